Background: an optimization exercise with open tools, aiming at small area and a short achievable clock period. Do not read the settings as production practice.
The RTL was checked by simulation tests, not by an equivalence proof against the original design.
Order is by start time. A run may have started before the one above it ended, and the first run may already hold edits.
Some runs may be left out. An edit can pass the tests and still lose a function that they never use.

==> flow/design.v <==
module main_decoder(
    input [31:0] instr,
    output [6:0] opcode,
    output [4:0] rd,
    output [4:0] rs1,
    output [4:0] rs2,
    output [2:0] funct3,
    output [6:0] funct7,
    output [11:0] imm_I,
    output [11:0] imm_S,
    output [11:0] imm_B,
    output [19:0] imm_U,
    output [19:0] imm_J);
    assign opcode = instr[6:0];
    assign rd = instr[11:7];
    assign rs1 = instr[19:15];
    assign rs2 = instr[24:20];
    assign funct3 = instr[14:12];
    assign funct7 = instr[31:25];
    assign imm_I = instr[31:20];
    assign imm_S = {instr[31:25], instr[11:7]};
    assign imm_B = {instr[31], instr[7], instr[30:25], instr[11:8]};
    assign imm_U = instr[31:12];
    assign imm_J = {instr[31], instr[19:12], instr[20], instr[30:21]};
endmodule
module alu_decoder(
    input [6:0] opcode,
    input [2:0] funct3,
    input [6:0] funct7,
    output [3:0] alu_ctrl);
parameter I_INSTR = 7'b0010011;
parameter R_INSTR = 7'b0110011;
parameter B_INSTR = 7'b1100011;
parameter LUI_INSTR = 7'b0110111;
parameter AUIPC_INSTR = 7'b0010111;
parameter JAL_INSTR = 7'b1101111;
parameter JALR_INSTR = 7'b1100111;
parameter ADD_SUB = 3'b000;
parameter SLL     = 3'b001;
parameter SLT     = 3'b010;
parameter SLTU    = 3'b011;
parameter XOR     = 3'b100;
parameter SRL_SRA = 3'b101;
parameter OR      = 3'b110;
parameter AND     = 3'b111;
parameter ALU_ADD = 4'b0000;
parameter ALU_SUB = 4'b0001;
parameter ALU_SLL = 4'b0010;
parameter ALU_SLT = 4'b0011;
parameter ALU_SLTU = 4'b0100;
parameter ALU_XOR = 4'b0101;
parameter ALU_SRL = 4'b0110;
parameter ALU_SRA = 4'b0111;
parameter ALU_OR = 4'b1000;
parameter ALU_AND = 4'b1001;
parameter BEQ = 3'b000;
parameter BNE = 3'b001;
parameter BLT = 3'b100;
parameter BGE = 3'b101;
parameter BLTU = 3'b110;
parameter BGEU = 3'b111;
parameter ALU_BEQ = 4'b0001;
parameter ALU_BNE = 4'b0001;
parameter ALU_BLT = 4'b0011;
parameter ALU_BGE = 4'b0011;
parameter ALU_BLTU = 4'b0100;
parameter ALU_BGEU = 4'b0100;
parameter ALU_LUI = 4'b1010;
parameter ALU_AUIPC = 4'b0000;
parameter ALU_JAL = 4'b0000;
parameter ALU_JALR = 4'b0000;
    assign alu_ctrl = alu_decode(opcode, funct3, funct7);
    function [3:0] alu_decode(input [6:0] opcode,
                                  input [2:0] funct3,
                                  input [6:0] funct7);
        begin
            alu_decode = ALU_ADD;
            case(opcode)
                I_INSTR: begin
                    case(funct3)
                        ADD_SUB: alu_decode = ALU_ADD;
                        SLT : alu_decode = ALU_SLT;
                        SLTU: alu_decode = ALU_SLTU;
                        XOR : alu_decode = ALU_XOR;
                        OR  : alu_decode = ALU_OR;
                        AND : alu_decode = ALU_AND;
                        SLL : alu_decode = ALU_SLL;
                        SRL_SRA : begin
                            case(funct7)
                                7'b0000000: alu_decode = ALU_SRL;
                                7'b0100000: alu_decode = ALU_SRA;
                            endcase
                        end
                    endcase
                end
                R_INSTR: begin
                    case(funct3)
                        ADD_SUB: begin
                            case(funct7)
                                7'b0000000: alu_decode = ALU_ADD;
                                7'b0100000: alu_decode = ALU_SUB;
                            endcase
                        end
                        SLL: alu_decode = ALU_SLL;
                        SLT: alu_decode = ALU_SLT;
                        SLTU: alu_decode = ALU_SLTU;
                        XOR: alu_decode = ALU_XOR;
                        SRL_SRA: begin
                            case(funct7)
                                7'b0000000: alu_decode = ALU_SRL;
                                7'b0100000: alu_decode = ALU_SRA;
                            endcase
                        end
                        OR: alu_decode = ALU_OR;
                        AND: alu_decode = ALU_AND;
                    endcase
                end
                B_INSTR: begin
                    case(funct3)
                        BEQ: alu_decode = ALU_BEQ;
                        BNE: alu_decode = ALU_BNE;
                        BLT: alu_decode = ALU_BLT;
                        BGE: alu_decode = ALU_BGE;
                        BLTU: alu_decode = ALU_BLTU;
                        BGEU: alu_decode = ALU_BGEU;
                    endcase
                end
                LUI_INSTR: alu_decode = ALU_LUI; 
                AUIPC_INSTR: alu_decode = ALU_AUIPC;
                JAL_INSTR: alu_decode = ALU_JAL;
                JALR_INSTR: alu_decode = ALU_JALR;
            endcase
        end
    endfunction
endmodule
module main_controller(
    input [6:0] opcode,
    input [2:0] funct3,
    input [6:0] funct7,
    output reg_w_en,         
    output dmem_w_en,        
    output store_load_sel,   
    output [1:0] reg_w_sel,  
    output rs2_imm_sel,      
    output [1:0] imm_sel,    
    output rs1_pc_sel,       
    output jump_en,          
    output csr_w_en,         
    output ret,              
    output wfi);             
    assign {reg_w_en, dmem_w_en, store_load_sel, reg_w_sel, rs2_imm_sel, imm_sel, rs1_pc_sel, jump_en, csr_w_en, ret, wfi} = control(opcode, funct3, funct7);
    function [12:0] control(input [6:0] opcode, input [2:0] funct3, input [6:0] funct7);
        begin
            control = 13'b0;
            case(opcode)
                7'b0000011: control = 13'b101_00_0_01_00000;   
                7'b0100011: control = 13'b010_00_0_01_00000;   
                7'b0110011: control = 13'b100_01_0_01_00000;   
                7'b0010011: control = 13'b100_01_1_01_00000;   
                7'b1100011: control = 13'b000_00_0_01_00000;   
                7'b0110111: control = 13'b100_01_1_00_00000;   
                7'b0010111: control = 13'b100_01_1_00_10000;   
                7'b1101111: control = 13'b100_10_1_10_11000;   
                7'b1100111: control = 13'b100_10_1_01_01000;   
                7'b1110011: begin
                    case(funct3)
                        3'b000:  begin
                            case(funct7)
                            7'b0011000: control = 13'b000_00_0_00_00010;  
                            7'b0001000: control = 13'b000_00_0_00_00001;
                            endcase
                        end
                        default: control = 13'b100_11_0_11_00100;   
                    endcase
                end   
            endcase
        end
    endfunction
endmodule
module alu(
    input [3:0] alu_ctrl,
    input [31:0] data_x,
    input [31:0] data_y,
    output [31:0] alu_out);
parameter ALU_ADD = 4'b0000;
parameter ALU_SUB = 4'b0001;
parameter ALU_SLL = 4'b0010;
parameter ALU_SLT = 4'b0011;
parameter ALU_SLTU = 4'b0100;
parameter ALU_XOR = 4'b0101;
parameter ALU_SRL = 4'b0110;
parameter ALU_SRA = 4'b0111;
parameter ALU_OR = 4'b1000;
parameter ALU_AND = 4'b1001;
parameter ALU_LUI = 4'b1010;
    assign alu_out = alu_exec(data_x, data_y, alu_ctrl);
    function [31:0] alu_exec(input [31:0] data_x, 
                             input [31:0] data_y, 
                             input [3:0] alu_ctrl);
        begin
            alu_exec = 32'h00000000;
            case(alu_ctrl)
                ALU_ADD : alu_exec = data_x + data_y;
                ALU_SUB : alu_exec = data_x - data_y;
                ALU_SLL : alu_exec = data_x << data_y[4:0];
                ALU_SLT : alu_exec = $signed(data_x) < $signed(data_y);
                ALU_SLTU: alu_exec = data_x < data_y;
                ALU_XOR : alu_exec = data_x ^ data_y;
                ALU_SRL : alu_exec = data_x >> data_y[4:0];
                ALU_SRA : alu_exec = $signed(data_x) >>> data_y[4:0];
                ALU_OR  : alu_exec = data_x | data_y;
                ALU_AND : alu_exec = data_x & data_y;
                ALU_LUI : alu_exec = data_y;
            endcase
        end
    endfunction
endmodule
module branch_controller(
    input [6:0] opcode,
    input [2:0] funct3,
    input [31:0] alu_out,
    output branch_ctrl);
parameter BEQ = 3'b000;
parameter BNE = 3'b001;
parameter BLT = 3'b100;
parameter BGE = 3'b101;
parameter BLTU = 3'b110;
parameter BGEU = 3'b111;
    assign branch_ctrl = branch_control(opcode, funct3, alu_out);
    function branch_control(input [6:0] opcode, input [2:0] funct3, input [31:0] alu_out);
        begin
            branch_control = 1'b0;
            case(opcode)
                7'b1100011:begin
                    case(funct3)
                        BEQ: branch_control = ~|alu_out;
                        BNE: branch_control = |alu_out;
                        BLT: branch_control = alu_out[0];
                        BGE: branch_control = ~alu_out[0];
                        BLTU: branch_control = alu_out[0];
                        BGEU: branch_control = ~alu_out[0];
                    endcase
                end
                default: branch_control = 1'b0;
            endcase
        end
    endfunction
endmodule
module regfile(
    input [4:0] rd_addr,
    input [4:0] rs1_addr,
    input [4:0] rs2_addr,
    input [31:0] w_data,
    input w_en,
    output [31:0] rs1_data,
    output [31:0] rs2_data,
    input clock);
    reg [31:0] register[0:31];
    assign rs1_data = (rs1_addr == 5'd0) ? 32'h0000_0000 : register[rs1_addr];
    assign rs2_data = (rs2_addr == 5'd0) ? 32'h0000_0000 : register[rs2_addr];
    always @(posedge clock) begin
        if(w_en == 1 && rd_addr != 32'h0000_0000) begin
            register[rd_addr] <= w_data;
        end else begin
            register[rd_addr] <= register[rd_addr];
        end
    end
endmodule
module csr_controller(input [2:0] funct3,
                      input [31:0] csr_r_data,
                      input [31:0] zimm,
                      input [31:0] rs1_data,
                      output [31:0] csr_w_data);
    assign csr_w_data = csr_wd_gen(funct3, csr_r_data, zimm, rs1_data);
    function [31:0] csr_wd_gen(input [2:0] funct3,
                               input [31:0] csr_r_data,
                               input [31:0] zimm,
                               input [31:0] rs1_data);
        begin
            case(funct3)
                3'b001: csr_wd_gen = rs1_data;      
                3'b010: csr_wd_gen = csr_r_data | rs1_data;  
                3'b011: csr_wd_gen = csr_r_data & (~rs1_data);  
                3'b101: csr_wd_gen = zimm;  
                3'b110: csr_wd_gen = csr_r_data | zimm;  
                3'b111: csr_wd_gen = csr_r_data & (~zimm);   
                default: csr_wd_gen = 32'h00000000;
            endcase
        end
    endfunction
endmodule
module csr_regfile(
    input [11:0] csr_addr,
    input [31:0] csr_w_data,
    input [31:0] pc,
    input csr_w_en,
    output [31:0] csr_r_data,
    output reg [31:0] mtvec,
    output reg [31:0] mepc,
    output reg [31:0] mie,
    input int_req,
    input ret,
    input reset,
    input clock);
parameter MSTATUS   = 12'h300;
parameter MIE       = 12'h304;
parameter MTVEC     = 12'h305;
parameter MSCRATCH  = 12'h340;
parameter MEPC      = 12'h341;
parameter MCAUSE    = 12'h342;
parameter MTVAL     = 12'h343;
parameter MIP       = 12'h344;
    reg [31:0] mstatus;
    reg [31:0] mcause, mtval, mip, mscratch;
    assign csr_r_data = (csr_addr == MSTATUS)   ? mstatus
                      : (csr_addr == MIE)       ? mie
                      : (csr_addr == MTVEC)     ? mtvec
                      : (csr_addr == MSCRATCH)  ? mscratch
                      : (csr_addr == MEPC)      ? mepc
                      : (csr_addr == MCAUSE)    ? mcause
                      : (csr_addr == MTVAL)     ? mtval
                      : 32'h00000000;
    always @(posedge clock) begin
        if(csr_w_en) begin
            case(csr_addr)
                MSCRATCH: mscratch <= csr_w_data;
            endcase
        end
        if(reset) begin
            mstatus <= 32'h00000008;
        end else if(ret) begin
            mstatus <= 32'h00000008;
        end else if(mstatus[3] && mie[11] && int_req) begin
            mstatus <= 32'h00000000;
        end else begin
            mstatus <= mstatus;
        end
        if(reset) begin
            mie <= 32'h00000800;
        end else if(ret) begin
            mie <= 32'h00000800;
        end else if(mstatus[3] && mie[11] && int_req) begin   
            mie <= 32'h00000000;
        end else begin
            mie <= mie;
        end
        if(mstatus[3] && mie[11] && int_req) begin
            mcause <= 32'h8000000b;
        end
        if(reset) begin
            mtvec <= 32'h00000500;
        end else if(mstatus[3] && mie[11] && int_req) begin
            mtvec <= 32'h00000500;
        end else begin
            mtvec <= 32'h00000500;
        end
        if(mstatus[3] && mie[11] && int_req) begin
            mtval <= 32'h0000000f;
        end else begin
            mtval <= mtval;
        end
        if(mstatus[3] && mie[11] && int_req) begin
            mepc <= pc;
        end else begin
            mepc <= mepc;
        end
    end
endmodule
module cpu(
    output reg [31:0] pc,
    input [31:0] instr,
    output [31:0] dmem_rw_addr,
    output [31:0] rs2_data,
    output dmem_w_en,
    output [2:0] funct3,
    input [31:0] dmem_r_data,
    input int_req,
    input clock,
    output reg_w_en,
    input reset
);
    wire [31:0] _pc;
    wire [31:0] load_addr;
    wire [31:0] store_addr;
    wire store_load_sel;     
    wire [4:0] rd_addr;
    wire [4:0] rs1_addr;
    wire [4:0] rs2_addr;
    wire [31:0] rs1_data;
    wire [31:0] reg_w_data;
    wire [1:0] reg_w_sel;       
    wire [11:0] imm_I;
    wire [11:0] offset_s;
    wire [6:0] funct7;
    wire [6:0] opcode;
    wire [3:0] alu_ctrl;
    wire [31:0] alu_out;
    wire [31:0] alu_data_y;
    wire [31:0] alu_data_x;
    wire rs2_imm_sel;    
    wire [31:0] imm_I_data;
    wire [11:0] imm_B;
    wire branch_ctrl;  
    wire [19:0] imm_U;
    wire [31:0] imm_U_data;
    wire [1:0] imm_sel;    
    wire rs1_pc_sel;     
    wire [19:0] imm_J;
    wire [31:0] imm_J_data;
    wire [31:0] imm_data;
    wire jump_en;    
    wire [31:0] csr_w_data;
    wire csr_w_en;
    wire [31:0] csr_r_data;
    wire ret;
    wire wfi;
    main_decoder main_dec(.instr(instr),
                          .opcode(opcode),
                          .rd(rd_addr), 
                          .rs1(rs1_addr),
                          .rs2(rs2_addr),
                          .funct3(funct3),
                          .funct7(funct7),
                          .imm_I(imm_I),
                          .imm_S(offset_s),
                          .imm_B(imm_B),
                          .imm_U(imm_U),
                          .imm_J(imm_J));
    alu_decoder alu_dec(.opcode(opcode),
                        .funct3(funct3),
                        .funct7(funct7),
                        .alu_ctrl(alu_ctrl));
    main_controller main_controller(.opcode(opcode),
                                    .funct3(funct3),
                                    .funct7(funct7),
                                    .reg_w_en(reg_w_en),
                                    .dmem_w_en(dmem_w_en),
                                    .store_load_sel(store_load_sel),
                                    .reg_w_sel(reg_w_sel),
                                    .rs2_imm_sel(rs2_imm_sel),
                                    .imm_sel(imm_sel),
                                    .rs1_pc_sel(rs1_pc_sel),
                                    .jump_en(jump_en),
                                    .csr_w_en(csr_w_en),
                                    .ret(ret),
                                    .wfi(wfi));
    assign imm_I_data = (funct3 == 3'b001 || funct3 == 3'b101) ? {27'h0, imm_I[4:0]}
                                                           : imm_I[11] ? {20'hfffff, imm_I} 
                                                                       : {20'h00000, imm_I};    
    assign imm_U_data = {imm_U, 12'h000};
    assign imm_J_data = imm_J[19] ? {8'hff, 3'b111, imm_J, 1'b0} : {11'b0, imm_J, 1'b0};
    assign imm_data = (imm_sel == 2'b01) ? imm_I_data 
                    : (imm_sel == 2'b00) ? imm_U_data
                    : (imm_sel == 2'b10) ? imm_J_data 
                    : (imm_sel == 2'b11) ? {24'h000000, 3'b000, rs1_addr}
                    : 32'h00000000;
    assign alu_data_x = rs1_pc_sel ? pc : rs1_data;
    assign alu_data_y = rs2_imm_sel ? imm_data : rs2_data; 
    alu alu(.alu_ctrl(alu_ctrl),
            .data_x(alu_data_x),
            .data_y(alu_data_y),
            .alu_out(alu_out));
    assign reg_w_data = (reg_w_sel == 2'b00) ? dmem_r_data
                      : (reg_w_sel == 2'b01) ? alu_out
                      : (reg_w_sel == 2'b10) ? pc + 4 
                      : (reg_w_sel == 2'b11) ? csr_r_data
                      : 32'h00000000;
    regfile regfile(.rd_addr(rd_addr),
                    .rs1_addr(rs1_addr),
                    .rs2_addr(rs2_addr),
                    .w_data(reg_w_data),
                    .w_en(reg_w_en),
                    .rs1_data(rs1_data),
                    .rs2_data(rs2_data),
                    .clock(clock));
    csr_controller csr_controller(.funct3(funct3),
                                  .csr_r_data(csr_r_data),
                                  .zimm(imm_data),
                                  .rs1_data(rs1_data),
                                  .csr_w_data(csr_w_data));
    wire [31:0] csr_ro_data;
    wire [11:0] csr_ro_addr;
    wire [31:0] mtvec;
    wire [31:0] mepc;
    wire [31:0] mie;
    csr_regfile csr_regfile(.csr_addr(imm_I),
                            .csr_w_data(csr_w_data),
                            .csr_w_en(csr_w_en),
                            .pc(_pc),
                            .csr_r_data(csr_r_data),
                            .mtvec(mtvec),
                            .mepc(mepc),
                            .mie(mie),
                            .int_req(|int_req),
                            .ret(ret),
                            .reset(reset),
                            .clock(clock));
    assign load_addr = rs1_data + {imm_I[11] ? 20'hfffff : 20'h00000, imm_I};
    assign store_addr = rs1_data + {offset_s[11] ? 20'hfffff : 20'h00000, offset_s};
    assign dmem_rw_addr = store_load_sel ? load_addr : store_addr;
    branch_controller branch_controller(.opcode(opcode),
                                        .funct3(funct3),
                                        .alu_out(alu_out),
                                        .branch_ctrl(branch_ctrl));
    assign _pc = (branch_ctrl) ? pc + {imm_B[11] ? {16'hffff, 3'b111} : {16'h0000, 3'b000}, imm_B, 1'b0}
               : (jump_en) ? {alu_out[31:1], 1'b0}
               : pc + 4;
    always @(posedge clock) begin
        if(reset) begin
            pc <= 32'h00000000;
        end else if(int_req && mie[11]) begin
            pc <= mtvec;
        end else if(wfi) begin
            pc <= pc;
        end else if(ret) begin
            pc <= mepc;
        end else if(branch_ctrl) begin
            pc <= pc + {imm_B[11] ? {16'hffff, 3'b111} : {16'h0000, 3'b000}, imm_B, 1'b0};
		  end else if(jump_en) begin				
            pc <= {alu_out[31:1], 1'b0};
        end else begin
            pc <= pc + 4;
        end
    end
endmodule
==> flow/run.sh <==
#!/bin/bash
# synth_recipe.tcl (not shown) runs the flow's synth.tcl, then flattens the netlist and writes it again
# the make line also repeats each setting of config.mk as NAME=value (left out here)
make -C /OpenROAD-flow-scripts/flow DESIGN_CONFIG=/design/flow/config.mk WORK_HOME=/design/flow/orfs CLKGATE_MAP_FILE= SYNTH_SCRIPT=/design/flow/synth_recipe.tcl finish
==> flow/config.mk <==
export PLATFORM = sky130hd
export DESIGN_NAME = cpu
export DESIGN_NICKNAME = cpu
export VERILOG_FILES = /design/flow/design.v
export SDC_FILE = /design/flow/constraint.sdc
export NUM_CORES = 4
export LEC_CHECK = 0
export CAP_MARGIN = 20
export CORE_MARGIN = 2
export CORE_UTILIZATION = 40
export SLEW_MARGIN = 20
==> flow/constraint.sdc <==
create_clock -name core_clock -period 15.0 [get_ports {clock}]
set_input_delay 3.0000 -clock core_clock [delete_from_list [all_inputs] [get_ports {clock}]]
set_output_delay 3.0000 -clock core_clock [all_outputs]
set_load 0.01 [all_outputs]
==> results of run 1 <==
==> kinds of logic after synthesis <==
group / Yosys count
XOR/XNOR: 98
AO/OA/AOI/OAI: 1222
buffers and inverters: 541
flip-flops: 1121
other: 1
AND/OR/NAND/NOR: 1050
multiplexers: 924
adder cells (fa/ha/maj): 163
==> worst reg2reg max path: stages, from the launching register on <==
cell      delay [ns]
edfxtp_1        0.39
mux4_2          0.46
mux2i_1         0.19
o22a_1          0.20
nand4_1         0.64
nand2_2         0.29
buf_4           0.37
ha_1            0.45
nand3_1         0.13
o21ai_0         0.11
or4_1           0.48
and3_1          0.22
nor4_1          0.72
o21a_1          0.26
o21ai_0         0.28
a21oi_1         0.52
a21oi_1         0.13
o31ai_1         0.34
buf_4           0.23
nor4b_1         0.06
and4_1          0.24
a41oi_1         0.40
nand3_4         0.46
buf_4           0.44
mux2_4          0.33
o21a_1          0.16
==> per-stage QoR <==
step	area [sq um]	setup WS [ns]	std cells
after floorplan	68400	2.34	5151
after global placement	73000	1.34	7357
after detailed placement	73100	1.33	7360
after CTS	76900	1.32	7579
after global routing	77000	0.875	7584
final	77000	1.13	7588
==> synth_stat cells (37+ instances only) <==
master,count,share of area [%]
edfxtp_1,1088,48
mux4_2,497,16
mux2i_1,366,5.4
nor2_1,313,1.7
nand2_1,286,1.6
a21oi_1,251,1.8
clkbuf_1,209,1.1
ha_1,159,2.9
o21ai_0,154,1.1
inv_1,131,0.72
a22oi_1,88,0.97
nand3_1,87,0.64
buf_2,78,0.57
a211oi_1,77,0.85
nor3_1,73,0.54
o211ai_1,73,0.80
a22o_1,72,0.92
xnor2_1,58,0.74
o21a_1,52,0.57
and3_1,48,0.44
o22ai_1,45,0.41
mux2_2,44,0.73
buf_1,42,0.23
xor2_1,40,0.51
a21o_1,37,0.41
==> layout make-up <==
class / count / share of cell area [%]
sequential: 1121 / 43.3
multi-input combinational: 3489 / 42.9
timing repair buffer: 387 / 4.44
clock buffer: 141 / 3.95
tap: 2218 / 3.60
clock inverter: 78 / 1.08
inverter: 148 / 0.728
antenna: 6 / 0.0195
==> per-layer routing <==
metal  wire length (microns)  vias to the layer above  part of all wire (%)  GRT usage, %
met5                      81                        -                 0.028             0
met4                   23900                       14                   8.1          22.9
met3                   32500                      859                    11          7.99
met2                  131000                     3704                    45          50.5
met1                  107000                    26700                    36          41.9
li1                        -                    21063                     -             -
==> sequential cells by signal, indices dropped and copies added (netlist names) <==
name,cells
csr_regfile.mepc,32
csr_regfile.mie,1
csr_regfile.mscratch,32
pc,32
regfile.register,1024
==> final timing paths <==
path                 endpoint  slack [ns]  cells after the start
max          dmem_rw_addr[30]        1.13                     25
min                     pc[0]        0.55                      2
max reg2reg            pc[31]        6.38                     25
min reg2reg             pc[0]        0.55                      2
==> reports/results.txt, run 1 <==
xor/xnor cell area share of the yosys netlist = 1.26%
layout cell share with drive strength beyond 1 = 20.9%
Post-synth ARST share = 0%
Critical Path Start = instr[18]
largest net degree at the start of global routing = 82
post-CTS setup buffers = 0
Arrival @ worst endpoint = 10.87 ns
per-cell routed wire length = 38.8 microns
clock-pin slew on the worst setup and hold paths = 0.06 ns
Clock Path Buffers = 3
Slew headroom = 13.1%
register area share after synthesis = 48.8%
max cap viols = 0
RSZ-0062 raised after global routing = no
Die ar. = 0.174 sq mm
critical path type = input port to output pin
Clock Latency Late Sink = 0.79 ns
Clock Skew = 0.0926 ns
Synth Area in Simple Gates = 7.34%
Mapped Cells = 5,120
Compound-Gate Fraction of Synth Area = 13.0%
dominant synthesized flop cell = edfxtp_1
drt via density = 6.90
Post-CTS Hold Buffers = 0
Multi-input gate area = 0.0330 sq mm
Post-synth EDFFs = 1,088
core area = 0.169 sq mm
Top delay family on crit path = compound AO/OA/AOI/OAI gates
fin crit period = 13.87 ns
Hold WS = 0.550 ns
initial antenna violation count = 27
worst slew pin tran = 1.30 ns
CTS tree = done
CP Capture Type = output pin
Nets = 5,495
Root Buffer = clkbuf_16
die height = 417 microns
number of global-route vias before repair = 49,804
syn avg cell area = 13.3 sq um
final setup TNS = 0 ns
routability cong. = 1.04
mapped cell area = 0.0682 sq mm
filler instances = 14,979
Yosys cell types = 111
clock sink count = 1,121
final core occ = 45.4%
Routed WL = 294,000 microns
Hold/Removal Path Class = register to register
GRT Total Usage = 33.2%
worst reg2reg path startpoint = regfile.register[10][3]
# setup viols final = 0
IO Pins = 168
Achievable Freq = 0.0721 GHz
CP max stage cell = a21boi_0
Crit path buffers/inverters = 4
maximum level of the CTS H-tree = 3
endpoints failing hold = 0
total CTS buffers = 118
Detailed Place HPWL = 200,000 microns
mux contribution to synthesized area = 22.8%
Max Fanout on Critical Path = 28
register area = 0.0333 sq mm
Final ANT Viol Nets = 0
Iter 0 DRT Violations = 8,165
Largest stage delay, worst path = 0.76 ns
Remaining DRCs = 0
gr ovfl total = 0
P&R area growth vs syn = 12.8%
critical path required time = 12.00 ns
Starting Density = 40.3%
PortBufs = 167
critical path startpoint category = input port
most frequent cells in the layout = edfxtp_1, mux4_2, mux2i_1
leading cell type in the layout, fill and taps excluded = edfxtp_1
hold_sp = csr_regfile.mepc[0]
synthesis warning total = 8
Seq cells post-synth = 1,121
Die X = 417 microns
DR pass1 iterations = 6
post-CTS resize count = 0
vias after detailed routing = 52,340
largest family of logic cells by synthesized area = multiplexers
first-pass GRT wire length = 404,000 microns
status = no timing/DRC/antenna violations
Most Frequent Cell on Critical Path = o21ai_0
Rows = 151
final-report max-slew violation count = 0
Post-Synth Adder-Cell Area = 3.03%
Final Cycle Share = 92.5%
Power of run 1 is not shown: the default activity estimate is doubtful for this run.
==> run 2: changes to the inputs <==
==> flow/design.v (replaced) <==
module add32_ks(
    input [31:0] a,
    input [31:0] b,
    output [31:0] s,
    output [31:0] po,
    output [31:0] go,
    output cout);
    wire [31:0] p = a ^ b;
    wire [31:0] g = a & b;
    assign po = p;
    assign go = g;
    wire G0 = g[1] | (p[1] & g[0]);
    wire P0 = p[1] & p[0];
    wire G1 = g[2] | (p[2] & g[1]);
    wire P1 = p[2] & p[1];
    wire G2 = g[3] | (p[3] & g[2]);
    wire P2 = p[3] & p[2];
    wire G3 = g[4] | (p[4] & g[3]);
    wire P3 = p[4] & p[3];
    wire G4 = g[5] | (p[5] & g[4]);
    wire P4 = p[5] & p[4];
    wire G5 = g[6] | (p[6] & g[5]);
    wire P5 = p[6] & p[5];
    wire G6 = g[7] | (p[7] & g[6]);
    wire P6 = p[7] & p[6];
    wire G7 = g[8] | (p[8] & g[7]);
    wire P7 = p[8] & p[7];
    wire G8 = g[9] | (p[9] & g[8]);
    wire P8 = p[9] & p[8];
    wire G9 = g[10] | (p[10] & g[9]);
    wire P9 = p[10] & p[9];
    wire G10 = g[11] | (p[11] & g[10]);
    wire P10 = p[11] & p[10];
    wire G11 = g[12] | (p[12] & g[11]);
    wire P11 = p[12] & p[11];
    wire G12 = g[13] | (p[13] & g[12]);
    wire P12 = p[13] & p[12];
    wire G13 = g[14] | (p[14] & g[13]);
    wire P13 = p[14] & p[13];
    wire G14 = g[15] | (p[15] & g[14]);
    wire P14 = p[15] & p[14];
    wire G15 = g[16] | (p[16] & g[15]);
    wire P15 = p[16] & p[15];
    wire G16 = g[17] | (p[17] & g[16]);
    wire P16 = p[17] & p[16];
    wire G17 = g[18] | (p[18] & g[17]);
    wire P17 = p[18] & p[17];
    wire G18 = g[19] | (p[19] & g[18]);
    wire P18 = p[19] & p[18];
    wire G19 = g[20] | (p[20] & g[19]);
    wire P19 = p[20] & p[19];
    wire G20 = g[21] | (p[21] & g[20]);
    wire P20 = p[21] & p[20];
    wire G21 = g[22] | (p[22] & g[21]);
    wire P21 = p[22] & p[21];
    wire G22 = g[23] | (p[23] & g[22]);
    wire P22 = p[23] & p[22];
    wire G23 = g[24] | (p[24] & g[23]);
    wire P23 = p[24] & p[23];
    wire G24 = g[25] | (p[25] & g[24]);
    wire P24 = p[25] & p[24];
    wire G25 = g[26] | (p[26] & g[25]);
    wire P25 = p[26] & p[25];
    wire G26 = g[27] | (p[27] & g[26]);
    wire P26 = p[27] & p[26];
    wire G27 = g[28] | (p[28] & g[27]);
    wire P27 = p[28] & p[27];
    wire G28 = g[29] | (p[29] & g[28]);
    wire P28 = p[29] & p[28];
    wire G29 = g[30] | (p[30] & g[29]);
    wire P29 = p[30] & p[29];
    wire G30 = g[31] | (p[31] & g[30]);
    wire P30 = p[31] & p[30];
    wire G31 = G1 | (P1 & g[0]);
    wire P31 = P1 & p[0];
    wire G32 = G2 | (P2 & G0);
    wire P32 = P2 & P0;
    wire G33 = G3 | (P3 & G1);
    wire P33 = P3 & P1;
    wire G34 = G4 | (P4 & G2);
    wire P34 = P4 & P2;
    wire G35 = G5 | (P5 & G3);
    wire P35 = P5 & P3;
    wire G36 = G6 | (P6 & G4);
    wire P36 = P6 & P4;
    wire G37 = G7 | (P7 & G5);
    wire P37 = P7 & P5;
    wire G38 = G8 | (P8 & G6);
    wire P38 = P8 & P6;
    wire G39 = G9 | (P9 & G7);
    wire P39 = P9 & P7;
    wire G40 = G10 | (P10 & G8);
    wire P40 = P10 & P8;
    wire G41 = G11 | (P11 & G9);
    wire P41 = P11 & P9;
    wire G42 = G12 | (P12 & G10);
    wire P42 = P12 & P10;
    wire G43 = G13 | (P13 & G11);
    wire P43 = P13 & P11;
    wire G44 = G14 | (P14 & G12);
    wire P44 = P14 & P12;
    wire G45 = G15 | (P15 & G13);
    wire P45 = P15 & P13;
    wire G46 = G16 | (P16 & G14);
    wire P46 = P16 & P14;
    wire G47 = G17 | (P17 & G15);
    wire P47 = P17 & P15;
    wire G48 = G18 | (P18 & G16);
    wire P48 = P18 & P16;
    wire G49 = G19 | (P19 & G17);
    wire P49 = P19 & P17;
    wire G50 = G20 | (P20 & G18);
    wire P50 = P20 & P18;
    wire G51 = G21 | (P21 & G19);
    wire P51 = P21 & P19;
    wire G52 = G22 | (P22 & G20);
    wire P52 = P22 & P20;
    wire G53 = G23 | (P23 & G21);
    wire P53 = P23 & P21;
    wire G54 = G24 | (P24 & G22);
    wire P54 = P24 & P22;
    wire G55 = G25 | (P25 & G23);
    wire P55 = P25 & P23;
    wire G56 = G26 | (P26 & G24);
    wire P56 = P26 & P24;
    wire G57 = G27 | (P27 & G25);
    wire P57 = P27 & P25;
    wire G58 = G28 | (P28 & G26);
    wire P58 = P28 & P26;
    wire G59 = G29 | (P29 & G27);
    wire P59 = P29 & P27;
    wire G60 = G30 | (P30 & G28);
    wire P60 = P30 & P28;
    wire G61 = G33 | (P33 & g[0]);
    wire P61 = P33 & p[0];
    wire G62 = G34 | (P34 & G0);
    wire P62 = P34 & P0;
    wire G63 = G35 | (P35 & G31);
    wire P63 = P35 & P31;
    wire G64 = G36 | (P36 & G32);
    wire P64 = P36 & P32;
    wire G65 = G37 | (P37 & G33);
    wire P65 = P37 & P33;
    wire G66 = G38 | (P38 & G34);
    wire P66 = P38 & P34;
    wire G67 = G39 | (P39 & G35);
    wire P67 = P39 & P35;
    wire G68 = G40 | (P40 & G36);
    wire P68 = P40 & P36;
    wire G69 = G41 | (P41 & G37);
    wire P69 = P41 & P37;
    wire G70 = G42 | (P42 & G38);
    wire P70 = P42 & P38;
    wire G71 = G43 | (P43 & G39);
    wire P71 = P43 & P39;
    wire G72 = G44 | (P44 & G40);
    wire P72 = P44 & P40;
    wire G73 = G45 | (P45 & G41);
    wire P73 = P45 & P41;
    wire G74 = G46 | (P46 & G42);
    wire P74 = P46 & P42;
    wire G75 = G47 | (P47 & G43);
    wire P75 = P47 & P43;
    wire G76 = G48 | (P48 & G44);
    wire P76 = P48 & P44;
    wire G77 = G49 | (P49 & G45);
    wire P77 = P49 & P45;
    wire G78 = G50 | (P50 & G46);
    wire P78 = P50 & P46;
    wire G79 = G51 | (P51 & G47);
    wire P79 = P51 & P47;
    wire G80 = G52 | (P52 & G48);
    wire P80 = P52 & P48;
    wire G81 = G53 | (P53 & G49);
    wire P81 = P53 & P49;
    wire G82 = G54 | (P54 & G50);
    wire P82 = P54 & P50;
    wire G83 = G55 | (P55 & G51);
    wire P83 = P55 & P51;
    wire G84 = G56 | (P56 & G52);
    wire P84 = P56 & P52;
    wire G85 = G57 | (P57 & G53);
    wire P85 = P57 & P53;
    wire G86 = G58 | (P58 & G54);
    wire P86 = P58 & P54;
    wire G87 = G59 | (P59 & G55);
    wire P87 = P59 & P55;
    wire G88 = G60 | (P60 & G56);
    wire P88 = P60 & P56;
    wire G89 = G65 | (P65 & g[0]);
    wire P89 = P65 & p[0];
    wire G90 = G66 | (P66 & G0);
    wire P90 = P66 & P0;
    wire G91 = G67 | (P67 & G31);
    wire P91 = P67 & P31;
    wire G92 = G68 | (P68 & G32);
    wire P92 = P68 & P32;
    wire G93 = G69 | (P69 & G61);
    wire P93 = P69 & P61;
    wire G94 = G70 | (P70 & G62);
    wire P94 = P70 & P62;
    wire G95 = G71 | (P71 & G63);
    wire P95 = P71 & P63;
    wire G96 = G72 | (P72 & G64);
    wire P96 = P72 & P64;
    wire G97 = G73 | (P73 & G65);
    wire P97 = P73 & P65;
    wire G98 = G74 | (P74 & G66);
    wire P98 = P74 & P66;
    wire G99 = G75 | (P75 & G67);
    wire P99 = P75 & P67;
    wire G100 = G76 | (P76 & G68);
    wire P100 = P76 & P68;
    wire G101 = G77 | (P77 & G69);
    wire P101 = P77 & P69;
    wire G102 = G78 | (P78 & G70);
    wire P102 = P78 & P70;
    wire G103 = G79 | (P79 & G71);
    wire P103 = P79 & P71;
    wire G104 = G80 | (P80 & G72);
    wire P104 = P80 & P72;
    wire G105 = G81 | (P81 & G73);
    wire P105 = P81 & P73;
    wire G106 = G82 | (P82 & G74);
    wire P106 = P82 & P74;
    wire G107 = G83 | (P83 & G75);
    wire P107 = P83 & P75;
    wire G108 = G84 | (P84 & G76);
    wire P108 = P84 & P76;
    wire G109 = G85 | (P85 & G77);
    wire P109 = P85 & P77;
    wire G110 = G86 | (P86 & G78);
    wire P110 = P86 & P78;
    wire G111 = G87 | (P87 & G79);
    wire P111 = P87 & P79;
    wire G112 = G88 | (P88 & G80);
    wire P112 = P88 & P80;
    wire G113 = G97 | (P97 & g[0]);
    wire P113 = P97 & p[0];
    wire G114 = G98 | (P98 & G0);
    wire P114 = P98 & P0;
    wire G115 = G99 | (P99 & G31);
    wire P115 = P99 & P31;
    wire G116 = G100 | (P100 & G32);
    wire P116 = P100 & P32;
    wire G117 = G101 | (P101 & G61);
    wire P117 = P101 & P61;
    wire G118 = G102 | (P102 & G62);
    wire P118 = P102 & P62;
    wire G119 = G103 | (P103 & G63);
    wire P119 = P103 & P63;
    wire G120 = G104 | (P104 & G64);
    wire P120 = P104 & P64;
    wire G121 = G105 | (P105 & G89);
    wire P121 = P105 & P89;
    wire G122 = G106 | (P106 & G90);
    wire P122 = P106 & P90;
    wire G123 = G107 | (P107 & G91);
    wire P123 = P107 & P91;
    wire G124 = G108 | (P108 & G92);
    wire P124 = P108 & P92;
    wire G125 = G109 | (P109 & G93);
    wire P125 = P109 & P93;
    wire G126 = G110 | (P110 & G94);
    wire P126 = P110 & P94;
    wire G127 = G111 | (P111 & G95);
    wire P127 = P111 & P95;
    wire G128 = G112 | (P112 & G96);
    wire P128 = P112 & P96;
    assign s[0] = p[0];
    assign s[1] = p[1] ^ g[0];
    assign s[2] = p[2] ^ G0;
    assign s[3] = p[3] ^ G31;
    assign s[4] = p[4] ^ G32;
    assign s[5] = p[5] ^ G61;
    assign s[6] = p[6] ^ G62;
    assign s[7] = p[7] ^ G63;
    assign s[8] = p[8] ^ G64;
    assign s[9] = p[9] ^ G89;
    assign s[10] = p[10] ^ G90;
    assign s[11] = p[11] ^ G91;
    assign s[12] = p[12] ^ G92;
    assign s[13] = p[13] ^ G93;
    assign s[14] = p[14] ^ G94;
    assign s[15] = p[15] ^ G95;
    assign s[16] = p[16] ^ G96;
    assign s[17] = p[17] ^ G113;
    assign s[18] = p[18] ^ G114;
    assign s[19] = p[19] ^ G115;
    assign s[20] = p[20] ^ G116;
    assign s[21] = p[21] ^ G117;
    assign s[22] = p[22] ^ G118;
    assign s[23] = p[23] ^ G119;
    assign s[24] = p[24] ^ G120;
    assign s[25] = p[25] ^ G121;
    assign s[26] = p[26] ^ G122;
    assign s[27] = p[27] ^ G123;
    assign s[28] = p[28] ^ G124;
    assign s[29] = p[29] ^ G125;
    assign s[30] = p[30] ^ G126;
    assign s[31] = p[31] ^ G127;
    assign cout = G128;
endmodule
module add32c_bk(
    input [31:0] a,
    input [31:0] b,
    input cin,
    output [31:0] s,
    output [31:0] po,
    output [31:0] go,
    output cout);
    wire [31:0] p = a ^ b;
    wire [31:0] g = a & b;
    assign po = p;
    assign go = g;
    wire G0 = g[0] | (p[0] & cin);
    wire G1 = g[2] | (p[2] & g[1]);
    wire P1 = p[2] & p[1];
    wire G2 = g[4] | (p[4] & g[3]);
    wire P2 = p[4] & p[3];
    wire G3 = g[6] | (p[6] & g[5]);
    wire P3 = p[6] & p[5];
    wire G4 = g[8] | (p[8] & g[7]);
    wire P4 = p[8] & p[7];
    wire G5 = g[10] | (p[10] & g[9]);
    wire P5 = p[10] & p[9];
    wire G6 = g[12] | (p[12] & g[11]);
    wire P6 = p[12] & p[11];
    wire G7 = g[14] | (p[14] & g[13]);
    wire P7 = p[14] & p[13];
    wire G8 = g[16] | (p[16] & g[15]);
    wire P8 = p[16] & p[15];
    wire G9 = g[18] | (p[18] & g[17]);
    wire P9 = p[18] & p[17];
    wire G10 = g[20] | (p[20] & g[19]);
    wire P10 = p[20] & p[19];
    wire G11 = g[22] | (p[22] & g[21]);
    wire P11 = p[22] & p[21];
    wire G12 = g[24] | (p[24] & g[23]);
    wire P12 = p[24] & p[23];
    wire G13 = g[26] | (p[26] & g[25]);
    wire P13 = p[26] & p[25];
    wire G14 = g[28] | (p[28] & g[27]);
    wire P14 = p[28] & p[27];
    wire G15 = g[30] | (p[30] & g[29]);
    wire P15 = p[30] & p[29];
    wire G16 = G1 | (P1 & G0);
    wire G17 = G3 | (P3 & G2);
    wire P17 = P3 & P2;
    wire G18 = G5 | (P5 & G4);
    wire P18 = P5 & P4;
    wire G19 = G7 | (P7 & G6);
    wire P19 = P7 & P6;
    wire G20 = G9 | (P9 & G8);
    wire P20 = P9 & P8;
    wire G21 = G11 | (P11 & G10);
    wire P21 = P11 & P10;
    wire G22 = G13 | (P13 & G12);
    wire P22 = P13 & P12;
    wire G23 = G15 | (P15 & G14);
    wire P23 = P15 & P14;
    wire G24 = G17 | (P17 & G16);
    wire G25 = G19 | (P19 & G18);
    wire P25 = P19 & P18;
    wire G26 = G21 | (P21 & G20);
    wire P26 = P21 & P20;
    wire G27 = G23 | (P23 & G22);
    wire P27 = P23 & P22;
    wire G28 = G25 | (P25 & G24);
    wire G29 = G27 | (P27 & G26);
    wire P29 = P27 & P26;
    wire G30 = G29 | (P29 & G28);
    wire G31 = G26 | (P26 & G28);
    wire G32 = G18 | (P18 & G24);
    wire G33 = G20 | (P20 & G28);
    wire G34 = G22 | (P22 & G31);
    wire G35 = G2 | (P2 & G16);
    wire G36 = G4 | (P4 & G24);
    wire G37 = G6 | (P6 & G32);
    wire G38 = G8 | (P8 & G28);
    wire G39 = G10 | (P10 & G33);
    wire G40 = G12 | (P12 & G31);
    wire G41 = G14 | (P14 & G34);
    wire G42 = g[1] | (p[1] & G0);
    wire G43 = g[3] | (p[3] & G16);
    wire G44 = g[5] | (p[5] & G35);
    wire G45 = g[7] | (p[7] & G24);
    wire G46 = g[9] | (p[9] & G36);
    wire G47 = g[11] | (p[11] & G32);
    wire G48 = g[13] | (p[13] & G37);
    wire G49 = g[15] | (p[15] & G28);
    wire G50 = g[17] | (p[17] & G38);
    wire G51 = g[19] | (p[19] & G33);
    wire G52 = g[21] | (p[21] & G39);
    wire G53 = g[23] | (p[23] & G31);
    wire G54 = g[25] | (p[25] & G40);
    wire G55 = g[27] | (p[27] & G34);
    wire G56 = g[29] | (p[29] & G41);
    wire G57 = g[31] | (p[31] & G30);
    assign s[0] = p[0] ^ cin;
    assign s[1] = p[1] ^ G0;
    assign s[2] = p[2] ^ G42;
    assign s[3] = p[3] ^ G16;
    assign s[4] = p[4] ^ G43;
    assign s[5] = p[5] ^ G35;
    assign s[6] = p[6] ^ G44;
    assign s[7] = p[7] ^ G24;
    assign s[8] = p[8] ^ G45;
    assign s[9] = p[9] ^ G36;
    assign s[10] = p[10] ^ G46;
    assign s[11] = p[11] ^ G32;
    assign s[12] = p[12] ^ G47;
    assign s[13] = p[13] ^ G37;
    assign s[14] = p[14] ^ G48;
    assign s[15] = p[15] ^ G28;
    assign s[16] = p[16] ^ G49;
    assign s[17] = p[17] ^ G38;
    assign s[18] = p[18] ^ G50;
    assign s[19] = p[19] ^ G33;
    assign s[20] = p[20] ^ G51;
    assign s[21] = p[21] ^ G39;
    assign s[22] = p[22] ^ G52;
    assign s[23] = p[23] ^ G31;
    assign s[24] = p[24] ^ G53;
    assign s[25] = p[25] ^ G40;
    assign s[26] = p[26] ^ G54;
    assign s[27] = p[27] ^ G34;
    assign s[28] = p[28] ^ G55;
    assign s[29] = p[29] ^ G41;
    assign s[30] = p[30] ^ G56;
    assign s[31] = p[31] ^ G30;
    assign cout = G57;
endmodule
module add31_bk(
    input [30:0] a,
    input [30:0] b,
    output [30:0] s,
    output [30:0] po,
    output [30:0] go,
    output cout);
    wire [30:0] p = a ^ b;
    wire [30:0] g = a & b;
    assign po = p;
    assign go = g;
    wire G0 = g[1] | (p[1] & g[0]);
    wire P0 = p[1] & p[0];
    wire G1 = g[3] | (p[3] & g[2]);
    wire P1 = p[3] & p[2];
    wire G2 = g[5] | (p[5] & g[4]);
    wire P2 = p[5] & p[4];
    wire G3 = g[7] | (p[7] & g[6]);
    wire P3 = p[7] & p[6];
    wire G4 = g[9] | (p[9] & g[8]);
    wire P4 = p[9] & p[8];
    wire G5 = g[11] | (p[11] & g[10]);
    wire P5 = p[11] & p[10];
    wire G6 = g[13] | (p[13] & g[12]);
    wire P6 = p[13] & p[12];
    wire G7 = g[15] | (p[15] & g[14]);
    wire P7 = p[15] & p[14];
    wire G8 = g[17] | (p[17] & g[16]);
    wire P8 = p[17] & p[16];
    wire G9 = g[19] | (p[19] & g[18]);
    wire P9 = p[19] & p[18];
    wire G10 = g[21] | (p[21] & g[20]);
    wire P10 = p[21] & p[20];
    wire G11 = g[23] | (p[23] & g[22]);
    wire P11 = p[23] & p[22];
    wire G12 = g[25] | (p[25] & g[24]);
    wire P12 = p[25] & p[24];
    wire G13 = g[27] | (p[27] & g[26]);
    wire P13 = p[27] & p[26];
    wire G14 = g[29] | (p[29] & g[28]);
    wire P14 = p[29] & p[28];
    wire G15 = G1 | (P1 & G0);
    wire P15 = P1 & P0;
    wire G16 = G3 | (P3 & G2);
    wire P16 = P3 & P2;
    wire G17 = G5 | (P5 & G4);
    wire P17 = P5 & P4;
    wire G18 = G7 | (P7 & G6);
    wire P18 = P7 & P6;
    wire G19 = G9 | (P9 & G8);
    wire P19 = P9 & P8;
    wire G20 = G11 | (P11 & G10);
    wire P20 = P11 & P10;
    wire G21 = G13 | (P13 & G12);
    wire P21 = P13 & P12;
    wire G22 = G16 | (P16 & G15);
    wire P22 = P16 & P15;
    wire G23 = G18 | (P18 & G17);
    wire P23 = P18 & P17;
    wire G24 = G20 | (P20 & G19);
    wire P24 = P20 & P19;
    wire G25 = G23 | (P23 & G22);
    wire P25 = P23 & P22;
    wire G26 = G24 | (P24 & G25);
    wire P26 = P24 & P25;
    wire G27 = G17 | (P17 & G22);
    wire P27 = P17 & P22;
    wire G28 = G19 | (P19 & G25);
    wire P28 = P19 & P25;
    wire G29 = G21 | (P21 & G26);
    wire P29 = P21 & P26;
    wire G30 = G2 | (P2 & G15);
    wire P30 = P2 & P15;
    wire G31 = G4 | (P4 & G22);
    wire P31 = P4 & P22;
    wire G32 = G6 | (P6 & G27);
    wire P32 = P6 & P27;
    wire G33 = G8 | (P8 & G25);
    wire P33 = P8 & P25;
    wire G34 = G10 | (P10 & G28);
    wire P34 = P10 & P28;
    wire G35 = G12 | (P12 & G26);
    wire P35 = P12 & P26;
    wire G36 = G14 | (P14 & G29);
    wire P36 = P14 & P29;
    wire G37 = g[2] | (p[2] & G0);
    wire P37 = p[2] & P0;
    wire G38 = g[4] | (p[4] & G15);
    wire P38 = p[4] & P15;
    wire G39 = g[6] | (p[6] & G30);
    wire P39 = p[6] & P30;
    wire G40 = g[8] | (p[8] & G22);
    wire P40 = p[8] & P22;
    wire G41 = g[10] | (p[10] & G31);
    wire P41 = p[10] & P31;
    wire G42 = g[12] | (p[12] & G27);
    wire P42 = p[12] & P27;
    wire G43 = g[14] | (p[14] & G32);
    wire P43 = p[14] & P32;
    wire G44 = g[16] | (p[16] & G25);
    wire P44 = p[16] & P25;
    wire G45 = g[18] | (p[18] & G33);
    wire P45 = p[18] & P33;
    wire G46 = g[20] | (p[20] & G28);
    wire P46 = p[20] & P28;
    wire G47 = g[22] | (p[22] & G34);
    wire P47 = p[22] & P34;
    wire G48 = g[24] | (p[24] & G26);
    wire P48 = p[24] & P26;
    wire G49 = g[26] | (p[26] & G35);
    wire P49 = p[26] & P35;
    wire G50 = g[28] | (p[28] & G29);
    wire P50 = p[28] & P29;
    wire G51 = g[30] | (p[30] & G36);
    wire P51 = p[30] & P36;
    assign s[0] = p[0];
    assign s[1] = p[1] ^ g[0];
    assign s[2] = p[2] ^ G0;
    assign s[3] = p[3] ^ G37;
    assign s[4] = p[4] ^ G15;
    assign s[5] = p[5] ^ G38;
    assign s[6] = p[6] ^ G30;
    assign s[7] = p[7] ^ G39;
    assign s[8] = p[8] ^ G22;
    assign s[9] = p[9] ^ G40;
    assign s[10] = p[10] ^ G31;
    assign s[11] = p[11] ^ G41;
    assign s[12] = p[12] ^ G27;
    assign s[13] = p[13] ^ G42;
    assign s[14] = p[14] ^ G32;
    assign s[15] = p[15] ^ G43;
    assign s[16] = p[16] ^ G25;
    assign s[17] = p[17] ^ G44;
    assign s[18] = p[18] ^ G33;
    assign s[19] = p[19] ^ G45;
    assign s[20] = p[20] ^ G28;
    assign s[21] = p[21] ^ G46;
    assign s[22] = p[22] ^ G34;
    assign s[23] = p[23] ^ G47;
    assign s[24] = p[24] ^ G26;
    assign s[25] = p[25] ^ G48;
    assign s[26] = p[26] ^ G35;
    assign s[27] = p[27] ^ G49;
    assign s[28] = p[28] ^ G29;
    assign s[29] = p[29] ^ G50;
    assign s[30] = p[30] ^ G36;
    assign cout = G51;
endmodule
module alu_addsub(
    input [31:0] x,
    input [31:0] y,
    input sub,
    output [31:0] sum,
    output [31:0] p,
    output [31:0] g,
    output eq,
    output lt,
    output ltu);
    wire cout;
    add32c_bk a(.a(x), .b(y ^ {32{sub}}), .cin(sub), .s(sum), .po(p), .go(g), .cout(cout));
    assign eq  = ~|sum;
    assign ltu = ~cout;
    assign lt  = (x[31] ^ y[31]) ? x[31] : sum[31];
endmodule
module muxi(
    input s,
    input a1,
    input a0,
    output y_n);
    assign y_n = ~(s ? a1 : a0);
endmodule
module alu_shift(
    input [31:0] x,
    input [4:0] sh,
    input left,
    input arith,
    output [31:0] sr,      
    output [31:0] sl);     
    wire fill = arith & x[31];
    wire [31:0] t0, t1, t2, t3, t4, t5;
    genvar i;
    generate
        for (i = 0; i < 32; i = i + 1) begin : g_st
            muxi m0(.s(left),  .a1(x[31-i]), .a0(x[i]), .y_n(t0[i]));
            muxi m1(.s(sh[0]), .a1(i + 1  < 32 ? t0[(i + 1) % 32]  : ~fill), .a0(t0[i]), .y_n(t1[i]));
            muxi m2(.s(sh[1]), .a1(i + 2  < 32 ? t1[(i + 2) % 32]  : fill),  .a0(t1[i]), .y_n(t2[i]));
            muxi m3(.s(sh[2]), .a1(i + 4  < 32 ? t2[(i + 4) % 32]  : ~fill), .a0(t2[i]), .y_n(t3[i]));
            muxi m4(.s(sh[3]), .a1(i + 8  < 32 ? t3[(i + 8) % 32]  : fill),  .a0(t3[i]), .y_n(t4[i]));
            muxi m5(.s(sh[4]), .a1(i + 16 < 32 ? t4[(i + 16) % 32] : ~fill), .a0(t4[i]), .y_n(t5[i]));
            assign sl[i] = t5[31-i];
        end
    endgenerate
    assign sr = t5;
endmodule
module addr_add(
    input [31:0] a,
    input [31:0] b,
    output [31:0] s);
    wire [31:0] p, g;
    wire cout;
    add32_ks u(.a(a), .b(b), .s(s), .po(p), .go(g), .cout(cout));
endmodule
module rf_hold(
    input we,
    input we_n,
    input d,
    input q,
    output y);
    assign y = (d & we) | (q & we_n);
endmodule
module rf_word(
    input clock,
    input we,
    input we_n,
    input [31:0] d,
    output reg [31:0] q);
    wire [31:0] nxt;
    genvar b;
    generate
        for (b = 0; b < 32; b = b + 1) begin : g_bit
            rf_hold h(.we(we), .we_n(we_n), .d(d[b]), .q(q[b]), .y(nxt[b]));
        end
    endgenerate
    always @(posedge clock)
        q <= nxt;
endmodule
module rf_aoi3(
    input sa,
    input sb,
    input sc,
    input a,
    input b,
    input c,
    output y_n);
    assign y_n = ~((a & sa) | (b & sb) | (c & sc));
endmodule
module rf_nand(
    input sa,
    input a,
    output y_n);
    assign y_n = ~(a & sa);
endmodule
module rf_port(
    input [4:0] addr,
    input [32*31-1:0] flat,
    output [31:0] data);
    wire [31:1] sel;
    genvar k, b;
    generate
        for (k = 1; k < 32; k = k + 1) begin : g_sel
            assign sel[k] = (addr == k);
        end
    endgenerate
    wire [32*11-1:0] t_n;
    generate
        for (b = 0; b < 32; b = b + 1) begin : g_bit
            for (k = 0; k < 10; k = k + 1) begin : g_a3
                rf_aoi3 u(.sa(sel[3*k+1]), .sb(sel[3*k+2]), .sc(sel[3*k+3]),
                          .a(flat[(3*k)*32 + b]), .b(flat[(3*k+1)*32 + b]), .c(flat[(3*k+2)*32 + b]),
                          .y_n(t_n[k*32 + b]));
            end
            rf_nand u(.sa(sel[31]), .a(flat[30*32 + b]), .y_n(t_n[10*32 + b]));
        end
    endgenerate
    function [31:0] nand_all(input [32*11-1:0] v);
        integer j;
        begin
            nand_all = 32'hffffffff;
            for (j = 0; j < 11; j = j + 1)
                nand_all = nand_all & v[j*32 +: 32];
            nand_all = ~nand_all;
        end
    endfunction
    assign data = nand_all(t_n);
endmodule
module regfile(
    input clock,
    input [4:0] rd_addr,
    input [4:0] rs1_addr,
    input [4:0] rs2_addr,
    input [31:0] w_data,
    input w_en,
    output [31:0] rs1_data,
    output [31:0] rs2_data);
    wire [32*31-1:0] flat;
    genvar i;
    generate
        for (i = 1; i < 32; i = i + 1) begin : g_reg
            wire we = w_en && (rd_addr == i);
            rf_word w(.clock(clock), .we(we), .we_n(~we), .d(w_data), .q(flat[(i-1)*32 +: 32]));
        end
    endgenerate
    rf_port p1(.addr(rs1_addr), .flat(flat), .data(rs1_data));
    rf_port p2(.addr(rs2_addr), .flat(flat), .data(rs2_data));
endmodule
module csr_unit(
    input clock,
    input [11:0] addr,
    input is_csr,
    input [2:0] f3,
    input [4:0] zimm,
    input [31:0] rs1_data,
    input [31:1] mepc,
    input ie,
    output reg [31:0] csr_r);
    reg [31:0] mscratch;
    always @(*) begin
        case (addr)
            12'h300: csr_r = {28'h0, ie, 3'b000};
            12'h304: csr_r = {20'h0, ie, 11'h000};
            12'h305: csr_r = 32'h00000500;
            12'h340: csr_r = mscratch;
            12'h341: csr_r = {mepc, 1'b0};
            12'h342: csr_r = 32'h8000000b;    
            12'h343: csr_r = 32'h0000000f;    
            default: csr_r = 32'h0;
        endcase
    end
    wire [31:0] src = f3[2] ? {27'h0, zimm} : rs1_data;
    reg  [31:0] nxt;
    always @(*) begin
        case (f3[1:0])
            2'b01: nxt = src;
            2'b10: nxt = mscratch | src;
            2'b11: nxt = mscratch & ~src;
            default: nxt = 32'h0;
        endcase
    end
    always @(posedge clock)
        if (is_csr && addr == 12'h340)
            mscratch <= nxt;
endmodule
module pc_unit(
    input clock,
    input reset,
    input int_req,
    input is_wfi,
    input is_mret,
    input take_rel,          
    input is_jalr,
    input [31:0] p_imm,
    input [31:1] jalr_t,
    output [31:0] pc,
    output [31:1] pc4,
    output [31:0] p_sum,
    output [31:1] mepc_o,
    output ie_o);
    reg [31:1] pc_q;
    reg [31:1] mepc;
    reg        ie;           
    assign pc = {pc_q, 1'b0};
    assign mepc_o = mepc;
    assign ie_o = ie;
    assign pc4 = pc_q + 31'd2;
    wire [31:1] ps, pp, pg;
    wire pco;
    add31_bk pa(.a(pc_q), .b(p_imm[31:1]), .s(ps), .po(pp), .go(pg), .cout(pco));
    assign p_sum = {ps, 1'b0};
    wire        int_take = int_req & ie;
    wire [31:1] seq_pc = take_rel ? p_sum[31:1]
                       : is_jalr ? jalr_t
                       : pc4;
    always @(posedge clock) begin
        if (reset)
            pc_q <= 31'h0;
        else if (int_take)
            pc_q <= 31'h280;
        else if (is_wfi)
            pc_q <= pc_q;
        else if (is_mret)
            pc_q <= mepc;
        else
            pc_q <= seq_pc;
        if (int_take)
            mepc <= seq_pc;
        if (reset | is_mret)
            ie <= 1'b1;
        else if (int_take)
            ie <= 1'b0;
    end
endmodule
module cpu(
    output [31:0] pc,
    input [31:0] instr,
    output [31:0] dmem_rw_addr,
    output [31:0] rs2_data,
    output dmem_w_en,
    output [2:0] funct3,
    input [31:0] dmem_r_data,
    input int_req,
    input clock,
    output reg_w_en,
    input reset
);
    wire [6:0] op = instr[6:0];
    wire [4:0] rd = instr[11:7];
    wire [2:0] f3 = instr[14:12];
    wire [4:0] rs1 = instr[19:15];
    wire [4:0] rs2 = instr[24:20];
    wire [6:0] f7 = instr[31:25];
    assign funct3 = f3;
    wire is_load   = (op == 7'b0000011);
    wire is_store  = (op == 7'b0100011);
    wire is_op     = (op == 7'b0110011);
    wire is_opimm  = (op == 7'b0010011);
    wire is_branch = (op == 7'b1100011);
    wire is_lui    = (op == 7'b0110111);
    wire is_auipc  = (op == 7'b0010111);
    wire is_jal    = (op == 7'b1101111);
    wire is_jalr   = (op == 7'b1100111);
    wire is_sys    = (op == 7'b1110011);
    wire is_csr    = is_sys & (f3 != 3'b000);
    wire is_mret   = is_sys & (f3 == 3'b000) & (f7 == 7'b0011000);
    wire is_wfi    = is_sys & (f3 == 3'b000) & (f7 == 7'b0001000);
    wire is_alu    = is_op | is_opimm;
    assign reg_w_en  = is_load | is_alu | is_lui | is_auipc | is_jal | is_jalr | is_csr;
    assign dmem_w_en = is_store;
    wire f7_zero = (f7 == 7'b0000000);
    wire f7_alt  = (f7 == 7'b0100000);
    wire sh_f3   = (f3 == 3'b001) | (f3 == 3'b101);
    wire [31:0] rs1_data;
    wire [31:0] w_data;
    regfile rf(.clock(clock), .rd_addr(rd), .rs1_addr(rs1), .rs2_addr(rs2),
               .w_data(w_data), .w_en(reg_w_en), .rs1_data(rs1_data), .rs2_data(rs2_data));
    wire [31:0] imm_i  = {{20{instr[31]}}, instr[31:20]};
    wire [31:0] imm_s  = {{20{instr[31]}}, instr[31:25], instr[11:7]};
    wire [31:0] imm_sh = {27'h0, instr[24:20]};
    wire [31:0] imm_b  = {{20{instr[31]}}, instr[7], instr[30:25], instr[11:8], 1'b0};
    wire [31:0] imm_u  = {instr[31:12], 12'h0};
    wire [31:0] imm_j  = {{12{instr[31]}}, instr[19:12], instr[20], instr[30:21], 1'b0};
    wire [31:0] a_imm = is_store ? imm_s
                      : (is_jalr & sh_f3) ? imm_sh
                      : imm_i;
    wire [31:0] a_sum;
    addr_add aa(.a(rs1_data), .b(a_imm), .s(a_sum));
    assign dmem_rw_addr = a_sum;
    wire [31:0] alu_y = (is_op | is_branch) ? rs2_data
                      : sh_f3 ? imm_sh
                      : imm_i;
    wire alu_sub = is_branch | (f3 == 3'b010) | (f3 == 3'b011) | (is_op & (f3 == 3'b000) & f7_alt);
    wire [31:0] sum, sr, sl, ap, ag;
    wire eq, lt, ltu;
    alu_addsub as(.x(rs1_data), .y(alu_y), .sub(alu_sub), .sum(sum), .p(ap), .g(ag), .eq(eq), .lt(lt), .ltu(ltu));
    alu_shift shf(.x(rs1_data), .sh(is_op ? rs2_data[4:0] : instr[24:20]),
                  .left(~f3[2]), .arith(f7_alt & f3[2]), .sr(sr), .sl(sl));
    reg br_taken;
    always @(*) begin
        case (f3)
            3'b000: br_taken = eq;
            3'b001: br_taken = ~eq;
            3'b100: br_taken = lt;
            3'b101: br_taken = ~lt;
            3'b110: br_taken = ltu;
            3'b111: br_taken = ~ltu;
            default: br_taken = 1'b0;
        endcase
        br_taken = br_taken & is_branch;
    end
    wire [31:0] p_imm = is_jal ? imm_j : is_auipc ? imm_u : imm_b;
    wire [31:1] pc4, mepc;
    wire [31:0] p_sum;
    wire ie;
    pc_unit pcu(.clock(clock), .reset(reset), .int_req(int_req), .is_wfi(is_wfi), .is_mret(is_mret),
                .take_rel(br_taken | is_jal), .is_jalr(is_jalr), .p_imm(p_imm), .jalr_t(a_sum[31:1]),
                .pc(pc), .pc4(pc4), .p_sum(p_sum), .mepc_o(mepc), .ie_o(ie));
    wire [31:0] csr_r;
    csr_unit csr(.clock(clock), .addr(instr[31:20]), .is_csr(is_csr), .f3(f3), .zimm(rs1),
                 .rs1_data(rs1_data), .mepc(mepc), .ie(ie), .csr_r(csr_r));
    wire a_add  = (f3 == 3'b000) | ((f3 == 3'b101) & ~f7_zero & ~f7_alt);
    wire s_sum  = is_alu & a_add;
    wire s_sl   = is_alu & (f3 == 3'b001);
    wire s_slt  = is_alu & (f3 == 3'b010);
    wire s_sltu = is_alu & (f3 == 3'b011);
    wire s_xor  = is_alu & (f3 == 3'b100);
    wire s_sr   = is_alu & (f3 == 3'b101) & ~a_add;
    wire s_or   = is_alu & (f3 == 3'b110);
    wire s_and  = is_alu & (f3 == 3'b111);
    wire s_link = is_jal | is_jalr;
    assign w_data = ({32{is_load}}  & dmem_r_data)
                  | ({32{s_sum}}    & sum)
                  | ({32{s_sl}}     & sl)
                  | ({32{s_sr}}     & sr)
                  | ({32{s_xor}}    & ap)
                  | ({32{s_or}}     & (ap | ag))
                  | ({32{s_and}}    & ag)
                  | {31'h0, (s_slt & lt) | (s_sltu & ltu)}
                  | ({32{is_lui}}   & imm_u)
                  | ({32{is_auipc}} & p_sum)
                  | ({32{s_link}}   & {pc4, 1'b0})
                  | ({32{is_csr}}   & csr_r);
endmodule
--- a/flow/config.mk
+++ b/flow/config.mk
@@ -7,5 +7,9 @@
 export LEC_CHECK = 0
 export CAP_MARGIN = 20
 export CORE_MARGIN = 2
-export CORE_UTILIZATION = 40
+export CORE_UTILIZATION = 50
+export CTS_BUF_LIST = sky130_fd_sc_hd__clkbuf_8
+export SETUP_SLACK_MARGIN = 5
 export SLEW_MARGIN = 20
+export SYNTH_HIERARCHICAL = 1
+export SYNTH_MINIMUM_KEEP_SIZE = 0
==> run 2 against run 1 <==
Final cell count down 4.1%. First-iteration DRC count grew 98%. Sequential cell count shrank 34. Clock skew shrank 0.046 ns. Critical endpoint unchanged. Largest cell class is now multi-input combinational cells. Highest routed layer unchanged.
==> reports/results.txt, run 2 <==
Final Cycle Share = 73.7%
Remaining DRCs = 0
CTS tree = done
fin crit period = 11.05 ns
status = no timing/DRC/antenna violations
leading cell type in the layout, fill and taps excluded = dfxtp_1
critical path startpoint category = input port
Hold WS = 0.501 ns
Iter 0 DRT Violations = 16,127
syn avg cell area = 10.6 sq um
maximum level of the CTS H-tree = 4
# setup viols final = 0
Clock Skew = 0.0469 ns
R2R Setup Slk = 7.44 ns
Rows = 120
gr ovfl total = 0
routability cong. = 1.10
clock-pin slew on the worst setup and hold paths = 0.06 ns
layout cell share with drive strength beyond 1 = 19.5%
Post-CTS Hold Buffers = 0
Regs by FF count = rf.g.w.q: 992 flops, csr.mscratch: 32 flops
DR pass1 iterations = 17
number of global-route vias before repair = 53,141
clock sink count = 1,087
Final ANT Viol Nets = 0
mapped cell area = 0.0539 sq mm
Achievable Freq = 0.0905 GHz
PortBufs = 166
met3 routed WL = 55,000 microns
final-report max-slew violation count = 0
Slew headroom = 12.7%
met2 wire length = 117,000 microns
M1 WL = 106,000 microns
die height = 332 microns
Largest register FFs = 992
Top Metal Used = met5
core area = 0.107 sq mm
critical path type = input port to output pin
max cap viols = 0
P&R area growth vs syn = 24.1%
Detailed Place HPWL = 189,000 microns
Hold/Removal Path Class = register to register
drt via density = 8.19
total CTS buffers = 182
synthesis warning total = 11
Mapped Cells = 5,077
Die ar. = 0.111 sq mm
Die X = 332 microns
filler instances = 8,850
Max Fanout on Critical Path = 8
GRT Total Usage = 52.2%
Clock Latency Late Sink = 0.91 ns
Routed WL = 306,000 microns
most frequent cells in the layout = dfxtp_1, a22o_1, a222oi_1
RSZ-0062 raised after global routing = yes
Root Buffer = clkbuf_8
final setup TNS = 0 ns
largest net degree at the start of global routing = 55
IO Pins = 168
per-cell routed wire length = 42.0 microns
pre-CTS WS = 1.85 ns
critical path required time = 12.00 ns
initial antenna violation count = 37
largest reg by FF count = rf.g.w.q
CP Capture Type = output pin
Arrival @ worst endpoint = 8.05 ns
worst setup margin = 3.95 ns
first-pass GRT wire length = 418,000 microns
Clock Path Buffers = 3
Starting Density = 50.4%
worst slew pin tran = 1.31 ns
vias after detailed routing = 59,603
endpoints failing hold = 0
Nets = 5,915
[run 2: cell types whose count changed in the layout (fill, tap and decap cells not counted), moves of 158 or more]
cell | previous run | this run
nor2_1 | 281 | 50
a22o_1 | 72 | 1016
dfxtp_1 | 33 | 1024
edfxtp_1 | 1088 | 63
clkbuf_8 | 1 | 229
mux4_2 | 497 | 0
a21oi_1 | 246 | 88
a222oi_1 | 3 | 662
[run 2: cell type report]
cell class	count	area (sq um)	area share, %
Antenna cell	10	25.0	0.0374
Timing Repair Buffer	605	5780	8.62
Clock buffer	229	3150	4.71
Inverter	67	255	0.381
Sequential cell	1087	22400	33.4
Multi-Input combinational cell	3776	32900	49.2
Tap cell	1403	1760	2.62
Clock inverter	99	674	1.01
[run 2: timing repair]
| action | 4_1_cts | 5_1_grt |
|---|---|---|
| endpoints found under the setup margin | 437 | 141 |
| gates cloned | 23 | 3 |
| pin swaps | 171 | 178 |
| buffers inserted | 181 | 72 |
| gates resized for setup | 366 | 163 |
[run 2: routing by layer]
layer	vias up	track usage (%)
li1	23333	-
met1	28663	65.0
met2	6133	70.2
met3	1428	25.4
met4	46	35.5
met5	-	0.564
[run 2: stage by stage]
stage                     utilization (%)  area, sq um  std cells
after floorplan                         -        54100       5078
after global placement               54.8        58600       6653
after detailed placement             54.8        58600       6653
after CTS                            61.1        65400       7185
after global routing                 62.5        67000       7269
final                                62.6        67000       7276
[run 2: critical path, cell delays in order]
cell and delay [ns]:
buf_12 0.13, buf_12 0.14, or3b_4 0.32, nor3_4 0.07, buf_12 0.17, buf_4 0.16, a222oi_1 0.53, nand4_1 0.57
or3_4 0.67, ha_4 0.32, a21oi_1 0.23, o21ai_1 0.17, a21oi_2 0.16, o21bai_2 0.10, o31ai_4 0.28, o22ai_2 0.15
or4b_1 0.49, nand3_2 0.10, clkdlybuf4s15_2 0.22
[run 2: path summary, 6_finish.rpt]
kind / from / end / depth (start not counted)
worst min-delay path: rf.g_reg[1].w.q[16] / rf.g_reg[1].w.q[16] / 1
worst max-delay path: instr[15] / dmem_rw_addr[30] / 19
worst min register to register: rf.g_reg[1].w.q[16] / rf.g_reg[1].w.q[16] / 1
worst max register to register: rf.g_reg[16].w.q[20] / pcu.pc_q[2] / 28
Power of run 2 is not shown: the default activity estimate is doubtful for this run.
==> run 3: changes to the inputs <==
--- a/flow/design.v
+++ b/flow/design.v
@@ -1,305 +1,442 @@
-module add32_ks(
-    input [31:0] a,
+module c_nand2(input a, input b, output y); assign y = ~(a & b); endmodule
+module c_nor2(input a, input b, output y); assign y = ~(a | b); endmodule
+module c_inv(input a, output y); assign y = ~a; endmodule
+module c_nand3(input a, input b, input c, output y); assign y = ~(a & b & c); endmodule
+module c_nand4(input a, input b, input c, input d, output y); assign y = ~(a & b & c & d); endmodule
+module c_nor3(input a, input b, input c, output y); assign y = ~(a | b | c); endmodule
+module c_xor2(input a, input b, output y); assign y = a ^ b; endmodule
+module c_xnor2(input a, input b, output y); assign y = ~(a ^ b); endmodule
+module c_a21oi(input a1, input a2, input b1, output y); assign y = ~((a1 & a2) | b1); endmodule
+module c_o21ai(input a1, input a2, input b1, output y); assign y = ~((a1 | a2) & b1); endmodule
+module add32_fast(
+    input [31:0] an,
     input [31:0] b,
-    output [31:0] s,
-    output [31:0] po,
-    output [31:0] go,
-    output cout);
-    wire [31:0] p = a ^ b;
-    wire [31:0] g = a & b;
-    assign po = p;
-    assign go = g;
-    wire G0 = g[1] | (p[1] & g[0]);
-    wire P0 = p[1] & p[0];
-    wire G1 = g[2] | (p[2] & g[1]);
-    wire P1 = p[2] & p[1];
-    wire G2 = g[3] | (p[3] & g[2]);
-    wire P2 = p[3] & p[2];
-    wire G3 = g[4] | (p[4] & g[3]);
-    wire P3 = p[4] & p[3];
-    wire G4 = g[5] | (p[5] & g[4]);
-    wire P4 = p[5] & p[4];
-    wire G5 = g[6] | (p[6] & g[5]);
-    wire P5 = p[6] & p[5];
-    wire G6 = g[7] | (p[7] & g[6]);
-    wire P6 = p[7] & p[6];
-    wire G7 = g[8] | (p[8] & g[7]);
-    wire P7 = p[8] & p[7];
-    wire G8 = g[9] | (p[9] & g[8]);
-    wire P8 = p[9] & p[8];
-    wire G9 = g[10] | (p[10] & g[9]);
-    wire P9 = p[10] & p[9];
-    wire G10 = g[11] | (p[11] & g[10]);
-    wire P10 = p[11] & p[10];
-    wire G11 = g[12] | (p[12] & g[11]);
-    wire P11 = p[12] & p[11];
-    wire G12 = g[13] | (p[13] & g[12]);
-    wire P12 = p[13] & p[12];
-    wire G13 = g[14] | (p[14] & g[13]);
-    wire P13 = p[14] & p[13];
-    wire G14 = g[15] | (p[15] & g[14]);
-    wire P14 = p[15] & p[14];
-    wire G15 = g[16] | (p[16] & g[15]);
-    wire P15 = p[16] & p[15];
-    wire G16 = g[17] | (p[17] & g[16]);
-    wire P16 = p[17] & p[16];
-    wire G17 = g[18] | (p[18] & g[17]);
-    wire P17 = p[18] & p[17];
-    wire G18 = g[19] | (p[19] & g[18]);
-    wire P18 = p[19] & p[18];
-    wire G19 = g[20] | (p[20] & g[19]);
-    wire P19 = p[20] & p[19];
-    wire G20 = g[21] | (p[21] & g[20]);
-    wire P20 = p[21] & p[20];
-    wire G21 = g[22] | (p[22] & g[21]);
-    wire P21 = p[22] & p[21];
-    wire G22 = g[23] | (p[23] & g[22]);
-    wire P22 = p[23] & p[22];
-    wire G23 = g[24] | (p[24] & g[23]);
-    wire P23 = p[24] & p[23];
-    wire G24 = g[25] | (p[25] & g[24]);
-    wire P24 = p[25] & p[24];
-    wire G25 = g[26] | (p[26] & g[25]);
-    wire P25 = p[26] & p[25];
-    wire G26 = g[27] | (p[27] & g[26]);
-    wire P26 = p[27] & p[26];
-    wire G27 = g[28] | (p[28] & g[27]);
-    wire P27 = p[28] & p[27];
-    wire G28 = g[29] | (p[29] & g[28]);
-    wire P28 = p[29] & p[28];
-    wire G29 = g[30] | (p[30] & g[29]);
-    wire P29 = p[30] & p[29];
-    wire G30 = g[31] | (p[31] & g[30]);
-    wire P30 = p[31] & p[30];
-    wire G31 = G1 | (P1 & g[0]);
-    wire P31 = P1 & p[0];
-    wire G32 = G2 | (P2 & G0);
-    wire P32 = P2 & P0;
-    wire G33 = G3 | (P3 & G1);
-    wire P33 = P3 & P1;
-    wire G34 = G4 | (P4 & G2);
-    wire P34 = P4 & P2;
-    wire G35 = G5 | (P5 & G3);
-    wire P35 = P5 & P3;
-    wire G36 = G6 | (P6 & G4);
-    wire P36 = P6 & P4;
-    wire G37 = G7 | (P7 & G5);
-    wire P37 = P7 & P5;
-    wire G38 = G8 | (P8 & G6);
-    wire P38 = P8 & P6;
-    wire G39 = G9 | (P9 & G7);
-    wire P39 = P9 & P7;
-    wire G40 = G10 | (P10 & G8);
-    wire P40 = P10 & P8;
-    wire G41 = G11 | (P11 & G9);
-    wire P41 = P11 & P9;
-    wire G42 = G12 | (P12 & G10);
-    wire P42 = P12 & P10;
-    wire G43 = G13 | (P13 & G11);
-    wire P43 = P13 & P11;
-    wire G44 = G14 | (P14 & G12);
-    wire P44 = P14 & P12;
-    wire G45 = G15 | (P15 & G13);
-    wire P45 = P15 & P13;
-    wire G46 = G16 | (P16 & G14);
-    wire P46 = P16 & P14;
-    wire G47 = G17 | (P17 & G15);
-    wire P47 = P17 & P15;
-    wire G48 = G18 | (P18 & G16);
-    wire P48 = P18 & P16;
-    wire G49 = G19 | (P19 & G17);
-    wire P49 = P19 & P17;
-    wire G50 = G20 | (P20 & G18);
-    wire P50 = P20 & P18;
-    wire G51 = G21 | (P21 & G19);
-    wire P51 = P21 & P19;
-    wire G52 = G22 | (P22 & G20);
-    wire P52 = P22 & P20;
-    wire G53 = G23 | (P23 & G21);
-    wire P53 = P23 & P21;
-    wire G54 = G24 | (P24 & G22);
-    wire P54 = P24 & P22;
-    wire G55 = G25 | (P25 & G23);
-    wire P55 = P25 & P23;
-    wire G56 = G26 | (P26 & G24);
-    wire P56 = P26 & P24;
-    wire G57 = G27 | (P27 & G25);
-    wire P57 = P27 & P25;
-    wire G58 = G28 | (P28 & G26);
-    wire P58 = P28 & P26;
-    wire G59 = G29 | (P29 & G27);
-    wire P59 = P29 & P27;
-    wire G60 = G30 | (P30 & G28);
-    wire P60 = P30 & P28;
-    wire G61 = G33 | (P33 & g[0]);
-    wire P61 = P33 & p[0];
-    wire G62 = G34 | (P34 & G0);
-    wire P62 = P34 & P0;
-    wire G63 = G35 | (P35 & G31);
-    wire P63 = P35 & P31;
-    wire G64 = G36 | (P36 & G32);
-    wire P64 = P36 & P32;
-    wire G65 = G37 | (P37 & G33);
-    wire P65 = P37 & P33;
-    wire G66 = G38 | (P38 & G34);
-    wire P66 = P38 & P34;
-    wire G67 = G39 | (P39 & G35);
-    wire P67 = P39 & P35;
-    wire G68 = G40 | (P40 & G36);
-    wire P68 = P40 & P36;
-    wire G69 = G41 | (P41 & G37);
-    wire P69 = P41 & P37;
-    wire G70 = G42 | (P42 & G38);
-    wire P70 = P42 & P38;
-    wire G71 = G43 | (P43 & G39);
-    wire P71 = P43 & P39;
-    wire G72 = G44 | (P44 & G40);
-    wire P72 = P44 & P40;
-    wire G73 = G45 | (P45 & G41);
-    wire P73 = P45 & P41;
-    wire G74 = G46 | (P46 & G42);
-    wire P74 = P46 & P42;
-    wire G75 = G47 | (P47 & G43);
-    wire P75 = P47 & P43;
-    wire G76 = G48 | (P48 & G44);
-    wire P76 = P48 & P44;
-    wire G77 = G49 | (P49 & G45);
-    wire P77 = P49 & P45;
-    wire G78 = G50 | (P50 & G46);
-    wire P78 = P50 & P46;
-    wire G79 = G51 | (P51 & G47);
-    wire P79 = P51 & P47;
-    wire G80 = G52 | (P52 & G48);
-    wire P80 = P52 & P48;
-    wire G81 = G53 | (P53 & G49);
-    wire P81 = P53 & P49;
-    wire G82 = G54 | (P54 & G50);
-    wire P82 = P54 & P50;
-    wire G83 = G55 | (P55 & G51);
-    wire P83 = P55 & P51;
-    wire G84 = G56 | (P56 & G52);
-    wire P84 = P56 & P52;
-    wire G85 = G57 | (P57 & G53);
-    wire P85 = P57 & P53;
-    wire G86 = G58 | (P58 & G54);
-    wire P86 = P58 & P54;
-    wire G87 = G59 | (P59 & G55);
-    wire P87 = P59 & P55;
-    wire G88 = G60 | (P60 & G56);
-    wire P88 = P60 & P56;
-    wire G89 = G65 | (P65 & g[0]);
-    wire P89 = P65 & p[0];
-    wire G90 = G66 | (P66 & G0);
-    wire P90 = P66 & P0;
-    wire G91 = G67 | (P67 & G31);
-    wire P91 = P67 & P31;
-    wire G92 = G68 | (P68 & G32);
-    wire P92 = P68 & P32;
-    wire G93 = G69 | (P69 & G61);
-    wire P93 = P69 & P61;
-    wire G94 = G70 | (P70 & G62);
-    wire P94 = P70 & P62;
-    wire G95 = G71 | (P71 & G63);
-    wire P95 = P71 & P63;
-    wire G96 = G72 | (P72 & G64);
-    wire P96 = P72 & P64;
-    wire G97 = G73 | (P73 & G65);
-    wire P97 = P73 & P65;
-    wire G98 = G74 | (P74 & G66);
-    wire P98 = P74 & P66;
-    wire G99 = G75 | (P75 & G67);
-    wire P99 = P75 & P67;
-    wire G100 = G76 | (P76 & G68);
-    wire P100 = P76 & P68;
-    wire G101 = G77 | (P77 & G69);
-    wire P101 = P77 & P69;
-    wire G102 = G78 | (P78 & G70);
-    wire P102 = P78 & P70;
-    wire G103 = G79 | (P79 & G71);
-    wire P103 = P79 & P71;
-    wire G104 = G80 | (P80 & G72);
-    wire P104 = P80 & P72;
-    wire G105 = G81 | (P81 & G73);
-    wire P105 = P81 & P73;
-    wire G106 = G82 | (P82 & G74);
-    wire P106 = P82 & P74;
-    wire G107 = G83 | (P83 & G75);
-    wire P107 = P83 & P75;
-    wire G108 = G84 | (P84 & G76);
-    wire P108 = P84 & P76;
-    wire G109 = G85 | (P85 & G77);
-    wire P109 = P85 & P77;
-    wire G110 = G86 | (P86 & G78);
-    wire P110 = P86 & P78;
-    wire G111 = G87 | (P87 & G79);
-    wire P111 = P87 & P79;
-    wire G112 = G88 | (P88 & G80);
-    wire P112 = P88 & P80;
-    wire G113 = G97 | (P97 & g[0]);
-    wire P113 = P97 & p[0];
-    wire G114 = G98 | (P98 & G0);
-    wire P114 = P98 & P0;
-    wire G115 = G99 | (P99 & G31);
-    wire P115 = P99 & P31;
-    wire G116 = G100 | (P100 & G32);
-    wire P116 = P100 & P32;
-    wire G117 = G101 | (P101 & G61);
-    wire P117 = P101 & P61;
-    wire G118 = G102 | (P102 & G62);
-    wire P118 = P102 & P62;
-    wire G119 = G103 | (P103 & G63);
-    wire P119 = P103 & P63;
-    wire G120 = G104 | (P104 & G64);
-    wire P120 = P104 & P64;
-    wire G121 = G105 | (P105 & G89);
-    wire P121 = P105 & P89;
-    wire G122 = G106 | (P106 & G90);
-    wire P122 = P106 & P90;
-    wire G123 = G107 | (P107 & G91);
-    wire P123 = P107 & P91;
-    wire G124 = G108 | (P108 & G92);
-    wire P124 = P108 & P92;
-    wire G125 = G109 | (P109 & G93);
-    wire P125 = P109 & P93;
-    wire G126 = G110 | (P110 & G94);
-    wire P126 = P110 & P94;
-    wire G127 = G111 | (P111 & G95);
-    wire P127 = P111 & P95;
-    wire G128 = G112 | (P112 & G96);
-    wire P128 = P112 & P96;
-    assign s[0] = p[0];
-    assign s[1] = p[1] ^ g[0];
-    assign s[2] = p[2] ^ G0;
-    assign s[3] = p[3] ^ G31;
-    assign s[4] = p[4] ^ G32;
-    assign s[5] = p[5] ^ G61;
-    assign s[6] = p[6] ^ G62;
-    assign s[7] = p[7] ^ G63;
-    assign s[8] = p[8] ^ G64;
-    assign s[9] = p[9] ^ G89;
-    assign s[10] = p[10] ^ G90;
-    assign s[11] = p[11] ^ G91;
-    assign s[12] = p[12] ^ G92;
-    assign s[13] = p[13] ^ G93;
-    assign s[14] = p[14] ^ G94;
-    assign s[15] = p[15] ^ G95;
-    assign s[16] = p[16] ^ G96;
-    assign s[17] = p[17] ^ G113;
-    assign s[18] = p[18] ^ G114;
-    assign s[19] = p[19] ^ G115;
-    assign s[20] = p[20] ^ G116;
-    assign s[21] = p[21] ^ G117;
-    assign s[22] = p[22] ^ G118;
-    assign s[23] = p[23] ^ G119;
-    assign s[24] = p[24] ^ G120;
-    assign s[25] = p[25] ^ G121;
-    assign s[26] = p[26] ^ G122;
-    assign s[27] = p[27] ^ G123;
-    assign s[28] = p[28] ^ G124;
-    assign s[29] = p[29] ^ G125;
-    assign s[30] = p[30] ^ G126;
-    assign s[31] = p[31] ^ G127;
-    assign cout = G128;
+    output [31:0] s);
+    wire w1, w3, w5, w7, w9, w11, w13, w15, w17, w19, w21, w23;
+    wire w25, w27, w29, w31, w33, w35, w37, w39, w41, w43, w45, w47;
+    wire w49, w51, w53, w55, w57, w59, w61, w63, w65, w67, w69, w71;
+    wire w73, w75, w77, w79, w81, w83, w85, w87, w89, w91, w93, w95;
+    wire w97, w99, w101, w103, w105, w107, w109, w111, w113, w115, w117, w119;
+    wire w121, w123, w125, w127, w129, w131, w133, w135, w137, w139, w141, w143;
+    wire w145, w147, w149, w151, w153, w155, w157, w159, w161, w163, w165, w167;
+    wire w169, w171, w173, w175, w177, w179, w181, w183, w185, w187, w189, w191;
+    wire w193, w195, w197, w199, w201, w203, w205, w207, w209, w211, w213, w215;
+    wire w217, w219, w221, w223, w225, w227, w229, w231, w233, w235, w237, w239;
+    wire w241, w243, w245, w247, w249, w251, w253, w255, w257, w259, w261, w263;
+    wire w265, w267, w269, w271, w273, w275, w277, w279, w281, w283, w285, w287;
+    wire w289, w291, w293, w295, w297, w299, w301, w303, w305, w307, w309, w311;
+    wire w313, w315, w317, w319, w321, w323, w325, w327, w329, w331, w333, w335;
+    wire w337, w339, w341, w343, w345, w347, w349, w351, w353, w355, w357, w359;
+    wire w361, w363, w365, w367, w369, w371, w373, w375, w377, w379, w381, w383;
+    wire w385, w387, w389, w391, w393, w395, w397, w399, w401, w403, w405, w407;
+    wire w409, w411, w413, w415, w417, w419, w421, w423, w425, w427, w429, w431;
+    wire w433, w435, w437, w439, w441, w443, w445, w447, w449, w451, w453, w455;
+    wire w457, w459, w461, w463, w465, w467, w469, w471, w473, w475, w477, w479;
+    wire w481, w483, w485, w487, w489, w491, w493, w495, w497, w499, w501, w503;
+    wire w505, w507, w509, w511, w513, w515, w517, w519, w521, w523, w525, w527;
+    wire w529, w531, w533, w535, w537, w539, w541, w543, w545, w547, w549, w551;
+    wire w553, w555, w557, w559, w561, w563, w565, w567, w569, w571, w573, w575;
+    wire w577, w579, w581, w583, w585, w587, w589, w591, w593, w595, w597, w599;
+    wire w601, w603, w605, w607, w609, w611, w613, w615, w617, w619, w621, w623;
+    wire w625, w627, w629, w631, w633, w635, w637, w639, w641, w643, w645, w647;
+    wire w649, w651, w653, w655, w657, w659, w661, w663, w665, w667, w669, w671;
+    wire w673, w675, w677, w679, w681, w683, w685, w687, w689, w691, w693, w695;
+    wire w697, w699, w701, w703, w705, w707, w709, w711, w713, w715, w717, w719;
+    wire w721, w723;
+    assign s[0] = w3;
+    c_inv u2(.a(b[0]), .y(w1));
+    c_xnor2 u4(.a(an[0]), .b(b[0]), .y(w3));
+    c_nor2 u6(.a(an[0]), .b(w1), .y(w5));
+    c_inv u8(.a(b[1]), .y(w7));
+    c_xnor2 u10(.a(an[1]), .b(b[1]), .y(w9));
+    c_nor2 u12(.a(an[1]), .b(w7), .y(w11));
+    c_nand2 u14(.a(an[1]), .b(w7), .y(w13));
+    c_inv u16(.a(b[2]), .y(w15));
+    c_xnor2 u18(.a(an[2]), .b(b[2]), .y(w17));
+    c_nor2 u20(.a(an[2]), .b(w15), .y(w19));
+    c_nand2 u22(.a(an[2]), .b(w15), .y(w21));
+    c_inv u24(.a(b[3]), .y(w23));
+    c_xnor2 u26(.a(an[3]), .b(b[3]), .y(w25));
+    c_nor2 u28(.a(an[3]), .b(w23), .y(w27));
+    c_nand2 u30(.a(an[3]), .b(w23), .y(w29));
+    c_inv u32(.a(b[4]), .y(w31));
+    c_xnor2 u34(.a(an[4]), .b(b[4]), .y(w33));
+    c_nor2 u36(.a(an[4]), .b(w31), .y(w35));
+    c_nand2 u38(.a(an[4]), .b(w31), .y(w37));
+    c_inv u40(.a(b[5]), .y(w39));
+    c_xnor2 u42(.a(an[5]), .b(b[5]), .y(w41));
+    c_nor2 u44(.a(an[5]), .b(w39), .y(w43));
+    c_nand2 u46(.a(an[5]), .b(w39), .y(w45));
+    c_inv u48(.a(b[6]), .y(w47));
+    c_xnor2 u50(.a(an[6]), .b(b[6]), .y(w49));
+    c_nor2 u52(.a(an[6]), .b(w47), .y(w51));
+    c_nand2 u54(.a(an[6]), .b(w47), .y(w53));
+    c_inv u56(.a(b[7]), .y(w55));
+    c_xnor2 u58(.a(an[7]), .b(b[7]), .y(w57));
+    c_nor2 u60(.a(an[7]), .b(w55), .y(w59));
+    c_nand2 u62(.a(an[7]), .b(w55), .y(w61));
+    c_inv u64(.a(b[8]), .y(w63));
+    c_xnor2 u66(.a(an[8]), .b(b[8]), .y(w65));
+    c_nor2 u68(.a(an[8]), .b(w63), .y(w67));
+    c_nand2 u70(.a(an[8]), .b(w63), .y(w69));
+    c_inv u72(.a(b[9]), .y(w71));
+    c_xnor2 u74(.a(an[9]), .b(b[9]), .y(w73));
+    c_nor2 u76(.a(an[9]), .b(w71), .y(w75));
+    c_nand2 u78(.a(an[9]), .b(w71), .y(w77));
+    c_inv u80(.a(b[10]), .y(w79));
+    c_xnor2 u82(.a(an[10]), .b(b[10]), .y(w81));
+    c_nor2 u84(.a(an[10]), .b(w79), .y(w83));
+    c_nand2 u86(.a(an[10]), .b(w79), .y(w85));
+    c_inv u88(.a(b[11]), .y(w87));
+    c_xnor2 u90(.a(an[11]), .b(b[11]), .y(w89));
+    c_nor2 u92(.a(an[11]), .b(w87), .y(w91));
+    c_nand2 u94(.a(an[11]), .b(w87), .y(w93));
+    c_inv u96(.a(b[12]), .y(w95));
+    c_xnor2 u98(.a(an[12]), .b(b[12]), .y(w97));
+    c_nor2 u100(.a(an[12]), .b(w95), .y(w99));
+    c_nand2 u102(.a(an[12]), .b(w95), .y(w101));
+    c_inv u104(.a(b[13]), .y(w103));
+    c_xnor2 u106(.a(an[13]), .b(b[13]), .y(w105));
+    c_nor2 u108(.a(an[13]), .b(w103), .y(w107));
+    c_nand2 u110(.a(an[13]), .b(w103), .y(w109));
+    c_inv u112(.a(b[14]), .y(w111));
+    c_xnor2 u114(.a(an[14]), .b(b[14]), .y(w113));
+    c_nor2 u116(.a(an[14]), .b(w111), .y(w115));
+    c_nand2 u118(.a(an[14]), .b(w111), .y(w117));
+    c_inv u120(.a(b[15]), .y(w119));
+    c_xnor2 u122(.a(an[15]), .b(b[15]), .y(w121));
+    c_nor2 u124(.a(an[15]), .b(w119), .y(w123));
+    c_nand2 u126(.a(an[15]), .b(w119), .y(w125));
+    c_inv u128(.a(b[16]), .y(w127));
+    c_xnor2 u130(.a(an[16]), .b(b[16]), .y(w129));
+    c_nor2 u132(.a(an[16]), .b(w127), .y(w131));
+    c_nand2 u134(.a(an[16]), .b(w127), .y(w133));
+    c_inv u136(.a(b[17]), .y(w135));
+    c_xnor2 u138(.a(an[17]), .b(b[17]), .y(w137));
+    c_nor2 u140(.a(an[17]), .b(w135), .y(w139));
+    c_nand2 u142(.a(an[17]), .b(w135), .y(w141));
+    c_inv u144(.a(b[18]), .y(w143));
+    c_xnor2 u146(.a(an[18]), .b(b[18]), .y(w145));
+    c_nor2 u148(.a(an[18]), .b(w143), .y(w147));
+    c_nand2 u150(.a(an[18]), .b(w143), .y(w149));
+    c_inv u152(.a(b[19]), .y(w151));
+    c_xnor2 u154(.a(an[19]), .b(b[19]), .y(w153));
+    c_nor2 u156(.a(an[19]), .b(w151), .y(w155));
+    c_nand2 u158(.a(an[19]), .b(w151), .y(w157));
+    c_inv u160(.a(b[20]), .y(w159));
+    c_xnor2 u162(.a(an[20]), .b(b[20]), .y(w161));
+    c_nor2 u164(.a(an[20]), .b(w159), .y(w163));
+    c_nand2 u166(.a(an[20]), .b(w159), .y(w165));
+    c_inv u168(.a(b[21]), .y(w167));
+    c_xnor2 u170(.a(an[21]), .b(b[21]), .y(w169));
+    c_nor2 u172(.a(an[21]), .b(w167), .y(w171));
+    c_nand2 u174(.a(an[21]), .b(w167), .y(w173));
+    c_inv u176(.a(b[22]), .y(w175));
+    c_xnor2 u178(.a(an[22]), .b(b[22]), .y(w177));
+    c_nor2 u180(.a(an[22]), .b(w175), .y(w179));
+    c_nand2 u182(.a(an[22]), .b(w175), .y(w181));
+    c_inv u184(.a(b[23]), .y(w183));
+    c_xnor2 u186(.a(an[23]), .b(b[23]), .y(w185));
+    c_nor2 u188(.a(an[23]), .b(w183), .y(w187));
+    c_nand2 u190(.a(an[23]), .b(w183), .y(w189));
+    c_inv u192(.a(b[24]), .y(w191));
+    c_xnor2 u194(.a(an[24]), .b(b[24]), .y(w193));
+    c_nor2 u196(.a(an[24]), .b(w191), .y(w195));
+    c_nand2 u198(.a(an[24]), .b(w191), .y(w197));
+    c_inv u200(.a(b[25]), .y(w199));
+    c_xnor2 u202(.a(an[25]), .b(b[25]), .y(w201));
+    c_nor2 u204(.a(an[25]), .b(w199), .y(w203));
+    c_nand2 u206(.a(an[25]), .b(w199), .y(w205));
+    c_inv u208(.a(b[26]), .y(w207));
+    c_xnor2 u210(.a(an[26]), .b(b[26]), .y(w209));
+    c_nor2 u212(.a(an[26]), .b(w207), .y(w211));
+    c_nand2 u214(.a(an[26]), .b(w207), .y(w213));
+    c_inv u216(.a(b[27]), .y(w215));
+    c_xnor2 u218(.a(an[27]), .b(b[27]), .y(w217));
+    c_nor2 u220(.a(an[27]), .b(w215), .y(w219));
+    c_nand2 u222(.a(an[27]), .b(w215), .y(w221));
+    c_inv u224(.a(b[28]), .y(w223));
+    c_xnor2 u226(.a(an[28]), .b(b[28]), .y(w225));
+    c_nor2 u228(.a(an[28]), .b(w223), .y(w227));
+    c_nand2 u230(.a(an[28]), .b(w223), .y(w229));
+    c_inv u232(.a(b[29]), .y(w231));
+    c_xnor2 u234(.a(an[29]), .b(b[29]), .y(w233));
+    c_nor2 u236(.a(an[29]), .b(w231), .y(w235));
+    c_nand2 u238(.a(an[29]), .b(w231), .y(w237));
+    c_inv u240(.a(b[30]), .y(w239));
+    c_xnor2 u242(.a(an[30]), .b(b[30]), .y(w241));
+    c_nor2 u244(.a(an[30]), .b(w239), .y(w243));
+    c_nand2 u246(.a(an[30]), .b(w239), .y(w245));
+    c_inv u248(.a(b[31]), .y(w247));
+    c_xnor2 u250(.a(an[31]), .b(b[31]), .y(w249));
+    c_nor2 u252(.a(an[31]), .b(w247), .y(w251));
+    c_nand2 u254(.a(an[31]), .b(w247), .y(w253));
+    c_a21oi u256(.a1(w13), .a2(w5), .b1(w11), .y(w255));
+    c_a21oi u258(.a1(w21), .a2(w11), .b1(w19), .y(w257));
+    c_nand2 u260(.a(w21), .b(w13), .y(w259));
+    c_a21oi u262(.a1(w29), .a2(w19), .b1(w27), .y(w261));
+    c_nand2 u264(.a(w29), .b(w21), .y(w263));
+    c_a21oi u266(.a1(w37), .a2(w27), .b1(w35), .y(w265));
+    c_nand2 u268(.a(w37), .b(w29), .y(w267));
+    c_a21oi u270(.a1(w45), .a2(w35), .b1(w43), .y(w269));
+    c_nand2 u272(.a(w45), .b(w37), .y(w271));
+    c_a21oi u274(.a1(w53), .a2(w43), .b1(w51), .y(w273));
+    c_nand2 u276(.a(w53), .b(w45), .y(w275));
+    c_a21oi u278(.a1(w61), .a2(w51), .b1(w59), .y(w277));
+    c_nand2 u280(.a(w61), .b(w53), .y(w279));
+    c_a21oi u282(.a1(w69), .a2(w59), .b1(w67), .y(w281));
+    c_nand2 u284(.a(w69), .b(w61), .y(w283));
+    c_a21oi u286(.a1(w77), .a2(w67), .b1(w75), .y(w285));
+    c_nand2 u288(.a(w77), .b(w69), .y(w287));
+    c_a21oi u290(.a1(w85), .a2(w75), .b1(w83), .y(w289));
+    c_nand2 u292(.a(w85), .b(w77), .y(w291));
+    c_a21oi u294(.a1(w93), .a2(w83), .b1(w91), .y(w293));
+    c_nand2 u296(.a(w93), .b(w85), .y(w295));
+    c_a21oi u298(.a1(w101), .a2(w91), .b1(w99), .y(w297));
+    c_nand2 u300(.a(w101), .b(w93), .y(w299));
+    c_a21oi u302(.a1(w109), .a2(w99), .b1(w107), .y(w301));
+    c_nand2 u304(.a(w109), .b(w101), .y(w303));
+    c_a21oi u306(.a1(w117), .a2(w107), .b1(w115), .y(w305));
+    c_nand2 u308(.a(w117), .b(w109), .y(w307));
+    c_a21oi u310(.a1(w125), .a2(w115), .b1(w123), .y(w309));
+    c_nand2 u312(.a(w125), .b(w117), .y(w311));
+    c_a21oi u314(.a1(w133), .a2(w123), .b1(w131), .y(w313));
+    c_nand2 u316(.a(w133), .b(w125), .y(w315));
+    c_a21oi u318(.a1(w141), .a2(w131), .b1(w139), .y(w317));
+    c_nand2 u320(.a(w141), .b(w133), .y(w319));
+    c_a21oi u322(.a1(w149), .a2(w139), .b1(w147), .y(w321));
+    c_nand2 u324(.a(w149), .b(w141), .y(w323));
+    c_a21oi u326(.a1(w157), .a2(w147), .b1(w155), .y(w325));
+    c_nand2 u328(.a(w157), .b(w149), .y(w327));
+    c_a21oi u330(.a1(w165), .a2(w155), .b1(w163), .y(w329));
+    c_nand2 u332(.a(w165), .b(w157), .y(w331));
+    c_a21oi u334(.a1(w173), .a2(w163), .b1(w171), .y(w333));
+    c_nand2 u336(.a(w173), .b(w165), .y(w335));
+    c_a21oi u338(.a1(w181), .a2(w171), .b1(w179), .y(w337));
+    c_nand2 u340(.a(w181), .b(w173), .y(w339));
+    c_a21oi u342(.a1(w189), .a2(w179), .b1(w187), .y(w341));
+    c_nand2 u344(.a(w189), .b(w181), .y(w343));
+    c_a21oi u346(.a1(w197), .a2(w187), .b1(w195), .y(w345));
+    c_nand2 u348(.a(w197), .b(w189), .y(w347));
+    c_a21oi u350(.a1(w205), .a2(w195), .b1(w203), .y(w349));
+    c_nand2 u352(.a(w205), .b(w197), .y(w351));
+    c_a21oi u354(.a1(w213), .a2(w203), .b1(w211), .y(w353));
+    c_nand2 u356(.a(w213), .b(w205), .y(w355));
+    c_a21oi u358(.a1(w221), .a2(w211), .b1(w219), .y(w357));
+    c_nand2 u360(.a(w221), .b(w213), .y(w359));
+    c_a21oi u362(.a1(w229), .a2(w219), .b1(w227), .y(w361));
+    c_nand2 u364(.a(w229), .b(w221), .y(w363));
+    c_a21oi u366(.a1(w237), .a2(w227), .b1(w235), .y(w365));
+    c_nand2 u368(.a(w237), .b(w229), .y(w367));
+    c_a21oi u370(.a1(w245), .a2(w235), .b1(w243), .y(w369));
+    c_nand2 u372(.a(w245), .b(w237), .y(w371));
+    c_a21oi u374(.a1(w253), .a2(w243), .b1(w251), .y(w373));
+    c_nand2 u376(.a(w253), .b(w245), .y(w375));
+    c_inv u378(.a(w5), .y(w377));
+    c_o21ai u380(.a1(w259), .a2(w377), .b1(w257), .y(w379));
+    c_o21ai u382(.a1(w263), .a2(w255), .b1(w261), .y(w381));
+    c_o21ai u384(.a1(w267), .a2(w257), .b1(w265), .y(w383));
+    c_nor2 u386(.a(w267), .b(w259), .y(w385));
+    c_o21ai u388(.a1(w271), .a2(w261), .b1(w269), .y(w387));
+    c_nor2 u390(.a(w271), .b(w263), .y(w389));
+    c_o21ai u392(.a1(w275), .a2(w265), .b1(w273), .y(w391));
+    c_nor2 u394(.a(w275), .b(w267), .y(w393));
+    c_o21ai u396(.a1(w279), .a2(w269), .b1(w277), .y(w395));
+    c_nor2 u398(.a(w279), .b(w271), .y(w397));
+    c_o21ai u400(.a1(w283), .a2(w273), .b1(w281), .y(w399));
+    c_nor2 u402(.a(w283), .b(w275), .y(w401));
+    c_o21ai u404(.a1(w287), .a2(w277), .b1(w285), .y(w403));
+    c_nor2 u406(.a(w287), .b(w279), .y(w405));
+    c_o21ai u408(.a1(w291), .a2(w281), .b1(w289), .y(w407));
+    c_nor2 u410(.a(w291), .b(w283), .y(w409));
+    c_o21ai u412(.a1(w295), .a2(w285), .b1(w293), .y(w411));
+    c_nor2 u414(.a(w295), .b(w287), .y(w413));
+    c_o21ai u416(.a1(w299), .a2(w289), .b1(w297), .y(w415));
+    c_nor2 u418(.a(w299), .b(w291), .y(w417));
+    c_o21ai u420(.a1(w303), .a2(w293), .b1(w301), .y(w419));
+    c_nor2 u422(.a(w303), .b(w295), .y(w421));
+    c_o21ai u424(.a1(w307), .a2(w297), .b1(w305), .y(w423));
+    c_nor2 u426(.a(w307), .b(w299), .y(w425));
+    c_o21ai u428(.a1(w311), .a2(w301), .b1(w309), .y(w427));
+    c_nor2 u430(.a(w311), .b(w303), .y(w429));
+    c_o21ai u432(.a1(w315), .a2(w305), .b1(w313), .y(w431));
+    c_nor2 u434(.a(w315), .b(w307), .y(w433));
+    c_o21ai u436(.a1(w319), .a2(w309), .b1(w317), .y(w435));
+    c_nor2 u438(.a(w319), .b(w311), .y(w437));
+    c_o21ai u440(.a1(w323), .a2(w313), .b1(w321), .y(w439));
+    c_nor2 u442(.a(w323), .b(w315), .y(w441));
+    c_o21ai u444(.a1(w327), .a2(w317), .b1(w325), .y(w443));
+    c_nor2 u446(.a(w327), .b(w319), .y(w445));
+    c_o21ai u448(.a1(w331), .a2(w321), .b1(w329), .y(w447));
+    c_nor2 u450(.a(w331), .b(w323), .y(w449));
+    c_o21ai u452(.a1(w335), .a2(w325), .b1(w333), .y(w451));
+    c_nor2 u454(.a(w335), .b(w327), .y(w453));
+    c_o21ai u456(.a1(w339), .a2(w329), .b1(w337), .y(w455));
+    c_nor2 u458(.a(w339), .b(w331), .y(w457));
+    c_o21ai u460(.a1(w343), .a2(w333), .b1(w341), .y(w459));
+    c_nor2 u462(.a(w343), .b(w335), .y(w461));
+    c_o21ai u464(.a1(w347), .a2(w337), .b1(w345), .y(w463));
+    c_nor2 u466(.a(w347), .b(w339), .y(w465));
+    c_o21ai u468(.a1(w351), .a2(w341), .b1(w349), .y(w467));
+    c_nor2 u470(.a(w351), .b(w343), .y(w469));
+    c_o21ai u472(.a1(w355), .a2(w345), .b1(w353), .y(w471));
+    c_nor2 u474(.a(w355), .b(w347), .y(w473));
+    c_o21ai u476(.a1(w359), .a2(w349), .b1(w357), .y(w475));
+    c_nor2 u478(.a(w359), .b(w351), .y(w477));
+    c_o21ai u480(.a1(w363), .a2(w353), .b1(w361), .y(w479));
+    c_nor2 u482(.a(w363), .b(w355), .y(w481));
+    c_o21ai u484(.a1(w367), .a2(w357), .b1(w365), .y(w483));
+    c_nor2 u486(.a(w367), .b(w359), .y(w485));
+    c_o21ai u488(.a1(w371), .a2(w361), .b1(w369), .y(w487));
+    c_nor2 u490(.a(w371), .b(w363), .y(w489));
+    c_o21ai u492(.a1(w375), .a2(w365), .b1(w373), .y(w491));
+    c_nor2 u494(.a(w375), .b(w367), .y(w493));
+    c_a21oi u496(.a1(w385), .a2(w5), .b1(w383), .y(w495));
+    c_inv u498(.a(w255), .y(w497));
+    c_a21oi u500(.a1(w389), .a2(w497), .b1(w387), .y(w499));
+    c_a21oi u502(.a1(w393), .a2(w379), .b1(w391), .y(w501));
+    c_a21oi u504(.a1(w397), .a2(w381), .b1(w395), .y(w503));
+    c_a21oi u506(.a1(w401), .a2(w383), .b1(w399), .y(w505));
+    c_nand2 u508(.a(w401), .b(w385), .y(w507));
+    c_a21oi u510(.a1(w405), .a2(w387), .b1(w403), .y(w509));
+    c_nand2 u512(.a(w405), .b(w389), .y(w511));
+    c_a21oi u514(.a1(w409), .a2(w391), .b1(w407), .y(w513));
+    c_nand2 u516(.a(w409), .b(w393), .y(w515));
+    c_a21oi u518(.a1(w413), .a2(w395), .b1(w411), .y(w517));
+    c_nand2 u520(.a(w413), .b(w397), .y(w519));
+    c_a21oi u522(.a1(w417), .a2(w399), .b1(w415), .y(w521));
+    c_nand2 u524(.a(w417), .b(w401), .y(w523));
+    c_a21oi u526(.a1(w421), .a2(w403), .b1(w419), .y(w525));
+    c_nand2 u528(.a(w421), .b(w405), .y(w527));
+    c_a21oi u530(.a1(w425), .a2(w407), .b1(w423), .y(w529));
+    c_nand2 u532(.a(w425), .b(w409), .y(w531));
+    c_a21oi u534(.a1(w429), .a2(w411), .b1(w427), .y(w533));
+    c_nand2 u536(.a(w429), .b(w413), .y(w535));
+    c_a21oi u538(.a1(w433), .a2(w415), .b1(w431), .y(w537));
+    c_nand2 u540(.a(w433), .b(w417), .y(w539));
+    c_a21oi u542(.a1(w437), .a2(w419), .b1(w435), .y(w541));
+    c_nand2 u544(.a(w437), .b(w421), .y(w543));
+    c_a21oi u546(.a1(w441), .a2(w423), .b1(w439), .y(w545));
+    c_nand2 u548(.a(w441), .b(w425), .y(w547));
+    c_a21oi u550(.a1(w445), .a2(w427), .b1(w443), .y(w549));
+    c_nand2 u552(.a(w445), .b(w429), .y(w551));
+    c_a21oi u554(.a1(w449), .a2(w431), .b1(w447), .y(w553));
+    c_nand2 u556(.a(w449), .b(w433), .y(w555));
+    c_a21oi u558(.a1(w453), .a2(w435), .b1(w451), .y(w557));
+    c_nand2 u560(.a(w453), .b(w437), .y(w559));
+    c_a21oi u562(.a1(w457), .a2(w439), .b1(w455), .y(w561));
+    c_nand2 u564(.a(w457), .b(w441), .y(w563));
+    c_a21oi u566(.a1(w461), .a2(w443), .b1(w459), .y(w565));
+    c_nand2 u568(.a(w461), .b(w445), .y(w567));
+    c_a21oi u570(.a1(w465), .a2(w447), .b1(w463), .y(w569));
+    c_nand2 u572(.a(w465), .b(w449), .y(w571));
+    c_a21oi u574(.a1(w469), .a2(w451), .b1(w467), .y(w573));
+    c_nand2 u576(.a(w469), .b(w453), .y(w575));
+    c_a21oi u578(.a1(w473), .a2(w455), .b1(w471), .y(w577));
+    c_nand2 u580(.a(w473), .b(w457), .y(w579));
+    c_a21oi u582(.a1(w477), .a2(w459), .b1(w475), .y(w581));
+    c_nand2 u584(.a(w477), .b(w461), .y(w583));
+    c_a21oi u586(.a1(w481), .a2(w463), .b1(w479), .y(w585));
+    c_nand2 u588(.a(w481), .b(w465), .y(w587));
+    c_a21oi u590(.a1(w485), .a2(w467), .b1(w483), .y(w589));
+    c_nand2 u592(.a(w485), .b(w469), .y(w591));
+    c_a21oi u594(.a1(w489), .a2(w471), .b1(w487), .y(w593));
+    c_nand2 u596(.a(w489), .b(w473), .y(w595));
+    c_a21oi u598(.a1(w493), .a2(w475), .b1(w491), .y(w597));
+    c_nand2 u600(.a(w493), .b(w477), .y(w599));
+    c_o21ai u602(.a1(w507), .a2(w377), .b1(w505), .y(w601));
+    c_o21ai u604(.a1(w511), .a2(w255), .b1(w509), .y(w603));
+    c_inv u606(.a(w379), .y(w605));
+    c_o21ai u608(.a1(w515), .a2(w605), .b1(w513), .y(w607));
+    c_inv u610(.a(w381), .y(w609));
+    c_o21ai u612(.a1(w519), .a2(w609), .b1(w517), .y(w611));
+    c_o21ai u614(.a1(w523), .a2(w495), .b1(w521), .y(w613));
+    c_o21ai u616(.a1(w527), .a2(w499), .b1(w525), .y(w615));
+    c_o21ai u618(.a1(w531), .a2(w501), .b1(w529), .y(w617));
+    c_o21ai u620(.a1(w535), .a2(w503), .b1(w533), .y(w619));
+    c_o21ai u622(.a1(w539), .a2(w505), .b1(w537), .y(w621));
+    c_nor2 u624(.a(w539), .b(w507), .y(w623));
+    c_o21ai u626(.a1(w543), .a2(w509), .b1(w541), .y(w625));
+    c_nor2 u628(.a(w543), .b(w511), .y(w627));
+    c_o21ai u630(.a1(w547), .a2(w513), .b1(w545), .y(w629));
+    c_nor2 u632(.a(w547), .b(w515), .y(w631));
+    c_o21ai u634(.a1(w551), .a2(w517), .b1(w549), .y(w633));
+    c_nor2 u636(.a(w551), .b(w519), .y(w635));
+    c_o21ai u638(.a1(w555), .a2(w521), .b1(w553), .y(w637));
+    c_nor2 u640(.a(w555), .b(w523), .y(w639));
+    c_o21ai u642(.a1(w559), .a2(w525), .b1(w557), .y(w641));
+    c_nor2 u644(.a(w559), .b(w527), .y(w643));
+    c_o21ai u646(.a1(w563), .a2(w529), .b1(w561), .y(w645));
+    c_nor2 u648(.a(w563), .b(w531), .y(w647));
+    c_o21ai u650(.a1(w567), .a2(w533), .b1(w565), .y(w649));
+    c_nor2 u652(.a(w567), .b(w535), .y(w651));
+    c_o21ai u654(.a1(w571), .a2(w537), .b1(w569), .y(w653));
+    c_nor2 u656(.a(w571), .b(w539), .y(w655));
+    c_o21ai u658(.a1(w575), .a2(w541), .b1(w573), .y(w657));
+    c_nor2 u660(.a(w575), .b(w543), .y(w659));
+    c_o21ai u662(.a1(w579), .a2(w545), .b1(w577), .y(w661));
+    c_nor2 u664(.a(w579), .b(w547), .y(w663));
+    c_o21ai u666(.a1(w583), .a2(w549), .b1(w581), .y(w665));
+    c_nor2 u668(.a(w583), .b(w551), .y(w667));
+    c_o21ai u670(.a1(w587), .a2(w553), .b1(w585), .y(w669));
+    c_nor2 u672(.a(w587), .b(w555), .y(w671));
+    c_o21ai u674(.a1(w591), .a2(w557), .b1(w589), .y(w673));
+    c_nor2 u676(.a(w591), .b(w559), .y(w675));
+    c_o21ai u678(.a1(w595), .a2(w561), .b1(w593), .y(w677));
+    c_nor2 u680(.a(w595), .b(w563), .y(w679));
+    c_o21ai u682(.a1(w599), .a2(w565), .b1(w597), .y(w681));
+    c_nor2 u684(.a(w599), .b(w567), .y(w683));
+    c_a21oi u686(.a1(w623), .a2(w5), .b1(w621), .y(w685));
+    c_a21oi u688(.a1(w627), .a2(w497), .b1(w625), .y(w687));
+    c_a21oi u690(.a1(w631), .a2(w379), .b1(w629), .y(w689));
+    c_a21oi u692(.a1(w635), .a2(w381), .b1(w633), .y(w691));
+    c_inv u694(.a(w495), .y(w693));
+    c_a21oi u696(.a1(w639), .a2(w693), .b1(w637), .y(w695));
+    c_inv u698(.a(w499), .y(w697));
+    c_a21oi u700(.a1(w643), .a2(w697), .b1(w641), .y(w699));
+    c_inv u702(.a(w501), .y(w701));
+    c_a21oi u704(.a1(w647), .a2(w701), .b1(w645), .y(w703));
+    c_inv u706(.a(w503), .y(w705));
+    c_a21oi u708(.a1(w651), .a2(w705), .b1(w649), .y(w707));
+    c_a21oi u710(.a1(w655), .a2(w601), .b1(w653), .y(w709));
+    c_a21oi u712(.a1(w659), .a2(w603), .b1(w657), .y(w711));
+    c_a21oi u714(.a1(w663), .a2(w607), .b1(w661), .y(w713));
+    c_a21oi u716(.a1(w667), .a2(w611), .b1(w665), .y(w715));
+    c_a21oi u718(.a1(w671), .a2(w613), .b1(w669), .y(w717));
+    c_a21oi u720(.a1(w675), .a2(w615), .b1(w673), .y(w719));
+    c_a21oi u722(.a1(w679), .a2(w617), .b1(w677), .y(w721));
+    c_a21oi u724(.a1(w683), .a2(w619), .b1(w681), .y(w723));
+    c_xor2 u725(.a(w9), .b(w5), .y(s[1]));
+    c_xnor2 u726(.a(w17), .b(w255), .y(s[2]));
+    c_xor2 u727(.a(w25), .b(w379), .y(s[3]));
+    c_xor2 u728(.a(w33), .b(w381), .y(s[4]));
+    c_xnor2 u729(.a(w41), .b(w495), .y(s[5]));
+    c_xnor2 u730(.a(w49), .b(w499), .y(s[6]));
+    c_xnor2 u731(.a(w57), .b(w501), .y(s[7]));
+    c_xnor2 u732(.a(w65), .b(w503), .y(s[8]));
+    c_xor2 u733(.a(w73), .b(w601), .y(s[9]));
+    c_xor2 u734(.a(w81), .b(w603), .y(s[10]));
+    c_xor2 u735(.a(w89), .b(w607), .y(s[11]));
+    c_xor2 u736(.a(w97), .b(w611), .y(s[12]));
+    c_xor2 u737(.a(w105), .b(w613), .y(s[13]));
+    c_xor2 u738(.a(w113), .b(w615), .y(s[14]));
+    c_xor2 u739(.a(w121), .b(w617), .y(s[15]));
+    c_xor2 u740(.a(w129), .b(w619), .y(s[16]));
+    c_xnor2 u741(.a(w137), .b(w685), .y(s[17]));
+    c_xnor2 u742(.a(w145), .b(w687), .y(s[18]));
+    c_xnor2 u743(.a(w153), .b(w689), .y(s[19]));
+    c_xnor2 u744(.a(w161), .b(w691), .y(s[20]));
+    c_xnor2 u745(.a(w169), .b(w695), .y(s[21]));
+    c_xnor2 u746(.a(w177), .b(w699), .y(s[22]));
+    c_xnor2 u747(.a(w185), .b(w703), .y(s[23]));
+    c_xnor2 u748(.a(w193), .b(w707), .y(s[24]));
+    c_xnor2 u749(.a(w201), .b(w709), .y(s[25]));
+    c_xnor2 u750(.a(w209), .b(w711), .y(s[26]));
+    c_xnor2 u751(.a(w217), .b(w713), .y(s[27]));
+    c_xnor2 u752(.a(w225), .b(w715), .y(s[28]));
+    c_xnor2 u753(.a(w233), .b(w717), .y(s[29]));
+    c_xnor2 u754(.a(w241), .b(w719), .y(s[30]));
+    c_xnor2 u755(.a(w249), .b(w721), .y(s[31]));
 endmodule
 module add32c_bk(
     input [31:0] a,
@@ -626,12 +763,10 @@
     assign sr = t5;
 endmodule
 module addr_add(
-    input [31:0] a,
+    input [31:0] an,
     input [31:0] b,
     output [31:0] s);
-    wire [31:0] p, g;
-    wire cout;
-    add32_ks u(.a(a), .b(b), .s(s), .po(p), .go(g), .cout(cout));
+    add32_fast u(.an(an), .b(b), .s(s));
 endmodule
 module rf_hold(
     input we,
@@ -676,7 +811,7 @@
 module rf_port(
     input [4:0] addr,
     input [32*31-1:0] flat,
-    output [31:0] data);
+    output [31:0] data_n);
     wire [31:1] sel;
     genvar k, b;
     generate
@@ -695,16 +830,15 @@
             rf_nand u(.sa(sel[31]), .a(flat[30*32 + b]), .y_n(t_n[10*32 + b]));
         end
     endgenerate
-    function [31:0] nand_all(input [32*11-1:0] v);
-        integer j;
-        begin
-            nand_all = 32'hffffffff;
-            for (j = 0; j < 11; j = j + 1)
-                nand_all = nand_all & v[j*32 +: 32];
-            nand_all = ~nand_all;
+    wire [31:0] o0, o1, o2;
+    generate
+        for (b = 0; b < 32; b = b + 1) begin : g_or
+            c_nand4 n0(.a(t_n[0*32+b]), .b(t_n[1*32+b]), .c(t_n[2*32+b]), .d(t_n[3*32+b]), .y(o0[b]));
+            c_nand4 n1(.a(t_n[4*32+b]), .b(t_n[5*32+b]), .c(t_n[6*32+b]), .d(t_n[7*32+b]), .y(o1[b]));
+            c_nand3 n2(.a(t_n[8*32+b]), .b(t_n[9*32+b]), .c(t_n[10*32+b]), .y(o2[b]));
+            c_nor3  n3(.a(o0[b]), .b(o1[b]), .c(o2[b]), .y(data_n[b]));
         end
-    endfunction
-    assign data = nand_all(t_n);
+    endgenerate
 endmodule
 module regfile(
     input clock,
@@ -713,6 +847,7 @@
     input [4:0] rs2_addr,
     input [31:0] w_data,
     input w_en,
+    output [31:0] rs1_n,
     output [31:0] rs1_data,
     output [31:0] rs2_data);
     wire [32*31-1:0] flat;
@@ -723,8 +858,15 @@
             rf_word w(.clock(clock), .we(we), .we_n(~we), .d(w_data), .q(flat[(i-1)*32 +: 32]));
         end
     endgenerate
-    rf_port p1(.addr(rs1_addr), .flat(flat), .data(rs1_data));
-    rf_port p2(.addr(rs2_addr), .flat(flat), .data(rs2_data));
+    wire [31:0] rs2_n;
+    rf_port p1(.addr(rs1_addr), .flat(flat), .data_n(rs1_n));
+    rf_port p2(.addr(rs2_addr), .flat(flat), .data_n(rs2_n));
+    generate
+        for (i = 0; i < 32; i = i + 1) begin : g_inv
+            c_inv v1(.a(rs1_n[i]), .y(rs1_data[i]));
+            c_inv v2(.a(rs2_n[i]), .y(rs2_data[i]));
+        end
+    endgenerate
 endmodule
 module csr_unit(
     input clock,
@@ -851,10 +993,10 @@
     wire f7_zero = (f7 == 7'b0000000);
     wire f7_alt  = (f7 == 7'b0100000);
     wire sh_f3   = (f3 == 3'b001) | (f3 == 3'b101);
-    wire [31:0] rs1_data;
+    wire [31:0] rs1_data, rs1_n;
     wire [31:0] w_data;
     regfile rf(.clock(clock), .rd_addr(rd), .rs1_addr(rs1), .rs2_addr(rs2),
-               .w_data(w_data), .w_en(reg_w_en), .rs1_data(rs1_data), .rs2_data(rs2_data));
+               .w_data(w_data), .w_en(reg_w_en), .rs1_n(rs1_n), .rs1_data(rs1_data), .rs2_data(rs2_data));
     wire [31:0] imm_i  = {{20{instr[31]}}, instr[31:20]};
     wire [31:0] imm_s  = {{20{instr[31]}}, instr[31:25], instr[11:7]};
     wire [31:0] imm_sh = {27'h0, instr[24:20]};
@@ -865,7 +1007,7 @@
                       : (is_jalr & sh_f3) ? imm_sh
                       : imm_i;
     wire [31:0] a_sum;
-    addr_add aa(.a(rs1_data), .b(a_imm), .s(a_sum));
+    addr_add aa(.an(rs1_n), .b(a_imm), .s(a_sum));
     assign dmem_rw_addr = a_sum;
     wire [31:0] alu_y = (is_op | is_branch) ? rs2_data
                       : sh_f3 ? imm_sh
==> flow/flow/run.sh (new file) <==
#!/bin/bash
# The standard layout (the make command of standard.sh), with extra ORFS
# variables from flow/extra.txt (one VAR=VALUE per line) appended to the make
# command line. Each tool's output stays in the ORFS logs under orfs/logs/;
# make's own output goes to flow_make.log.
set -euo pipefail
line=$(grep -E '^make -C ' standard.sh)
line=${line% \"\$\{@:-finish\}\"}
eval "args=(${line#make })"
while IFS= read -r kv; do
  [[ -z "$kv" ]] && continue
  args+=("$kv")
done < flow/extra.txt
printf '%q ' make "${args[@]}" finish > make_cmd.txt
echo >> make_cmd.txt
make "${args[@]}" finish > flow_make.log 2>&1
# write the final DEF as standard.sh does after finish
sed -n '/^if \[\[ -f /,/^fi/p' standard.sh > write_def.sh
grep -q write_def write_def.sh
bash write_def.sh > write_def.log 2>&1
==> flow/flow/extra.txt (new file) <==
SETUP_SLACK_MARGIN=5
CTS_ARGS=-sink_clustering_enable -repair_clock_nets -dont_use_dummy_load
BUFFER_PORTS_ARGS=-buffer_cell sky130_fd_sc_hd__buf_2
==> flow/standard.sh (new file) <==
#!/bin/bash
# synth_recipe.tcl (not shown) runs the flow's synth.tcl, then flattens the netlist and writes it again
# the make line also repeats each setting of config.mk as NAME=value (left out here)
make -C /OpenROAD-flow-scripts/flow DESIGN_CONFIG=/design/flow/config.mk WORK_HOME=/design/flow/orfs CLKGATE_MAP_FILE= SYNTH_SCRIPT=/design/flow/synth_recipe.tcl "${@:-finish}"
--- a/flow/config.mk
+++ b/flow/config.mk
@@ -7,9 +7,7 @@
 export LEC_CHECK = 0
 export CAP_MARGIN = 20
 export CORE_MARGIN = 2
-export CORE_UTILIZATION = 50
-export CTS_BUF_LIST = sky130_fd_sc_hd__clkbuf_8
-export SETUP_SLACK_MARGIN = 5
+export CORE_UTILIZATION = 40
 export SLEW_MARGIN = 20
 export SYNTH_HIERARCHICAL = 1
 export SYNTH_MINIMUM_KEEP_SIZE = 0
removed: flow/run.sh
==> run 3 against run 2 <==
Routed wire length shrank 3.5%. Synthesized cell count increased by 4.6%. Clock-buffer cell count decreased by 115. Critical path type unchanged. Final cell count rose by 3.5%. Hold slack got worse by 0.0034 ns. Design area decreased by 3.9%. Maximum frequency is 10% higher. Sequential cell count stayed put.
==> reports/results.txt, run 3 <==
most frequent cells in the layout = dfxtp_1, a22o_1, a222oi_1
met3 usage = 11.6%
Remaining DRCs = 0
syn avg cell area = 10.4 sq um
Root Buffer = clkbuf_16
Detailed Place HPWL = 190,000 microns
RSZ-0062 raised after global routing = no
number of global-route vias before repair = 51,878
die height = 375 microns
critical path startpoint category = input port
CTS tree = done
CP Capture Type = output pin
Post-CTS Hold Buffers = 0
fin crit period = 10.04 ns
Rows = 136
final-report max-slew violation count = 0
P&R area growth vs syn = 17.0%
grt met1 use = 50.0%
max cap viols = 0
filler instances = 12,684
mapped cell area = 0.0550 sq mm
Achievable Freq = 0.0996 GHz
leading cell type in the layout, fill and taps excluded = dfxtp_1
DR pass1 iterations = 17
PortBufs = 166
largest net degree at the start of global routing = 46
clock sink count = 1,087
Routed WL = 295,000 microns
Placed Cells = 7,272
Arrival @ worst endpoint = 7.04 ns
Starting Density = 40.2%
Max Fanout on Critical Path = 32
Largest register FFs = 992
pre-CTS WS = 3.24 ns
Die ar. = 0.141 sq mm
Clock Path Buffers = 3
maximum level of the CTS H-tree = 3
Mapped Cells = 5,311
Die X = 375 microns
first-pass GRT wire length = 407,000 microns
clock-pin slew on the worst setup and hold paths = 0.05 ns
Clock Skew = 0.0884 ns
largest reg by FF count = rf.g.w.q
Final ANT Viol Nets = 0
GRT Total Usage = 39.7%
IO Pins = 168
worst setup margin = 4.96 ns
Slew headroom = 14.1%
Hold/Removal Path Class = register to register
initial antenna violation count = 10
critical path type = input port to output pin
# setup viols final = 0
drt via density = 7.65
endpoints failing hold = 0
core area = 0.137 sq mm
routability cong. = 1.07
per-cell routed wire length = 39.2 microns
Final Cycle Share = 66.9%
GR Layer Usage met2 = 57.2%
Iter 0 DRT Violations = 12,844
critical path required time = 12.00 ns
vias after detailed routing = 57,655
layout cell share with drive strength beyond 1 = 17.0%
synthesis warning total = 10
status = no timing/DRC/antenna violations
GR peak layer = met2
non-filler cells in the finished layout = 7,534
Regs by FF count = rf.g.w.q: 992 flops, csr.mscratch: 32 flops
worst slew pin tran = 1.29 ns
final setup TNS = 0 ns
total CTS buffers = 114
gr ovfl total = 0
Clock Latency Late Sink = 0.79 ns
Nets = 5,898
-- run 3: cell types whose count changed in the layout (fill, tap and decap cells not counted), sizes merged, moves of 13 or more --
cell           before  now
nor3               49   90
clkdlybuf4s50     125    0
ha                 95   63
nand2             288  351
a21o               68   55
clkbuf            236  118
or3                70    3
a21oi             109  151
inv               123  164
clkinv             31    2
nor2              149  231
o21ai              77  113
xnor2              40   75
-- run 3: metrics by stage --
stage	hold WS (ns)	utilization, %	instance area (sq um)
final	0.498	47.0	64400
after global routing	0.508	47.0	64300
after CTS	0.498	46.0	63000
after detailed placement	0.476	43.2	59200
after global placement	0.477	43.2	59100
after floorplan	0.464	-	55000
-- run 3: worst paths after layout --
path	slack (ns)	cells after the start	to	startpoint
max	4.96	17	dmem_rw_addr[21]	instr[15]
min	0.50	1	rf.g_reg[1].w.q[4]	rf.g_reg[1].w.q[4]
max reg2reg	7.95	28	pcu.mepc[19]	rf.g_reg[16].w.q[2]
min reg2reg	0.50	1	rf.g_reg[1].w.q[4]	rf.g_reg[1].w.q[4]
-- run 3: cell type report --
cell class                      instances  area, sq um  area share (%)
Multi-Input combinational cell       3908        32600            50.6
Inverter                              166          623           0.968
Timing Repair Buffer                  458         3660            5.69
Tap cell                             1794         2240            3.49
Sequential cell                      1087        22400            34.8
Clock buffer                          114         2850            4.43
Antenna cell                            7         17.5          0.0272
-- run 3: worst max-delay path: stages --
cell	delay [ns]
buf_6	0.22
nand3b_1	0.18
buf_4	0.17
nor2_4	0.04
buf_4	0.28
a222oi_1	0.55
nand4_1	0.64
nor3_4	0.34
buf_4	0.19
nand2_2	0.12
a21oi_2	0.19
o21ai_1	0.14
a21oi_2	0.17
o21ai_1	0.10
a21oi_2	0.12
xnor2_1	0.29
buf_2	0.24
-- run 3: layer usage --
layer,wire length (microns),part of all wire (%)
met1,107000,36
met4,27600,9.3
met2,121000,41
met3,39600,13
met5,79,0.027
-- run 3: timing repair --
item,in CTS,in global routing
endpoints found under the setup margin,121,82
resized for setup,76,99
pin swaps,31,101
cloned,11,4
setup buffers,46,75
Power of run 3 is not shown: the default activity estimate is doubtful for this run.
==> run 4: changes to the inputs <==
--- a/flow/design.v
+++ b/flow/design.v
@@ -802,6 +802,14 @@
     output y_n);
     assign y_n = ~((a & sa) | (b & sb) | (c & sc));
 endmodule
+module rf_aoi2(
+    input sa,
+    input sb,
+    input a,
+    input b,
+    output y_n);
+    assign y_n = ~((a & sa) | (b & sb));
+endmodule
 module rf_nand(
     input sa,
     input a,
@@ -870,27 +878,11 @@
 endmodule
 module csr_unit(
     input clock,
-    input [11:0] addr,
-    input is_csr,
+    input we,                
     input [2:0] f3,
     input [4:0] zimm,
     input [31:0] rs1_data,
-    input [31:1] mepc,
-    input ie,
-    output reg [31:0] csr_r);
-    reg [31:0] mscratch;
-    always @(*) begin
-        case (addr)
-            12'h300: csr_r = {28'h0, ie, 3'b000};
-            12'h304: csr_r = {20'h0, ie, 11'h000};
-            12'h305: csr_r = 32'h00000500;
-            12'h340: csr_r = mscratch;
-            12'h341: csr_r = {mepc, 1'b0};
-            12'h342: csr_r = 32'h8000000b;    
-            12'h343: csr_r = 32'h0000000f;    
-            default: csr_r = 32'h0;
-        endcase
-    end
+    output reg [31:0] mscratch);
     wire [31:0] src = f3[2] ? {27'h0, zimm} : rs1_data;
     reg  [31:0] nxt;
     always @(*) begin
@@ -902,9 +894,39 @@
         endcase
     end
     always @(posedge clock)
-        if (is_csr && addr == 12'h340)
+        if (we)
             mscratch <= nxt;
 endmodule
+module wb_mux(
+    input s_load, input s_sum, input s_sl, input s_sr, input s_p, input s_g,
+    input s_lui, input s_auipc, input s_link, input s_ms, input s_mepc,
+    input [31:0] load, input [31:0] sum, input [31:0] sl, input [31:0] sr,
+    input [31:0] p, input [31:0] g, input [31:12] lui, input [31:1] auipc,
+    input [31:1] link, input [31:0] ms, input [31:1] mepc,
+    input [7:0] kc,          
+    output [31:0] y);
+    wire [31:0] ta, tb, tc, td;
+    genvar i;
+    generate
+        for (i = 0; i < 32; i = i + 1) begin : g_bit
+            rf_aoi3 ua(.sa(s_load), .sb(s_sum), .sc(s_sl), .a(load[i]), .b(sum[i]), .c(sl[i]), .y_n(ta[i]));
+            rf_aoi3 ub(.sa(s_sr), .sb(s_p), .sc(s_g), .a(sr[i]), .b(p[i]), .c(g[i]), .y_n(tb[i]));
+            if (i == 0) begin : g_b0
+                rf_nand uc(.sa(s_ms), .a(ms[0]), .y_n(tc[0]));
+                assign td[0] = 1'b1;
+            end else begin : g_bn
+                rf_aoi3 uc(.sa(s_auipc), .sb(s_ms), .sc(s_mepc), .a(auipc[i]), .b(ms[i]), .c(mepc[i]), .y_n(tc[i]));
+                if (i >= 12) begin : g_hi
+                    rf_aoi2 ud(.sa(s_lui), .sb(s_link), .a(lui[i]), .b(link[i]), .y_n(td[i]));
+                end else begin : g_lo
+                    rf_nand ud(.sa(s_link), .a(link[i]), .y_n(td[i]));
+                end
+            end
+        end
+    endgenerate
+    wire [31:0] k = {kc[7], 19'h0, kc[6], kc[5], 1'b0, kc[4], 4'h0, kc[3:0]};
+    assign y = ~(ta & tb & tc & td) | k;
+endmodule
 module pc_unit(
     input clock,
     input reset,
@@ -931,21 +953,31 @@
     wire pco;
     add31_bk pa(.a(pc_q), .b(p_imm[31:1]), .s(ps), .po(pp), .go(pg), .cout(pco));
     assign p_sum = {ps, 1'b0};
-    wire        int_take = int_req & ie;
-    wire [31:1] seq_pc = take_rel ? p_sum[31:1]
-                       : is_jalr ? jalr_t
-                       : pc4;
+    wire int_take = int_req & ie;
+    wire s_rel  = take_rel;
+    wire s_jalr = ~take_rel & is_jalr;
+    wire s_inc  = ~take_rel & ~is_jalr;
+    wire run    = ~reset & ~int_take;
+    wire s_hold = run & is_wfi;
+    wire s_mret = run & ~is_wfi & is_mret;
+    wire s_seq  = run & ~is_wfi & ~is_mret;
+    wire vec_n  = ~(~reset & int_take);      
+    wire [31:1] seq_n, seq_pc, pcd_n, pc_d;
+    genvar i;
+    generate
+        for (i = 1; i < 32; i = i + 1) begin : g_pc
+            rf_aoi3 us(.sa(s_rel), .sb(s_jalr), .sc(s_inc), .a(ps[i]), .b(jalr_t[i]), .c(pc4[i]), .y_n(seq_n[i]));
+            c_inv   ui(.a(seq_n[i]), .y(seq_pc[i]));
+            rf_aoi3 up(.sa(s_hold), .sb(s_mret), .sc(s_seq), .a(pc_q[i]), .b(mepc[i]), .c(seq_pc[i]), .y_n(pcd_n[i]));
+            if (i == 8 || i == 10) begin : g_vec
+                c_nand2 uv(.a(pcd_n[i]), .b(vec_n), .y(pc_d[i]));
+            end else begin : g_nv
+                c_inv uv(.a(pcd_n[i]), .y(pc_d[i]));
+            end
+        end
+    endgenerate
     always @(posedge clock) begin
-        if (reset)
-            pc_q <= 31'h0;
-        else if (int_take)
-            pc_q <= 31'h280;
-        else if (is_wfi)
-            pc_q <= pc_q;
-        else if (is_mret)
-            pc_q <= mepc;
-        else
-            pc_q <= seq_pc;
+        pc_q <= pc_d;
         if (int_take)
             mepc <= seq_pc;
         if (reset | is_mret)
@@ -1038,9 +1070,17 @@
     pc_unit pcu(.clock(clock), .reset(reset), .int_req(int_req), .is_wfi(is_wfi), .is_mret(is_mret),
                 .take_rel(br_taken | is_jal), .is_jalr(is_jalr), .p_imm(p_imm), .jalr_t(a_sum[31:1]),
                 .pc(pc), .pc4(pc4), .p_sum(p_sum), .mepc_o(mepc), .ie_o(ie));
-    wire [31:0] csr_r;
-    csr_unit csr(.clock(clock), .addr(instr[31:20]), .is_csr(is_csr), .f3(f3), .zimm(rs1),
-                 .rs1_data(rs1_data), .mepc(mepc), .ie(ie), .csr_r(csr_r));
+    wire [11:0] csr_a = instr[31:20];
+    wire s_ms   = is_csr & (csr_a == 12'h340);
+    wire s_mepc = is_csr & (csr_a == 12'h341);
+    wire s300   = is_csr & (csr_a == 12'h300);
+    wire s304   = is_csr & (csr_a == 12'h304);
+    wire s305   = is_csr & (csr_a == 12'h305);
+    wire s342   = is_csr & (csr_a == 12'h342);    
+    wire s343   = is_csr & (csr_a == 12'h343);    
+    wire [31:0] mscratch;
+    csr_unit csr(.clock(clock), .we(s_ms), .f3(f3), .zimm(rs1),
+                 .rs1_data(rs1_data), .mscratch(mscratch));
     wire a_add  = (f3 == 3'b000) | ((f3 == 3'b101) & ~f7_zero & ~f7_alt);
     wire s_sum  = is_alu & a_add;
     wire s_sl   = is_alu & (f3 == 3'b001);
@@ -1051,16 +1091,19 @@
     wire s_or   = is_alu & (f3 == 3'b110);
     wire s_and  = is_alu & (f3 == 3'b111);
     wire s_link = is_jal | is_jalr;
-    assign w_data = ({32{is_load}}  & dmem_r_data)
-                  | ({32{s_sum}}    & sum)
-                  | ({32{s_sl}}     & sl)
-                  | ({32{s_sr}}     & sr)
-                  | ({32{s_xor}}    & ap)
-                  | ({32{s_or}}     & (ap | ag))
-                  | ({32{s_and}}    & ag)
-                  | {31'h0, (s_slt & lt) | (s_sltu & ltu)}
-                  | ({32{is_lui}}   & imm_u)
-                  | ({32{is_auipc}} & p_sum)
-                  | ({32{s_link}}   & {pc4, 1'b0})
-                  | ({32{is_csr}}   & csr_r);
+    wire [7:0] kc;       
+    assign kc[0] = (s_slt & lt) | (s_sltu & ltu) | s342 | s343;
+    assign kc[1] = s342 | s343;
+    assign kc[2] = s343;
+    assign kc[3] = s342 | s343 | (s300 & ie);
+    assign kc[4] = s305;
+    assign kc[5] = s305;
+    assign kc[6] = s304 & ie;
+    assign kc[7] = s342;
+    wb_mux wb(.s_load(is_load), .s_sum(s_sum), .s_sl(s_sl), .s_sr(s_sr),
+              .s_p(s_xor | s_or), .s_g(s_or | s_and), .s_lui(is_lui), .s_auipc(is_auipc),
+              .s_link(s_link), .s_ms(s_ms), .s_mepc(s_mepc),
+              .load(dmem_r_data), .sum(sum), .sl(sl), .sr(sr), .p(ap), .g(ag),
+              .lui(instr[31:12]), .auipc(p_sum[31:1]), .link(pc4), .ms(mscratch), .mepc(mepc),
+              .kc(kc), .y(w_data));
 endmodule
==> flow/flow/extra.txt (replaced) <==
SETUP_SLACK_MARGIN=5
CTS_ARGS=-sink_clustering_enable -repair_clock_nets -dont_use_dummy_load -sink_clustering_size 18 -sink_clustering_max_diameter 80 -buf_list sky130_fd_sc_hd__clkbuf_16
BUFFER_PORTS_ARGS=-buffer_cell sky130_fd_sc_hd__buf_2
==> run 4 against run 3 <==
Via count shrank 4.6%. First-iteration DRC count is 3.6% higher. Die area decreased by 2.9%. Critical path depth fell by 1. Sequential cell count did not move.
==> reports/results.txt, run 4 <==
PortBufs = 166
Rows = 134
Nets = 5,542
Final Cycle Share = 67.7%
Iter 0 DRT Violations = 13,310
routability cong. = 1.04
Clock Path Buffers = 3
worst slew pin tran = 1.26 ns
Root Buffer = clkbuf_16
Die X = 369 microns
core area = 0.133 sq mm
Final ANT Viol Nets = 0
RSZ-0062 raised after global routing = yes
critical path type = input port to output pin
Post-DP Area = 0.0579 sq mm
design area = 0.0617 sq mm
worst setup margin = 4.84 ns
drt via density = 7.69
Slew headroom = 15.6%
Regs by FF count = rf.g.w.q: 992 flops, csr.mscratch: 32 flops
CP Capture Type = output pin
Clock Latency Late Sink = 0.75 ns
total CTS buffers = 75
CTS tree = done
Detailed Place HPWL = 179,000 microns
Largest register FFs = 992
clock-pin slew on the worst setup and hold paths = 0.06 ns
per-cell routed wire length = 39.3 microns
crit-path cells = buf_4, nand3b_1, buf_4, nor2_4, buf_4, a222oi_1, nand4_1, nor3_4, nand2_1, nand2_1, nor2_1, a21oi_4, o21ai_2, a21oi_2, xnor2_2, buf_2
initial antenna violation count = 4
gr ovfl total = 0
mapped cell area = 0.0534 sq mm
largest net degree at the start of global routing = 62
critical path startpoint category = input port
number of global-route vias before repair = 49,702
largest reg by FF count = rf.g.w.q
Placed Cells = 6,957
Hold/Removal Path Class = register to register
Largest stage delay, worst path = 0.54 ns
# setup viols final = 0
final-report max-slew violation count = 0
fin crit period = 10.16 ns
clock sink count = 1,087
CP max stage cell = nand4_1
critical path required time = 12.00 ns
synthesis warning total = 10
non-filler cells in the finished layout = 7,152
syn avg cell area = 10.8 sq um
filler instances = 12,427
P&R area growth vs syn = 15.5%
Most Frequent Cell on Critical Path = buf_4
first-pass GRT wire length = 388,000 microns
final setup TNS = 0 ns
die height = 369 microns
most frequent cells in the layout = dfxtp_1, a22o_1, a222oi_1
vias after detailed routing = 54,980
maximum level of the CTS H-tree = 3
layout cell share with drive strength beyond 1 = 16.9%
IO Pins = 168
leading cell type in the layout, fill and taps excluded = dfxtp_1
Max Fanout on Critical Path = 32
Achievable Freq = 0.0985 GHz
DR pass1 iterations = 17
Die ar. = 0.136 sq mm
pre-CTS WS = 3.32 ns
GRT Total Usage = 39.0%
Starting Density = 40.2%
Remaining DRCs = 0
Mapped Cells = 4,964
Arrival @ worst endpoint = 7.16 ns
endpoints failing hold = 0
max cap viols = 0
Routed WL = 281,000 microns
Clock Skew = 0.0963 ns
status = no timing/DRC/antenna violations
[run 4: per-stage QoR]
step | util (%) | hold WS, ns
after floorplan | - | 0.456
after global placement | 43.4 | 0.477
after detailed placement | 43.5 | 0.476
after CTS | 45.7 | 0.491
after global routing | 46.4 | 0.506
final | 46.4 | 0.496
[run 4: final timing paths]
path                             from          endpoint  slack, ns  cells after the start
setup / recovery            instr[16]  dmem_rw_addr[30]       4.84                     16
hold / removal           pcu.mepc[15]      pcu.pc_q[15]       0.50                      2
setup reg to reg  rf.g_reg[1].w.q[24]       pcu.pc_q[8]       7.92                     29
hold reg to reg          pcu.mepc[15]      pcu.pc_q[15]       0.50                      2
[run 4: what timing repair did]
| item | in CTS | in global routing |
|---|---|---|
| setup endpoints to repair | 123 | 84 |
| pin swaps | 48 | 57 |
| resized for setup | 90 | 73 |
| hold buffers | 0 | 0 |
| buffers inserted | 59 | 39 |
| gates cloned | 10 | 1 |
[run 4: worst max-delay path: cells and delay by family]
| kind | cells | cell delay, ns |
|---|---|---|
| simple gates | 7 | 1.85 |
| compound gates | 4 | 1.08 |
| buf+inv | 4 | 0.95 |
| xor+xnor | 1 | 0.22 |
[run 4: final cells by class]
| cell class | instances | area, sq um | share of cell area, % |
|---|---|---|---|
| timing repair buffer | 424 | 3350 | 5.43 |
| antenna | 6 | 15.0 | 0.0243 |
| multi-input combinational | 3581 | 31000 | 50.3 |
| sequential | 1087 | 22400 | 36.3 |
| tap | 1768 | 2210 | 3.59 |
| inverter | 211 | 792 | 1.28 |
| clock buffer | 75 | 1880 | 3.04 |
[run 4: per-layer routing]
metal / wire length, microns / vias up / track usage (%)
met4: 24500 / 6 / 27.2
met1: 104000 / 27055 / 49.3
met3: 37100 / 997 / 12.2
met5: 204 / - / 1.07
met2: 116000 / 4711 / 56.2
li1: - / 22211 / -
Power of run 4 is not shown: the default activity estimate is doubtful for this run.
==> run 5: changes to the inputs <==
--- a/flow/config.mk
+++ b/flow/config.mk
@@ -7,7 +7,7 @@
 export LEC_CHECK = 0
 export CAP_MARGIN = 20
 export CORE_MARGIN = 2
-export CORE_UTILIZATION = 40
+export CORE_UTILIZATION = 45
 export SLEW_MARGIN = 20
 export SYNTH_HIERARCHICAL = 1
 export SYNTH_MINIMUM_KEEP_SIZE = 0
==> run 5 against run 4 <==
Synthesized cell count is the same. First-iteration DRC count grew 4.4%. Register-to-register slack is essentially flat. Sequential share of layout area is essentially flat. Critical path depth is the same. Maximum frequency grew 0.72%. Setup slack gained 0.072 ns. Design area is essentially flat. Final cell count shrank 2.8%. Critical endpoint is now dmem_rw_addr[27]. Clock-buffer cell count grew 1. Sequential cell count is the same.
==> reports/results.txt, run 5 <==
Arrival @ worst endpoint = 7.09 ns
gr ovfl total = 0
routability cong. = 1.04
mapped cell area = 0.0534 sq mm
Hold/Removal Path Class = register to register
Placed Cells = 6,710
Regs by FF count = rf.g.w.q: 992 flops, csr.mscratch: 32 flops
Clock Path Buffers = 3
number of global-route vias before repair = 49,959
total CTS buffers = 76
clock-pin slew on the worst setup and hold paths = 0.08 ns
DR pass1 iterations = 17
CP Capture Type = output pin
Detailed Place HPWL = 179,000 microns
Iter 0 DRT Violations = 13,902
endpoints failing hold = 0
filler instances = 10,643
largest reg by FF count = rf.g.w.q
Final Cycle Share = 67.2%
hold_sp = pcu.mepc[23]
die height = 348 microns
Nets = 5,581
Die X = 348 microns
Multi-input gate area = 0.0311 sq mm
core area = 0.118 sq mm
per-cell routed wire length = 41.4 microns
IO Pins = 168
Hold Path End = pcu.pc_q[23]
Slew headroom = 15.1%
Clock Skew = 0.102 ns
fin crit period = 10.09 ns
Post-CTS Hold Buffers = 0
Final ANT Viol Nets = 0
Root Buffer = clkbuf_16
Achievable Freq = 0.0992 GHz
Largest register FFs = 992
Starting Density = 45.3%
RSZ-0062 raised after global routing = yes
most frequent cells in the layout = dfxtp_1, a22o_1, a222oi_1
syn avg cell area = 10.8 sq um
final-report max-slew violation count = 0
vias after detailed routing = 55,533
hold path cells = 2
R2R Setup Slk = 7.92 ns
GRT Total Usage = 44.9%
first-pass GRT wire length = 394,000 microns
PortBufs = 166
final setup TNS = 0 ns
P&R area growth vs syn = 15.5%
critical path required time = 12.00 ns
Remaining DRCs = 0
Routed WL = 288,000 microns
largest net degree at the start of global routing = 60
synthesis warning total = 10
layout cell share with drive strength beyond 1 = 17.6%
Mapped Cells = 4,964
leading cell type in the layout, fill and taps excluded = dfxtp_1
Die ar. = 0.121 sq mm
status = no timing/DRC/antenna violations
reg-to-reg endpoint = pcu.pc_q[20]
clock sink count = 1,087
Critical Path Start = instr[17]
Max Fanout on Critical Path = 32
CTS tree = done
maximum level of the CTS H-tree = 3
R2R cell count = 28
Hold WS = 0.498 ns
worst slew pin tran = 1.27 ns
non-filler cells in the finished layout = 6,954
critical path startpoint category = input port
drt via density = 7.99
register area = 0.0224 sq mm
Rows = 126
initial antenna violation count = 6
worst reg2reg path startpoint = rf.g_reg[4].w.q[12]
Clock Latency Late Sink = 0.72 ns
max cap viols = 0
critical path type = input port to output pin
# setup viols final = 0
-- run 5: cell count changes in the layout (fill, tap and decap cells not counted), sizes merged --
cell / before / now
nor2: 203 / 208
clkinvlp: 0 / 1
nor2b: 18 / 19
buf: 423 / 456
diode: 6 / 1
inv: 210 / 209
-- run 5: area by class of cell --
| type | instances | area share [%] |
|---|---|---|
| multi-input cells | 3587 | 50.5 |
| flip-flops and latches | 1087 | 36.3 |
| well taps | 1536 | 3.12 |
| inverters | 211 | 1.29 |
| diodes | 1 | 0.00406 |
| clock buffers | 76 | 3.08 |
| repair buffers | 456 | 5.72 |
-- run 5: metrics by stage --
| step | utilization (%) | area, sq um | worst slack [ns] |
|---|---|---|---|
| after floorplan | - | 53500 | 5.03 |
| after global placement | 48.6 | 57400 | 3.11 |
| after detailed placement | 48.7 | 57400 | 3.04 |
| after CTS | 51.6 | 60800 | 4.98 |
| after global routing | 52.3 | 61700 | 4.99 |
| final | 52.3 | 61700 | 4.91 |
-- run 5: worst max-delay path by stage --
stage                  endpoint  slack (ns)  cells past startpoint
2_1_floorplan  dmem_rw_addr[31]        5.03                     13
3_3_place_gp       pcu.pc_q[27]        3.11                     29
3_5_place_dp       pcu.pc_q[21]        3.04                     29
4_1_cts        dmem_rw_addr[25]        4.98                     16
5_1_grt        dmem_rw_addr[28]        4.99                     15
6_report       dmem_rw_addr[27]        4.91                     16
-- run 5: metal layers --
layer / GRT usage [%] / part of all wire [%]
met1: 56.8 / 36
met2: 64.4 / 40
met3: 15.2 / 15
met5: 0 / 0.019
met4: 30.5 / 8.9
-- run 5: repair_timing --
action,4_1_cts,5_1_grt
setup endpoints to repair,123,86
gates cloned,16,0
setup buffers,97,47
gates resized for setup,91,78
pin swaps,70,79
-- run 5: critical path: stages --
cell,delay (ns)
buf_4,0.19
or3b_4,0.31
nor2_4,0.04
buf_8,0.20
a222oi_1,0.64
nand4_1,0.63
nor3_4,0.31
buf_4,0.18
nand2_1,0.12
a21oi_2,0.21
o21ai_1,0.15
a21oi_2,0.22
o21ai_2,0.14
a21oi_2,0.25
xnor2_2,0.22
buf_2,0.21
Power of run 5 is not shown: the default activity estimate is doubtful for this run.
==> run 6: changes to the inputs <==
--- a/flow/config.mk
+++ b/flow/config.mk
@@ -7,7 +7,7 @@
 export LEC_CHECK = 0
 export CAP_MARGIN = 20
 export CORE_MARGIN = 2
-export CORE_UTILIZATION = 45
+export CORE_UTILIZATION = 50
 export SLEW_MARGIN = 20
 export SYNTH_HIERARCHICAL = 1
 export SYNTH_MINIMUM_KEEP_SIZE = 0
==> run 6 against run 5 <==
Sequential share of layout area grew 0.41 points. Critical path type is now input port to register. Synthesized cell count is the same. Maximum frequency is 0.22% lower. Critical path depth is 16 higher. Final cell count is 2.7% lower. Design area decreased by 1.1%. Setup slack got worse by 0.022 ns. Core utilization increased by 5.5 points. Via count barely moved. Synthesized area did not move.
==> reports/results.txt, run 6 <==
status = no timing/DRC/antenna violations
non-filler cells in the finished layout = 6,763
Top delay family on crit path = simple AND/OR/NAND/NOR gates
final-report max-slew violation count = 0
CTS tree = done
die height = 331 microns
reg-to-reg endpoint = pcu.pc_q[20]
initial antenna violation count = 4
mapped cell area = 0.0534 sq mm
Iter 0 DRT Violations = 14,235
syn avg cell area = 10.8 sq um
Detailed Place HPWL = 178,000 microns
number of global-route vias before repair = 49,198
synthesis warning total = 10
GRT Total Usage = 48.2%
critical path type = input port to register
first-pass GRT wire length = 382,000 microns
final core occ = 57.8%
DR pass1 iterations = 22
total CTS buffers = 76
routability cong. = 1.05
Most Frequent Cell on Critical Path = inv_1
Routed WL = 278,000 microns
hold_sp = pcu.mepc[13]
gr ovfl total = 0
Die X = 331 microns
CP max stage cell = nand4_1
largest reg by FF count = rf.g.w.q
IO Pins = 168
max cap viols = 0
clock-pin slew on the worst setup and hold paths = 0.08 ns
Mapped Cells = 4,964
# setup viols final = 0
largest net degree at the start of global routing = 65
Clock Skew = 0.115 ns
Hold WS = 0.483 ns
Root Buffer = clkbuf_16
final setup TNS = 0 ns
Regs by FF count = rf.g.w.q: 992 flops, csr.mscratch: 32 flops
Arrival @ worst endpoint = 10.66 ns
Largest stage delay, worst path = 0.65 ns
Achievable Freq = 0.0989 GHz
layout cell share with drive strength beyond 1 = 16.8%
leading cell type in the layout, fill and taps excluded = dfxtp_1
per-cell routed wire length = 41.2 microns
Clock Path Buffers = 3
R2R Setup Slk = 7.87 ns
Hold/Removal Path Class = register to register
hold path cells = 2
P&R area growth vs syn = 14.2%
Crit path buffers/inverters = 9
worst slew pin tran = 1.28 ns
Die ar. = 0.109 sq mm
Final ANT Viol Nets = 0
Clock Latency Late Sink = 0.72 ns
RSZ-0062 raised after global routing = yes
critical path startpoint category = input port
endpoints failing hold = 0
core area = 0.106 sq mm
Final Cycle Share = 67.4%
most frequent cells in the layout = dfxtp_1, a22o_1, a222oi_1
critical path required time = 15.55 ns
fin crit period = 10.11 ns
Starting Density = 50.6%
Remaining DRCs = 0
Rows = 119
vias after detailed routing = 55,486
CP Capture Type = register
clock sink count = 1,087
Placed Cells = 6,585
maximum level of the CTS H-tree = 3
Largest register FFs = 992
PortBufs = 166
Hold Path End = pcu.pc_q[13]
Slew headroom = 14.5%
R2R cell count = 27
Nets = 5,534
worst reg2reg path startpoint = rf.g_reg[4].w.q[26]
Max Fanout on Critical Path = 32
drt via density = 8.20
run 6: timing repair:
action | in CTS | in global routing
hold buffers | 0 | 0
setup buffers | 29 | 61
gates cloned | 3 | 2
pin swaps | 35 | 109
gates resized for setup | 65 | 95
setup endpoints to repair | 110 | 86
run 6: cell type report:
cell class	count	area, sq um
Sequential cell	1087	22400
Multi-Input combinational cell	3576	31000
Clock buffer	76	1900
Inverter	211	796
Tap cell	1391	1740
Fill cell	9100	44600
Timing Repair Buffer	420	3140
Antenna cell	2	5.00
run 6: worst reg2reg max path, stage by stage, from the launching register on:
cell and delay (ns):
dfxtp_1 0.33, a222oi_1 0.66, nand4_1 0.66, nor3_2 0.32, inv_1 0.20, a21o_1 0.24
xor2_2 0.20, ha_1 0.46, nand4_1 0.27, nor3_2 0.20, a21oi_2 0.11, o31a_1 0.33
fa_1 0.48, inv_1 0.10, nor4_2 0.24, nand4_1 0.13, nor2_1 0.14, xnor2_1 0.09
nor3_2 0.27, a21oi_4 0.09, o21bai_4 0.19, buf_12 0.16, nor2_4 0.06, buf_12 0.19
a222oi_1 0.35, inv_1 0.10, a222oi_1 0.36, inv_1 0.09
run 6: stage by stage:
stage / instance area [sq um] / setup slack [ns]
2_1_floorplan: 53500 / 5.03
3_3_place_gp: 57300 / 3.68
3_5_place_dp: 57400 / 3.63
4_1_cts: 59900 / 4.99
5_1_grt: 61000 / 4.94
6_report: 61000 / 4.89
run 6: worst max path at each step:
| stage | end | slack [ns] | depth (start not counted) | from |
|---|---|---|---|---|
| 2_1_floorplan | dmem_rw_addr[31] | 5.03 | 13 | instr[13] |
| 5_1_grt | pcu.pc_q[20] | 4.94 | 36 | instr[21] |
| 3_3_place_gp | pcu.pc_q[28] | 3.68 | 30 | instr[24] |
| 3_5_place_dp | pcu.pc_q[30] | 3.63 | 30 | instr[24] |
| 4_1_cts | dmem_rw_addr[31] | 4.99 | 15 | instr[18] |
| 6_report | pcu.pc_q[20] | 4.89 | 32 | instr[24] |
run 6: metal layers:
layer / wire [microns] / vias up / part of all wire [%] / GRT usage, %
met2: 111000 / 5432 / 40 / 68.5
li1: - / 22184 / - / -
met4: 24000 / 6 / 8.6 / 30.4
met1: 99900 / 26825 / 36 / 62.7
met3: 43700 / 1039 / 16 / 16.2
met5: 44 / - / 0.016 / 0
Power of run 6 is not shown: the default activity estimate is doubtful for this run.
==> run 7: changes to the inputs <==
--- a/flow/design.v
+++ b/flow/design.v
@@ -882,20 +882,34 @@
     input [2:0] f3,
     input [4:0] zimm,
     input [31:0] rs1_data,
+    input [31:0] rs1_n,      
     output reg [31:0] mscratch);
-    wire [31:0] src = f3[2] ? {27'h0, zimm} : rs1_data;
-    reg  [31:0] nxt;
+    wire [4:0] src = f3[2] ? zimm : rs1_data[4:0];
+    reg  [4:0] nlo;
     always @(*) begin
         case (f3[1:0])
-            2'b01: nxt = src;
-            2'b10: nxt = mscratch | src;
-            2'b11: nxt = mscratch & ~src;
-            default: nxt = 32'h0;
+            2'b01: nlo = src;
+            2'b10: nlo = mscratch[4:0] | src;
+            2'b11: nlo = mscratch[4:0] & ~src;
+            default: nlo = 5'h0;
         endcase
     end
+    wire c01 = (f3[1:0] == 2'b01), c10 = (f3[1:0] == 2'b10), c11 = (f3[1:0] == 2'b11);
+    wire A  = (c01 | c10) & ~f3[2];
+    wire Bn = ~(c10 | (c11 & f3[2]));
+    wire C  = c11 & ~f3[2];
+    wire [31:5] n1, inner, nhi;
+    genvar i;
+    generate
+        for (i = 5; i < 32; i = i + 1) begin : g_hi
+            c_nand2 u1(.a(C), .b(rs1_n[i]), .y(n1[i]));
+            c_nand2 u2(.a(Bn), .b(n1[i]), .y(inner[i]));
+            rf_hold u3(.we(A), .we_n(inner[i]), .d(rs1_data[i]), .q(mscratch[i]), .y(nhi[i]));
+        end
+    endgenerate
     always @(posedge clock)
         if (we)
-            mscratch <= nxt;
+            mscratch <= {nhi, nlo};
 endmodule
 module wb_mux(
     input s_load, input s_sum, input s_sl, input s_sr, input s_p, input s_g,
@@ -1080,7 +1094,7 @@
     wire s343   = is_csr & (csr_a == 12'h343);    
     wire [31:0] mscratch;
     csr_unit csr(.clock(clock), .we(s_ms), .f3(f3), .zimm(rs1),
-                 .rs1_data(rs1_data), .mscratch(mscratch));
+                 .rs1_data(rs1_data), .rs1_n(rs1_n), .mscratch(mscratch));
     wire a_add  = (f3 == 3'b000) | ((f3 == 3'b101) & ~f7_zero & ~f7_alt);
     wire s_sum  = is_alu & a_add;
     wire s_sl   = is_alu & (f3 == 3'b001);
==> flow/flow/extra.txt (replaced) <==
SETUP_SLACK_MARGIN=5
CTS_ARGS=-sink_clustering_enable -repair_clock_nets -dont_use_dummy_load -sink_clustering_size 18 -sink_clustering_max_diameter 80 -buf_list sky130_fd_sc_hd__clkbuf_16
BUFFER_PORTS_ARGS=-buffer_cell sky130_fd_sc_hd__buf_1
--- a/flow/config.mk
+++ b/flow/config.mk
@@ -7,7 +7,7 @@
 export LEC_CHECK = 0
 export CAP_MARGIN = 20
 export CORE_MARGIN = 2
-export CORE_UTILIZATION = 50
+export CORE_UTILIZATION = 40
 export SLEW_MARGIN = 20
 export SYNTH_HIERARCHICAL = 1
 export SYNTH_MINIMUM_KEEP_SIZE = 0
==> run 7 against run 6 <==
Sequential cell count did not move. Via count is 1.1% lower. Clock skew is 0.025 ns lower. Sequential share of layout area fell by 0.52 points. First-iteration DRC count shrank 0.12%. Final cell count increased by 6.0%. Synthesized cell count down 0.54%. Critical path depth decreased by 15. Core utilization decreased by 11 points. Design area rose by 1.4%. Global-route usage fell by 10 points.
==> reports/results.txt, run 7 <==
initial antenna violation count = 2
clock-pin slew on the worst setup and hold paths = 0.08 ns
crit-path cells = buf_1, buf_6, or3b_4, nor2_2, buf_6, a222oi_1, nand4_1, nor3_4, buf_4, nand2_1, a21oi_2, o21ai_1, a21oi_2, o21ai_1, a21oi_2, xnor2_1, buf_1
largest net degree at the start of global routing = 58
Final Cycle Share = 67.8%
Clock Path Buffers = 3
Die ar. = 0.136 sq mm
clock sink count = 1,087
drt via density = 7.66
endpoints failing hold = 0
total CTS buffers = 82
design area = 0.0619 sq mm
Rows = 133
status = no timing/DRC/antenna violations
gr ovfl total = 0
routability cong. = 1.04
critical path required time = 12.00 ns
Remaining DRCs = 0
Nets = 5,579
Post-DP Area = 0.0576 sq mm
worst slew pin tran = 1.46 ns
Die X = 368 microns
Clock Latency Late Sink = 0.72 ns
maximum level of the CTS H-tree = 3
max cap viols = 0
P&R area growth vs syn = 16.4%
Most Frequent Cell on Critical Path = a21oi_2
Max Fanout on Critical Path = 32
R2R cell count = 26
Clock Skew = 0.0898 ns
Arrival @ worst endpoint = 7.17 ns
filler instances = 12,189
Detailed Place HPWL = 175,000 microns
hold path cells = 2
PortBufs = 166
# setup viols final = 0
Achievable Freq = 0.0984 GHz
critical path startpoint category = input port
R2R Setup Slk = 8.00 ns
CP Capture Type = output pin
most frequent cells in the layout = a22o_1, dfxtp_1, a222oi_1
vias after detailed routing = 54,875
Mapped Cells = 4,937
CP max stage cell = nand4_1
DR pass1 iterations = 17
Hold/Removal Path Class = register to register
synthesis warning total = 10
per-cell routed wire length = 38.8 microns
Root Buffer = clkbuf_16
CTS tree = done
Final ANT Viol Nets = 0
Iter 0 DRT Violations = 14,218
final setup TNS = 0 ns
Slew headroom = 2.51%
largest reg by FF count = rf.g.w.q
Routed WL = 278,000 microns
Largest stage delay, worst path = 0.72 ns
die height = 368 microns
core area = 0.132 sq mm
Starting Density = 40.4%
IO Pins = 168
hold_sp = pcu.mepc[14]
fin crit period = 10.17 ns
final-report max-slew violation count = 0
worst reg2reg path startpoint = rf.g_reg[1].w.q[22]
RSZ-0062 raised after global routing = yes
reg-to-reg endpoint = pcu.pc_q[3]
Hold Path End = pcu.pc_q[14]
syn avg cell area = 10.8 sq um
number of global-route vias before repair = 49,308
first-pass GRT wire length = 380,000 microns
layout cell share with drive strength beyond 1 = 14.8%
GRT Total Usage = 38.0%
Post-CTS Hold Buffers = 0
Regs by FF count = rf.g.w.q: 992 flops, csr.mscratch: 32 flops
Largest register FFs = 992
critical path type = input port to output pin
mapped cell area = 0.0531 sq mm
## run 7: critical path: cells and delay by family
family	cells	cell delay (ns)
and+or+nand+nor	5	1.56
AOI/OAI and AO/OA	6	1.35
buffers and inverters	5	0.89
xor gates and xnor gates	1	0.32
## run 7: final cells by class
class / count / area, sq um / share of cell area (%)
Multi-Input combinational cell: 3565 / 30800 / 49.9
Sequential cell: 1087 / 22400 / 36.2
Timing Repair Buffer: 466 / 3580 / 5.78
Tap cell: 1755 / 2200 / 3.55
Clock buffer: 82 / 2050 / 3.32
Inverter: 210 / 788 / 1.27
Antenna cell: 2 / 5.00 / 0.00809
## run 7: through the flow
stage,hold WS (ns),cells,setup WS [ns],util [%]
detailed placement,0.477,6954,3.62,43.7
global route,0.499,7165,4.86,47.0
CTS,0.456,7075,4.93,45.8
finish,0.466,7167,4.83,47.0
floorplan,0.456,4937,5.03,-
global placement,0.478,6952,3.60,43.7
## run 7: metal layers
layer  track usage, %  wire, microns  vias up
li1                 -              -    22209
met1             49.2         102000    26920
met2             56.3         115000     4890
met3             10.9          39700      856
met4             22.2          20800        0
met5            0.142              0        -
## run 7: worst max path at each step
stage | start | to | cells past startpoint
floorplan | instr[13] | dmem_rw_addr[31] | 13
global placement | instr[18] | pcu.pc_q[23] | 30
detailed placement | instr[18] | pcu.pc_q[22] | 30
CTS | instr[16] | dmem_rw_addr[18] | 17
global route | instr[16] | dmem_rw_addr[23] | 16
finish | instr[15] | dmem_rw_addr[23] | 17
## run 7: what timing repair did
item / CTS / global route
setup endpoints to repair: 123 / 119
gates cloned: 4 / 12
resized for setup: 74 / 134
setup buffers: 35 / 75
pin swaps: 43 / 94
Power of run 7 is not shown: the default activity estimate is doubtful for this run.
==> run 8: changes to the inputs <==
==> flow/flow/extra.txt (replaced) <==
SETUP_SLACK_MARGIN=5
CTS_ARGS=-sink_clustering_enable -repair_clock_nets -dont_use_dummy_load -sink_clustering_size 22 -sink_clustering_max_diameter 90 -buf_list sky130_fd_sc_hd__clkbuf_16
BUFFER_PORTS_ARGS=-buffer_cell sky130_fd_sc_hd__buf_1
==> run 8 against run 7 <==
Die area unchanged. Non-clock buffer count shrank 17. Final cell count decreased by 0.49%. Critical endpoint is now dmem_rw_addr[29]. Design area down 1.0%. Clock-buffer cell count decreased by 16. Synthesized area unchanged.
==> reports/results.txt, run 8 <==
clock-pin slew on the worst setup and hold paths = 0.09 ns
drt via density = 7.64
M1 WL = 102,000 microns
critical path required time = 12.00 ns
non-filler cells in the finished layout = 7,132
Die ar. = 0.136 sq mm
Placed Cells = 6,954
worst reg2reg path startpoint = rf.g_reg[19].w.q[3]
routability cong. = 1.04
CTS tree = done
Remaining DRCs = 0
core area = 0.132 sq mm
hold path cells = 2
# setup viols final = 0
reg-to-reg endpoint = rf.g_reg[28].w.q[0]
endpoints failing hold = 0
Die X = 368 microns
R2R Setup Slk = 8.00 ns
die height = 368 microns
mapped cell area = 0.0531 sq mm
hold_sp = pcu.mepc[14]
Mapped Cells = 4,937
fin crit period = 10.10 ns
Final Cycle Share = 67.4%
pre-CTS WS = 3.62 ns
final-report max-slew violation count = 0
P&R area growth vs syn = 15.3%
PortBufs = 166
Hold Path End = pcu.pc_q[14]
Post-DP Area = 0.0576 sq mm
Arrival @ worst endpoint = 7.10 ns
RSZ-0062 raised after global routing = yes
critical path type = input port to output pin
maximum level of the CTS H-tree = 3
Detailed Place HPWL = 175,000 microns
Regs by FF count = rf.g.w.q: 992 flops, csr.mscratch: 32 flops
Max Fanout on Critical Path = 32
layout cell share with drive strength beyond 1 = 14.1%
largest reg by FF count = rf.g.w.q
final setup TNS = 0 ns
most frequent cells in the layout = a22o_1, dfxtp_1, a222oi_1
clock sink count = 1,087
max cap viols = 0
Critical Path Start = instr[15]
Hold/Removal Path Class = register to register
vias after detailed routing = 54,470
worst setup margin = 4.90 ns
R2R cell count = 21
met3 routed WL = 38,300 microns
Slew headroom = 16.3%
Clock Path Buffers = 3
worst slew pin tran = 1.26 ns
status = no timing/DRC/antenna violations
design area = 0.0612 sq mm
critical path startpoint category = input port
Clock Skew = 0.0785 ns
Starting Density = 40.4%
total CTS buffers = 66
Final ANT Viol Nets = 0
met2 wire length = 114,000 microns
Root Buffer = clkbuf_16
syn avg cell area = 10.8 sq um
Post-CTS Hold Buffers = 0
Routed WL = 276,000 microns
CP Capture Type = output pin
initial antenna violation count = 8
number of global-route vias before repair = 49,150
Rows = 133
IO Pins = 168
Iter 0 DRT Violations = 13,917
first-pass GRT wire length = 378,000 microns
Top Metal Used = met5
Clock Latency Late Sink = 0.71 ns
DR pass1 iterations = 17
gr ovfl total = 0
Achievable Freq = 0.0990 GHz
Largest register FFs = 992
largest net degree at the start of global routing = 58
per-cell routed wire length = 38.7 microns
Nets = 5,545
synthesis warning total = 10
GRT Total Usage = 37.9%
-- run 8: worst max-delay path, stage by stage --
cell and delay [ns]:
buf_1 0.09, buf_8 0.18, or3b_4 0.34, nor2_2 0.05
buf_6 0.23, a222oi_1 0.63, nand4_1 0.70, nor3_4 0.32
buf_4 0.19, nand2_1 0.11, a21oi_2 0.18, o21ai_1 0.15
a21oi_2 0.17, o21ai_1 0.09, a21oi_2 0.21, xnor2_2 0.22
buf_2 0.21
-- run 8: worst max path at each step --
stage                     depth (start not counted)               end  slack [ns]
after CTS                                        17  dmem_rw_addr[18]        4.93
final                                            17  dmem_rw_addr[29]        4.90
after floorplan                                  13  dmem_rw_addr[31]        5.03
after global placement                           30      pcu.pc_q[23]        3.60
after global routing                             16  dmem_rw_addr[30]        4.90
after detailed placement                         30      pcu.pc_q[22]        3.62
-- run 8: per-stage QoR --
step           util, %  hold WS (ns)
6_report          46.5         0.471
2_1_floorplan        -         0.456
3_5_place_dp      43.7         0.477
4_1_cts           45.5         0.469
3_3_place_gp      43.7         0.478
5_1_grt           46.5         0.515
-- run 8: repair_timing --
action                     in CTS  in global routing
pin swaps                      38                 80
cloned                          2                 10
setup buffers                  38                 57
gates resized for setup        72                135
setup endpoints to repair     123                120
-- run 8: metal layers --
layer | GRT usage [%] | vias to the layer above
met5 | 0.0712 | -
met4 | 23.0 | 8
met3 | 10.9 | 824
met2 | 55.7 | 4689
met1 | 48.9 | 26820
li1 | - | 22129
-- run 8: cell type report --
| class | count | area [sq um] |
|---|---|---|
| diodes | 1 | 2.50 |
| clock buffers | 66 | 1650 |
| fillers | 12256 | 70400 |
| inverters | 210 | 788 |
| multi-input cells | 3564 | 30800 |
| flip-flops and latches | 1087 | 22400 |
| well taps | 1755 | 2200 |
| repair buffers | 449 | 3440 |
Power of run 8 is not shown: the default activity estimate is doubtful for this run.

[static timing again, ports no longer ideal]
The flow's constraints put no driver on any port. The routed layouts listed below were extracted and timed again, unchanged, in two steps. Step 1 (the two cells are an assumption about what drives the block):
set clk [get_ports {clock}]
set_driving_cell -lib_cell sky130_fd_sc_hd__clkbuf_16 $clk
set_driving_cell -lib_cell sky130_fd_sc_hd__buf_2 [delete_from_list [all_inputs] $clk]
Step 2 times the ports against the registers' clock, not the clock port: input delays grow and output delays shrink by t, the midpoint of the rising clock arrivals with the driver on. Slacks: no drivers / after step 1 / after step 2; pairs: no drivers / after step 1.
| run | shift t [ns] | setup WS [ns] | slew at the worst register clock pin (ns) | pins driven straight from the clock port |
|---|---|---|---|---|
| run 1 | 0.834 | 1.129 / 1.102 / 1.102 | 0.07 / 0.07 | 1 |
| run 2 | 0.966 | 3.951 / 3.904 / 3.798 | 0.09 / 0.09 | 1 |
| run 3 | 0.819 | 4.959 / 4.920 / 4.290 | 0.08 / 0.08 | 1 |
| run 4 | 0.774 | 4.843 / 4.811 / 4.300 | 0.09 / 0.09 | 1 |
| run 5 | 0.754 | 4.915 / 4.870 / 4.302 | 0.09 / 0.09 | 1 |
| run 6 | 0.740 | 4.892 / 4.852 / 4.177 | 0.08 / 0.08 | 1 |
| run 7 | 0.754 | 4.834 / 4.808 / 4.353 | 0.08 / 0.08 | 1 |
| run 8 | 0.752 | 4.896 / 4.871 / 4.363 | 0.10 / 0.10 | 1 |
After both steps setup and hold are still met in every run listed. For run 6, which loses most, drivers alone change the setup slack by -0.040 ns; drivers and shift together by -0.715 ns.
